Background: an optimization exercise with open tools, aiming at small area, a short achievable clock period and few clock cycles. Do not read the settings as production practice.
RTL that was checked went through simulation tests only; none was proved equivalent to the original.
The runs stand in the order in which they began. Some may have run side by side, so a run need not build on the results above it, and the first need not be the original design.
The series may have gaps, and a smaller design here may also do less where the tests do not look.
Function not checked in runs 5 to 7, 9 to 11, 13, 14, 17, 18, 20 to 22, 24 and 26: the RTL went through the layout flow alone.
No activity file was given, so power comes from the tool's default toggle rates.

[flow/config.mk]
export PLATFORM = sky130hd
export DESIGN_NAME = Main
export DESIGN_NICKNAME = Main
export VERILOG_FILES = /design/flow/design.v
export SDC_FILE = /design/flow/constraint.sdc
export NUM_CORES = 4
export LEC_CHECK = 0
export CAP_MARGIN = 20
export CORE_MARGIN = 2
export CORE_UTILIZATION = 40
export SLEW_MARGIN = 20
[flow/run.sh]
#!/bin/bash
# synth_recipe.tcl (not shown) runs the flow's synth.tcl, then flattens the netlist and writes it again
# the make line also repeats each setting of config.mk as NAME=value (left out here)
make -C /OpenROAD-flow-scripts/flow DESIGN_CONFIG=/design/flow/config.mk WORK_HOME=/design/flow/orfs CLKGATE_MAP_FILE= SYNTH_SCRIPT=/design/flow/synth_recipe.tcl finish
[flow/design.v]
`timescale 1ns / 1ps
module fsm(
    input clk,
    input rst,
    input [1:0] operacion,
	 input [3:0] pc,
    output reg enmem,
    output reg enir,
    output reg enrop1,
    output reg enrop2,
    output reg enrio,
    output reg enpc,
	 output reg [1:0]seloper,
    output reg [1:0] selmux,
    output halted
    );
	 parameter SUM=2'b00, RES= 2'b01, MOV= 2'b10, OUT=2'b11;
	 parameter F = 4'b0000, D = 4'b0001, OP1 = 4'b0010, OP2 = 4'b0011, WC = 4'b0100, COU = 4'b0101, GA = 4'b0110, WB = 4'b0111, OA = 4'b1000, END= 4'b1111;
	 reg [3:0] actual, futuro;
	 assign halted = (actual == END);
	 always @(posedge clk)
	 begin
		if(rst)
			actual <= F;
		else
			actual <= futuro;
	 end
	 always @(actual, operacion, pc)
	 begin
			case(actual)
				F: futuro = D;
				D:begin
						case(operacion)
							SUM: futuro = OP1;
							RES: futuro = OP1;
							MOV: futuro = GA;
							default: futuro = OA;
						endcase
				  end
				OP1: futuro = OP2;
				OP2: futuro = WC;
				WC: futuro = COU;
				GA: futuro = WB;
				WB: futuro = COU;
				OA: futuro = COU;
				COU: begin
						if(pc == END)
							futuro = END;
						else
							futuro = F;
					  end
				END: futuro = END;
				default futuro = F;
			endcase
	 end
	 always @(actual, operacion)
	 begin
			enmem = 0;
			enir= 0;
			enrop1= 0;
			enrop2= 0;
			enrio= 0;
			enpc= 0;
			seloper = 0;
			selmux= 0;
			case(actual)
				F: begin
					enir= 1;
					end
				OP1: begin
					enrop1= 1;
					selmux= 2'b01;
					end
				OP2: begin
					enrop2= 1;
					selmux= 2'b10;
					seloper = operacion;
					end
				WC: begin
					enmem = 1;
					seloper = operacion;
					selmux= 2'b11;
					end
				GA: begin
					enrop1= 1;
					selmux= 2'b01;
					end
				WB: begin
					enmem = 1;
					seloper = operacion;
					selmux= 2'b10;
					end
				OA: begin
					enrio= 1;
					selmux= 2'b01;
					end
				COU: begin
					enpc= 1;
					end
				default: begin
					end
			endcase
	 end
endmodule
`timescale 1ns / 1ps
module contador(
    input en,
    input clk,
    input rst,
    output reg [3:0] c
    );
	 always  @(posedge clk)
	 begin
		if(rst)
			c <= 4'd0;
		else if(en)
			c <= c +1;
	 end
endmodule
`timescale 1ns / 1ps
module registro(
    input clk,
    input rst,
    input en,
    input [13:0] datain,
    output reg[13:0] dataout
    );
	 always @(posedge clk)
	 begin
		if(rst)
			dataout <= 14'd0;
		else if(en)
			dataout <= datain;
	 end
endmodule
`timescale 1ns / 1ps
module sumador(
    input [13:0] a,
    input [13:0] b,
	 input [1:0]oper,
    output reg [13:0] c
    );
	 parameter SUM=2'b00, RES= 2'b01, NO = 2'b10;
	 always @(a, b, oper)
	 begin
		case(oper)
			SUM: c = a+b;
			RES: c = a-b;
			NO: c = a;
			default: c = a;
		endcase
	 end
endmodule
`timescale 1ns / 1ps
module mux(
    input [1:0] sel,
    input [3:0] d1,
    input [3:0] d2,
    input [3:0] d3,
    input [3:0] d4,
    output reg [4:0] q
    );
	 parameter COM= 2'b00, A= 2'b01, B=2'b10, C=2'b11;
	always @(sel, d1, d2, d3, d4)
	begin
		case(sel)
			COM:begin
					q = {1'b0, d1};
				end
			A:begin
					q = {1'b1, d2};
				end
			B:begin
					q = {1'b1, d3};
				end
			default:begin
					q = {1'b1, d4};
				end
			endcase
	end
endmodule
`timescale 1ns / 1ps
module memoria(
    input clk,
    input en,
    input [4:0] address,
    input [13:0] datain,
    input ld_en,
    input [4:0] ld_addr,
    input [13:0] ld_data,
    output [13:0] dataout
    );
	 reg [13:0] mem [31:0];
	 assign dataout = mem[address];
	 always @( posedge clk)
	 begin
		if(ld_en)
			mem[ld_addr] <= ld_data;
		else if(en)
			mem[address] <= datain;
	 end
endmodule
`timescale 1ns / 1ps
module Main(
    input clk,
    input rst,
    input ld_en,
    input [4:0] ld_addr,
    input [13:0] ld_data,
    output [13:0] Outp,
    output reg out_valid,
    output halted
    );
	 wire wenmem, wenir, wenrop1, wenrop2, wenrio, wenpc;
	 wire [4:0] wadd;
	 wire [3:0] wpc;
	 wire [13:0] wRIo, wdop1, wdop2, wdatain, wmemdo;
	 wire [1:0] wselmux, wseloper;
	 fsm CONTROL(clk, rst, wRIo[13:12], wpc,wenmem, wenir, wenrop1, wenrop2, wenrio, wenpc, wseloper, wselmux, halted);
	 contador PC(wenpc, clk, rst, wpc);
	 registro RI(clk, rst, wenir, wmemdo, wRIo);
	 registro OP1(clk, rst, wenrop1, wmemdo, wdop1);
	 registro OP2(clk, rst, wenrop2, wmemdo, wdop2);
	 registro IO(clk, rst, wenrio, wmemdo, Outp);
	 sumador ALU(wdop1, wdop2, wseloper, wdatain);
	 mux addsel(wselmux, wpc, wRIo[11:8], wRIo[7:4], wRIo[3:0], wadd);
	 memoria mem(clk, wenmem, wadd, wdatain, ld_en, ld_addr, ld_data, wmemdo);
	 always @(posedge clk)
	 begin
		if(rst)
			out_valid <= 1'b0;
		else
			out_valid <= wenrio;
	 end
endmodule
[flow/constraint.sdc]
create_clock -name core_clock -period 7.0 [get_ports {clk}]
set_input_delay 1.4000 -clock core_clock [delete_from_list [all_inputs] [get_ports {clk}]]
set_output_delay 1.4000 -clock core_clock [all_outputs]
set_load 0.01 [all_outputs]
==> results of run 1 <==
## Yosys cell counts, drive strengths merged, types with 3 or more instances
library cell | count | area (um2)
or3 | 6 | 37.5
nand4 | 6 | 37.5
ha | 15 | 188
dfxtp | 65 | 1300
mux2i | 39 | 390
o21ai | 58 | 294
edfxtp | 448 | 13500
a2111oi | 40 | 357
nand2 | 247 | 927
inv | 10 | 37.5
and3 | 102 | 638
a211oi | 123 | 1050
nor4b | 3 | 26.3
a21oi | 53 | 265
nor3 | 12 | 60.1
a22oi | 41 | 308
a21o | 3 | 22.5
a31oi | 69 | 432
nand3 | 65 | 325
nor2 | 112 | 430
a21boi | 7 | 52.6
clkbuf | 76 | 287
nor4 | 3 | 18.8
nor2b | 9 | 56.3
xor2 | 13 | 114
and4 | 13 | 146
buf | 53 | 272
o31ai | 5 | 51.3
xnor2 | 10 | 87.6
nand2b | 6 | 37.5
and2 | 3 | 18.8
a32oi | 15 | 139
## registers in the layout, indices dropped and copies added (netlist names)
name,count
mem.mem,448
IO.dataout,14
OP1.dataout,14
OP2.dataout,14
RI.dataout,14
CONTROL.actual,4
PC.c,4
out_valid,1
## cells by family (layout without fill, tap and decap cells)
family                   count (synthesis)  count (layout)
AO/OA/AOI/OAI                          434             434
adder cells (fa/ha/maj)                 16              16
AND/OR/NAND/NOR                        600             600
flip-flops                             513             513
buffers and inverters                  139             195
multiplexers                            40              40
XOR/XNOR                                23              23
## routing by layer
metal	wire, um	vias to the layer above	global-route usage [%]
met5	103	-	1.39
met4	2420	2	8.58
met3	4050	116	3.13
met2	27800	570	33.1
met1	27300	7510	30.8
li1	-	6854	-
## area by class of cell
cell class                      instances  area [um2]
Timing Repair Buffer                   90         836
Sequential cell                       513       14800
Clock buffer                           68        1450
Inverter                               10        37.5
Multi-Input combinational cell       1113        7070
Fill cell                            4842       29700
Tap cell                              748         936
Clock inverter                         27         221
## power by group
group | total, mW | switching [mW] | internal (mW)
Combinational | 1.84 | 1.26 | 0.582
Sequential | 3.47 | 0.0488 | 3.42
Clock | 2.74 | 1.18 | 1.56
## worst register-to-register path, cell delays in order (launching register included)
cell      delay, ps
dfxtp_1         820
nand2_1         160
a21boi_1        200
or4b_1          720
nor2_1          160
a21o_1          130
inv_1            60
ha_1            260
nor2b_1         110
o21ai_0         100
a21boi_0        250
o21ai_0         150
a21oi_1         300
o21ai_0         110
a21boi_0        250
mux2_2          390
a31oi_4         740
## metrics by stage
stage                     total power, mW  setup slack, ps  instances  util [%]
after floorplan                      4.70             1830       1765         -
after global placement               5.32             1820       2469      42.7
after detailed placement             5.34             1640       2470      42.8
after CTS                            8.07             1620       2565      45.8
after global routing                 8.35             1380       2569      46.0
final                                8.06             1750       2569      46.0
## final timing paths
kind | startpoint | endpoint | slack, ps | cells after the start
hold reg to reg | RI.dataout[10] | RI.dataout[10] | 450 | 2
setup / recovery | CONTROL.actual[1] | mem.mem[0][11] | 1750 | 16
hold / removal | RI.dataout[10] | RI.dataout[10] | 450 | 2
setup reg to reg | CONTROL.actual[1] | mem.mem[0][11] | 1750 | 16
==> impl_metrics.yaml, run 1 <==
route:
  vias_per_cell: 5.86
  drt_iter0_drc: 1630
  first_pass_iters: 6
  vias: 15100
  drc: 0
  ant_nets: 0
  wl_mm: 61.7
  wl_per_cell_um: 24.0
critical_path:
  path_max_fanout: 32
  critPathKind: "flip-flop to flip-flop"
  worstSetupStartpointType: "flip-flop"
  worstPathCellList: "nand2_1, a21boi_1, or4b_1, nor2_1, a21o_1, inv_1, ha_1, nor2b_1, o21ai_0, a21boi_0, o21ai_0, a21oi_1, o21ai_0, a21boi_0, mux2_2, a31oi_4"
  end_kind: "flip-flop"
  required_ps: 7280
  worstPathArrival_ps: 5520
  critPathTopFamily: "compound AO/OA/AOI/OAI gates"
  cpMostUsedCell: "o21ai_0"
  crit_slowest_cell: "dfxtp_1"
  crit_path_max_incr_delay_ps: 820
  worst-path-buf-inv: 1
sta:
  fin_crit_sh_pct: 75.0
  finalMaxSlewViolations: 0
  finClkSkew_ps: 22.4
  fin_crit_ps: 5250
  finalHoldViolations: 0
  tightest_slew_ps: 1140
  hold_ws_ps: 451
  finalSetupViolations: 0
  max_freq_mhz: 191
  tns_ps: 0
  slew_headroom_pct: 21.9
  rsz0062_at_grt: "no"
clocking:
  cts-root-buf: "clkbuf_16"
  cts_buffer_depth: 3
  cts_hold_buffers: 0
  clk_latency_ps: 620
  post-cts-setup-buffers: 0
  ctsResizeCount: 0
  cts_tree: "yes"
  htreeDepth: 2
  cts.sinks: 513
  cts_made_buffers: 55
  clk_pin_slew_ps: 60
cells_and_area:
  design_area_um2: 25300
  final_nets: 1821
  layout_common_cells: "448 x edfxtp_1, 245 x nand2_1, 102 x and3_1"
  layout.cells.most_common: "edfxtp_1"
  area_growth_syn_to_layout_pct: 14.0
  insertedDiodeCount: 0
  drive_above_1_share_pct: 11.9
grt:
  grt_pass1_wl_mm: 92.6
  antenna_found_initial: 0
  grt_max_degree: 107
  grt_pass1_vias: 14500
  overflow: 0
  globalRouteTotalUtil_pct: 21.6
hold_path:
  hold_path.class: "flip-flop to flip-flop"
yosys:
  syn_nets: 1803
  ys_types: 70
  syn_inst: 1765
  synth_edf_count: 448
  synth_compound_area_share_pct: 14.2
  yosysWarnings: 7
  syn_area_um2: 22200
  ys_ff_latch: 513
  muxShareOfSynthArea_pct: 1.81
  synth_top_family_by_area: "compound AO/OA/AOI/OAI gates"
  avgSynthCellArea_um2: 12.6
  ys_seq_area_share_pct: 66.5
  synthXorXnorAreaFrac_pct: 0.908
  synth-async-reset-ratio_pct: 0
  synthAdderAreaFrac_pct: 0.936
  synth-simple-area-share_pct: 13.0
  synth_ff_type: "edfxtp_1"
floorplanning:
  die_area_um2: 57400
  dieWidth_um: 240
  die_h_um: 240
  io_pins: 38
  core_area_um2: 55000
  fp-row-count: 86
  initial_core_util_pct: 40.4
power_and_ir_drop:
  powerDensity_nw_per_um2: 318
  peakVddDrop_uv: 228
  leakagePower_nw: 8.32
place:
  place_area_um2: 23500
  io_buffers: 37
  routabilityCongestion: 0.873
  place_hpwl_mm: 37.7
outcome:
  status: "finished clean"
flow_run:
  drv_cap: 0
Testbench counts, summed over its fixed seeds: cycles 139,105.
==> run 2, diff against run 1 <==
==> flow/design.v (replaced) <==
`timescale 1ns / 1ps
module Main(
    input clk,
    input rst,
    input ld_en,
    input [4:0] ld_addr,
    input [13:0] ld_data,
    output reg [13:0] Outp,
    output reg out_valid,
    output reg halted
    );
    reg [13:0] prog [1:15];
    reg [13:0] data [0:15];
    reg [13:0] ir;
    reg [3:0]  pc;
    reg        fin;      
    reg        pend;     
    reg        xv;       
    reg [3:0]  xd;
    reg [13:0] xa, xb;
    reg        xc;
    wire [1:0] op = ir[13:12];
    wire [3:0] fa = ir[11:8];
    wire [3:0] fb = ir[7:4];
    wire [3:0] fc = ir[3:0];
    wire active = !rst && !fin;
    wire is_out = (op == 2'b11);
    wire is_mov = (op == 2'b10);
    wire is_sub = (op == 2'b01);
    wire [13:0] xres = xa + xb + {13'd0, xc};
    wire [13:0] ra = (xv && xd == fa) ? xres : data[fa];
    wire [13:0] rb = (xv && xd == fb) ? xres : data[fb];
    integer i;
    always @(posedge clk) begin
        for (i = 1; i < 16; i = i + 1)
            if (ld_en && ld_addr == i)
                prog[i] <= ld_data;
    end
    wire [13:0] wd = ld_en ? ld_data : xres;
    always @(posedge clk) begin
        for (i = 0; i < 16; i = i + 1)
            if ((ld_en && ld_addr == 16 + i) || (!ld_en && xv && xd == i))
                data[i] <= wd;
    end
    always @(posedge clk) begin
        if (rst) begin
            if (ld_en && ld_addr == 5'd0)
                ir <= ld_data;
        end else if (!fin)
            ir <= prog[pc + 4'd1];
    end
    always @(posedge clk) begin
        if (rst) begin
            pc <= 4'd0;
            fin <= 1'b0;
            pend <= 1'b0;
            halted <= 1'b0;
            xv <= 1'b0;
            out_valid <= 1'b0;
            Outp <= 14'd0;
        end else begin
            xv <= active && !is_out;
            out_valid <= active && is_out;
            pend <= active && pc == 4'd15 && is_out;
            if (pend || (active && pc == 4'd15 && !is_out))
                halted <= 1'b1;
            if (active) begin
                pc <= pc + 4'd1;
                if (pc == 4'd15)
                    fin <= 1'b1;
                if (is_out)
                    Outp <= ra;
            end
        end
    end
    always @(posedge clk) begin
        if (active && !is_out) begin
            xd <= is_mov ? fb : fc;
            xa <= ra;
            xb <= (rb & {14{~is_mov}}) ^ {14{is_sub}};
            xc <= is_sub;
        end
    end
endmodule
==> run 2 against run 1 <==
Clock-buffer cell count is 5 higher. Synthesized area up 11%. Combinational power down 15%. Highest routed layer unchanged.
==> impl_metrics.yaml, run 2 <==
outcome:
  status: "finished clean"
yosys:
  synthTopCellsByArea: "edfxtp_1 59%, mux2i_1 2.6%, a22oi_1 2.6%, o21ai_0 2.2%, nand2_1 2.0%"
  synth_commonest_cells: "481 x edfxtp_1, 130 x nand2_1, 108 x nor2_1"
  synth-async-reset-ratio_pct: 0
  netlist.area_leader.share_pct: 58.6
  synth.most_common_cell: "edfxtp_1"
  syn_nets: 2047
  avgSynthCellArea_um2: 12.3
  syn_inst: 2006
  yosysWarnings: 17
  yosys.area.top_type: "edfxtp_1"
  ys_ff_latch: 504
  synth_edf_count: 481
  ys_seq_area_share_pct: 60.5
  synth_ff_type: "edfxtp_1"
  syn_area_um2: 24600
  ys_types: 87
cells_and_area:
  utilization_pct: 46.5
  layout.cells.most_common: "edfxtp_1"
  final_nets: 2078
  layout_common_cells: "481 x edfxtp_1, 130 x nand2_1, 107 x o21ai_0"
  top_regs: "data: 224 flops, prog: 210 flops"
  largest_reg_flops: 224
  area_growth_syn_to_layout_pct: 14.2
  regMostFlops: "data"
  drive_above_1_share_pct: 13.3
grt:
  overflow: 0
  grt_max_degree: 65
  antenna_found_initial: 3
  grt_pass1_wl_mm: 136
  globalRouteTotalUtil_pct: 29.6
  grt_pass1_vias: 18900
clocking:
  cts_made_buffers: 56
  htreeDepth: 2
  cts-root-buf: "clkbuf_16"
  ctsResizeCount: 0
  cts_tree: "yes"
  clk_pin_slew_ps: 60
  cts.sinks: 504
  clk_latency_ps: 630
  post-cts-setup-buffers: 0
  cts_hold_buffers: 0
  cts_buffer_depth: 3
route:
  wl_per_cell_um: 33.1
  drt_iter0_drc: 2990
  wl_mm: 94.9
  ant_nets: 0
  first_pass_iters: 8
  vias: 19500
  vias_per_cell: 6.79
  drc: 0
sta:
  tightest_slew_ps: 1190
  finClkSkew_ps: 38.1
  finalMaxSlewViolations: 0
  hold_ws_ps: 464
  max_freq_mhz: 266
  rsz0062_at_grt: "no"
  slew_headroom_pct: 20.2
  fin_crit_ps: 3760
  finalSetupViolations: 0
  fin_crit_sh_pct: 53.7
  finalHoldViolations: 0
  setup_ws_ps: 3240
  tns_ps: 0
place:
  dp_slack_ps: 2740
  routabilityCongestion: 0.976
  place_hpwl_mm: 64.5
  io_buffers: 37
floorplanning:
  initial_core_util_pct: 40.7
  io_pins: 38
  core_area_um2: 60600
  die_h_um: 252
  die_area_um2: 63600
  dieWidth_um: 252
  fp-row-count: 90
critical_path:
  worstSetupStartpointType: "flip-flop"
  critPathKind: "flip-flop to flip-flop"
  path_max_fanout: 60
  worst-path-buf-inv: 2
  worstPathArrival_ps: 4140
  end_kind: "flip-flop"
  worstPathCellList: "ha_4, buf_4, nor3_1, a21oi_1, a21boi_1, buf_4, nor2_1, o2111ai_1, o211a_1"
  cpMostUsedCell: "buf_4"
  required_ps: 7380
  crit_slowest_cell: "ha_4"
  critPathTopFamily: "buffers and inverters"
  crit_path_max_incr_delay_ps: 690
power_and_ir_drop:
  powerDensity_nw_per_um2: 293
  leakagePower_nw: 9.14
  peakVddDrop_uv: 285
flow_run:
  drv_cap: 0
hold_path:
  hold_path.class: "flip-flop to flip-flop"
==> run 2: changes by cell type after synthesis, sizes merged, moves of 45 or more <==
| cell | previous run | this run |
|---|---|---|
| nand2 | 247 | 130 |
| a211oi | 123 | 22 |
| and3 | 102 | 25 |
| o21ai | 58 | 123 |
| a22oi | 41 | 87 |
| a31oi | 69 | 23 |
| mux2 | 1 | 47 |
| a221oi | 1 | 46 |
==> run 2: where the power goes <==
| group | internal [mW] | switching, mW | leakage (nW) |
|---|---|---|---|
| Sequential | 3.53 | 0.0689 | 4.56 |
| Clock | 1.81 | 1.26 | 0.942 |
| Combinational | 0.473 | 1.09 | 3.64 |
| Total | 5.82 | 2.42 | 9.14 |
==> run 2: worst paths after layout <==
| check | slack, ps | end | start | cells after the start |
|---|---|---|---|---|
| max reg2reg | 3240 | ir[8] | pc[0] | 9 |
| min reg2reg | 460 | Outp[6] | Outp[6] | 2 |
| max | 3240 | ir[8] | pc[0] | 9 |
| min | 460 | Outp[6] | Outp[6] | 2 |
==> run 2: logic make-up after synthesis <==
logic type      synth area share (%)
buf+inv                         3.25
xor+xnor                       0.711
fa+ha+maj                       1.03
mux                             5.34
flops                           60.5
compound gates                  19.3
simple gates                    9.89
==> run 2: layout make-up <==
type	instances	area (um2)
Fill cell	5443	32400
Sequential cell	504	14900
Multi-Input combinational cell	1310	9150
Clock buffer	73	1580
Timing Repair Buffer	122	1030
Tap cell	782	978
Clock inverter	33	334
Inverter	43	161
Antenna cell	3	7.51
==> run 2: layer usage <==
metal | global-route usage (%) | wire [um] | up-vias
met2 | 45.6 | 42200 | 1388
met1 | 37.7 | 35700 | 9603
met4 | 19.5 | 7030 | 4
met5 | 0 | 27 | -
met3 | 6.41 | 10000 | 343
li1 | - | - | 8141
==> run 2: worst reg2reg max path, stage by stage (launching register included) <==
cell and delay, ps:
dfxtp_1 540, ha_4 690, buf_4 700, nor3_1 130, a21oi_1 290, a21boi_1 120, buf_4 200, nor2_1 420
o2111ai_1 270, o211a_1 170
==> run 2: through the flow <==
| step | power (mW) | area [um2] | std cells |
|---|---|---|---|
| 2_1_floorplan | 4.51 | 24600 | 2006 |
| 3_3_place_gp | 5.16 | 26100 | 2759 |
| 3_5_place_dp | 5.17 | 26200 | 2760 |
| 4_1_cts | 8.21 | 28100 | 2866 |
| 5_1_grt | 8.46 | 28100 | 2867 |
| 6_report | 8.24 | 28100 | 2870 |
Testbench counts for the RTL of run 2, summed over its fixed seeds: cycles 57,899.
==> run 3, diff against run 2 <==
--- a/flow/design.v
+++ b/flow/design.v
@@ -14,3 +14,4 @@
     reg [13:0] ir;
-    reg [3:0]  pc;
+    reg [3:0]  pc;       
+    reg [3:0]  fidx;     
     reg        fin;      
@@ -29,6 +30,19 @@
     wire is_sub = (op == 2'b01);
+    wire last   = (pc == 4'd15);
     wire [13:0] xres = xa + xb + {13'd0, xc};
-    wire [13:0] ra = (xv && xd == fa) ? xres : data[fa];
-    wire [13:0] rb = (xv && xd == fb) ? xres : data[fb];
     integer i;
+    reg [13:0] ma, mb, mf;
+    always @(*) begin
+        ma = 14'd0;
+        mb = 14'd0;
+        mf = 14'd0;
+        for (i = 0; i < 16; i = i + 1) begin
+            ma = ma | (data[i] & {14{fa == i}});
+            mb = mb | (data[i] & {14{fb == i}});
+        end
+        for (i = 1; i < 16; i = i + 1)
+            mf = mf | (prog[i] & {14{fidx == i}});
+    end
+    wire [13:0] ra = (xv && xd == fa) ? xres : ma;
+    wire [13:0] rb = (xv && xd == fb) ? xres : mb;
     always @(posedge clk) begin
@@ -49,3 +63,3 @@
         end else if (!fin)
-            ir <= prog[pc + 4'd1];
+            ir <= mf;
     end
@@ -54,2 +68,3 @@
             pc <= 4'd0;
+            fidx <= 4'd1;
             fin <= 1'b0;
@@ -63,4 +78,4 @@
             out_valid <= active && is_out;
-            pend <= active && pc == 4'd15 && is_out;
-            if (pend || (active && pc == 4'd15 && !is_out))
+            pend <= active && last && is_out;
+            if (pend || (active && last && !is_out))
                 halted <= 1'b1;
@@ -68,3 +83,4 @@
                 pc <= pc + 4'd1;
-                if (pc == 4'd15)
+                fidx <= fidx + 4'd1;
+                if (last)
                     fin <= 1'b1;
@@ -76,8 +92,6 @@
     always @(posedge clk) begin
-        if (active && !is_out) begin
-            xd <= is_mov ? fb : fc;
-            xa <= ra;
-            xb <= (rb & {14{~is_mov}}) ^ {14{is_sub}};
-            xc <= is_sub;
-        end
+        xd <= is_mov ? fb : fc;
+        xa <= ra;
+        xb <= (rb & {14{~is_mov}}) ^ {14{is_sub}};
+        xc <= is_sub;
     end
==> run 3 against run 2 <==
Routed wire length decreased by 12%. Global-route usage decreased by 1.6 points. Critical endpoint is now Outp[8]. Synthesized area decreased by 6.8%. Still clean. First-iteration DRC count decreased by 12%. Register-to-register slack improved by 30 ps. Combinational power increased by about 20%. Final area decreased by 7.5%.
==> impl_metrics.yaml, run 3 <==
outcome:
  status: "finished clean"
floorplanning:
  core_area_um2: 56600
  io_pins: 38
  fp-row-count: 87
  die_area_um2: 59400
  die_h_um: 244
  dieWidth_um: 244
  initial_core_util_pct: 40.6
place:
  io_buffers: 37
  routabilityCongestion: 0.973
  place_hpwl_mm: 54.7
grt:
  grt_max_degree: 58
  antenna_found_initial: 1
  grt_pass1_wl_mm: 120
  grt_pass1_vias: 16600
  globalRouteTotalUtil_pct: 28.0
  overflow: 0
cells_and_area:
  drive_above_1_share_pct: 13.1
  utilization_pct: 46.0
  final_nets: 1826
  area_growth_syn_to_layout_pct: 13.4
  insertedDiodeCount: 0
  regMostFlops: "data"
  layout.cells.most_common: "edfxtp_1"
  largest_reg_flops: 224
  top_regs: "data: 224 flops, prog: 210 flops"
  layout_common_cells: "448 x edfxtp_1, 112 x nand2_1, 87 x nor2_1"
clocking:
  htreeDepth: 2
  cts_buffer_depth: 3
  cts_hold_buffers: 0
  post-cts-setup-buffers: 0
  cts.sinks: 508
  cts_made_buffers: 52
  clk_pin_slew_ps: 60
  ctsResizeCount: 0
  cts_tree: "yes"
  clk_latency_ps: 630
  cts-root-buf: "clkbuf_16"
sta:
  rsz0062_at_grt: "no"
  fin_crit_sh_pct: 53.3
  finClkSkew_ps: 23.3
  finalHoldViolations: 0
  finalSetupViolations: 0
  tns_ps: 0
  finalMaxSlewViolations: 0
  fin_crit_ps: 3730
  max_freq_mhz: 268
  tightest_slew_ps: 1200
  hold_ws_ps: 437
  slew_headroom_pct: 19.9
critical_path:
  path_max_fanout: 37
  crit_slowest_cell: "a2111oi_0"
  crit_path_max_incr_delay_ps: 900
  end_kind: "flip-flop"
  worstPathCellList: "buf_4, buf_4, nor3b_1, a32oi_1, a21oi_1, a2111oi_0, a31oi_1, a21o_1"
  worstSetupStartpointType: "flip-flop"
  required_ps: 7510
  critPathTopFamily: "compound AO/OA/AOI/OAI gates"
  worstPathArrival_ps: 4240
  cpMostUsedCell: "buf_4"
  critPathKind: "flip-flop to flip-flop"
  worst-path-buf-inv: 2
yosys:
  synth_edf_count: 448
  synth-async-reset-ratio_pct: 0
  avgSynthCellArea_um2: 13.2
  synth_ff_type: "edfxtp_1"
  ys_types: 80
  syn_area_um2: 23000
  ys_seq_area_share_pct: 63.8
  synth_commonest_cells: "448 x edfxtp_1, 112 x nand2_1, 92 x nor2_1"
  ys_ff_latch: 508
  synth.most_common_cell: "edfxtp_1"
  syn_nets: 1784
  netlist.area_leader.share_pct: 58.6
  yosys.area.top_type: "edfxtp_1"
  syn_inst: 1743
  synthTopCellsByArea: "edfxtp_1 59%, dfxtp_1 5.2%, mux2i_1 2.7%, a22oi_1 2.4%, nand2_1 1.8%"
  yosysWarnings: 3
route:
  drc: 0
  ant_nets: 0
  vias_per_cell: 6.64
  wl_mm: 83.7
  wl_per_cell_um: 32.4
  drt_iter0_drc: 2629
  first_pass_iters: 6
  vias: 17200
power_and_ir_drop:
  powerDensity_nw_per_um2: 323
  peakVddDrop_uv: 252
  leakagePower_nw: 8.69
flow_run:
  drv_cap: 0
hold_path:
  hold_path.class: "flip-flop to flip-flop"
[run 3: routing by layer]
metal | routed length [um] | GRT usage [%] | vias up
met3 | 9550 | 6.22 | 301
met1 | 32100 | 37.5 | 8528
li1 | - | - | 7022
met5 | 13 | 0 | -
met4 | 5580 | 16.4 | 2
met2 | 36500 | 41.9 | 1303
[run 3: cell families (layout without fill, tap and decap cells)]
logic type	Yosys count	after routing	synth area share (%)
AO/OA/AOI/OAI	515	515	16.7
AND/OR/NAND/NOR	413	413	8.86
XOR/XNOR	22	22	0.839
buffers and inverters	159	243	3.51
adder cells (fa/ha/maj)	19	19	1.10
flip-flops	508	508	63.8
multiplexers	107	107	5.25
[run 3: final cells by class]
class | count | area, um2
fill | 5060 | 30600
sequential | 508 | 14700
multi-input combinational | 1076 | 7670
clock buffer | 65 | 1370
tap | 756 | 946
timing repair buffer | 114 | 943
clock inverter | 31 | 342
inverter | 33 | 124
[run 3: final timing paths]
kind / startpoint / endpoint / slack (ps) / depth (start not counted)
worst max-delay path: ir[10] / Outp[8] / 3270 / 8
worst min-delay path: ir[0] / xd[0] / 440 / 2
worst max register to register: ir[10] / Outp[8] / 3270 / 8
worst min register to register: ir[0] / xd[0] / 440 / 2
[run 3: worst min-delay path, stage by stage, from the launching register on]
cell and delay [ps]:
edfxtp_1 330, nand2_1 40, o21ai_0 50
[run 3: report_power, final]
| part | leakage (nW) | internal (mW) | switching, mW | total, mW |
|---|---|---|---|---|
| Clock | 0.834 | 1.59 | 1.24 | 2.83 |
| Combinational | 3.30 | 0.563 | 1.32 | 1.88 |
| Sequential | 4.56 | 3.63 | 0.0839 | 3.72 |
[run 3: metrics by stage]
step	instances	area, um2	setup slack (ps)	power (mW)
finish	2583	26000	3270	8.43
global route	2583	26000	3310	8.67
CTS	2583	26000	3430	8.36
detailed placement	2487	24300	2790	5.58
global placement	2487	24300	2860	5.57
floorplan	1743	23000	3620	4.81
Testbench counts for the RTL of run 3, summed over its fixed seeds: cycles 57,899.
==> run 4, diff against run 3 <==
--- a/flow/config.mk
+++ b/flow/config.mk
@@ -10,2 +10,3 @@
 export CORE_UTILIZATION = 40
+export SETUP_SLACK_MARGIN = 3.5
 export SLEW_MARGIN = 20
==> run 4 against run 3 <==
Sequential power about the same. First-iteration DRC count decreased by 5.0%. Register-to-register slack improved by 170 ps. Core utilization increased by 0.11 points. Critical path type is now input port to flip-flop. Fmax increased by 4.5%. Critical endpoint is now data[9][0].
==> impl_metrics.yaml, run 4 <==
yosys:
  yosysWarnings: 3
  avgSynthCellArea_um2: 13.2
  ys_ff_latch: 508
  synthTopCellsByArea: "edfxtp_1 59%, dfxtp_1 5.2%, mux2i_1 2.7%, a22oi_1 2.4%, nand2_1 1.8%"
  ys_seq_area_share_pct: 63.8
  synth_ff_type: "edfxtp_1"
  synth-async-reset-ratio_pct: 0
  synth_edf_count: 448
  ys_types: 80
  synth.most_common_cell: "edfxtp_1"
  netlist.area_leader.share_pct: 58.6
  synth_commonest_cells: "448 x edfxtp_1, 112 x nand2_1, 92 x nor2_1"
  yosys.area.top_type: "edfxtp_1"
  syn_nets: 1784
  syn_area_um2: 23000
  syn_inst: 1743
cells_and_area:
  design_area_um2: 26100
  regMostFlops: "data"
  final_nets: 1830
  stdcell_count: 2588
  area_growth_syn_to_layout_pct: 13.7
  top_regs: "data: 224 flops, prog: 210 flops"
  utilization_pct: 46.1
  largest_reg_flops: 224
  layout_common_cells: "448 x edfxtp_1, 112 x nand2_1, 87 x nor2_1"
  drive_above_1_share_pct: 13.3
  layout.cells.most_common: "edfxtp_1"
critical_path:
  required_ps: 7230
  reg2reg_from: "ir[10]"
  critPathKind: "input port to flip-flop"
  worstSetupStartpointType: "input port"
  reg2reg_depth: 8
  crit_path_max_incr_delay_ps: 880
  crit_slowest_cell: "o22ai_2"
  worstPathCellList: "clkdlybuf4s50_1, buf_4, nor2b_1, nand3_1, o22ai_2"
  crit_path_end: "data[9][0]"
  cp-startpoint: "ld_en"
  r2r_end: "Outp[5]"
  path_max_fanout: 29
  end_kind: "flip-flop"
  r2r_slack_ps: 3440
  worstPathArrival_ps: 3800
route:
  wl_per_cell_um: 32.4
  drt_iter0_drc: 2498
  vias: 17100
  ant_nets: 0
  first_pass_iters: 8
  vias_per_cell: 6.62
  drc: 0
  wl_mm: 83.9
floorplanning:
  initial_core_util_pct: 40.6
  fp-row-count: 87
  dieWidth_um: 244
  io_pins: 38
  core_area_um2: 56600
  die_area_um2: 59400
  die_h_um: 244
hold_path:
  hold_path.class: "flip-flop to flip-flop"
sta:
  finalSetupViolations: 0
  fin_crit_ps: 3570
  hold_ws_ps: 433
  finClkSkew_ps: 24.4
  finalHoldViolations: 0
  setup_ws_ps: 3430
  tightest_slew_ps: 1170
  finalMaxSlewViolations: 0
  fin_crit_sh_pct: 51.0
  slew_headroom_pct: 22.0
  max_freq_mhz: 280
  tns_ps: 0
  rsz0062_at_grt: "yes"
grt:
  grt_pass1_vias: 16600
  antenna_found_initial: 1
  grt_max_degree: 58
  globalRouteTotalUtil_pct: 28.0
  grt_pass1_wl_mm: 120
  overflow: 0
place:
  place_area_um2: 24300
  io_buffers: 37
  dp_slack_ps: 2790
  routabilityCongestion: 0.973
  place_hpwl_mm: 54.7
  dp_cells: 2487
clocking:
  cts_buffer_depth: 3
  cts_hold_buffers: 0
  htreeDepth: 2
  cts.sinks: 508
  cts-root-buf: "clkbuf_16"
  clk_latency_ps: 630
  clk_pin_slew_ps: 60
  cts_made_buffers: 52
  cts_tree: "yes"
power_and_ir_drop:
  p_clk_share_pct: 33.5
  powerDensity_nw_per_um2: 323
  p_sw_mw: 2.65
  peakVddDrop_uv: 254
  p_seq_share_pct: 44.0
  p_comb_share_pct: 22.5
  intPower_mw: 5.79
  totalPowerFinal_mw: 8.44
  swShare_pct: 31.4
  leakagePower_nw: 8.71
outcome:
  status: "finished clean"
flow_run:
  drv_cap: 0
==> run 4: worst min-delay path by stage <==
stage / startpoint / end / slack, ps / cells past startpoint
4_1_cts: ir[0] / xd[0] / 440 / 2
6_report: ir[0] / xd[0] / 430 / 2
5_1_grt: ir[0] / xd[0] / 470 / 2
2_1_floorplan: pend / halted / 420 / 2
3_3_place_gp: ir[1] / xd[1] / 430 / 2
3_5_place_dp: ir[1] / xd[1] / 440 / 2
==> run 4: power groups by stage <==
stage               Sequential (mW)  Clock (mW)  Combinational (mW)
global route                   3.72        2.97                1.99
detailed placement             3.78           0                1.80
floorplan                      3.75           0                1.07
CTS                            3.71        2.84                1.81
global placement               3.78           0                1.80
finish                         3.71        2.83                1.90
==> run 4: routing by layer <==
metal  share of wire (%)  vias to the layer above  track usage, %
li1                    -                     7028               -
met1                  38                     8524            37.5
met2                  44                     1289            41.8
met3                  12                      298            6.26
met4                 6.5                        2            16.5
met5               0.015                        -               0
==> run 4: layout make-up <==
class | instances | area, um2
diodes | 1 | 2.50
multi-input cells | 1076 | 7680
flip-flops and latches | 508 | 14700
clock inverters | 31 | 342
well taps | 756 | 946
fillers | 5054 | 30500
repair buffers | 118 | 986
clock buffers | 65 | 1370
inverters | 33 | 124
==> run 4: worst max-delay path: cells and delay by family <==
kind	cells	cell delay (ps)
and+or+nand+nor	2	700
buffers and inverters	2	800
AOI/OAI and AO/OA	1	880
==> run 4: cell families after synthesis <==
family                     synth area share [%]
AOI/OAI and AO/OA                          16.7
xor gates and xnor gates                  0.839
adders and majority gates                  1.10
buffers and inverters                      3.51
DFF                                        63.8
muxes                                      5.25
and+or+nand+nor                            8.86
==> run 4: repair_timing <==
action                     4_1_cts  5_1_grt
buffers inserted                 0        4
cloned                           0        0
resized for setup                1        5
setup endpoints to repair       28       55
==> run 5, diff against run 4 <==
--- a/flow/design.v
+++ b/flow/design.v
@@ -55,3 +55,3 @@
         for (i = 0; i < 16; i = i + 1)
-            if ((ld_en && ld_addr == 16 + i) || (!ld_en && xv && xd == i))
+            if ((ld_en && ld_addr == 16 + i) || (xv && xd == i))
                 data[i] <= wd;
==> flow/flow/run.sh (new file) <==
#!/bin/bash
# The standard layout, with plain buffers on the ports (the platform's default
# picks a delay cell) and sizing not held to each cell's footprint.
set -euo pipefail
bash standard.sh \
  BUFFER_PORTS_ARGS="-buffer_cell sky130_fd_sc_hd__buf_4" \
  MATCH_CELL_FOOTPRINT=0 \
  finish > standard_flow.log 2>&1
==> flow/standard.sh (new file) <==
#!/bin/bash
# synth_recipe.tcl (not shown) runs the flow's synth.tcl, then flattens the netlist and writes it again
# the make line also repeats each setting of config.mk as NAME=value (left out here)
make -C /OpenROAD-flow-scripts/flow DESIGN_CONFIG=/design/flow/config.mk WORK_HOME=/design/flow/orfs CLKGATE_MAP_FILE= SYNTH_SCRIPT=/design/flow/synth_recipe.tcl "${@:-finish}"
--- a/flow/config.mk
+++ b/flow/config.mk
@@ -10,3 +10,3 @@
 export CORE_UTILIZATION = 40
-export SETUP_SLACK_MARGIN = 3.5
+export SETUP_SLACK_MARGIN = 4.5
 export SLEW_MARGIN = 20
removed: flow/run.sh
==> run 5 against run 4 <==
Register-to-register slack better by 800 ps. Critical path depth is 6 higher. Fmax is 29% higher. First-iteration DRC count is 3.6% higher. Die area is 0.21% higher. Clock skew is 0.83 ps higher. Clock power is 5% higher. Synthesized area is 0.21% higher. Largest cell class unchanged.
==> impl_metrics.yaml, run 5 <==
cells_and_area:
  multi_input_area_um2: 8750
  top_regs: "data: 224 flops, prog: 210 flops"
  regMostFlops: "data"
  layout_common_cells: "448 x edfxtp_1, 104 x nand2_1, 101 x buf_4"
  drive_above_1_share_pct: 26.8
  final_nets: 1920
  layout.cells.most_common: "edfxtp_1"
  design_area_um2: 28700
  largest_reg_flops: 224
  fillerInstances: 4775
  area_growth_syn_to_layout_pct: 24.5
  layout.area.seq_um2: 14700
power_and_ir_drop:
  leakagePower_nw: 9.64
  powerDensity_nw_per_um2: 323
  peakVddDrop_uv: 244
clocking:
  cts.sinks: 508
  cts-root-buf: "clkbuf_16"
  htreeDepth: 2
  cts_buffer_depth: 3
  cts_hold_buffers: 0
  cts_tree: "yes"
  cts_made_buffers: 54
  clk_pin_slew_ps: 60
  clk_latency_ps: 630
yosys:
  syn_area_um2: 23000
  synth_ff_type: "edfxtp_1"
  ys_types: 82
  syn_inst: 1769
  synth_commonest_cells: "448 x edfxtp_1, 110 x nand2_1, 104 x nor2_1"
  ys_ff_latch: 508
  synthTopCellsByArea: "edfxtp_1 58%, dfxtp_1 5.2%, mux2_2 2.5%, mux2i_1 2.2%, a22oi_1 2.0%"
  yosysWarnings: 3
  synth.most_common_cell: "edfxtp_1"
  synth-async-reset-ratio_pct: 0
  netlist.area_leader.share_pct: 58.4
  synth_edf_count: 448
  ys_seq_area_share_pct: 63.7
  syn_nets: 1810
  avgSynthCellArea_um2: 13.0
  yosys.area.top_type: "edfxtp_1"
sta:
  finalMaxSlewViolations: 0
  finalSetupViolations: 0
  tightest_slew_ps: 978
  max_freq_mhz: 363
  finalHoldViolations: 0
  slew_headroom_pct: 34.8
  fin_crit_ps: 2760
  rsz0062_at_grt: "yes"
  fin_crit_sh_pct: 39.4
  tns_ps: 0
  finClkSkew_ps: 25.2
floorplanning:
  die_h_um: 244
  initial_core_util_pct: 40.7
  dieWidth_um: 244
  core_area_um2: 56600
  io_pins: 38
  die_area_um2: 59500
  fp-row-count: 87
place:
  place_area_um2: 24500
  place_hpwl_mm: 53.7
  routabilityCongestion: 0.955
  io_buffers: 37
grt:
  antenna_found_initial: 6
  grt_pass1_vias: 17100
  grt_max_degree: 53
  overflow: 0
  grt_pass1_wl_mm: 124
  globalRouteTotalUtil_pct: 28.9
critical_path:
  worstPathCellList: "fa_2, inv_2, fa_2, nor2b_2, o31ai_4, a211oi_4, o31ai_2, nand2b_1, xnor2_2, o21ai_4, clkbuf_16"
  r2r_slack_ps: 4240
  required_ps: 7370
  reg2reg_depth: 11
  reg2reg_from: "xc"
  end_kind: "flip-flop"
  crit_path_max_incr_delay_ps: 390
  crit_slowest_cell: "fa_2"
  worstSetupStartpointType: "flip-flop"
  critPathTopFamily: "compound AO/OA/AOI/OAI gates"
  r2r_end: "data[3][12]"
  cpMostUsedCell: "fa_2"
  worstPathArrival_ps: 3120
  path_max_fanout: 8
  critPathKind: "flip-flop to flip-flop"
  worst-path-buf-inv: 2
flow_run:
  drv_cap: 0
hold_path:
  whs_path_depth: 2
  hold_path.class: "flip-flop to flip-flop"
  min_from: "ir[3]"
  min_to: "xd[3]"
route:
  wl_per_cell_um: 33.0
  drc: 0
  wl_mm: 88.6
  first_pass_iters: 6
  drt_iter0_drc: 2588
  vias: 17800
  ant_nets: 0
  vias_per_cell: 6.65
outcome:
  status: "finished clean"
## run 5: worst max path at each step
stage / startpoint / end / cells after the start
final: xc / data[3][12] / 11
after global routing: xc / data[3][12] / 11
after CTS: xc / data[3][12] / 11
after detailed placement: ld_en / data[3][1] / 3
after global placement: fidx[2] / ir[13] / 9
after floorplan: ld_en / data[12][0] / 4
## run 5: tightest hold or removal path: stages, from the launching register on
cell      delay, ps
edfxtp_1        320
nand2_1          40
o21ai_0          60
## run 5: logic make-up (layout without fill, tap and decap cells)
logic type	count (synthesis)	count (layout)	synth area share, %
xor+xnor	22	22	0.837
mux	112	112	5.66
simple gates	424	424	9.16
flops	508	508	63.7
compound gates	525	525	16.6
buf+inv	159	314	2.99
fa+ha+maj	19	19	1.10
other cells	0	4	0
## run 5: cell type report
class                   count  area share [%]
well taps                 756            3.30
flip-flops and latches    508            51.2
repair inverters            1          0.0262
clock buffers              68            5.15
inverters                  29           0.432
diodes                      4          0.0349
repair buffers            183            8.15
clock inverters            33            1.20
multi-input cells        1102            30.5
## run 5: power by group
group	switching (mW)	internal [mW]
sequential	0.0991	3.68
clock	1.24	1.72
combinational	1.62	0.917
total	2.96	6.31
## run 5: layer usage
| metal | GRT usage, % | share of wire (%) |
|---|---|---|
| met5 | 0 | 0.032 |
| met3 | 4.98 | 10 |
| met2 | 44.7 | 45 |
| met1 | 37.3 | 37 |
| met4 | 19.5 | 7.8 |
## run 5: through the flow
step	power, mW	hold WS, ps	util, %	instances	setup WS (ps)
global route	9.51	474	50.6	2680	4200
finish	9.27	452	50.6	2684	4240
floorplan	5.00	417	-	1769	4310
global placement	5.75	427	43.2	2472	3540
CTS	8.99	453	49.0	2641	4130
detailed placement	5.76	435	43.2	2472	3490
## run 5: timing repair
action | 4_1_cts | 5_1_grt
hold endpoints to repair | 0 | 0
setup buffers | 57 | 35
pin swaps | 40 | 40
setup endpoints to repair | 518 | 288
gates cloned | 11 | 4
resized for setup | 138 | 105
==> run 6, diff against run 5 <==
--- a/flow/config.mk
+++ b/flow/config.mk
@@ -10,3 +10,2 @@
 export CORE_UTILIZATION = 40
-export SETUP_SLACK_MARGIN = 4.5
 export SLEW_MARGIN = 20
==> run 6 against run 5 <==
Synthesized cell count is the same. Clock power shrank 1%. Worst setup slack lost 820 ps. Global-route usage shrank 2.4 points. Via count shrank 5.9%. Largest cell class unchanged. Clock skew grew 12 ps. Combinational power shrank 23%. Clock-buffer cell count shrank 8. Critical path depth shrank 2. Sequential share of layout area grew 5.0 points. Total power shrank 6.9%.
==> impl_metrics.yaml, run 6 <==
sta:
  slew_headroom_pct: 19.3
  tns_ps: 0
  tightest_slew_ps: 1200
  finalSetupViolations: 0
  finalMaxSlewViolations: 0
  max_freq_mhz: 280
  fin_crit_ps: 3570
  fin_crit_sh_pct: 51.0
  finClkSkew_ps: 37.4
  rsz0062_at_grt: "no"
  finalHoldViolations: 0
  setup_ws_ps: 3430
yosys:
  syn_area_um2: 23000
  synthTopCellsByArea: "edfxtp_1 58%, dfxtp_1 5.2%, mux2_2 2.5%, mux2i_1 2.2%, a22oi_1 2.0%"
  syn_nets: 1810
  synth_edf_count: 448
  ys_seq_area_share_pct: 63.7
  syn_inst: 1769
  synth_commonest_cells: "448 x edfxtp_1, 110 x nand2_1, 104 x nor2_1"
  synth.most_common_cell: "edfxtp_1"
  avgSynthCellArea_um2: 13.0
  synth_ff_type: "edfxtp_1"
  netlist.area_leader.share_pct: 58.4
  yosys.area.top_type: "edfxtp_1"
  ys_ff_latch: 508
  yosysWarnings: 3
  ys_types: 82
  synth-async-reset-ratio_pct: 0
hold_path:
  min_from: "pend"
  hold_path.class: "flip-flop to flip-flop"
grt:
  use_met1_pct: 35.1
  grt_pass1_vias: 16100
  grtUsageMet3_pct: 4.80
  grt_use_met2_pct: 41.5
  antenna_found_initial: 4
  overflow: 0
  grt_max_degree: 69
  globalRouteTotalUtil_pct: 26.5
  grt_pass1_wl_mm: 115
  top_usage_layer: "met2"
critical_path:
  worstPathCellList: "buf_4, clkinv_1, buf_4, nor2_2, and2_0, a22oi_1, o211ai_1, a2111oi_0, a21oi_1"
  critPathTopFamily: "buffers and inverters"
  cpMostUsedCell: "buf_4"
  cp-startpoint: "fidx[2]"
  crit_path_max_incr_delay_ps: 610
  end_kind: "flip-flop"
  critPathKind: "flip-flop to flip-flop"
  worst-path-buf-inv: 3
  reg2reg_from: "fidx[2]"
  path_max_fanout: 52
  required_ps: 7440
  worstPathArrival_ps: 4010
  crit_slowest_cell: "nor2_2"
  worstSetupStartpointType: "flip-flop"
cells_and_area:
  final_nets: 1836
  fillerInstances: 5071
  layout_common_cells: "448 x edfxtp_1, 110 x nand2_1, 102 x buf_4"
  stdcell_count: 2592
  utilization_pct: 46.1
  layout.area.seq_um2: 14700
  drive_above_1_share_pct: 15.4
  regMostFlops: "data"
  top_regs: "data: 224 flops, prog: 210 flops"
  layout.cells.most_common: "edfxtp_1"
  multi_input_area_um2: 7830
  largest_reg_flops: 224
  design_area_um2: 26100
  area_growth_syn_to_layout_pct: 13.4
  insertedDiodeCount: 0
clocking:
  cts.sinks: 508
  htreeDepth: 2
  cts_tree: "yes"
  cts_buffer_depth: 3
  post-cts-setup-buffers: 0
  clk_pin_slew_ps: 70
  cts_hold_buffers: 0
  cts_made_buffers: 50
  ctsResizeCount: 0
  cts-root-buf: "clkbuf_16"
  clk_latency_ps: 630
power_and_ir_drop:
  peakVddDrop_uv: 228
  leakagePower_nw: 8.72
  powerDensity_nw_per_um2: 330
floorplanning:
  dieWidth_um: 244
  fp-row-count: 87
  die_h_um: 244
  die_area_um2: 59500
  core_area_um2: 56600
  initial_core_util_pct: 40.7
  io_pins: 38
route:
  ant_nets: 0
  wl_mm: 80.0
  vias_per_cell: 6.47
  first_pass_iters: 8
  wl_per_cell_um: 30.9
  drt_iter0_drc: 2277
  vias: 16800
  drc: 0
flow_run:
  drv_cap: 0
place:
  dp_slack_ps: 3340
  dp_cells: 2499
  place_hpwl_mm: 51.8
  place_area_um2: 24300
  routabilityCongestion: 1.03
  io_buffers: 37
outcome:
  status: "finished clean"
==> run 6: cell families after synthesis <==
family	synth area share, %
compound gates	16.6
xor+xnor	0.837
fa+ha+maj	1.10
buf+inv	2.99
flops	63.7
mux	5.66
simple gates	9.16
==> run 6: layout make-up <==
class                      count  area share [%]
inverter                      29           0.417
timing repair buffer         104            3.07
clock buffer                  60            4.94
sequential                   508            56.1
multi-input combinational   1102            30.0
clock inverter                33            1.82
tap                          756            3.62
==> run 6: metrics by stage <==
step,power [mW],hold slack [ps]
finish,8.63,454
global route,8.88,480
CTS,8.59,464
detailed placement,5.71,443
global placement,5.68,430
floorplan,4.94,417
==> run 6: where the power goes <==
part           internal (mW)  switching [mW]
logic                  0.598            1.34
clock network           1.73            1.19
registers               3.67          0.0953
total                   6.00            2.63
==> run 6: worst reg2reg max path, stage by stage (launching register included) <==
cell	delay [ps]
dfxtp_2	320
buf_4	470
clkinv_1	550
buf_4	360
nor2_2	620
and2_0	520
a22oi_1	170
o211ai_1	100
a2111oi_0	90
a21oi_1	190
==> run 6: routing by layer <==
layer / vias up / routed length [um]
met5: - / 44
met3: 205 / 7690
met2: 1063 / 36500
li1: 7097 / -
met4: 6 / 4660
met1: 8409 / 31100
==> run 6: worst paths after layout <==
check	endpoint	slack [ps]	depth (start not counted)
max	ir[10]	3430	9
min	halted	450	2
max reg2reg	ir[10]	3430	9
min reg2reg	halted	450	2
==> run 7, diff against run 6 <==
--- a/flow/design.v
+++ b/flow/design.v
@@ -31,3 +31,19 @@
     wire last   = (pc == 4'd15);
-    wire [13:0] xres = xa + xb + {13'd0, xc};
+    reg [13:0] xres;
+    reg [13:0] pg_g, pg_p, ng, np;
+    integer k, d;
+    always @(*) begin
+        pg_g = xa & xb;
+        pg_p = xa ^ xb;
+        pg_g[0] = pg_g[0] | (pg_p[0] & xc);
+        ng = pg_g;
+        np = pg_p;
+        for (d = 1; d < 14; d = d * 2) begin
+            for (k = 13; k >= d; k = k - 1) begin
+                ng[k] = ng[k] | (np[k] & ng[k - d]);
+                np[k] = np[k] & np[k - d];
+            end
+        end
+        xres = pg_p ^ {ng[12:0], xc};
+    end
     integer i;
--- a/flow/config.mk
+++ b/flow/config.mk
@@ -10,2 +10,3 @@
 export CORE_UTILIZATION = 40
+export SETUP_SLACK_MARGIN = 4.5
 export SLEW_MARGIN = 20
==> run 7 against run 6 <==
Non-clock buffer count increased by 90. Fmax increased by 37%. Synthesized area increased by 0.46%. Worst setup slack improved by 960 ps. Clock power about the same. Register-to-register slack improved by 960 ps. Clock skew decreased by 21 ps. Sequential share of layout area decreased by 5.4 points. Final area increased by 11%. Critical endpoint is now data[14][12]. Highest routed layer unchanged.
==> impl_metrics.yaml, run 7 <==
critical_path:
  cpMostUsedCell: "fa_2"
  critPathKind: "flip-flop to flip-flop"
  worstPathArrival_ps: 2980
  required_ps: 7370
  critPathTopFamily: "adder cells"
  crit_slowest_cell: "fa_2"
  worstPathCellList: "fa_2, inv_2, fa_2, nand2b_4, a21o_4, a211o_1, and3b_2, xor2_4, o21ai_4, buf_12"
  worstSetupStartpointType: "flip-flop"
  end_kind: "flip-flop"
  path_max_fanout: 16
  worst-path-buf-inv: 2
  crit_path_max_incr_delay_ps: 360
yosys:
  ys_types: 89
  synth_commonest_cells: "448 x edfxtp_1, 119 x nand2_1, 86 x nor2_1"
  synthAdderAreaFrac_pct: 1.09
  yosysWarnings: 3
  synth.most_common_cell: "edfxtp_1"
  avgSynthCellArea_um2: 13.5
  synthTopCellsByArea: "edfxtp_1 58%, dfxtp_1 5.2%, mux2i_1 3.2%, mux2_2 2.4%, nand2_1 1.9%"
  yosys.area.top_type: "edfxtp_1"
  synth_edf_count: 448
  synth-async-reset-ratio_pct: 0
  syn_inst: 1712
  ys_seq_area_share_pct: 63.4
  synth_ff_type: "edfxtp_1"
  synth-simple-area-share_pct: 9.40
  netlist.area_leader.share_pct: 58.2
  synth_top_family_by_area: "compound AO/OA/AOI/OAI gates"
  ys_ff_latch: 508
  syn_area_um2: 23100
  synthXorXnorAreaFrac_pct: 1.06
  synth_compound_area_share_pct: 14.2
  syn_nets: 1753
  muxShareOfSynthArea_pct: 7.30
sta:
  fin_crit_sh_pct: 37.3
  tns_ps: 0
  finalSetupViolations: 0
  tightest_slew_ps: 909
  hold_ws_ps: 455
  slew_headroom_pct: 39.4
  finalHoldViolations: 0
  max_freq_mhz: 383
  fin_crit_ps: 2610
  finClkSkew_ps: 16.9
  rsz0062_at_grt: "yes"
  finalMaxSlewViolations: 0
route:
  drt_iter0_drc: 2943
  wl_mm: 86.4
  wl_per_cell_um: 32.6
  first_pass_iters: 8
  ant_nets: 0
  drc: 0
  vias: 17600
  vias_per_cell: 6.64
clocking:
  cts_tree: "yes"
  htreeDepth: 2
  cts_made_buffers: 54
  cts_buffer_depth: 3
  clk_pin_slew_ps: 60
  clk_latency_ps: 630
  cts-root-buf: "clkbuf_16"
  cts.sinks: 508
power_and_ir_drop:
  p_comb_share_pct: 27.4
  peakVddDrop_uv: 234
  p_seq_share_pct: 40.9
  totalPowerFinal_mw: 9.33
  p_clk_share_pct: 31.6
  p_sw_mw: 2.97
  intPower_mw: 6.36
  leakagePower_nw: 9.79
  swShare_pct: 31.8
  powerDensity_nw_per_um2: 323
cells_and_area:
  final_nets: 1883
  area_growth_syn_to_layout_pct: 25.0
  regMostFlops: "data"
  top_regs: "data: 224 flops, prog: 210 flops"
  drive_above_1_share_pct: 27.9
  largest_reg_flops: 224
  layout.cells.most_common: "edfxtp_1"
  layout_common_cells: "448 x edfxtp_1, 113 x nand2_1, 98 x buf_4"
grt:
  antenna_found_initial: 5
  grt_pass1_wl_mm: 119
  overflow: 0
  globalRouteTotalUtil_pct: 27.5
  grt_max_degree: 66
  grt_pass1_vias: 16400
floorplanning:
  die_area_um2: 59800
  dieWidth_um: 244
  io_pins: 38
  fp-row-count: 88
  die_h_um: 244
  initial_core_util_pct: 40.2
  core_area_um2: 57500
hold_path:
  hold_path.class: "flip-flop to flip-flop"
place:
  io_buffers: 37
  place_hpwl_mm: 51.3
  routabilityCongestion: 0.986
flow_run:
  drv_cap: 0
outcome:
  status: "finished clean"
run 7: changes by cell type in the layout (fill, tap and decap cells not counted), sizes merged, moves of 12 or more:
cell	before	now
mux2i	50	75
a21oi	71	34
and3	28	16
nand3	38	57
a22o	36	49
a22oi	60	42
o21ai	81	54
nor2	104	88
clkbuf	60	83
buf	104	179
run 7: cell type report:
type	instances	area, um2
Tap cell	765	957
Timing Repair inverter	1	7.51
Fill cell	4852	28600
Sequential cell	508	14700
Timing Repair Buffer	194	2520
Inverter	27	118
Multi-Input combinational cell	1056	8790
Clock buffer	68	1460
Antenna cell	1	2.50
Clock inverter	33	377
run 7: metrics by stage:
step                util, %  area (um2)  setup slack [ps]  std cells
finish                 50.3       28900              4390       2653
global route           50.3       28900              4290       2652
CTS                    48.2       27700              4290       2588
detailed placement     42.3       24300              3350       2420
floorplan                 -       23600              4330       1712
global placement       42.3       24300              3360       2419
run 7: worst register-to-register path, delay by kind of cell, from the launching register on:
kind | cells | cell delay (ps)
compound gates | 3 | 590
simple gates | 2 | 420
fa+ha+maj | 2 | 590
flops | 1 | 340
buf+inv | 2 | 210
xor+xnor | 1 | 200
run 7: timing repair:
item	CTS	global route
endpoints found under the setup margin	484	380
cloned	9	10
pin swaps	30	47
hold buffers	0	0
setup buffers	58	54
resized for setup	151	110
endpoints found under the hold margin	0	0
run 7: logic make-up (layout without fill, tap and decap cells):
family | after synthesis | after routing
multiplexers | 144 | 145
AND/OR/NAND/NOR | 433 | 434
other | 0 | 1
buffers and inverters | 150 | 323
adder cells (fa/ha/maj) | 19 | 19
flip-flops | 508 | 508
AO/OA/AOI/OAI | 430 | 430
XOR/XNOR | 28 | 28
run 7: final timing paths:
path | start | endpoint | slack [ps] | cells past startpoint
worst max-delay path | xc | data[14][12] | 4390 | 10
worst min register to register | ir[1] | xd[1] | 460 | 2
worst max register to register | xc | data[14][12] | 4390 | 10
worst min-delay path | ir[1] | xd[1] | 460 | 2
run 7: power by group through the flow:
stage	combinational, mW	sequential [mW]	clock (mW)
after floorplan	1.16	3.82	0
after global placement	1.82	3.87	0
after detailed placement	1.83	3.87	0
after CTS	2.19	3.81	2.97
after global routing	2.64	3.83	3.09
final	2.56	3.82	2.95
run 7: metal layers:
metal / part of all wire [%] / vias up / track usage (%)
met2: 44 / 1412 / 41.5
met4: 6.9 / 8 / 16.5
li1: - / 7078 / -
met5: 0.058 / - / 0
met1: 38 / 8793 / 36.9
met3: 11 / 322 / 5.19
==> run 8, diff against run 7 <==
--- a/flow/design.v
+++ b/flow/design.v
@@ -18,2 +18,3 @@
     reg        pend;     
+    reg        pv;       
     reg        xv;       
@@ -65,10 +66,9 @@
         for (i = 1; i < 16; i = i + 1)
-            if (ld_en && ld_addr == i)
-                prog[i] <= ld_data;
+            if (pv && xd == i)
+                prog[i] <= xa;
     end
-    wire [13:0] wd = ld_en ? ld_data : xres;
     always @(posedge clk) begin
         for (i = 0; i < 16; i = i + 1)
-            if ((ld_en && ld_addr == 16 + i) || (xv && xd == i))
-                data[i] <= wd;
+            if (xv && xd == i)
+                data[i] <= xres;
     end
@@ -79,3 +79,3 @@
         end else if (!fin)
-            ir <= mf;
+            ir <= (pv && xd == 4'd1) ? xa : mf;
     end
@@ -88,3 +88,4 @@
             halted <= 1'b0;
-            xv <= 1'b0;
+            xv <= ld_en && ld_addr[4];
+            pv <= ld_en && !ld_addr[4];
             out_valid <= 1'b0;
@@ -93,2 +94,3 @@
             xv <= active && !is_out;
+            pv <= 1'b0;
             out_valid <= active && is_out;
@@ -107,7 +109,9 @@
     end
+    wire pass = is_mov || rst;
+    wire neg  = is_sub && !rst;
     always @(posedge clk) begin
-        xd <= is_mov ? fb : fc;
-        xa <= ra;
-        xb <= (rb & {14{~is_mov}}) ^ {14{is_sub}};
-        xc <= is_sub;
+        xd <= rst ? ld_addr[3:0] : (is_mov ? fb : fc);
+        xa <= rst ? ld_data : ra;
+        xb <= (rb & {14{~pass}}) ^ {14{neg}};
+        xc <= neg;
     end
--- a/flow/config.mk
+++ b/flow/config.mk
@@ -10,2 +10,3 @@
 export CORE_UTILIZATION = 40
+export CTS_BUF_LIST = sky130_fd_sc_hd__clkbuf_4 sky130_fd_sc_hd__clkbuf_8
 export SETUP_SLACK_MARGIN = 4.5
==> run 8 against run 7 <==
Die area about the same. First-iteration DRC count down 14%. Sequential share of layout area up 2.9 points. Total power down 7.9%. Fmax down 3.4%. Critical path depth down 2. Clock power down 14%. Final area down 4.9%. Clock-buffer cell count up 46. Via count up 0.11%. Global-route usage down 0.48 points.
==> impl_metrics.yaml, run 8 <==
floorplanning:
  die_area_um2: 59700
  fp-row-count: 88
  die_h_um: 244
  io_pins: 38
  dieWidth_um: 244
  core_area_um2: 57400
  initial_core_util_pct: 40.3
sta:
  finalMaxSlewViolations: 0
  fin_crit_sh_pct: 38.6
  tightest_slew_ps: 1150
  max_freq_mhz: 370
  hold_ws_ps: 474
  slew_headroom_pct: 23.3
  setup_ws_ps: 4300
  finClkSkew_ps: 53.3
  fin_crit_ps: 2700
  rsz0062_at_grt: "yes"
  tns_ps: 0
  finalHoldViolations: 0
  finalSetupViolations: 0
clocking:
  clk_latency_ps: 700
  cts_buffer_depth: 3
  cts-root-buf: "clkbuf_8"
  cts_tree: "yes"
  cts.sinks: 509
  cts_made_buffers: 81
  clk_pin_slew_ps: 60
  cts_hold_buffers: 0
  htreeDepth: 3
critical_path:
  r2r_slack_ps: 4300
  worstSetupStartpointType: "flip-flop"
  reg2reg_from: "xa[5]"
  end_kind: "flip-flop"
  path_max_fanout: 17
  required_ps: 7530
  r2r_end: "Outp[13]"
  critPathKind: "flip-flop to flip-flop"
  reg2reg_depth: 8
  worstPathArrival_ps: 3230
grt:
  globalRouteTotalUtil_pct: 27.0
  grt_pass1_vias: 16600
  grt_pass1_wl_mm: 117
  grt_max_degree: 82
  antenna_found_initial: 0
  overflow: 0
power_and_ir_drop:
  powerDensity_nw_per_um2: 313
  p_sw_mw: 2.70
  swShare_pct: 31.4
  p_comb_share_pct: 25.3
  intPower_mw: 5.89
  p_clk_share_pct: 29.6
  leakagePower_nw: 9.21
  p_seq_share_pct: 45.1
  peakVddDrop_uv: 150
yosys:
  synth_edf_count: 448
  ys_ff_latch: 509
  syn_area_um2: 23100
  synth_ff_type: "edfxtp_1"
  avgSynthCellArea_um2: 13.3
  synth-async-reset-ratio_pct: 0
  ys_seq_area_share_pct: 63.5
  netlist.area_leader.share_pct: 58.2
  synth.most_common_cell: "edfxtp_1"
  synth_commonest_cells: "448 x edfxtp_1, 105 x nor2_1, 100 x nand2_1"
  yosys.area.top_type: "edfxtp_1"
  synthTopCellsByArea: "edfxtp_1 58%, dfxtp_1 5.3%, mux2_2 2.7%, mux2i_1 2.6%, a22oi_1 1.9%"
  yosysWarnings: 3
  syn_inst: 1737
  ys_types: 83
  syn_nets: 1778
place:
  routabilityCongestion: 0.939
  io_buffers: 37
  dp_slack_ps: 3380
  place_hpwl_mm: 48.4
hold_path:
  min_from: "pend"
  hold_path.class: "flip-flop to flip-flop"
  min_to: "halted"
  whs_path_depth: 2
route:
  vias_per_cell: 6.59
  drt_iter0_drc: 2535
  drc: 0
  wl_per_cell_um: 31.1
  ant_nets: 0
  first_pass_iters: 7
  vias: 17600
  wl_mm: 83.3
cells_and_area:
  layout.cells.most_common: "edfxtp_1"
  largest_reg_flops: 224
  insertedDiodeCount: 0
  layout_common_cells: "448 x edfxtp_1, 99 x nand2_1, 91 x buf_4"
  fillerInstances: 5036
  drive_above_1_share_pct: 26.6
  final_nets: 1888
  utilization_pct: 47.9
  area_growth_syn_to_layout_pct: 18.9
  top_regs: "data: 224 flops, prog: 210 flops"
  regMostFlops: "data"
outcome:
  status: "finished clean"
flow_run:
  drv_cap: 0
-- run 8: cell count changes in the layout (fill, tap and decap cells not counted), moves of 16 or more --
cell	before	now
a22oi_1	40	57
a32oi_1	25	42
buf_12	51	18
clkbuf_16	70	8
clkbuf_4	0	25
clkbuf_8	3	89
dfxtp_4	3	19
nor2_1	64	87
o21ai_0	41	57
o31ai_1	3	19
-- run 8: kinds of logic after synthesis --
logic type	synth area share, %
DFF	63.5
adders and majority gates	1.09
xor gates and xnor gates	0.720
AOI/OAI and AO/OA	15.5
muxes	7.03
buffers and inverters	2.92
and+or+nand+nor	9.27
-- run 8: area by class of cell --
type | instances | area [um2] | share of cell area, %
repair buffers | 155 | 1700 | 6.18
multi-input cells | 1072 | 8350 | 30.4
flip-flops and latches | 509 | 14800 | 53.7
well taps | 765 | 957 | 3.48
clock buffers | 114 | 1410 | 5.14
clock inverters | 32 | 173 | 0.628
repair inverters | 1 | 5.00 | 0.0182
inverters | 27 | 120 | 0.437
-- run 8: power by group through the flow --
stage	clock network, mW	registers [mW]	logic (mW)
after detailed placement	0	3.94	1.55
final	2.55	3.87	2.17
after global routing	2.70	3.88	2.24
after floorplan	0	3.86	1.00
after global placement	0	3.94	1.53
after CTS	2.57	3.87	1.86
-- run 8: worst max path at each step --
stage | from | end | slack, ps | cells after the start
after floorplan | xa[0] | data[0][13] | 4460 | 6
after global placement | xd[1] | ir[8] | 3360 | 8
after detailed placement | xd[1] | ir[8] | 3380 | 8
after CTS | xc | Outp[13] | 4240 | 8
after global routing | xa[0] | Outp[10] | 4250 | 10
final | xa[5] | Outp[13] | 4300 | 8
-- run 8: metrics by stage --
| step | instance area, um2 | instances | power (mW) |
|---|---|---|---|
| 6_report | 27500 | 2675 | 8.59 |
| 5_1_grt | 27500 | 2675 | 8.82 |
| 4_1_cts | 27000 | 2650 | 8.30 |
| 3_5_place_dp | 24300 | 2465 | 5.50 |
| 3_3_place_gp | 24300 | 2465 | 5.47 |
| 2_1_floorplan | 23200 | 1737 | 4.86 |
-- run 8: critical path, cell delays in order (launching register included) --
cell	delay, ps
dfxtp_2	440
ha_2	310
a2111o_1	470
or2_1	300
o211a_4	170
a311o_2	400
buf_6	150
o31ai_4	190
o21ai_1	90
-- run 8: layer usage --
layer	wire length [um]	up-vias	global-route usage (%)
met1	33200	8746	37.8
met4	4050	4	12.9
met2	35500	1411	39.1
li1	-	7198	-
met5	81	-	0.490
met3	10500	273	6.82
-- run 8: repair_timing --
action                                  4_1_cts  5_1_grt
gates resized for setup                     190       63
buffers inserted                             33       20
endpoints found under the setup margin      230      199
pin swaps                                    18       15
cloned                                        6        5
Testbench counts for the RTL of run 8, summed over its fixed seeds: cycles 57,899.
==> run 9, diff against run 8 <==
--- a/flow/design.v
+++ b/flow/design.v
@@ -21,4 +21,3 @@
     reg [3:0]  xd;
-    reg [13:0] xa, xb;
-    reg        xc;
+    reg [13:0] xg, xt, xq;   
     wire [1:0] op = ir[13:12];
@@ -33,17 +32,14 @@
     reg [13:0] xres;
-    reg [13:0] pg_g, pg_p, ng, np;
+    reg [13:0] ng, nt;
     integer k, d;
     always @(*) begin
-        pg_g = xa & xb;
-        pg_p = xa ^ xb;
-        pg_g[0] = pg_g[0] | (pg_p[0] & xc);
-        ng = pg_g;
-        np = pg_p;
+        ng = xg;
+        nt = xt;
         for (d = 1; d < 14; d = d * 2) begin
             for (k = 13; k >= d; k = k - 1) begin
-                ng[k] = ng[k] | (np[k] & ng[k - d]);
-                np[k] = np[k] & np[k - d];
+                ng[k] = ng[k] | (nt[k] & ng[k - d]);
+                nt[k] = nt[k] & nt[k - d];
             end
         end
-        xres = pg_p ^ {ng[12:0], xc};
+        xres = xq ^ {ng[12:0], 1'b0};
     end
@@ -67,3 +63,3 @@
             if (pv && xd == i)
-                prog[i] <= xa;
+                prog[i] <= xq;
     end
@@ -79,3 +75,3 @@
         end else if (!fin)
-            ir <= (pv && xd == 4'd1) ? xa : mf;
+            ir <= (pv && xd == 4'd1) ? xq : mf;
     end
@@ -111,7 +107,10 @@
     wire neg  = is_sub && !rst;
+    wire [13:0] sa = rst ? ld_data : ra;
+    wire [13:0] oa = sa ^ {14{neg}};
+    wire [13:0] ob = rb & {14{~pass}};
     always @(posedge clk) begin
         xd <= rst ? ld_addr[3:0] : (is_mov ? fb : fc);
-        xa <= rst ? ld_data : ra;
-        xb <= (rb & {14{~pass}}) ^ {14{neg}};
-        xc <= neg;
+        xg <= oa & ob;
+        xt <= oa | ob;
+        xq <= sa ^ ob;
     end
--- a/flow/config.mk
+++ b/flow/config.mk
@@ -10,3 +10,2 @@
 export CORE_UTILIZATION = 40
-export CTS_BUF_LIST = sky130_fd_sc_hd__clkbuf_4 sky130_fd_sc_hd__clkbuf_8
 export SETUP_SLACK_MARGIN = 4.5
==> run 9 against run 8 <==
Flip-flop and latch count rose by 10. Synthesized cell count rose by 3.8%. Worst setup slack got worse by 68 ps. Routed wire length rose by 12%. Clock-buffer cell count fell by 32. Critical path type unchanged. Critical endpoint is now xg[1].
==> impl_metrics.yaml, run 9 <==
power_and_ir_drop:
  leakagePower_nw: 10.0
  p_sw_mw: 3.07
  p_seq_share_pct: 44.7
  powerDensity_nw_per_um2: 325
  p_comb_share_pct: 24.7
  peakVddDrop_uv: 274
  intPower_mw: 6.43
  swShare_pct: 32.3
  p_clk_share_pct: 30.5
cells_and_area:
  regMostFlops: "data"
  area_growth_syn_to_layout_pct: 24.4
  layout.cells.most_common: "edfxtp_1"
  stdcell_count: 2777
  drive_above_1_share_pct: 28.6
  top_regs: "data: 224 flops, prog: 210 flops"
  design_area_um2: 29200
  layout_common_cells: "448 x edfxtp_1, 167 x buf_4, 97 x nand2_1"
  final_nets: 1992
  largest_reg_flops: 224
yosys:
  ys_types: 90
  synthTopCellsByArea: "edfxtp_1 57%, dfxtp_1 6.1%, a22oi_1 2.4%, mux2i_1 1.9%, nor2_1 1.7%"
  synth_edf_count: 448
  synth-async-reset-ratio_pct: 0
  avgSynthCellArea_um2: 13.0
  yosysWarnings: 3
  syn_nets: 1830
  syn_area_um2: 23500
  synth_ff_type: "edfxtp_1"
  ys_seq_area_share_pct: 63.3
  ys_ff_latch: 519
  synth_commonest_cells: "448 x edfxtp_1, 106 x nor2_1, 100 x nand2_1"
  netlist.area_leader.share_pct: 57.3
  synth.most_common_cell: "edfxtp_1"
  yosys.area.top_type: "edfxtp_1"
  syn_inst: 1803
route:
  ant_nets: 0
  wl_per_cell_um: 33.6
  drt_iter0_drc: 3557
  drc: 0
  first_pass_iters: 10
  vias_per_cell: 6.87
  wl_mm: 93.4
  vias: 19100
sta:
  fin_crit_ps: 2770
  finalSetupViolations: 0
  finalHoldViolations: 0
  setup_ws_ps: 4230
  finalMaxSlewViolations: 0
  rsz0062_at_grt: "yes"
  tns_ps: 0
  slew_headroom_pct: 27.2
  fin_crit_sh_pct: 39.5
  max_freq_mhz: 361
  tightest_slew_ps: 1090
  finClkSkew_ps: 45.6
  hold_ws_ps: 463
grt:
  antenna_found_initial: 0
  globalRouteTotalUtil_pct: 29.2
  grt_pass1_vias: 17400
  overflow: 0
  grt_pass1_wl_mm: 127
  grt_max_degree: 66
floorplanning:
  die_area_um2: 60700
  initial_core_util_pct: 40.6
  core_area_um2: 57900
  io_pins: 38
  dieWidth_um: 246
  die_h_um: 246
  fp-row-count: 88
place:
  place_hpwl_mm: 54.7
  dp_cells: 2539
  routabilityCongestion: 1.01
  io_buffers: 37
  dp_slack_ps: 3180
  place_area_um2: 24600
critical_path:
  required_ps: 7520
  path_max_fanout: 11
  end_kind: "flip-flop"
  critPathKind: "flip-flop to flip-flop"
  worstSetupStartpointType: "flip-flop"
  worstPathArrival_ps: 3290
hold_path:
  hold_path.class: "flip-flop to flip-flop"
clocking:
  cts-root-buf: "clkbuf_16"
  htreeDepth: 2
  cts_buffer_depth: 3
  clk_pin_slew_ps: 70
  clk_latency_ps: 650
  cts_made_buffers: 54
  cts.sinks: 519
  cts_tree: "yes"
outcome:
  status: "finished clean"
flow_run:
  drv_cap: 0
-- run 9: cell count changes after synthesis, sizes merged, moves of 16 or more --
cell,change
xnor2,+20
nand3b,-20
mux2,-17
mux2i,-16
a21oi,+19
a22oi,+18
-- run 9: timing repair --
item                       CTS  global route
hold buffers                 0             0
setup endpoints to repair  115            69
cloned                      15             8
resized for setup          220           138
buffers inserted            61            51
pin swaps                   25            64
-- run 9: cell families after synthesis --
| group | count (synthesis) | synth area share [%] |
|---|---|---|
| and+or+nand+nor | 450 | 9.85 |
| DFF | 519 | 63.3 |
| xor gates and xnor gates | 46 | 1.72 |
| buffers and inverters | 160 | 3.48 |
| AOI/OAI and AO/OA | 537 | 17.3 |
| muxes | 86 | 4.04 |
| adders and majority gates | 5 | 0.266 |
-- run 9: final timing paths --
path             end    start  slack, ps  depth (start not counted)
max            xg[1]   ir[10]       4230                         10
max reg2reg    xg[1]   ir[10]       4230                         10
min reg2reg  Outp[5]  Outp[5]        460                          2
min          Outp[5]  Outp[5]        460                          2
-- run 9: worst max-delay path, cell delays in order, from the launching register on --
cell and delay (ps):
edfxtp_1 440, buf_12 190, buf_12 130, clkbuf_16 180, and4b_1 180, o21ai_0 340, o221ai_2 210, nor3_4 390
a21oi_4 120, xnor2_2 170, a211oi_1 300
-- run 9: cell type report --
class | instances | area (um2)
fill | 4916 | 28700
antenna | 1 | 2.50
multi-input combinational | 1127 | 8870
clock buffer | 82 | 1520
timing repair inverter | 1 | 5.00
clock inverter | 20 | 238
tap | 765 | 957
timing repair buffer | 239 | 2580
sequential | 519 | 14900
inverter | 23 | 121
-- run 9: per-stage QoR --
step | power (mW) | util [%]
detailed placement | 5.97 | 42.6
global placement | 5.94 | 42.5
CTS | 9.10 | 48.5
floorplan | 5.17 | -
global route | 9.68 | 50.4
finish | 9.49 | 50.4
-- run 9: layer usage --
layer  up-vias  part of all wire, %  GRT usage (%)
li1       7557                    -              -
met1      9350                   37           38.2
met2      1692                   41           42.8
met3       468                   15           11.8
met4         4                  6.0           12.0
met5         -                 0.13          0.490
-- run 9: power by group through the flow --
stage	combinational, mW	clock [mW]	sequential [mW]
6_report	2.35	2.90	4.25
5_1_grt	2.37	3.04	4.26
4_1_cts	1.97	2.91	4.22
3_5_place_dp	1.68	0	4.29
3_3_place_gp	1.66	0	4.28
2_1_floorplan	1.02	0	4.14
==> run 10, diff against run 9 <==
--- a/flow/config.mk
+++ b/flow/config.mk
@@ -10,3 +10,3 @@
 export CORE_UTILIZATION = 40
-export SETUP_SLACK_MARGIN = 4.5
+export SETUP_SLACK_MARGIN = 4.8
 export SLEW_MARGIN = 20
==> run 10 against run 9 <==
Still clean on timing, DRC and antenna. Global-route usage rose by 1.8 points. Combinational power rose by 21%. Synthesized cell count did not move. Flip-flop and latch count did not move. Register-to-register slack improved by 100 ps. Via count rose by 4.0%. Fmax rose by 3.9%. Sequential share of layout area fell by 3.7 points. Routed wire length rose by 7.9%. First-iteration DRC count fell by 4.4%. Die area did not move.
==> impl_metrics.yaml, run 10 <==
route:
  wl_per_cell_um: 34.9
  first_pass_iters: 10
  vias_per_cell: 6.86
  ant_nets: 0
  drc: 0
  vias: 19800
  wl_mm: 101
  drt_iter0_drc: 3400
outcome:
  status: "finished clean"
cells_and_area:
  area_growth_syn_to_layout_pct: 34.3
  layout.area.seq_um2: 14900
  largest_reg_flops: 224
  regMostFlops: "data"
  drive_above_1_share_pct: 37.7
  fillerInstances: 4637
  insertedDiodeCount: 0
  design_area_um2: 31500
  multi_input_area_um2: 9660
  layout_common_cells: "448 x edfxtp_1, 207 x buf_4, 90 x nand2_1"
  top_regs: "data: 224 flops, prog: 210 flops"
  utilization_pct: 54.5
  final_nets: 2106
  layout.cells.most_common: "edfxtp_1"
yosys:
  synth_edf_count: 448
  ys_types: 90
  synth-async-reset-ratio_pct: 0
  synth.most_common_cell: "edfxtp_1"
  synthTopCellsByArea: "edfxtp_1 57%, dfxtp_1 6.1%, a22oi_1 2.4%, mux2i_1 1.9%, nor2_1 1.7%"
  synth_ff_type: "edfxtp_1"
  syn_nets: 1830
  syn_inst: 1803
  yosysWarnings: 3
  yosys.area.top_type: "edfxtp_1"
  ys_ff_latch: 519
  netlist.area_leader.share_pct: 57.3
  syn_area_um2: 23500
  ys_seq_area_share_pct: 63.3
  synth_commonest_cells: "448 x edfxtp_1, 106 x nor2_1, 100 x nand2_1"
  avgSynthCellArea_um2: 13.0
power_and_ir_drop:
  peakVddDrop_uv: 241
  p_comb_share_pct: 27.7
  leakagePower_nw: 11.0
  powerDensity_nw_per_um2: 326
  p_seq_share_pct: 41.5
  p_sw_mw: 3.35
  p_clk_share_pct: 30.8
  intPower_mw: 6.91
  swShare_pct: 32.7
sta:
  tightest_slew_ps: 1110
  tns_ps: 0
  finalMaxSlewViolations: 0
  fin_crit_sh_pct: 38.1
  max_freq_mhz: 375
  slew_headroom_pct: 26.0
  finalSetupViolations: 0
  finalHoldViolations: 0
  rsz0062_at_grt: "yes"
  finClkSkew_ps: 35.3
  fin_crit_ps: 2670
hold_path:
  min_to: "Outp[3]"
  min_from: "Outp[3]"
  whs_path_depth: 2
  hold_path.class: "flip-flop to flip-flop"
clocking:
  clk_latency_ps: 640
  cts_buffer_depth: 3
  cts.sinks: 519
  cts_tree: "yes"
  htreeDepth: 2
  clk_pin_slew_ps: 60
  cts_made_buffers: 55
  cts_hold_buffers: 0
  cts-root-buf: "clkbuf_16"
critical_path:
  critPathKind: "flip-flop to flip-flop"
  reg2reg_from: "ir[5]"
  r2r_slack_ps: 4330
  path_max_fanout: 6
  end_kind: "flip-flop"
  required_ps: 7500
  worstSetupStartpointType: "flip-flop"
  reg2reg_depth: 9
  r2r_end: "xt[1]"
  worstPathArrival_ps: 3160
  cp-startpoint: "ir[5]"
floorplanning:
  initial_core_util_pct: 40.6
  io_pins: 38
  fp-row-count: 88
  die_h_um: 246
  dieWidth_um: 246
  die_area_um2: 60700
  core_area_um2: 57900
grt:
  grt_max_degree: 47
  grt_pass1_vias: 18000
  overflow: 0
  grt_pass1_wl_mm: 133
  antenna_found_initial: 0
  globalRouteTotalUtil_pct: 31.0
place:
  place_area_um2: 24800
  routabilityCongestion: 1.02
  io_buffers: 37
  place_hpwl_mm: 55.7
flow_run:
  drv_cap: 0
==> run 10: changes by cell type in the layout (fill, tap and decap cells not counted), moves of 11 or more <==
cell,before,now
a21oi_1,60,49
o21ai_1,12,26
buf_6,25,69
nand3_1,53,41
nand3_2,4,15
a21oi_2,4,15
clkbuf_1,22,9
o21ai_0,47,26
buf_12,20,44
buf_4,167,207
==> run 10: layout make-up <==
cell class | instances | share of cell area, %
clock buffer | 64 | 4.47
clock inverter | 40 | 1.70
inverter | 23 | 0.425
multi-input combinational | 1130 | 30.6
sequential | 519 | 47.3
tap | 765 | 3.04
timing repair buffer | 350 | 12.4
==> run 10: per-layer routing <==
metal  wire length [um]  part of all wire, %  vias to the layer above  GRT usage (%)
met1              36400                   36                     9733           40.8
met3              16400                   16                      527           12.3
met2              41000                   41                     1804           44.5
met5                 26                0.026                        -              0
li1                   -                    -                     7770              -
met4               7000                  6.9                        2           14.8
==> run 10: per-stage QoR <==
step	setup slack (ps)	cells	hold WS, ps	total power [mW]
after CTS	4470	2756	466	9.63
after floorplan	4440	1803	446	5.19
final	4330	2891	476	10.3
after global placement	3400	2537	436	5.97
after detailed placement	3350	2537	438	6.00
after global routing	4250	2891	499	10.4
==> run 10: kinds of logic (layout without fill, tap and decap cells) <==
group           Yosys count  count (layout)  synth area share (%)
flops                   519             519                  63.3
buf+inv                 160             477                  3.48
fa+ha+maj                 5               5                 0.266
simple gates            450             452                  9.85
xor+xnor                 46              49                  1.72
compound gates          537             538                  17.3
mux                      86              86                  4.04
==> run 10: timing repair <==
action / CTS / global route
gates cloned: 23 / 16
setup endpoints to repair: 195 / 130
buffers inserted: 92 / 119
pin swaps: 62 / 131
gates resized for setup: 334 / 222
==> run 10: how the worst max path moves through the flow <==
stage | to | slack (ps)
global placement | ir[4] | 3400
global route | xt[3] | 4250
CTS | xq[10] | 4470
finish | xt[1] | 4330
floorplan | ir[0] | 4440
detailed placement | xq[0] | 3350
==> run 10: power by group through the flow <==
stage	registers (mW)	logic, mW	clock network [mW]
detailed placement	4.29	1.71	0
CTS	4.24	2.21	3.18
finish	4.26	2.84	3.16
floorplan	4.15	1.04	0
global placement	4.28	1.68	0
global route	4.28	2.86	3.31
==> run 10: worst max-delay path, stage by stage, from the launching register on <==
cell,delay (ps)
edfxtp_1,470
buf_12,200
nor2b_4,150
buf_6,130
a22oi_2,180
o21ai_1,90
a222oi_1,490
nand3_1,310
o211ai_1,320
o211ai_1,160
==> run 11, diff against run 10 <==
==> flow/flow/run.sh (replaced) <==
#!/bin/bash
# The standard layout, with plain buffers on the ports (the platform's default
# picks a delay cell), sizing not held to each cell's footprint, and a clock
# tree without dummy balancing loads.
set -euo pipefail
bash standard.sh \
  BUFFER_PORTS_ARGS="-buffer_cell sky130_fd_sc_hd__buf_4" \
  MATCH_CELL_FOOTPRINT=0 \
  CTS_ARGS="-sink_clustering_enable -repair_clock_nets -dont_use_dummy_load" \
  finish > standard_flow.log 2>&1
--- a/flow/config.mk
+++ b/flow/config.mk
@@ -10,3 +10,3 @@
 export CORE_UTILIZATION = 40
-export SETUP_SLACK_MARGIN = 4.8
+export SETUP_SLACK_MARGIN = 4.5
 export SLEW_MARGIN = 20
==> run 11 against run 10 <==
Flip-flop and latch count unchanged. Sequential power hardly changed. Worst setup slack worse by 48 ps. Core utilization shrank 4.6 points. Still clean. Routed wire length shrank 7.8%. Fmax shrank 1.8%. Clock-buffer cell count down 10.
==> impl_metrics.yaml, run 11 <==
outcome:
  status: "finished clean"
critical_path:
  r2r_end: "xt[3]"
  r2r_slack_ps: 4290
  worstPathCellList: "buf_12, buf_12, clkbuf_16, nor2b_1, buf_4, a32o_1, o21ai_0, a21oi_4, a211o_1"
  worstPathArrival_ps: 3230
  reg2reg_from: "ir[5]"
  cpMostUsedCell: "buf_12"
  reg2reg_depth: 9
  critPathKind: "flip-flop to flip-flop"
  worstSetupStartpointType: "flip-flop"
  required_ps: 7520
  crit_path_max_incr_delay_ps: 760
  path_max_fanout: 8
  end_kind: "flip-flop"
  crit_slowest_cell: "o21ai_0"
sta:
  finalMaxSlewViolations: 0
  slew_headroom_pct: 25.0
  finalSetupViolations: 0
  finClkSkew_ps: 79.4
  fin_crit_sh_pct: 38.8
  hold_ws_ps: 463
  tightest_slew_ps: 1120
  max_freq_mhz: 369
  rsz0062_at_grt: "yes"
  fin_crit_ps: 2710
  finalHoldViolations: 0
  tns_ps: 0
yosys:
  synth_ff_type: "edfxtp_1"
  synth.most_common_cell: "edfxtp_1"
  ys_ff_latch: 519
  netlist.area_leader.share_pct: 57.3
  synth-async-reset-ratio_pct: 0
  avgSynthCellArea_um2: 13.0
  synthTopCellsByArea: "edfxtp_1 57%, dfxtp_1 6.1%, a22oi_1 2.4%, mux2i_1 1.9%, nor2_1 1.7%"
  synth_edf_count: 448
  synth_commonest_cells: "448 x edfxtp_1, 106 x nor2_1, 100 x nand2_1"
  ys_types: 90
  ys_seq_area_share_pct: 63.3
  syn_area_um2: 23500
  yosys.area.top_type: "edfxtp_1"
  yosysWarnings: 3
  syn_nets: 1830
  syn_inst: 1803
floorplanning:
  die_h_um: 246
  dieWidth_um: 246
  fp-row-count: 88
  io_pins: 38
  initial_core_util_pct: 40.6
  core_area_um2: 57900
  die_area_um2: 60700
cells_and_area:
  regMostFlops: "data"
  final_nets: 1996
  layout.area.seq_um2: 14900
  layout_common_cells: "448 x edfxtp_1, 172 x buf_4, 97 x nand2_1"
  fillerInstances: 4952
  multi_input_area_um2: 8920
  drive_above_1_share_pct: 28.5
  utilization_pct: 49.8
  largest_reg_flops: 224
  layout.cells.most_common: "edfxtp_1"
  insertedDiodeCount: 0
  top_regs: "data: 224 flops, prog: 210 flops"
  area_growth_syn_to_layout_pct: 22.9
power_and_ir_drop:
  leakagePower_nw: 9.87
  powerDensity_nw_per_um2: 313
  peakVddDrop_uv: 269
grt:
  globalRouteTotalUtil_pct: 28.7
  grt_max_degree: 66
  antenna_found_initial: 1
  grt_pass1_vias: 17200
  grt_pass1_wl_mm: 125
  overflow: 0
flow_run:
  drv_cap: 0
clocking:
  cts-root-buf: "clkbuf_16"
  htreeDepth: 2
  cts_made_buffers: 54
  clk_pin_slew_ps: 60
  cts_tree: "yes"
  cts_buffer_depth: 3
  clk_latency_ps: 630
  cts.sinks: 519
  cts_hold_buffers: 0
route:
  vias: 19000
  ant_nets: 0
  wl_mm: 92.9
  drc: 0
  drt_iter0_drc: 3397
  wl_per_cell_um: 34.0
  vias_per_cell: 6.96
  first_pass_iters: 17
place:
  io_buffers: 37
  routabilityCongestion: 1.01
  place_hpwl_mm: 54.7
hold_path:
  whs_path_depth: 2
  min_from: "Outp[5]"
  hold_path.class: "flip-flop to flip-flop"
  min_to: "Outp[5]"
run 11: cell count changes in the layout (fill, tap and decap cells not counted), sizes merged, moves of 2 or more:
cell,delta
buf,-99
clkinv,-27
bufinv,-11
clkbuf,-17
inv,-2
run 11: area by class of cell:
| class | count | area share (%) |
|---|---|---|
| Sequential cell | 519 | 51.6 |
| Multi-Input combinational cell | 1126 | 30.9 |
| Timing Repair Buffer | 244 | 9.07 |
| Clock buffer | 54 | 4.68 |
| Tap cell | 765 | 3.32 |
| Inverter | 23 | 0.420 |
| Timing Repair inverter | 1 | 0.0173 |
run 11: cells by family after synthesis:
logic type	share of synthesized area (%)
xor+xnor	1.72
flops	63.3
buf+inv	3.48
fa+ha+maj	0.266
simple gates	9.85
compound gates	17.3
mux	4.04
run 11: stage by stage:
| step | instances | setup WS [ps] | total power, mW | cell area [um2] |
|---|---|---|---|---|
| after floorplan | 1803 | 4430 | 5.17 | 23600 |
| after global placement | 2539 | 3220 | 5.94 | 24600 |
| after detailed placement | 2539 | 3180 | 5.97 | 24600 |
| after CTS | 2659 | 4460 | 8.63 | 27500 |
| after global routing | 2732 | 4350 | 9.21 | 28900 |
| final | 2732 | 4290 | 9.03 | 28900 |
run 11: routing by layer:
metal | GRT usage [%] | vias up | routed length (um)
met2 | 42.4 | 1746 | 38500
met1 | 38.0 | 9265 | 34300
met3 | 10.9 | 485 | 14500
met4 | 11.7 | 0 | 5650
met5 | 0 | - | 0
li1 | - | 7506 | -
run 11: worst max-delay path by stage:
| stage | startpoint | endpoint | slack [ps] |
|---|---|---|---|
| 6_report | ir[5] | xt[3] | 4290 |
| 4_1_cts | ir[5] | xt[8] | 4460 |
| 3_5_place_dp | rst | xq[10] | 3180 |
| 2_1_floorplan | rst | ir[0] | 4430 |
| 5_1_grt | ir[5] | xt[3] | 4350 |
| 3_3_place_gp | rst | xq[10] | 3220 |
run 11: repair_timing:
action | 4_1_cts | 5_1_grt
hold endpoints to repair | 0 | 0
pin swaps | 27 | 70
endpoints found under the setup margin | 112 | 62
gates resized for setup | 209 | 149
cloned | 10 | 13
setup buffers | 56 | 60
run 11: worst max-delay path, delay by kind of cell (launching register included):
kind | cells | cell delay (ps)
AOI/OAI and AO/OA | 4 | 1520
buffers and inverters | 4 | 630
and+or+nand+nor | 1 | 70
DFF | 1 | 370
run 11: where the power goes:
| part | leakage (nW) | switching, mW | internal (mW) |
|---|---|---|---|
| Clock | 0.665 | 1.11 | 1.34 |
| Sequential | 4.66 | 0.303 | 3.94 |
| Combinational | 4.55 | 1.51 | 0.829 |
==> run 12, diff against run 11 <==
--- a/flow/design.v
+++ b/flow/design.v
@@ -21,3 +21,4 @@
     reg [3:0]  xd;
-    reg [13:0] xg, xt, xq;   
+    reg [13:0] xa, xb;
+    reg        xc;
     wire [1:0] op = ir[13:12];
@@ -32,14 +33,17 @@
     reg [13:0] xres;
-    reg [13:0] ng, nt;
+    reg [13:0] pg_g, pg_p, ng, np;
     integer k, d;
     always @(*) begin
-        ng = xg;
-        nt = xt;
+        pg_g = xa & xb;
+        pg_p = xa ^ xb;
+        pg_g[0] = pg_g[0] | (pg_p[0] & xc);
+        ng = pg_g;
+        np = pg_p;
         for (d = 1; d < 14; d = d * 2) begin
             for (k = 13; k >= d; k = k - 1) begin
-                ng[k] = ng[k] | (nt[k] & ng[k - d]);
-                nt[k] = nt[k] & nt[k - d];
+                ng[k] = ng[k] | (np[k] & ng[k - d]);
+                np[k] = np[k] & np[k - d];
             end
         end
-        xres = xq ^ {ng[12:0], 1'b0};
+        xres = pg_p ^ {ng[12:0], xc};
     end
@@ -63,3 +67,3 @@
             if (pv && xd == i)
-                prog[i] <= xq;
+                prog[i] <= xa;
     end
@@ -75,3 +79,3 @@
         end else if (!fin)
-            ir <= (pv && xd == 4'd1) ? xq : mf;
+            ir <= (pv && xd == 4'd1) ? xa : mf;
     end
@@ -107,10 +111,7 @@
     wire neg  = is_sub && !rst;
-    wire [13:0] sa = rst ? ld_data : ra;
-    wire [13:0] oa = sa ^ {14{neg}};
-    wire [13:0] ob = rb & {14{~pass}};
     always @(posedge clk) begin
         xd <= rst ? ld_addr[3:0] : (is_mov ? fb : fc);
-        xg <= oa & ob;
-        xt <= oa | ob;
-        xq <= sa ^ ob;
+        xa <= rst ? ld_data : ra;
+        xb <= (rb & {14{~pass}}) ^ {14{neg}};
+        xc <= neg;
     end
==> flow/flow/run.sh (replaced) <==
#!/bin/bash
# The standard layout, with plain buffers on the ports (the platform's default
# picks a delay cell) and sizing not held to each cell's footprint.
set -euo pipefail
bash standard.sh \
  BUFFER_PORTS_ARGS="-buffer_cell sky130_fd_sc_hd__buf_4" \
  MATCH_CELL_FOOTPRINT=0 \
  finish > standard_flow.log 2>&1
==> run 12 against run 11 <==
Still clean on timing, DRC and antenna. Flip-flop and latch count is 10 lower. Worst setup slack better by 18 ps. Routed wire length is 11% lower. First-iteration DRC count is 21% lower. Largest cell class unchanged. Largest power group unchanged.
==> impl_metrics.yaml, run 12 <==
route:
  ant_nets: 0
  drc: 0
  wl_per_cell_um: 31.4
  drt_iter0_drc: 2680
  vias_per_cell: 6.60
  first_pass_iters: 6
  wl_mm: 82.3
  vias: 17300
clocking:
  clk_pin_slew_ps: 60
  cts_hold_buffers: 0
  clk_latency_ps: 620
  cts.sinks: 509
  cts_made_buffers: 51
  cts-root-buf: "clkbuf_16"
  htreeDepth: 2
  cts_buffer_depth: 3
  cts_tree: "yes"
grt:
  grt_max_degree: 82
  globalRouteTotalUtil_pct: 26.6
  antenna_found_initial: 1
  overflow: 0
  grt_pass1_vias: 16300
  grt_pass1_wl_mm: 116
yosys:
  ys_seq_area_share_pct: 63.5
  yosysWarnings: 3
  synthXorXnorAreaFrac_pct: 0.720
  synthAdderAreaFrac_pct: 1.09
  ys_types: 83
  netlist.area_leader.share_pct: 58.2
  muxShareOfSynthArea_pct: 7.03
  synth-simple-area-share_pct: 9.27
  syn_nets: 1778
  synth_commonest_cells: "448 x edfxtp_1, 105 x nor2_1, 100 x nand2_1"
  synth-async-reset-ratio_pct: 0
  syn_area_um2: 23100
  synth_ff_type: "edfxtp_1"
  synth_top_family_by_area: "compound AO/OA/AOI/OAI gates"
  synth_edf_count: 448
  syn_inst: 1737
  synth_compound_area_share_pct: 15.5
  synthTopCellsByArea: "edfxtp_1 58%, dfxtp_1 5.3%, mux2_2 2.7%, mux2i_1 2.6%, a22oi_1 1.9%"
  ys_ff_latch: 509
  avgSynthCellArea_um2: 13.3
  synth.most_common_cell: "edfxtp_1"
  yosys.area.top_type: "edfxtp_1"
place:
  place_hpwl_mm: 48.4
  routabilityCongestion: 0.939
  io_buffers: 37
  dp_cells: 2465
critical_path:
  required_ps: 7340
  worstSetupStartpointType: "flip-flop"
  crit_slowest_cell: "fa_2"
  crit_path_max_incr_delay_ps: 440
  reg2reg_from: "xc"
  worstPathArrival_ps: 3040
  critPathKind: "flip-flop to flip-flop"
  cp-startpoint: "xc"
  critPathTopFamily: "compound AO/OA/AOI/OAI gates"
  path_max_fanout: 8
  worst-path-buf-inv: 0
  worstPathCellList: "fa_2, a211o_1, a211o_4, o211a_4, a311o_2, or2_4"
  end_kind: "flip-flop"
cells_and_area:
  area_growth_syn_to_layout_pct: 19.6
  insertedDiodeCount: 0
  largest_reg_flops: 224
  layout.cells.most_common: "edfxtp_1"
  utilization_pct: 48.2
  layout_common_cells: "448 x edfxtp_1, 101 x buf_4, 99 x nand2_1"
  multi_input_area_um2: 8450
  stdcell_count: 2621
  final_nets: 1855
  fillerInstances: 4926
  drive_above_1_share_pct: 24.8
  top_regs: "data: 224 flops, prog: 210 flops"
  layout.area.seq_um2: 14800
  regMostFlops: "data"
floorplanning:
  core_area_um2: 57400
  die_area_um2: 59700
  die_h_um: 244
  dieWidth_um: 244
  initial_core_util_pct: 40.3
  io_pins: 38
  fp-row-count: 88
hold_path:
  hold_path.class: "flip-flop to flip-flop"
  min_from: "pend"
sta:
  fin_crit_ps: 2690
  finalSetupViolations: 0
  hold_ws_ps: 487
  tightest_slew_ps: 1110
  finClkSkew_ps: 42.0
  fin_crit_sh_pct: 38.5
  slew_headroom_pct: 26.0
  tns_ps: 0
  finalHoldViolations: 0
  finalMaxSlewViolations: 0
  rsz0062_at_grt: "yes"
  max_freq_mhz: 371
power_and_ir_drop:
  peakVddDrop_uv: 192
  totalPowerFinal_mw: 8.87
  powerDensity_nw_per_um2: 321
  leakagePower_nw: 9.17
flow_run:
  drv_cap: 0
outcome:
  status: "finished clean"
-- run 12: cell type report --
class                   instances  area share (%)
flip-flops and latches        509            53.4
multi-input cells            1072            30.6
well taps                     765            3.46
clock inverters                32            1.41
inverters                      27           0.448
repair inverters                1          0.0181
clock buffers                  63            4.86
repair buffers                152            5.84
-- run 12: metal layers --
metal	vias to the layer above	global-route usage, %	part of all wire [%]
li1	7116	-	-
met2	1347	38.7	43
met1	8588	37.7	40
met5	-	0	0.016
met4	2	11.5	4.6
met3	252	6.78	13
-- run 12: final timing paths --
| path | endpoint | slack (ps) | depth (start not counted) |
|---|---|---|---|
| setup / recovery | data[6][13] | 4310 | 6 |
| hold / removal | halted | 490 | 2 |
| setup reg to reg | data[6][13] | 4310 | 6 |
| hold reg to reg | halted | 490 | 2 |
-- run 12: worst register-to-register path, stage by stage, from the launching register on --
cell     delay (ps)
dfxtp_2         320
fa_2            440
a211o_1         310
a211o_4         350
o211a_4         260
a311o_2         420
or2_4           320
-- run 12: report_power, final --
part / switching [mW] / internal, mW
combinational: 1.33 / 0.789
sequential: 0.149 / 3.72
clock: 1.19 / 1.69
total: 2.67 / 6.20
-- run 12: repair_timing --
action                     CTS  global route
cloned                       5             4
pin swaps                   27            17
buffers inserted            30            22
setup endpoints to repair  211           190
resized for setup          193            82
-- run 12: logic make-up (layout without fill, tap and decap cells) --
group | count (synthesis) | in the layout
flops | 509 | 509
simple gates | 420 | 422
fa+ha+maj | 19 | 19
buf+inv | 158 | 275
compound gates | 478 | 478
mux | 134 | 134
xor+xnor | 19 | 19
-- run 12: per-stage QoR --
step	instance area (um2)	setup slack, ps
after floorplan	23200	4460
after global placement	24300	3360
after detailed placement	24300	3380
after CTS	27000	4220
after global routing	27700	4280
final	27700	4310
Testbench counts for the RTL of run 12, summed over its fixed seeds: cycles 57,899.
==> run 13, diff against run 12 <==
--- a/flow/design.v
+++ b/flow/design.v
@@ -49,15 +49,26 @@
     end
+    function [13:0] rd16;
+        input [223:0] w;
+        input [3:0] s;
+        reg [13:0] q0, q1, q2, q3;
+        begin
+            q0 = s[1] ? (s[0] ? w[3*14 +: 14]  : w[2*14 +: 14])  : (s[0] ? w[1*14 +: 14]  : w[0*14 +: 14]);
+            q1 = s[1] ? (s[0] ? w[7*14 +: 14]  : w[6*14 +: 14])  : (s[0] ? w[5*14 +: 14]  : w[4*14 +: 14]);
+            q2 = s[1] ? (s[0] ? w[11*14 +: 14] : w[10*14 +: 14]) : (s[0] ? w[9*14 +: 14]  : w[8*14 +: 14]);
+            q3 = s[1] ? (s[0] ? w[15*14 +: 14] : w[14*14 +: 14]) : (s[0] ? w[13*14 +: 14] : w[12*14 +: 14]);
+            rd16 = s[3] ? (s[2] ? q3 : q2) : (s[2] ? q1 : q0);
+        end
+    endfunction
     integer i;
-    reg [13:0] ma, mb, mf;
+    reg [223:0] dflat, pflat;
     always @(*) begin
-        ma = 14'd0;
-        mb = 14'd0;
-        mf = 14'd0;
-        for (i = 0; i < 16; i = i + 1) begin
-            ma = ma | (data[i] & {14{fa == i}});
-            mb = mb | (data[i] & {14{fb == i}});
-        end
+        for (i = 0; i < 16; i = i + 1)
+            dflat[i*14 +: 14] = data[i];
+        pflat[13:0] = 14'd0;
         for (i = 1; i < 16; i = i + 1)
-            mf = mf | (prog[i] & {14{fidx == i}});
+            pflat[i*14 +: 14] = prog[i];
     end
+    wire [13:0] ma = rd16(dflat, fa);
+    wire [13:0] mb = rd16(dflat, fb);
+    wire [13:0] mf = rd16(pflat, fidx);
     wire [13:0] ra = (xv && xd == fa) ? xres : ma;
==> run 13 against run 12 <==
Cell count decreased by 18%. Worst hold slack got worse by 12 ps. Fmax shrank 4.7%. Via count shrank 27%. Worst setup slack worse by 130 ps. Synthesized area shrank 3.1%. Synthesized cell count decreased by 28%. Register-to-register slack worse by 130 ps. Critical endpoint is now xb[10]. Critical path depth grew 4. Clock-buffer cell count down 1.
==> impl_metrics.yaml, run 13 <==
yosys:
  ys_seq_area_share_pct: 65.5
  synth_edf_count: 448
  syn_inst: 1246
  synthTopCellsByArea: "edfxtp_1 60%, mux4_2 19%, dfxtp_1 5.4%, mux2_2 2.0%, nand2_1 1.2%"
  avgSynthCellArea_um2: 18.0
  muxShareOfSynthArea_pct: 22.1
  netlist.area_leader.share_pct: 60.0
  synthAdderAreaFrac_pct: 0.960
  ys_types: 63
  synth-simple-area-share_pct: 4.74
  synth_commonest_cells: "448 x edfxtp_1, 188 x mux4_2, 71 x nand2_1"
  yosys.area.top_type: "edfxtp_1"
  synth.most_common_cell: "edfxtp_1"
  synth-async-reset-ratio_pct: 0
  synth_ff_type: "edfxtp_1"
  ys_ff_latch: 509
  syn_nets: 1284
  synthXorXnorAreaFrac_pct: 0.860
  yosysWarnings: 3
  syn_area_um2: 22400
  synth_top_family_by_area: "multiplexers"
  synth_compound_area_share_pct: 4.08
clocking:
  cts_tree: "yes"
  htreeDepth: 2
  clk_pin_slew_ps: 60
  cts_buffer_depth: 3
  cts_made_buffers: 51
  cts.sinks: 509
  clk_latency_ps: 610
  cts_hold_buffers: 0
  cts-root-buf: "clkbuf_16"
route:
  ant_nets: 0
  wl_per_cell_um: 27.8
  drt_iter0_drc: 1312
  first_pass_iters: 5
  vias: 12600
  vias_per_cell: 5.91
  drc: 0
  wl_mm: 59.5
grt:
  overflow: 0
  grt_pass1_wl_mm: 85.5
  antenna_found_initial: 0
  globalRouteTotalUtil_pct: 20.6
  grt_max_degree: 86
  grt_pass1_vias: 12500
power_and_ir_drop:
  leakagePower_nw: 8.85
  peakVddDrop_uv: 182
  powerDensity_nw_per_um2: 312
  p_seq_share_pct: 46.7
  intPower_mw: 6.11
  p_comb_share_pct: 19.1
  p_clk_share_pct: 34.2
  swShare_pct: 26.2
  p_sw_mw: 2.17
  totalPowerFinal_mw: 8.28
sta:
  finClkSkew_ps: 29.1
  fin_crit_ps: 2830
  tightest_slew_ps: 1010
  tns_ps: 0
  fin_crit_sh_pct: 40.4
  finalHoldViolations: 0
  max_freq_mhz: 354
  rsz0062_at_grt: "yes"
  finalMaxSlewViolations: 0
  slew_headroom_pct: 32.7
  finalSetupViolations: 0
hold_path:
  hold_path.class: "flip-flop to flip-flop"
cells_and_area:
  layout.cells.most_common: "edfxtp_1"
  utilization_pct: 48.0
  drive_above_1_share_pct: 38.2
  layout_common_cells: "448 x edfxtp_1, 188 x mux4_2, 97 x buf_4"
  design_area_um2: 26500
  area_growth_syn_to_layout_pct: 18.3
  multi_input_area_um2: 7690
  regMostFlops: "data"
  largest_reg_flops: 224
  layout.area.seq_um2: 14800
  final_nets: 1385
  fillerInstances: 4559
  insertedDiodeCount: 0
  top_regs: "data: 224 flops, prog: 210 flops"
critical_path:
  critPathKind: "flip-flop to flip-flop"
  path_max_fanout: 4
  worstSetupStartpointType: "flip-flop"
  worstPathCellList: "fa_2, inv_2, fa_2, nor2b_4, o31a_1, o311a_4, or4_4, and3_4, or3_1, o2111ai_1"
  worstPathArrival_ps: 3350
  crit_slowest_cell: "or4_4"
  cpMostUsedCell: "fa_2"
  crit_path_max_incr_delay_ps: 410
  end_kind: "flip-flop"
  required_ps: 7530
place:
  routabilityCongestion: 0.870
  io_buffers: 37
  place_hpwl_mm: 34.0
  place_area_um2: 23800
floorplanning:
  initial_core_util_pct: 40.6
  dieWidth_um: 241
  core_area_um2: 55200
  fp-row-count: 86
  die_area_um2: 57900
  die_h_um: 241
  io_pins: 38
flow_run:
  drv_cap: 0
outcome:
  status: "finished clean"
## run 13: power by group through the flow
stage                     sequential (mW)  combinational, mW  clock (mW)
after floorplan                      3.86              0.885           0
after global routing                 3.88               1.69        2.99
after global placement               3.94               1.25           0
after detailed placement             3.95               1.27           0
after CTS                            3.87               1.49        2.88
final                                3.87               1.58        2.83
## run 13: through the flow
step	hold slack [ps]	setup WS, ps	instances
2_1_floorplan	446	4370	1246
3_3_place_gp	454	3570	1993
3_5_place_dp	464	3540	1994
4_1_cts	475	4170	2125
5_1_grt	498	4120	2137
6_report	475	4170	2137
## run 13: path summary, 6_finish.rpt
path	slack, ps	startpoint	depth (start not counted)	endpoint
max	4170	xa[0]	10	xb[10]
min	470	pend	2	halted
max reg2reg	4170	xa[0]	10	xb[10]
min reg2reg	470	pend	2	halted
## run 13: layout make-up
cell class / instances / area share [%]
clock inverters: 33 / 1.43
multi-input cells: 642 / 29.0
clock buffers: 62 / 5.13
inverters: 11 / 0.184
well taps: 748 / 3.53
repair buffers: 132 / 5.05
flip-flops and latches: 509 / 55.7
## run 13: critical path, delay by kind of cell, from the launching register on
kind | cells | cell delay [ps]
compound gates | 3 | 720
simple gates | 4 | 950
flops | 1 | 360
fa+ha+maj | 2 | 640
buf+inv | 1 | 70
## run 13: timing repair
action,4_1_cts,5_1_grt
cloned,4,4
pin swaps,16,7
setup endpoints to repair,212,102
buffers inserted,32,8
gates resized for setup,103,29
## run 13: kinds of logic after synthesis
kind of cell,count (synthesis)
mux,254
buf+inv,95
flops,509
simple gates,214
xor+xnor,22
fa+ha+maj,16
compound gates,136
## run 13: layer usage
layer	part of all wire [%]	up-vias	global-route usage, %
li1	-	5307	-
met1	42	6716	29.0
met2	47	528	32.8
met3	7.7	85	3.79
met4	2.6	0	6.06
met5	0	-	0
==> run 14, diff against run 13 <==
==> flow/flow/run.sh (replaced) <==
#!/bin/bash
# The standard layout, with plain buffers on the ports (the platform's default
# picks a delay cell), sizing not held to each cell's footprint, and a clock
# tree without dummy balancing loads.
set -euo pipefail
bash standard.sh \
  BUFFER_PORTS_ARGS="-buffer_cell sky130_fd_sc_hd__buf_4" \
  MATCH_CELL_FOOTPRINT=0 \
  CTS_ARGS="-sink_clustering_enable -repair_clock_nets -dont_use_dummy_load -sink_clustering_size 24 -sink_clustering_max_diameter 90" \
  finish > standard_flow.log 2>&1
==> run 14 against run 13 <==
Still clean. Sequential share of layout area rose by 2.0 points. Via count decreased by 1.4%. Clock power shrank 45%.
==> impl_metrics.yaml, run 14 <==
outcome:
  status: "finished clean"
sta:
  finClkSkew_ps: 47.9
  tightest_slew_ps: 1020
  rsz0062_at_grt: "yes"
  hold_ws_ps: 477
  tns_ps: 0
  fin_crit_sh_pct: 40.4
  max_freq_mhz: 354
  finalSetupViolations: 0
  fin_crit_ps: 2830
  slew_headroom_pct: 31.9
  finalHoldViolations: 0
  finalMaxSlewViolations: 0
grt:
  globalRouteTotalUtil_pct: 20.1
  antenna_found_initial: 0
  grt_pass1_wl_mm: 83.9
  grt_max_degree: 86
  grt_pass1_vias: 12200
  overflow: 0
cells_and_area:
  utilization_pct: 46.4
  top_regs: "data: 224 flops, prog: 210 flops"
  largest_reg_flops: 224
  fillerInstances: 4621
  area_growth_syn_to_layout_pct: 14.2
  layout.cells.most_common: "edfxtp_1"
  layout_common_cells: "448 x edfxtp_1, 188 x mux4_2, 99 x buf_4"
  regMostFlops: "data"
  insertedDiodeCount: 0
  drive_above_1_share_pct: 37.2
  final_nets: 1371
hold_path:
  min_from: "pend"
  whs_path_depth: 2
  min_to: "halted"
  hold_path.class: "flip-flop to flip-flop"
critical_path:
  end_kind: "flip-flop"
  r2r_end: "xa[8]"
  r2r_slack_ps: 4170
  reg2reg_from: "xa[0]"
  worstPathArrival_ps: 3280
  worstSetupStartpointType: "flip-flop"
  required_ps: 7450
  cp-startpoint: "xa[0]"
  reg2reg_depth: 11
  critPathKind: "flip-flop to flip-flop"
  path_max_fanout: 3
yosys:
  synth_edf_count: 448
  synth.most_common_cell: "edfxtp_1"
  synth_top_family_by_area: "multiplexers"
  synth-simple-area-share_pct: 4.74
  synth_ff_type: "edfxtp_1"
  yosys.area.top_type: "edfxtp_1"
  synthTopCellsByArea: "edfxtp_1 60%, mux4_2 19%, dfxtp_1 5.4%, mux2_2 2.0%, nand2_1 1.2%"
  ys_seq_area_share_pct: 65.5
  ys_types: 63
  synthXorXnorAreaFrac_pct: 0.860
  syn_nets: 1284
  synth_commonest_cells: "448 x edfxtp_1, 188 x mux4_2, 71 x nand2_1"
  syn_inst: 1246
  synth_compound_area_share_pct: 4.08
  muxShareOfSynthArea_pct: 22.1
  yosysWarnings: 3
  netlist.area_leader.share_pct: 60.0
  synthAdderAreaFrac_pct: 0.960
  synth-async-reset-ratio_pct: 0
  avgSynthCellArea_um2: 18.0
  syn_area_um2: 22400
  ys_ff_latch: 509
route:
  vias: 12500
  wl_per_cell_um: 28.0
  ant_nets: 0
  wl_mm: 58.2
  drt_iter0_drc: 1294
  first_pass_iters: 5
  vias_per_cell: 6.00
  drc: 0
power_and_ir_drop:
  leakagePower_nw: 8.42
  powerDensity_nw_per_um2: 277
  peakVddDrop_uv: 188
clocking:
  clk_latency_ps: 600
  cts_made_buffers: 26
  htreeDepth: 1
  cts-root-buf: "clkbuf_16"
  cts_buffer_depth: 3
  cts_hold_buffers: 0
  cts_tree: "yes"
  cts.sinks: 509
  clk_pin_slew_ps: 80
place:
  place_hpwl_mm: 34.0
  routabilityCongestion: 0.870
  io_buffers: 37
floorplanning:
  die_area_um2: 57900
  die_h_um: 241
  io_pins: 38
  fp-row-count: 86
  core_area_um2: 55200
  initial_core_util_pct: 40.6
  dieWidth_um: 241
flow_run:
  drv_cap: 0
run 14: what timing repair did:
action,4_1_cts,5_1_grt
resized for setup,96,51
setup buffers,31,22
cloned,4,2
pin swaps,10,17
setup endpoints to repair,211,114
run 14: worst max path at each step:
stage	endpoint	cells past startpoint
2_1_floorplan	xb[10]	10
3_3_place_gp	xa[8]	6
3_5_place_dp	xa[8]	6
4_1_cts	xb[10]	10
5_1_grt	xb[10]	10
6_report	xa[8]	11
run 14: per-stage QoR:
step	std cells	area [um2]	setup WS (ps)	total power [mW]
after global placement	1993	23800	3570	5.19
after detailed placement	1994	23800	3540	5.22
after global routing	2079	25600	4130	7.35
after floorplan	1246	22500	4370	4.74
final	2079	25600	4170	7.10
after CTS	2055	25200	4180	6.96
run 14: where the power goes:
| part | leakage [nW] | internal, mW | switching [mW] |
|---|---|---|---|
| Clock | 0.320 | 0.662 | 0.901 |
| Sequential | 4.56 | 3.72 | 0.138 |
| Combinational | 3.54 | 0.783 | 0.903 |
run 14: kinds of logic (layout without fill, tap and decap cells):
family                   Yosys count  count (layout)
AO/OA/AOI/OAI                    136             136
XOR/XNOR                          22              22
flip-flops                       509             509
buffers and inverters             95             180
multiplexers                     254             254
adder cells (fa/ha/maj)           16              16
AND/OR/NAND/NOR                  214             214
run 14: worst max-delay path, stage by stage (launching register included):
cell and delay [ps]:
dfxtp_4 370, fa_2 400, inv_2 60, fa_2 230, nor2b_4 50, o31a_1 280
o311a_4 330, buf_4 140, nor3_4 240, nor2_4 80, mux2_4 270, mux2_2 250
run 14: final cells by class:
cell class	instances	area [um2]	share of cell area [%]
flip-flops and latches	509	14800	57.6
multi-input cells	642	7730	30.2
repair buffers	143	1480	5.79
well taps	748	936	3.66
clock buffers	26	651	2.54
inverters	11	45.0	0.176
run 14: metal layers:
layer | global-route usage, % | wire, um
met5 | 0 | 0
met4 | 4.76 | 1290
met3 | 3.17 | 4450
met2 | 32.8 | 27900
met1 | 28.5 | 24600
==> run 15, diff against run 14 <==
--- a/flow/design.v
+++ b/flow/design.v
@@ -18,3 +18,6 @@
     reg        pend;     
+    reg        wv;       
     reg        pv;       
+    reg [3:0]  wd;
+    reg [13:0] wr;
     reg        xv;       
@@ -73,8 +76,8 @@
     wire [13:0] mf = rd16(pflat, fidx);
-    wire [13:0] ra = (xv && xd == fa) ? xres : ma;
-    wire [13:0] rb = (xv && xd == fb) ? xres : mb;
+    wire [13:0] ra = (xv && xd == fa) ? xres : (wv && wd == fa) ? wr : ma;
+    wire [13:0] rb = (xv && xd == fb) ? xres : (wv && wd == fb) ? wr : mb;
     always @(posedge clk) begin
         for (i = 1; i < 16; i = i + 1)
-            if (pv && xd == i)
-                prog[i] <= xa;
+            if (pv && wd == i)
+                prog[i] <= wr;
     end
@@ -82,4 +85,4 @@
         for (i = 0; i < 16; i = i + 1)
-            if (xv && xd == i)
-                data[i] <= xres;
+            if (wv && wd == i)
+                data[i] <= wr;
     end
@@ -90,3 +93,3 @@
         end else if (!fin)
-            ir <= (pv && xd == 4'd1) ? xa : mf;
+            ir <= (pv && wd == 4'd1) ? wr : mf;
     end
@@ -99,4 +102,3 @@
             halted <= 1'b0;
-            xv <= ld_en && ld_addr[4];
-            pv <= ld_en && !ld_addr[4];
+            xv <= 1'b0;
             out_valid <= 1'b0;
@@ -105,3 +107,2 @@
             xv <= active && !is_out;
-            pv <= 1'b0;
             out_valid <= active && is_out;
@@ -120,9 +121,13 @@
     end
-    wire pass = is_mov || rst;
-    wire neg  = is_sub && !rst;
     always @(posedge clk) begin
-        xd <= rst ? ld_addr[3:0] : (is_mov ? fb : fc);
-        xa <= rst ? ld_data : ra;
-        xb <= (rb & {14{~pass}}) ^ {14{neg}};
-        xc <= neg;
+        xd <= is_mov ? fb : fc;
+        xa <= ra;
+        xb <= (rb & {14{~is_mov}}) ^ {14{is_sub}};
+        xc <= is_sub;
+    end
+    always @(posedge clk) begin
+        wv <= rst ? (ld_en && ld_addr[4]) : xv;
+        pv <= rst && ld_en && !ld_addr[4];
+        wd <= rst ? ld_addr[3:0] : xd;
+        wr <= rst ? ld_data : xres;
     end
==> run 15 against run 14 <==
Sequential power up 6.0%. Highest routed layer unchanged. Sequential share of layout area down 0.64 points. Core utilization down 0.36 points. Fmax up 6.9%. Clock skew down 16 ps. Non-clock buffer count up 27. Global-route usage about the same. Die area up 3.4%. Critical path depth down 4. Still clean. Worst hold slack worse by 11 ps. Flip-flop and latch count up 19.
==> impl_metrics.yaml, run 15 <==
sta:
  fin_crit_sh_pct: 37.8
  hold_ws_ps: 467
  tns_ps: 0
  rsz0062_at_grt: "yes"
  finalSetupViolations: 0
  finalHoldViolations: 0
  fin_crit_ps: 2640
  setup_ws_ps: 4360
  tightest_slew_ps: 1100
  finalMaxSlewViolations: 0
  finClkSkew_ps: 32.0
  slew_headroom_pct: 26.8
  max_freq_mhz: 378
clocking:
  htreeDepth: 1
  cts.sinks: 528
  cts-root-buf: "clkbuf_16"
  cts_tree: "yes"
  clk_latency_ps: 570
  cts_made_buffers: 26
  cts_hold_buffers: 0
  clk_pin_slew_ps: 100
  cts_buffer_depth: 3
yosys:
  ys_seq_area_share_pct: 64.9
  ys_types: 63
  synth.most_common_cell: "edfxtp_1"
  synth_edf_count: 448
  syn_area_um2: 23200
  synth_ff_type: "edfxtp_1"
  syn_nets: 1365
  yosysWarnings: 3
  synthTopCellsByArea: "edfxtp_1 58%, mux4_2 18%, dfxtp_1 6.9%, mux2_2 1.7%, mux2i_1 1.3%"
  yosys.area.top_type: "edfxtp_1"
  syn_inst: 1327
  synth-async-reset-ratio_pct: 0
  netlist.area_leader.share_pct: 58.0
  ys_ff_latch: 528
  avgSynthCellArea_um2: 17.5
  synth_commonest_cells: "448 x edfxtp_1, 181 x mux4_2, 80 x dfxtp_1"
cells_and_area:
  final_nets: 1484
  design_area_um2: 26400
  utilization_pct: 46.0
  area_growth_syn_to_layout_pct: 14.1
  top_regs: "data: 224 flops, prog: 210 flops"
  regMostFlops: "data"
  drive_above_1_share_pct: 33.7
  layout.cells.most_common: "edfxtp_1"
  layout_common_cells: "448 x edfxtp_1, 183 x mux4_2, 133 x buf_4"
  fillerInstances: 4904
  largest_reg_flops: 224
flow_run:
  drv_cap: 0
route:
  vias_per_cell: 5.96
  ant_nets: 0
  wl_per_cell_um: 27.6
  drc: 0
  drt_iter0_drc: 1501
  wl_mm: 61.1
  vias: 13200
  first_pass_iters: 5
floorplanning:
  io_pins: 38
  die_h_um: 245
  initial_core_util_pct: 40.3
  dieWidth_um: 245
  fp-row-count: 88
  core_area_um2: 57500
  die_area_um2: 59900
grt:
  antenna_found_initial: 1
  overflow: 0
  globalRouteTotalUtil_pct: 20.1
  grt_pass1_vias: 13000
  grt_pass1_wl_mm: 88.3
  grt_max_degree: 59
place:
  io_buffers: 37
  routabilityCongestion: 0.859
  place_area_um2: 24500
  dp_slack_ps: 3350
  place_hpwl_mm: 36.0
critical_path:
  critPathKind: "flip-flop to flip-flop"
  path_max_fanout: 9
  critPathTopFamily: "multiplexers"
  cpMostUsedCell: "mux2_4"
  crit_slowest_cell: "mux4_1"
  worstSetupStartpointType: "flip-flop"
  worstPathCellList: "buf_12, buf_4, mux4_1, mux4_2, mux2_4, mux2_4, a21bo_1"
  worstPathArrival_ps: 3120
  end_kind: "flip-flop"
  crit_path_max_incr_delay_ps: 530
  required_ps: 7480
  worst-path-buf-inv: 2
outcome:
  status: "finished clean"
power_and_ir_drop:
  peakVddDrop_uv: 229
  powerDensity_nw_per_um2: 300
  leakagePower_nw: 8.85
hold_path:
  hold_path.class: "flip-flop to flip-flop"
run 15: layout make-up:
cell class / count / area [um2] / area share, %
timing repair inverter: 1 / 5.00 / 0.0189
sequential: 528 / 15100 / 57.0
multi-input combinational: 702 / 8010 / 30.3
clock buffer: 26 / 651 / 2.46
tap: 765 / 957 / 3.62
timing repair buffer: 170 / 1670 / 6.33
antenna: 1 / 2.50 / 0.00946
inverter: 17 / 71.3 / 0.270
run 15: through the flow:
stage	power [mW]	std cells
after floorplan	5.28	1327
after global placement	6.02	2105
after detailed placement	6.08	2105
after CTS	7.82	2169
after global routing	8.24	2210
final	7.94	2210
run 15: cells by family after synthesis:
group / synth area share [%]
XOR/XNOR: 1.40
adder cells (fa/ha/maj): 0.928
AO/OA/AOI/OAI: 5.18
multiplexers: 21.2
buffers and inverters: 1.98
flip-flops: 64.9
AND/OR/NAND/NOR: 4.43
run 15: where the power goes:
group	internal (mW)	switching (mW)	total (mW)
Combinational	0.861	1.42	2.28
Sequential	3.94	0.140	4.08
Clock	0.663	0.917	1.58
Total	5.47	2.48	7.94
run 15: what timing repair did:
item | CTS | global route
cloned | 10 | 5
buffers inserted | 28 | 35
pin swaps | 15 | 21
gates resized for setup | 98 | 46
setup endpoints to repair | 77 | 63
run 15: path summary, 6_finish.rpt:
check	slack [ps]	cells past startpoint	from	end
worst min register to register	470	2	Outp[8]	Outp[8]
worst max-delay path	4360	7	ir[8]	Outp[10]
worst min-delay path	470	2	Outp[8]	Outp[8]
worst max register to register	4360	7	ir[8]	Outp[10]
run 15: worst register-to-register path: stages (launching register included):
cell	delay [ps]
edfxtp_1	400
buf_12	170
buf_4	140
mux4_1	530
mux4_2	530
mux2_4	300
mux2_4	300
a21bo_1	170
run 15: per-layer routing:
metal  routed length (um)  track usage (%)  vias to the layer above
li1                     -                -                     5602
met1                26600             29.3                     6980
met2                28700             31.8                      504
met3                 4110             2.62                       83
met4                 1710             5.69                        0
met5                    0                0                        -
Testbench counts for the RTL of run 15, summed over its fixed seeds: cycles 57,899.
==> run 16, diff against run 15 <==
--- a/flow/config.mk
+++ b/flow/config.mk
@@ -9,3 +9,3 @@
 export CORE_MARGIN = 2
-export CORE_UTILIZATION = 40
+export CORE_UTILIZATION = 55
 export SETUP_SLACK_MARGIN = 4.5
==> run 16 against run 15 <==
Still clean. Clock-buffer cell count is the same. Synthesized cell count is the same. Worst setup slack gained 29 ps. Worst hold slack lost 24 ps. Total power shrank 0.73%. Critical path depth grew 1. Core utilization grew 16 points. Fmax grew 1.1%. Synthesized area is the same. Critical endpoint is now Outp[13]. Highest routed layer unchanged.
==> impl_metrics.yaml, run 16 <==
floorplanning:
  die_h_um: 209
  die_area_um2: 43800
  dieWidth_um: 209
  core_area_um2: 41800
  initial_core_util_pct: 55.5
  io_pins: 38
  fp-row-count: 75
yosys:
  netlist.area_leader.share_pct: 58.0
  synth_commonest_cells: "448 x edfxtp_1, 181 x mux4_2, 80 x dfxtp_1"
  syn_nets: 1365
  synth_edf_count: 448
  synth-async-reset-ratio_pct: 0
  synth_ff_type: "edfxtp_1"
  ys_ff_latch: 528
  syn_inst: 1327
  yosys.area.top_type: "edfxtp_1"
  ys_seq_area_share_pct: 64.9
  synthTopCellsByArea: "edfxtp_1 58%, mux4_2 18%, dfxtp_1 6.9%, mux2_2 1.7%, mux2i_1 1.3%"
  syn_area_um2: 23200
  synth.most_common_cell: "edfxtp_1"
  yosysWarnings: 3
  avgSynthCellArea_um2: 17.5
  ys_types: 63
clocking:
  cts.sinks: 528
  clk_pin_slew_ps: 100
  cts_tree: "yes"
  cts_buffer_depth: 3
  cts-root-buf: "clkbuf_16"
  htreeDepth: 1
  clk_latency_ps: 590
  cts_made_buffers: 26
sta:
  max_freq_mhz: 383
  finalHoldViolations: 0
  tightest_slew_ps: 898
  slew_headroom_pct: 40.0
  tns_ps: 0
  rsz0062_at_grt: "yes"
  finalMaxSlewViolations: 0
  finClkSkew_ps: 32.5
  fin_crit_ps: 2610
  finalSetupViolations: 0
  hold_ws_ps: 443
  fin_crit_sh_pct: 37.3
power_and_ir_drop:
  powerDensity_nw_per_um2: 303
  p_sw_mw: 2.48
  leakagePower_nw: 8.76
  peakVddDrop_uv: 229
  p_clk_share_pct: 20.0
  p_seq_share_pct: 51.8
  swShare_pct: 31.5
  p_comb_share_pct: 28.2
  intPower_mw: 5.40
critical_path:
  reg2reg_from: "ir[8]"
  r2r_end: "Outp[13]"
  r2r_slack_ps: 4390
  critPathKind: "flip-flop to flip-flop"
  worstPathArrival_ps: 3100
  path_max_fanout: 7
  worstSetupStartpointType: "flip-flop"
  required_ps: 7490
  reg2reg_depth: 8
  end_kind: "flip-flop"
route:
  wl_mm: 61.9
  first_pass_iters: 5
  drt_iter0_drc: 1579
  ant_nets: 0
  wl_per_cell_um: 31.4
  vias_per_cell: 6.71
  vias: 13200
  drc: 0
grt:
  overflow: 0
  grt_pass1_vias: 12700
  grt_pass1_wl_mm: 89.2
  grt_max_degree: 59
  globalRouteTotalUtil_pct: 28.6
  antenna_found_initial: 1
cells_and_area:
  layout.cells.most_common: "edfxtp_1"
  layout_common_cells: "448 x edfxtp_1, 186 x mux4_2, 123 x buf_4"
  area_growth_syn_to_layout_pct: 12.2
  drive_above_1_share_pct: 33.0
  largest_reg_flops: 224
  final_nets: 1471
  top_regs: "data: 224 flops, prog: 210 flops"
  regMostFlops: "data"
outcome:
  status: "finished clean"
hold_path:
  hold_path.class: "flip-flop to flip-flop"
  whs_path_depth: 2
  min_from: "pend"
  min_to: "halted"
place:
  io_buffers: 37
  routabilityCongestion: 0.825
  place_hpwl_mm: 36.3
flow_run:
  drv_cap: 0
-- run 16: cell count changes in the layout (fill, tap and decap cells not counted), sizes merged --
| cell | previous run | this run |
|---|---|---|
| clkdlybuf4s15 | 1 | 0 |
| diode | 1 | 4 |
| or2 | 2 | 1 |
| buf | 160 | 149 |
-- run 16: kinds of logic after synthesis --
group,count (synthesis),synth area share [%]
and+or+nand+nor,222,4.43
xor gates and xnor gates,37,1.40
buffers and inverters,99,1.98
muxes,251,21.2
adders and majority gates,16,0.928
AOI/OAI and AO/OA,174,5.18
DFF,528,64.9
-- run 16: critical path: stages (launching register included) --
cell      delay [ps]
edfxtp_1         390
buf_12           160
buf_8            120
buf_6            100
mux4_2           490
mux4_2           520
mux2_4           300
mux2_4           280
a21o_1           150
-- run 16: repair_timing --
action	4_1_cts	5_1_grt
hold buffers	0	0
setup endpoints to repair	83	68
setup buffers	34	15
pin swaps	10	5
cloned	12	3
gates resized for setup	96	29
-- run 16: cell type report --
cell class                      instances  area, um2
Clock buffer                           26        651
Sequential cell                       528      15100
Multi-Input combinational cell        701       7940
Inverter                               17       71.3
Timing Repair inverter                  1       5.00
Tap cell                              539        674
Fill cell                            3050      15800
Antenna cell                            4       10.0
Timing Repair Buffer                  158       1590
-- run 16: per-layer routing --
metal	up-vias	GRT usage (%)	routed length (um)
li1	5582	-	-
met1	6978	45.3	27300
met2	602	42.5	27700
met3	84	3.71	5150
met4	0	7.56	1750
met5	-	0	0
-- run 16: how the worst max path moves through the flow --
stage,startpoint,endpoint
floorplan,fidx[0],ir[0]
CTS,ir[8],Outp[10]
global route,ir[4],xb[13]
finish,ir[8],Outp[13]
detailed placement,rst,Outp[3]
global placement,rst,Outp[12]
-- run 16: per-stage QoR --
step | setup slack [ps] | utilization, % | total power [mW] | cell area (um2) | std cells
5_1_grt | 4310 | 62.3 | 8.16 | 26000 | 1971
2_1_floorplan | 4520 | - | 5.28 | 23200 | 1327
3_5_place_dp | 3460 | 58.0 | 6.08 | 24200 | 1880
4_1_cts | 4410 | 61.6 | 7.82 | 25700 | 1952
3_3_place_gp | 3480 | 58.0 | 6.05 | 24200 | 1880
6_report | 4390 | 62.3 | 7.89 | 26000 | 1974
-- run 16: power groups by stage --
stage / Combinational (mW) / Sequential (mW) / Clock (mW)
after floorplan: 1.02 / 4.26 / 0
after global placement: 1.90 / 4.15 / 0
after detailed placement: 1.93 / 4.15 / 0
after CTS: 2.12 / 4.08 / 1.62
after global routing: 2.34 / 4.10 / 1.71
final: 2.22 / 4.08 / 1.58
==> run 17, diff against run 16 <==
==> flow/design.v (replaced) <==
`timescale 1ns / 1ps
module Main(
    input clk,
    input rst,
    input ld_en,
    input [4:0] ld_addr,
    input [13:0] ld_data,
    output reg [13:0] Outp,
    output reg out_valid,
    output reg halted
    );
    function [3:0] dec2;
        input [1:0] x;
        dec2 = 4'b0001 << x;
    endfunction
    function [13:0] rd16;
        input [223:0] w;
        input [3:0] lo;
        input [3:0] hi;
        integer g, k;
        reg [13:0] q;
        begin
            rd16 = 14'd0;
            for (g = 0; g < 4; g = g + 1) begin
                q = 14'd0;
                for (k = 0; k < 4; k = k + 1)
                    q = q | (w[(4*g+k)*14 +: 14] & {14{lo[k]}});
                rd16 = rd16 | (q & {14{hi[g]}});
            end
        end
    endfunction
    reg [13:0] prog [1:15];
    reg [13:0] data [0:15];
    reg [1:0]  op;
    reg [3:0]  alo, ahi, blo, bhi, clo, chi;
    reg [3:0]  fidx;     
    reg        fin;      
    reg        pend;     
    reg        xv;       
    reg [3:0]  xlo, xhi;
    reg [13:0] xa, xb;
    reg        xc;
    reg        wv;       
    reg        pv;       
    reg [3:0]  wlo, whi;
    reg [13:0] wr;
    wire active = !rst && !fin;
    wire is_out = (op == 2'b11);
    wire is_mov = (op == 2'b10);
    wire is_sub = (op == 2'b01);
    wire last   = (fidx == 4'd0);
    wire [13:0] xres = xa + xb + {13'd0, xc};
    integer i;
    reg [223:0] dflat, pflat;
    always @(*) begin
        for (i = 0; i < 16; i = i + 1)
            dflat[i*14 +: 14] = data[i];
        pflat[13:0] = 14'd0;
        for (i = 1; i < 16; i = i + 1)
            pflat[i*14 +: 14] = prog[i];
    end
    wire [13:0] ma = rd16(dflat, alo, ahi);
    wire [13:0] mb = rd16(dflat, blo, bhi);
    wire [3:0]  flo = dec2(fidx[1:0]);
    wire [3:0]  fhi = dec2(fidx[3:2]);
    wire [13:0] mf = rd16(pflat, flo, fhi);
    wire xfa = xv && (xlo & alo) != 4'd0 && (xhi & ahi) != 4'd0;
    wire xfb = xv && (xlo & blo) != 4'd0 && (xhi & bhi) != 4'd0;
    wire wfa = wv && (wlo & alo) != 4'd0 && (whi & ahi) != 4'd0;
    wire wfb = wv && (wlo & blo) != 4'd0 && (whi & bhi) != 4'd0;
    wire [13:0] ra = xfa ? xres : wfa ? wr : ma;
    wire [13:0] rb = xfb ? xres : wfb ? wr : mb;
    always @(posedge clk) begin
        for (i = 1; i < 16; i = i + 1)
            if (pv && wlo[i % 4] && whi[i / 4])
                prog[i] <= wr;
    end
    always @(posedge clk) begin
        for (i = 0; i < 16; i = i + 1)
            if (wv && wlo[i % 4] && whi[i / 4])
                data[i] <= wr;
    end
    wire [13:0] fw = rst ? ld_data : (pv && wlo[1] && whi[0]) ? wr : mf;
    always @(posedge clk) begin
        if (rst ? (ld_en && ld_addr == 5'd0) : !fin) begin
            op  <= fw[13:12];
            ahi <= dec2(fw[11:10]);
            alo <= dec2(fw[9:8]);
            bhi <= dec2(fw[7:6]);
            blo <= dec2(fw[5:4]);
            chi <= dec2(fw[3:2]);
            clo <= dec2(fw[1:0]);
        end
    end
    always @(posedge clk) begin
        if (rst) begin
            fidx <= 4'd1;
            fin <= 1'b0;
            pend <= 1'b0;
            halted <= 1'b0;
            xv <= 1'b0;
            out_valid <= 1'b0;
            Outp <= 14'd0;
        end else begin
            xv <= active && !is_out;
            out_valid <= active && is_out;
            pend <= active && last && is_out;
            if (pend || (active && last && !is_out))
                halted <= 1'b1;
            if (active) begin
                fidx <= fidx + 4'd1;
                if (last)
                    fin <= 1'b1;
                if (is_out)
                    Outp <= ra;
            end
        end
    end
    always @(posedge clk) begin
        xlo <= is_mov ? blo : clo;
        xhi <= is_mov ? bhi : chi;
        xa <= ra;
        xb <= (rb & {14{~is_mov}}) ^ {14{is_sub}};
        xc <= is_sub;
    end
    always @(posedge clk) begin
        wv <= rst ? (ld_en && ld_addr[4]) : xv;
        pv <= rst && ld_en && !ld_addr[4];
        wlo <= rst ? dec2(ld_addr[1:0]) : xlo;
        whi <= rst ? dec2(ld_addr[3:2]) : xhi;
        wr <= rst ? ld_data : xres;
    end
endmodule
==> run 17 against run 16 <==
Highest routed layer unchanged. Die area is 1.0% lower. Via count increased by 18%. Clock skew up 2.4 ps. Clock power increased by 3%. Clock-buffer cell count unchanged. Core utilization about the same. Final area decreased by 1.7%. Synthesized area decreased by 1.0%. Flip-flop and latch count increased by 16. Synthesized cell count grew 25%. Worst hold slack improved by 18 ps. Fmax is 3.6% higher.
==> impl_metrics.yaml, run 17 <==
yosys:
  synth.most_common_cell: "edfxtp_1"
  syn_inst: 1656
  yosysWarnings: 3
  synth_commonest_cells: "460 x edfxtp_1, 264 x a22oi_1, 109 x nand2_1"
  avgSynthCellArea_um2: 13.9
  ys_ff_latch: 544
  ys_types: 74
  synthTopCellsByArea: "edfxtp_1 60%, a22oi_1 8.6%, dfxtp_1 7.3%, a22o_1 1.9%, nand2_1 1.8%"
  ys_seq_area_share_pct: 67.5
  synth_edf_count: 460
  synth-async-reset-ratio_pct: 0
  netlist.area_leader.share_pct: 60.2
  yosys.area.top_type: "edfxtp_1"
  syn_nets: 1696
  synth_ff_type: "edfxtp_1"
  syn_area_um2: 22900
cells_and_area:
  layout_common_cells: "460 x edfxtp_1, 263 x a22oi_1, 107 x nand2_1"
  insertedDiodeCount: 0
  regMostFlops: "data"
  top_regs: "data: 224 flops, prog: 210 flops"
  stdcell_count: 2224
  largest_reg_flops: 224
  area_growth_syn_to_layout_pct: 11.4
  layout.cells.most_common: "edfxtp_1"
  drive_above_1_share_pct: 15.9
  final_nets: 1734
floorplanning:
  initial_core_util_pct: 55.9
  die_area_um2: 43400
  io_pins: 38
  die_h_um: 208
  core_area_um2: 41000
  fp-row-count: 74
  dieWidth_um: 208
clocking:
  cts_buffer_depth: 3
  cts.sinks: 544
  clk_pin_slew_ps: 100
  cts-root-buf: "clkbuf_16"
  clk_latency_ps: 600
  cts_made_buffers: 26
  cts_tree: "yes"
  htreeDepth: 1
hold_path:
  hold_path.class: "flip-flop to flip-flop"
  whs_path_depth: 2
grt:
  antenna_found_initial: 1
  globalRouteTotalUtil_pct: 32.1
  grt_pass1_vias: 15000
  grt_pass1_wl_mm: 101
  overflow: 0
  grt_max_degree: 61
route:
  wl_per_cell_um: 32.1
  vias: 15700
  ant_nets: 0
  drc: 0
  wl_mm: 71.4
  drt_iter0_drc: 1977
  vias_per_cell: 7.04
  first_pass_iters: 8
sta:
  finalMaxSlewViolations: 0
  hold_ws_ps: 461
  finalSetupViolations: 0
  finalHoldViolations: 0
  tightest_slew_ps: 1150
  fin_crit_sh_pct: 36.1
  max_freq_mhz: 396
  rsz0062_at_grt: "yes"
  fin_crit_ps: 2520
  finClkSkew_ps: 34.9
  slew_headroom_pct: 23.4
  tns_ps: 0
power_and_ir_drop:
  p_clk_share_pct: 14.8
  powerDensity_nw_per_um2: 431
  p_comb_share_pct: 43.7
  leakagePower_nw: 8.84
  p_sw_mw: 4.33
  p_seq_share_pct: 41.6
  peakVddDrop_uv: 270
  intPower_mw: 6.68
  swShare_pct: 39.4
outcome:
  status: "finished clean"
critical_path:
  path_max_fanout: 12
  worstSetupStartpointType: "flip-flop"
  critPathKind: "flip-flop to flip-flop"
  required_ps: 7320
  reg2reg_depth: 10
  end_kind: "flip-flop"
  worstPathArrival_ps: 2850
flow_run:
  drv_cap: 0
place:
  dp_cells: 2164
  routabilityCongestion: 0.888
  io_buffers: 37
  place_hpwl_mm: 39.7
run 17: cell types whose count changed after synthesis, moves of 30 or more:
| cell | previous run | this run |
|---|---|---|
| a22oi_1 | 3 | 264 |
| mux4_2 | 181 | 10 |
| a21boi_0 | 3 | 50 |
| nand2_1 | 64 | 109 |
| and3_1 | 8 | 43 |
| a221oi_1 | 3 | 34 |
| a22o_1 | 21 | 51 |
run 17: timing repair:
action                     CTS  global route
gates resized for setup    112            53
pin swaps                    5            19
setup buffers                4            15
setup endpoints to repair   78            47
hold buffers                 0             0
cloned                       9             6
run 17: path summary, 6_finish.rpt:
check | slack (ps) | start | end
setup / recovery | 4480 | fidx[1] | op[0]
hold / removal | 460 | pend | halted
setup reg to reg | 4480 | fidx[1] | op[0]
hold reg to reg | 460 | pend | halted
run 17: final cells by class:
class | count | area (um2)
Inverter | 25 | 106
Clock buffer | 26 | 651
Timing Repair Buffer | 119 | 1240
Sequential cell | 544 | 15500
Multi-Input combinational cell | 975 | 7360
Fill cell | 3078 | 15500
Timing Repair inverter | 3 | 17.5
Tap cell | 532 | 666
run 17: logic make-up (layout without fill, tap and decap cells):
family,after synthesis,in the layout,share of synthesized area [%]
muxes,29,29,1.88
AOI/OAI and AO/OA,626,626,20.7
DFF,544,544,67.5
adders and majority gates,18,18,1.05
and+or+nand+nor,295,295,6.06
buffers and inverters,137,173,2.55
xor gates and xnor gates,7,7,0.267
run 17: routing by layer:
metal  global-route usage, %  share of wire (%)
met5                       0                  0
met4                    13.8                4.9
met3                    3.46                7.4
met2                    53.9                 49
met1                    42.9                 39
run 17: power by group through the flow:
stage	Sequential [mW]	Combinational, mW	Clock [mW]
after floorplan	4.71	2.38	0
after global placement	4.60	4.06	0
after detailed placement	4.61	4.10	0
after CTS	4.56	4.52	1.65
after global routing	4.61	5.08	1.74
final	4.57	4.81	1.63
run 17: critical path, stage by stage, from the launching register on:
cell	delay, ps
dfxtp_4	410
inv_4	60
ha_4	190
clkbuf_16	150
buf_4	200
a22o_1	230
a221oi_2	320
mux4_2	320
nand2_1	50
o21ai_0	180
o21ai_0	130
run 17: through the flow:
step                      instance area [um2]  worst slack, ps  total power, mW  util [%]
after floorplan                         23000             4590             7.09         -
after global placement                  23800             3200             8.67      58.0
after detailed placement                23800             3200             8.71      58.0
after CTS                               25100             4500             10.7      61.3
after global routing                    25600             4420             11.4      62.3
final                                   25600             4480             11.0      62.3
==> run 18, diff against run 17 <==
--- a/flow/config.mk
+++ b/flow/config.mk
@@ -9,3 +9,3 @@
 export CORE_MARGIN = 2
-export CORE_UTILIZATION = 55
+export CORE_UTILIZATION = 70
 export SETUP_SLACK_MARGIN = 4.5
==> run 18 against run 17 <==
Still clean on timing, DRC and antenna. Clock power hardly changed. Synthesized cell count stayed put. Total power is 1.1% lower. Register-to-register slack worse by 20 ps. Sequential share of layout area is 0.72 points higher. Routed wire length is 4.0% lower. Fmax is 0.86% lower. Via count is 4.3% higher. Clock-buffer cell count stayed put. Sequential power is 2% higher. Worst hold slack better by 19 ps. Largest power group is now sequential cells.
==> impl_metrics.yaml, run 18 <==
outcome:
  status: "finished clean"
clocking:
  clk_latency_ps: 590
  clk_pin_slew_ps: 100
  htreeDepth: 1
  cts_made_buffers: 26
  cts.sinks: 544
  cts_buffer_depth: 3
  cts-root-buf: "clkbuf_16"
  cts_hold_buffers: 0
  cts_tree: "yes"
place:
  dp_cells: 2062
  dp_slack_ps: 3210
  io_buffers: 37
  place_area_um2: 23600
  place_hpwl_mm: 36.6
  routabilityCongestion: 0.875
yosys:
  synth_ff_type: "edfxtp_1"
  netlist.area_leader.share_pct: 60.2
  syn_inst: 1656
  synth_edf_count: 460
  synth.most_common_cell: "edfxtp_1"
  ys_ff_latch: 544
  avgSynthCellArea_um2: 13.9
  syn_area_um2: 22900
  synth-async-reset-ratio_pct: 0
  yosysWarnings: 3
  yosys.area.top_type: "edfxtp_1"
  ys_seq_area_share_pct: 67.5
  ys_types: 74
  synth_commonest_cells: "460 x edfxtp_1, 264 x a22oi_1, 109 x nand2_1"
  synthTopCellsByArea: "edfxtp_1 60%, a22oi_1 8.6%, dfxtp_1 7.3%, a22o_1 1.9%, nand2_1 1.8%"
  syn_nets: 1696
sta:
  slew_headroom_pct: 19.9
  setup_ws_ps: 4450
  hold_ws_ps: 480
  finalSetupViolations: 0
  tightest_slew_ps: 1200
  fin_crit_sh_pct: 36.4
  fin_crit_ps: 2550
  finalMaxSlewViolations: 0
  rsz0062_at_grt: "yes"
  finClkSkew_ps: 31.5
  finalHoldViolations: 0
  tns_ps: 0
  max_freq_mhz: 393
grt:
  antenna_found_initial: 1
  grt_pass1_vias: 15400
  globalRouteTotalUtil_pct: 38.9
  grt_pass1_wl_mm: 96.0
  overflow: 0
  grt_max_degree: 61
flow_run:
  drv_cap: 0
floorplanning:
  core_area_um2: 32400
  fp-row-count: 66
  initial_core_util_pct: 70.9
  die_h_um: 185
  dieWidth_um: 185
  die_area_um2: 34200
  io_pins: 38
route:
  drt_iter0_drc: 2812
  wl_mm: 68.5
  ant_nets: 0
  vias: 16300
  first_pass_iters: 8
  wl_per_cell_um: 32.1
  vias_per_cell: 7.66
  drc: 0
critical_path:
  reg2reg_from: "alo[0]"
  crit_path_max_incr_delay_ps: 440
  path_max_fanout: 58
  end_kind: "flip-flop"
  reg2reg_depth: 8
  crit_slowest_cell: "a31oi_1"
  cp-startpoint: "alo[0]"
  r2r_end: "Outp[0]"
  worstPathArrival_ps: 3060
  worstPathCellList: "buf_6, a22o_1, o221ai_2, buf_6, nor2_1, a31oi_1, mux2_2, a21o_1"
  r2r_slack_ps: 4450
  required_ps: 7510
  worstSetupStartpointType: "flip-flop"
  critPathKind: "flip-flop to flip-flop"
  cpMostUsedCell: "buf_6"
power_and_ir_drop:
  totalPowerFinal_mw: 10.9
  leakagePower_nw: 8.79
  intPower_mw: 6.63
  peakVddDrop_uv: 395
  p_clk_share_pct: 14.7
  p_comb_share_pct: 42.6
  swShare_pct: 39.0
  powerDensity_nw_per_um2: 431
  p_sw_mw: 4.25
  p_seq_share_pct: 42.6
cells_and_area:
  utilization_pct: 78.0
  layout_common_cells: "460 x edfxtp_1, 264 x a22oi_1, 107 x nand2_1"
  area_growth_syn_to_layout_pct: 10.1
  regMostFlops: "data"
  layout.area.seq_um2: 15500
  top_regs: "data: 224 flops, prog: 210 flops"
  final_nets: 1733
  largest_reg_flops: 224
  drive_above_1_share_pct: 15.3
  layout.cells.most_common: "edfxtp_1"
  fillerInstances: 1935
  multi_input_area_um2: 7300
  design_area_um2: 25300
  stdcell_count: 2134
hold_path:
  min_from: "clo[1]"
  min_to: "xlo[1]"
  whs_path_depth: 1
  hold_path.class: "flip-flop to flip-flop"
-- run 18: how the worst max path moves through the flow --
stage / to / slack, ps
final: Outp[0] / 4450
after global routing: Outp[0] / 4440
after CTS: blo[1] / 4430
after detailed placement: alo[1] / 3210
after global placement: alo[1] / 3300
after floorplan: ahi[0] / 4590
-- run 18: power groups by stage --
stage	clock network (mW)	registers [mW]	logic, mW
3_5_place_dp	0	4.74	3.79
2_1_floorplan	0	4.71	2.38
6_report	1.60	4.64	4.64
4_1_cts	1.60	4.61	4.21
3_3_place_gp	0	4.72	3.72
5_1_grt	1.70	4.67	4.83
-- run 18: routing by layer --
metal / up-vias / share of wire, % / global-route usage, %
met5: - / 0 / 0
met4: 0 / 7.4 / 24.5
met3: 277 / 11 / 4.97
met2: 1237 / 47 / 61.8
met1: 8064 / 35 / 51.6
li1: 6765 / - / -
-- run 18: cell type report --
type                       instances  share of cell area [%]
antenna                            1                 0.00991
clock buffer                      26                    2.58
inverter                          25                   0.421
multi-input combinational        976                    28.9
sequential                       544                    61.4
tap                              442                    2.19
timing repair buffer             118                    4.45
timing repair inverter             2                  0.0495
-- run 18: critical path: cells and delay by family (launching register included) --
kind            cells  cell delay, ps
mux                 1             290
simple gates        1              80
buf+inv             2             540
flops               1             400
compound gates      4            1100
-- run 18: repair_timing --
action                                 CTS  global route
endpoints found under the hold margin    0             0
resized for setup                       71            49
setup endpoints to repair               72            79
buffers inserted                        16            15
cloned                                   7             7
pin swaps                                2            18
-- run 18: kinds of logic (layout without fill, tap and decap cells) --
kind of cell	Yosys count	in the layout	synth area share [%]
compound gates	626	627	20.7
flops	544	544	67.5
simple gates	295	295	6.06
buf+inv	137	171	2.55
mux	29	29	1.88
fa+ha+maj	18	18	1.05
xor+xnor	7	7	0.267
other cells	0	1	0
==> run 19, diff against run 18 <==
--- a/flow/design.v
+++ b/flow/design.v
@@ -35,3 +35,3 @@
     reg [3:0]  alo, ahi, blo, bhi, clo, chi;
-    reg [3:0]  fidx;     
+    reg [3:0]  flo, fhi;  
     reg        fin;      
@@ -50,3 +50,3 @@
     wire is_sub = (op == 2'b01);
-    wire last   = (fidx == 4'd0);
+    wire last   = flo[0] && fhi[0];
     wire [13:0] xres = xa + xb + {13'd0, xc};
@@ -63,4 +63,2 @@
     wire [13:0] mb = rd16(dflat, blo, bhi);
-    wire [3:0]  flo = dec2(fidx[1:0]);
-    wire [3:0]  fhi = dec2(fidx[3:2]);
     wire [13:0] mf = rd16(pflat, flo, fhi);
@@ -96,3 +94,4 @@
         if (rst) begin
-            fidx <= 4'd1;
+            flo <= 4'b0010;
+            fhi <= 4'b0001;
             fin <= 1'b0;
@@ -110,3 +109,5 @@
             if (active) begin
-                fidx <= fidx + 4'd1;
+                flo <= {flo[2:0], flo[3]};
+                if (flo[3])
+                    fhi <= {fhi[2:0], fhi[3]};
                 if (last)
--- a/flow/config.mk
+++ b/flow/config.mk
@@ -9,3 +9,3 @@
 export CORE_MARGIN = 2
-export CORE_UTILIZATION = 70
+export CORE_UTILIZATION = 55
 export SETUP_SLACK_MARGIN = 4.5
==> run 19 against run 18 <==
Still clean. Combinational power fell by 51%. Routed wire length fell by 0.67%. First-iteration DRC count fell by 35%. Flip-flop and latch count rose by 4. Critical path type unchanged. Critical endpoint is now xb[10].
==> impl_metrics.yaml, run 19 <==
route:
  drt_iter0_drc: 1834
  ant_nets: 0
  wl_per_cell_um: 30.0
  wl_mm: 68.0
  first_pass_iters: 6
  vias: 15300
  drc: 0
  vias_per_cell: 6.77
place:
  io_buffers: 37
  dp_cells: 2210
  dp_slack_ps: 3640
  place_hpwl_mm: 41.0
  place_area_um2: 23600
  routabilityCongestion: 0.874
sta:
  max_freq_mhz: 403
  slew_headroom_pct: 31.7
  fin_crit_sh_pct: 35.4
  hold_ws_ps: 450
  fin_crit_ps: 2480
  finalMaxSlewViolations: 0
  finClkSkew_ps: 46.3
  tightest_slew_ps: 1020
  rsz0062_at_grt: "yes"
  finalSetupViolations: 0
  setup_ws_ps: 4520
  finalHoldViolations: 0
  tns_ps: 0
hold_path:
  hold_path.class: "flip-flop to flip-flop"
  whs_path_depth: 2
floorplanning:
  io_pins: 38
  die_area_um2: 43200
  initial_core_util_pct: 55.8
  core_area_um2: 40900
  die_h_um: 208
  fp-row-count: 74
  dieWidth_um: 208
grt:
  antenna_found_initial: 0
  grt_pass1_wl_mm: 98.6
  grt_max_degree: 94
  overflow: 0
  globalRouteTotalUtil_pct: 31.0
  grt_pass1_vias: 14500
power_and_ir_drop:
  totalPowerFinal_mw: 8.18
  powerDensity_nw_per_um2: 328
  leakagePower_nw: 8.87
  peakVddDrop_uv: 271
clocking:
  cts-root-buf: "clkbuf_16"
  htreeDepth: 1
  cts_made_buffers: 27
  clk_pin_slew_ps: 90
  cts.sinks: 548
  clk_latency_ps: 610
  cts_tree: "yes"
  cts_buffer_depth: 3
critical_path:
  worstPathArrival_ps: 2920
  required_ps: 7440
  path_max_fanout: 36
  reg2reg_depth: 8
  end_kind: "flip-flop"
  critPathKind: "flip-flop to flip-flop"
  worstSetupStartpointType: "flip-flop"
cells_and_area:
  layout.cells.most_common: "edfxtp_1"
  area_growth_syn_to_layout_pct: 8.90
  final_nets: 1771
  layout_common_cells: "460 x edfxtp_1, 352 x a22oi_1, 207 x nand2_1"
  utilization_pct: 60.8
  stdcell_count: 2265
  largest_reg_flops: 224
  drive_above_1_share_pct: 11.7
  top_regs: "data: 224 flops, prog: 210 flops"
  regMostFlops: "data"
  design_area_um2: 24900
  insertedDiodeCount: 0
yosys:
  netlist.area_leader.share_pct: 60.4
  syn_nets: 1753
  ys_types: 67
  synth_ff_type: "edfxtp_1"
  syn_inst: 1717
  yosysWarnings: 3
  synth_commonest_cells: "460 x edfxtp_1, 357 x a22oi_1, 209 x nand2_1"
  syn_area_um2: 22900
  ys_ff_latch: 548
  synth-async-reset-ratio_pct: 0
  ys_seq_area_share_pct: 68.1
  avgSynthCellArea_um2: 13.3
  yosys.area.top_type: "edfxtp_1"
  synthTopCellsByArea: "edfxtp_1 60%, a22oi_1 12%, dfxtp_1 7.7%, nand2_1 3.4%, o21ai_0 1.7%"
  synth_edf_count: 460
  synth.most_common_cell: "edfxtp_1"
flow_run:
  drv_cap: 0
outcome:
  status: "finished clean"
[run 19: cell types whose count changed after synthesis, sizes merged, moves of 10 or more]
cell and delta:
a2111oi -11, a22o -29, mux4 -10, o21ai +24, a21oi -12, mux2i +13, nand2 +100, a22oi +93
a221oi -31, a21boi -44
[run 19: power breakdown]
group / total (mW) / leakage, nW / internal [mW] / switching [mW]
clock network: 1.65 / 0.333 / 0.687 / 0.965
logic: 2.26 / 3.61 / 0.702 / 1.56
registers: 4.26 / 4.93 / 4.11 / 0.158
[run 19: layout make-up]
| cell class | instances | area, um2 |
|---|---|---|
| fillers | 3141 | 16000 |
| flip-flops and latches | 548 | 15600 |
| multi-input cells | 1028 | 6900 |
| repair buffers | 105 | 947 |
| clock buffers | 27 | 676 |
| well taps | 532 | 666 |
| inverters | 24 | 101 |
| repair inverters | 1 | 7.51 |
[run 19: cells by family (layout without fill, tap and decap cells)]
group,after synthesis,after routing,synth area share [%]
fa+ha+maj,14,14,0.832
mux,25,25,1.13
flops,548,548,68.1
buf+inv,141,157,2.48
compound gates,597,597,19.5
simple gates,384,384,7.49
xor+xnor,8,8,0.389
[run 19: final timing paths]
kind | endpoint | start | slack (ps)
worst max register to register | xb[10] | blo[1] | 4520
worst max-delay path | xb[10] | blo[1] | 4520
worst min-delay path | xhi[2] | chi[2] | 450
worst min register to register | xhi[2] | chi[2] | 450
[run 19: routing by layer]
| metal | GRT usage, % | up-vias | wire, um |
|---|---|---|---|
| met5 | 0 | - | 0 |
| met4 | 12.4 | 0 | 3220 |
| met3 | 3.31 | 130 | 4870 |
| met2 | 51.0 | 726 | 33000 |
| met1 | 42.6 | 7679 | 27000 |
| li1 | - | 6789 | - |
[run 19: critical path: stages (launching register included)]
cell	delay [ps]
edfxtp_1	370
buf_4	250
buf_12	230
a22oi_1	190
nand2_1	120
a22oi_1	390
and3_1	250
nor2_1	70
a2111oi_1	420
[run 19: repair_timing]
action	4_1_cts	5_1_grt
cloned	2	0
setup endpoints to repair	88	34
setup buffers	19	7
pin swaps	8	14
hold buffers	0	0
gates resized for setup	60	34
Testbench counts for the RTL of run 19, summed over its fixed seeds: cycles 57,899.
==> run 20, diff against run 19 <==
--- a/flow/design.v
+++ b/flow/design.v
@@ -46,3 +46,2 @@
     reg [13:0] wr;
-    wire active = !rst && !fin;
     wire is_out = (op == 2'b11);
@@ -103,8 +102,8 @@
         end else begin
-            xv <= active && !is_out;
-            out_valid <= active && is_out;
-            pend <= active && last && is_out;
-            if (pend || (active && last && !is_out))
+            xv <= !fin && !is_out;
+            out_valid <= !fin && is_out;
+            pend <= !fin && last && is_out;
+            if (pend || (!fin && last && !is_out))
                 halted <= 1'b1;
-            if (active) begin
+            if (!fin) begin
                 flo <= {flo[2:0], flo[3]};
==> run 20 against run 19 <==
Clock power hardly changed. Cell count decreased by 1.1%. Critical endpoint is now xb[12]. Clock-buffer cell count stayed put. Fmax shrank 4.9%. Worst setup slack worse by 130 ps.
==> impl_metrics.yaml, run 20 <==
sta:
  setup_ws_ps: 4390
  finClkSkew_ps: 34.3
  finalHoldViolations: 0
  tightest_slew_ps: 981
  hold_ws_ps: 468
  fin_crit_sh_pct: 37.3
  finalMaxSlewViolations: 0
  finalSetupViolations: 0
  tns_ps: 0
  slew_headroom_pct: 34.4
  fin_crit_ps: 2610
  rsz0062_at_grt: "yes"
  max_freq_mhz: 383
place:
  place_hpwl_mm: 39.1
  io_buffers: 37
  dp_slack_ps: 3750
  routabilityCongestion: 0.884
flow_run:
  drv_cap: 0
floorplanning:
  die_area_um2: 42800
  io_pins: 38
  die_h_um: 207
  dieWidth_um: 207
  fp-row-count: 74
  core_area_um2: 40700
  initial_core_util_pct: 55.6
grt:
  grt_pass1_wl_mm: 96.0
  grt_max_degree: 92
  antenna_found_initial: 2
  overflow: 0
  globalRouteTotalUtil_pct: 31.2
  grt_pass1_vias: 14500
clocking:
  htreeDepth: 1
  cts.sinks: 548
  clk_pin_slew_ps: 100
  cts-root-buf: "clkbuf_16"
  cts_buffer_depth: 3
  cts_hold_buffers: 0
  cts_made_buffers: 27
  cts_tree: "yes"
  clk_latency_ps: 590
yosys:
  synth_edf_count: 460
  netlist.area_leader.share_pct: 61.0
  avgSynthCellArea_um2: 13.3
  synth.most_common_cell: "edfxtp_1"
  ys_ff_latch: 548
  synth_ff_type: "edfxtp_1"
  yosys.area.top_type: "edfxtp_1"
  ys_seq_area_share_pct: 68.8
  ys_types: 58
  syn_inst: 1700
  synthTopCellsByArea: "edfxtp_1 61%, a22oi_1 12%, dfxtp_1 7.8%, nand2_1 3.2%, o21ai_0 1.5%"
  yosysWarnings: 3
  syn_area_um2: 22600
  syn_nets: 1736
  synth_commonest_cells: "460 x edfxtp_1, 376 x a22oi_1, 193 x nand2_1"
  synth-async-reset-ratio_pct: 0
cells_and_area:
  utilization_pct: 60.6
  insertedDiodeCount: 0
  area_growth_syn_to_layout_pct: 8.98
  layout_common_cells: "460 x edfxtp_1, 367 x a22oi_1, 191 x nand2_1"
  final_nets: 1745
  largest_reg_flops: 224
  regMostFlops: "data"
  layout.cells.most_common: "edfxtp_1"
  fillerInstances: 3201
  top_regs: "data: 224 flops, prog: 210 flops"
  drive_above_1_share_pct: 12.7
critical_path:
  worstPathArrival_ps: 3110
  cp-startpoint: "xa[0]"
  reg2reg_from: "xa[0]"
  critPathKind: "flip-flop to flip-flop"
  path_max_fanout: 3
  end_kind: "flip-flop"
  required_ps: 7500
  worstSetupStartpointType: "flip-flop"
route:
  first_pass_iters: 7
  vias_per_cell: 6.80
  drt_iter0_drc: 2054
  drc: 0
  ant_nets: 0
  wl_mm: 67.2
  vias: 15200
  wl_per_cell_um: 30.0
hold_path:
  hold_path.class: "flip-flop to flip-flop"
  min_from: "Outp[13]"
power_and_ir_drop:
  swShare_pct: 33.2
  totalPowerFinal_mw: 8.29
  p_clk_share_pct: 20.0
  leakagePower_nw: 8.75
  p_seq_share_pct: 53.4
  peakVddDrop_uv: 314
  p_sw_mw: 2.75
  intPower_mw: 5.54
  p_comb_share_pct: 26.6
  powerDensity_nw_per_um2: 336
outcome:
  status: "finished clean"
[run 20: changes by cell type after synthesis, sizes merged, moves of 7 or more]
cell	delta
nand3	+15
a22oi	+19
nand2b	-7
a22o	-16
buf	+10
nand2	-15
o21ai	+18
nor3b	-8
nor3	+12
a21boi	-10
a2111oi	-7
a21o	-10
[run 20: power groups by stage]
stage	registers [mW]	logic (mW)	clock network [mW]
CTS	4.42	1.98	1.68
detailed placement	4.52	1.78	0
floorplan	4.45	0.943	0
global placement	4.51	1.76	0
global route	4.45	2.33	1.78
finish	4.43	2.20	1.66
[run 20: kinds of logic after synthesis]
kind of cell | Yosys count | synth area share [%]
compound gates | 568 | 18.1
flops | 548 | 68.8
simple gates | 379 | 7.45
buf+inv | 144 | 2.77
mux | 34 | 1.56
fa+ha+maj | 14 | 0.840
xor+xnor | 13 | 0.503
[run 20: critical path: stages, from the launching register on]
cell,delay (ps)
dfxtp_2,340
fa_2,410
inv_2,80
fa_2,190
and2b_2,240
nor3_2,120
o21ai_2,100
a31oi_2,230
o21ai_2,90
xnor2_2,160
buf_4,160
o221a_1,240
nor3_2,180
[run 20: timing repair]
| action | in CTS | in global routing |
|---|---|---|
| cloned | 0 | 2 |
| pin swaps | 12 | 24 |
| setup endpoints to repair | 109 | 76 |
| hold endpoints to repair | 0 | 0 |
| buffers inserted | 28 | 13 |
| resized for setup | 69 | 60 |
[run 20: final cells by class]
type	instances	area, um2	share of cell area, %
sequential	548	15600	63.2
inverter	21	82.6	0.335
timing repair buffer	102	961	3.89
multi-input combinational	1009	6690	27.1
clock buffer	27	676	2.74
tap	532	666	2.70
[run 20: per-layer routing]
metal / share of wire (%) / GRT usage [%]
met1: 40 / 42.4
met2: 49 / 51.6
met3: 7.2 / 3.64
met4: 4.5 / 12.3
met5: 0 / 0
[run 20: stage by stage]
| stage | std cells | area (um2) |
|---|---|---|
| after floorplan | 1700 | 22700 |
| after global placement | 2169 | 23200 |
| after detailed placement | 2169 | 23200 |
| after CTS | 2224 | 24400 |
| after global routing | 2239 | 24700 |
| final | 2239 | 24700 |
[run 20: final timing paths]
path | to | slack (ps) | cells after the start
worst max-delay path | xb[12] | 4390 | 12
worst min-delay path | Outp[13] | 470 | 2
worst min register to register | Outp[13] | 470 | 2
worst max register to register | xb[12] | 4390 | 12
==> run 21, diff against run 20 <==
--- a/flow/config.mk
+++ b/flow/config.mk
@@ -9,3 +9,3 @@
 export CORE_MARGIN = 2
-export CORE_UTILIZATION = 55
+export CORE_UTILIZATION = 70
 export SETUP_SLACK_MARGIN = 4.5
==> run 21 against run 20 <==
Fmax grew 1.3%. Clock power decreased by 4%. Synthesized area unchanged. Clock skew grew 32 ps. Core utilization rose by 17 points. Sequential power decreased by 2%. Routed wire length down 3.3%. Clock-buffer cell count is 1 lower. Via count increased by 3.8%. Final area shrank 0.18%. Critical path type unchanged. Critical endpoint is now Outp[12]. Largest cell class unchanged. Highest routed layer unchanged.
==> impl_metrics.yaml, run 21 <==
power_and_ir_drop:
  p_comb_share_pct: 27.7
  intPower_mw: 5.48
  p_sw_mw: 2.71
  peakVddDrop_uv: 319
  p_seq_share_pct: 52.8
  leakagePower_nw: 8.81
  powerDensity_nw_per_um2: 332
  swShare_pct: 33.1
  p_clk_share_pct: 19.5
cells_and_area:
  top_regs: "data: 224 flops, prog: 210 flops"
  layout.cells.most_common: "edfxtp_1"
  fillerInstances: 1918
  drive_above_1_share_pct: 12.6
  largest_reg_flops: 224
  regMostFlops: "data"
  area_growth_syn_to_layout_pct: 8.79
  final_nets: 1751
  layout_common_cells: "460 x edfxtp_1, 359 x a22oi_1, 191 x nand2_1"
yosys:
  syn_inst: 1700
  synth-async-reset-ratio_pct: 0
  netlist.area_leader.share_pct: 61.0
  synth_edf_count: 460
  ys_seq_area_share_pct: 68.8
  synthTopCellsByArea: "edfxtp_1 61%, a22oi_1 12%, dfxtp_1 7.8%, nand2_1 3.2%, o21ai_0 1.5%"
  synth.most_common_cell: "edfxtp_1"
  yosys.area.top_type: "edfxtp_1"
  synth_commonest_cells: "460 x edfxtp_1, 376 x a22oi_1, 193 x nand2_1"
  synth_ff_type: "edfxtp_1"
  syn_nets: 1736
  ys_ff_latch: 548
  ys_types: 58
  yosysWarnings: 3
  syn_area_um2: 22600
  avgSynthCellArea_um2: 13.3
route:
  vias: 15800
  first_pass_iters: 8
  wl_met3_mm: 7.12
  drt_iter0_drc: 2721
  drc: 0
  drt-met1-wl_mm: 22.5
  ant_nets: 0
  wl_mm: 65.0
  dr_wl_met2_mm: 31.0
  vias_per_cell: 7.47
  top_layer_used: "met4"
  wl_per_cell_um: 30.7
sta:
  finalHoldViolations: 0
  max_freq_mhz: 389
  tightest_slew_ps: 1060
  finalMaxSlewViolations: 0
  fin_crit_ps: 2570
  fin_crit_sh_pct: 36.8
  rsz0062_at_grt: "yes"
  hold_ws_ps: 465
  tns_ps: 0
  finalSetupViolations: 0
  slew_headroom_pct: 29.1
  finClkSkew_ps: 66.5
place:
  place_hpwl_mm: 36.7
  routabilityCongestion: 0.933
  io_buffers: 37
floorplanning:
  initial_core_util_pct: 71.4
  die_h_um: 184
  dieWidth_um: 184
  io_pins: 38
  die_area_um2: 33800
  fp-row-count: 65
  core_area_um2: 31700
clocking:
  cts_made_buffers: 26
  cts-root-buf: "clkbuf_16"
  htreeDepth: 1
  cts_hold_buffers: 0
  cts_tree: "yes"
  clk_latency_ps: 610
  clk_pin_slew_ps: 100
  cts.sinks: 548
  cts_buffer_depth: 3
critical_path:
  required_ps: 7440
  path_max_fanout: 3
  end_kind: "flip-flop"
  worstSetupStartpointType: "flip-flop"
  worstPathArrival_ps: 3020
  critPathKind: "flip-flop to flip-flop"
grt:
  overflow: 0
  antenna_found_initial: 0
  globalRouteTotalUtil_pct: 37.5
  grt_pass1_wl_mm: 92.0
  grt_max_degree: 92
  grt_pass1_vias: 14800
outcome:
  status: "finished clean"
hold_path:
  hold_path.class: "flip-flop to flip-flop"
flow_run:
  drv_cap: 0
==> run 21: changes by cell type in the layout (fill, tap and decap cells not counted), sizes merged <==
cell,change
buf,-2
clkbuf,+7
clkinvlp,-1
diode,+1
inv,+1
nand2,+1
==> run 21: path summary, 6_finish.rpt <==
kind / cells after the start / slack, ps / startpoint / endpoint
max reg2reg: 11 / 4430 / xa[0] / Outp[12]
min reg2reg: 2 / 470 / pend / halted
min: 2 / 470 / pend / halted
max: 11 / 4430 / xa[0] / Outp[12]
==> run 21: kinds of logic after synthesis <==
kind of cell / share of synthesized area, %
AO/OA/AOI/OAI: 18.1
flip-flops: 68.8
AND/OR/NAND/NOR: 7.45
buffers and inverters: 2.77
multiplexers: 1.56
adder cells (fa/ha/maj): 0.840
XOR/XNOR: 0.503
==> run 21: per-stage QoR <==
stage          cells  total power, mW  setup WS (ps)  utilization, %  cell area (um2)
6_report        2116             8.19           4430            77.7            24600
5_1_grt         2115             8.41           4320            77.7            24600
4_1_cts         2098             7.90           4430            76.4            24200
3_5_place_dp    2041             6.23           3840            72.8            23100
3_3_place_gp    2041             6.19           3860            72.8            23100
2_1_floorplan   1700             5.40           4350               -            22700
==> run 21: metal layers <==
layer	up-vias	global-route usage, %
li1	6711	-
met1	7684	50.3
met2	1167	60.7
met3	238	5.49
met4	0	19.3
met5	-	0
==> run 21: final cells by class <==
class	instances	area [um2]	share of cell area, %
clock buffer	26	651	2.64
multi-input combinational	1010	6760	27.4
sequential	548	15600	63.3
inverter	21	78.8	0.320
timing repair buffer	108	1050	4.25
antenna	1	2.50	0.0102
tap	402	503	2.04
==> run 21: worst max-delay path, stage by stage (launching register included) <==
cell and delay [ps]:
dfxtp_2 340, fa_2 410, inv_2 70, fa_2 200
and2b_2 250, nor3_4 150, o21ai_4 100, a31oi_4 200
o21ai_2 90, xnor2_2 280, mux2i_2 170, o21a_1 210
==> run 21: repair_timing <==
item	CTS	global route
setup endpoints to repair	103	67
pin swaps	14	23
setup buffers	29	11
cloned	2	6
gates resized for setup	66	55
==> run 21: power groups by stage <==
stage                     clock, mW  sequential [mW]  combinational, mW
final                          1.60             4.32               2.26
after global routing           1.70             4.34               2.37
after detailed placement          0             4.41               1.82
after global placement            0             4.40               1.79
after CTS                      1.59             4.31               2.00
after floorplan                   0             4.45              0.943
==> run 22, diff against run 21 <==
--- a/flow/design.v
+++ b/flow/design.v
@@ -40,4 +40,3 @@
     reg [3:0]  xlo, xhi;
-    reg [13:0] xa, xb;
-    reg        xc;
+    reg [13:0] xg, xt, xq;   
     reg        wv;       
@@ -50,3 +49,18 @@
     wire last   = flo[0] && fhi[0];
-    wire [13:0] xres = xa + xb + {13'd0, xc};
+    reg [13:0] xres;
+    reg [13:0] ng, nt;
+    integer k, d;
+    always @(*) begin
+        ng = xg;
+        nt = xt;
+        for (d = 1; d < 14; d = d * 2) begin
+            for (k = 13; k >= 0; k = k - 1) begin
+                if ((k & d) != 0) begin
+                    ng[k] = ng[k] | (nt[k] & ng[(k & ~(d - 1)) - 1]);
+                    nt[k] = nt[k] & nt[(k & ~(d - 1)) - 1];
+                end
+            end
+        end
+        xres = xq ^ {ng[12:0], 1'b0};
+    end
     integer i;
@@ -118,2 +132,4 @@
     end
+    wire [13:0] oa = ra ^ {14{is_sub}};
+    wire [13:0] ob = rb & {14{~is_mov}};
     always @(posedge clk) begin
@@ -121,5 +137,5 @@
         xhi <= is_mov ? bhi : chi;
-        xa <= ra;
-        xb <= (rb & {14{~is_mov}}) ^ {14{is_sub}};
-        xc <= is_sub;
+        xg <= oa & ob;
+        xt <= oa | ob;
+        xq <= ra ^ ob;
     end
==> run 22 against run 21 <==
Global-route usage fell by 0.59 points. Critical endpoint is now xt[5]. Synthesized cell count rose by 1.3%. Synthesized area increased by 1.5%. Highest routed layer unchanged. Critical path type unchanged. Non-clock buffer count unchanged. Core utilization is 0.18 points lower. Clock power increased by 3%. Critical path depth is 1 lower.
==> impl_metrics.yaml, run 22 <==
power_and_ir_drop:
  totalPowerFinal_mw: 8.12
  leakagePower_nw: 8.79
  powerDensity_nw_per_um2: 323
  peakVddDrop_uv: 324
grt:
  grtUsageMet3_pct: 6.13
  top_usage_layer: "met2"
  grt_max_degree: 90
  overflow: 0
  grt_pass1_wl_mm: 92.3
  grt_pass1_vias: 15100
  antenna_found_initial: 2
  grt_use_met2_pct: 60.4
  globalRouteTotalUtil_pct: 36.9
  use_met1_pct: 47.4
yosys:
  syn_nets: 1744
  avgSynthCellArea_um2: 13.4
  syn_inst: 1722
  syn_area_um2: 23000
  synthTopCellsByArea: "edfxtp_1 60%, a22oi_1 12%, dfxtp_1 8.5%, nand2_1 3.2%, nor2_1 1.3%"
  yosys.area.top_type: "edfxtp_1"
  synth_edf_count: 460
  ys_ff_latch: 558
  yosysWarnings: 3
  synth_commonest_cells: "460 x edfxtp_1, 379 x a22oi_1, 195 x nand2_1"
  ys_types: 64
  synth_ff_type: "edfxtp_1"
  synth-async-reset-ratio_pct: 0
  netlist.area_leader.share_pct: 60.1
  ys_seq_area_share_pct: 68.6
  synth.most_common_cell: "edfxtp_1"
critical_path:
  cpMostUsedCell: "buf_12"
  worstPathCellList: "buf_12, buf_16, a22o_4, o221ai_4, buf_12, nor2_1, a31o_1, mux2_4, xor2_2, nand2_1"
  critPathKind: "flip-flop to flip-flop"
  crit_slowest_cell: "edfxtp_1"
  worst-path-buf-inv: 3
  end_kind: "flip-flop"
  worstSetupStartpointType: "flip-flop"
  critPathTopFamily: "compound AO/OA/AOI/OAI gates"
  required_ps: 7470
  crit_path_max_incr_delay_ps: 480
  worstPathArrival_ps: 2970
  path_max_fanout: 8
route:
  wl_per_cell_um: 29.7
  vias_per_cell: 7.29
  drt_iter0_drc: 2602
  first_pass_iters: 8
  ant_nets: 0
  wl_mm: 64.7
  drc: 0
  vias: 15900
cells_and_area:
  area_growth_syn_to_layout_pct: 9.38
  layout.cells.most_common: "edfxtp_1"
  multi_input_area_um2: 7000
  top_regs: "data: 224 flops, prog: 210 flops"
  drive_above_1_share_pct: 13.0
  final_nets: 1761
  layout.area.seq_um2: 15800
  layout_common_cells: "460 x edfxtp_1, 370 x a22oi_1, 193 x nand2_1"
  design_area_um2: 25200
  largest_reg_flops: 224
  fillerInstances: 1975
  regMostFlops: "data"
  insertedDiodeCount: 0
sta:
  finalMaxSlewViolations: 0
  slew_headroom_pct: 31.6
  tightest_slew_ps: 1030
  tns_ps: 0
  fin_crit_ps: 2500
  finalSetupViolations: 0
  finalHoldViolations: 0
  rsz0062_at_grt: "yes"
  finClkSkew_ps: 33.8
  fin_crit_sh_pct: 35.7
  max_freq_mhz: 400
place:
  io_buffers: 37
  place_area_um2: 23500
  routabilityCongestion: 0.883
  place_hpwl_mm: 36.2
floorplanning:
  io_pins: 38
  core_area_um2: 32500
  die_h_um: 185
  initial_core_util_pct: 70.9
  die_area_um2: 34300
  fp-row-count: 66
  dieWidth_um: 185
flow_run:
  drv_cap: 0
clocking:
  cts-root-buf: "clkbuf_16"
  cts_made_buffers: 27
  htreeDepth: 1
  clk_latency_ps: 590
  cts_buffer_depth: 3
  cts_tree: "yes"
  cts.sinks: 558
  clk_pin_slew_ps: 100
hold_path:
  hold_path.class: "flip-flop to flip-flop"
outcome:
  status: "finished clean"
[run 22: worst register-to-register path, cell delays in order, from the launching register on]
cell and delay, ps:
edfxtp_1 480, buf_12 210, buf_16 160, a22o_4 320
o221ai_4 220, buf_12 170, nor2_1 50, a31o_1 230
mux2_4 310, xor2_2 170, nand2_1 60
[run 22: worst paths after layout]
path	end	startpoint	cells after the start	slack (ps)
min	halted	pend	2	460
max reg2reg	xt[5]	alo[0]	10	4500
min reg2reg	halted	pend	2	460
max	xt[5]	alo[0]	10	4500
[run 22: per-layer routing]
| layer | vias to the layer above | routed length (um) |
|---|---|---|
| li1 | 6756 | - |
| met1 | 7665 | 22000 |
| met2 | 1157 | 30500 |
| met3 | 313 | 7260 |
| met4 | 0 | 5000 |
| met5 | - | 0 |
[run 22: what timing repair did]
| item | CTS | global route |
|---|---|---|
| setup endpoints to repair | 115 | 96 |
| resized for setup | 38 | 58 |
| hold buffers | 0 | 0 |
| gates cloned | 4 | 6 |
| pin swaps | 3 | 22 |
| setup buffers | 21 | 13 |
| hold endpoints to repair | 0 | 0 |
[run 22: cell type report]
type	instances	area share, %
Sequential cell	558	62.8
Multi-Input combinational cell	1030	27.8
Timing Repair Buffer	108	4.31
Clock buffer	27	2.69
Tap cell	442	2.20
Inverter	14	0.209
[run 22: per-stage QoR]
stage	std cells	utilization [%]	hold WS (ps)	setup slack [ps]
2_1_floorplan	1722	-	417	4350
3_3_place_gp	2108	72.5	430	3800
3_5_place_dp	2108	72.5	444	3740
4_1_cts	2160	75.9	466	4470
5_1_grt	2179	77.5	499	4440
6_report	2179	77.5	462	4500
[run 22: where the power goes]
group	switching (mW)	internal, mW
Combinational	1.36	0.646
Sequential	0.247	4.22
Clock	0.960	0.687
[run 22: kinds of logic (layout without fill, tap and decap cells)]
kind of cell	Yosys count	count (layout)	share of synthesized area [%]
AO/OA/AOI/OAI	557	561	18.0
AND/OR/NAND/NOR	395	395	7.66
XOR/XNOR	39	39	1.49
multiplexers	35	35	1.73
flip-flops	558	558	68.6
buffers and inverters	138	149	2.57
==> run 23, diff against run 22 <==
--- a/flow/design.v
+++ b/flow/design.v
@@ -40,3 +40,4 @@
     reg [3:0]  xlo, xhi;
-    reg [13:0] xg, xt, xq;   
+    reg [13:0] xa, xb;
+    reg        xc;
     reg        wv;       
@@ -45,2 +46,3 @@
     reg [13:0] wr;
+    wire active = !rst && !fin;
     wire is_out = (op == 2'b11);
@@ -49,18 +51,3 @@
     wire last   = flo[0] && fhi[0];
-    reg [13:0] xres;
-    reg [13:0] ng, nt;
-    integer k, d;
-    always @(*) begin
-        ng = xg;
-        nt = xt;
-        for (d = 1; d < 14; d = d * 2) begin
-            for (k = 13; k >= 0; k = k - 1) begin
-                if ((k & d) != 0) begin
-                    ng[k] = ng[k] | (nt[k] & ng[(k & ~(d - 1)) - 1]);
-                    nt[k] = nt[k] & nt[(k & ~(d - 1)) - 1];
-                end
-            end
-        end
-        xres = xq ^ {ng[12:0], 1'b0};
-    end
+    wire [13:0] xres = xa + xb + {13'd0, xc};
     integer i;
@@ -116,8 +103,8 @@
         end else begin
-            xv <= !fin && !is_out;
-            out_valid <= !fin && is_out;
-            pend <= !fin && last && is_out;
-            if (pend || (!fin && last && !is_out))
+            xv <= active && !is_out;
+            out_valid <= active && is_out;
+            pend <= active && last && is_out;
+            if (pend || (active && last && !is_out))
                 halted <= 1'b1;
-            if (!fin) begin
+            if (active) begin
                 flo <= {flo[2:0], flo[3]};
@@ -132,4 +119,2 @@
     end
-    wire [13:0] oa = ra ^ {14{is_sub}};
-    wire [13:0] ob = rb & {14{~is_mov}};
     always @(posedge clk) begin
@@ -137,5 +122,5 @@
         xhi <= is_mov ? bhi : chi;
-        xg <= oa & ob;
-        xt <= oa | ob;
-        xq <= ra ^ ob;
+        xa <= ra;
+        xb <= (rb & {14{~is_mov}}) ^ {14{is_sub}};
+        xc <= is_sub;
     end
--- a/flow/flow/run.sh
+++ b/flow/flow/run.sh
@@ -8,3 +8,3 @@
   MATCH_CELL_FOOTPRINT=0 \
-  CTS_ARGS="-sink_clustering_enable -repair_clock_nets -dont_use_dummy_load -sink_clustering_size 24 -sink_clustering_max_diameter 90" \
+  CTS_ARGS="-sink_clustering_enable -repair_clock_nets -dont_use_dummy_load -sink_clustering_size 32 -sink_clustering_max_diameter 70" \
   finish > standard_flow.log 2>&1
--- a/flow/config.mk
+++ b/flow/config.mk
@@ -9,3 +9,3 @@
 export CORE_MARGIN = 2
-export CORE_UTILIZATION = 70
+export CORE_UTILIZATION = 55
 export SETUP_SLACK_MARGIN = 4.5
==> run 23 against run 22 <==
Still clean. Flip-flop and latch count fell by 10. Fmax fell by 1.4%. Sequential share of layout area fell by 0.52 points. Core utilization fell by 16 points. First-iteration DRC count fell by 31%. Via count fell by 2.3%. Worst setup slack got worse by 36 ps. Synthesized cell count fell by 0.29%. Total power rose by 4.0%. Sequential power fell by 4%. Clock power rose by 16%. Critical path type unchanged.
==> impl_metrics.yaml, run 23 <==
clocking:
  cts_made_buffers: 35
  clk_pin_slew_ps: 110
  cts_hold_buffers: 0
  htreeDepth: 2
  clk_latency_ps: 590
  cts_buffer_depth: 3
  cts-root-buf: "clkbuf_16"
  cts.sinks: 548
  cts_tree: "yes"
yosys:
  syn_area_um2: 22900
  synthTopCellsByArea: "edfxtp_1 60%, a22oi_1 12%, dfxtp_1 7.7%, nand2_1 3.4%, o21ai_0 1.7%"
  synth_edf_count: 460
  syn_inst: 1717
  yosysWarnings: 3
  ys_seq_area_share_pct: 68.1
  synth-async-reset-ratio_pct: 0
  yosys.area.top_type: "edfxtp_1"
  synth.most_common_cell: "edfxtp_1"
  netlist.area_leader.share_pct: 60.4
  syn_nets: 1753
  synth_ff_type: "edfxtp_1"
  avgSynthCellArea_um2: 13.3
  synth_commonest_cells: "460 x edfxtp_1, 357 x a22oi_1, 209 x nand2_1"
  ys_types: 67
  ys_ff_latch: 548
grt:
  overflow: 0
  grt_pass1_vias: 14600
  grt_pass1_wl_mm: 99.3
  antenna_found_initial: 0
  globalRouteTotalUtil_pct: 31.4
  grt_max_degree: 94
critical_path:
  reg2reg_depth: 8
  worstPathArrival_ps: 2950
  r2r_slack_ps: 4460
  critPathKind: "flip-flop to flip-flop"
  required_ps: 7410
  reg2reg_from: "blo[1]"
  end_kind: "flip-flop"
  cp-startpoint: "blo[1]"
  r2r_end: "xb[10]"
  path_max_fanout: 36
  worstSetupStartpointType: "flip-flop"
cells_and_area:
  utilization_pct: 61.2
  top_regs: "data: 224 flops, prog: 210 flops"
  final_nets: 1775
  regMostFlops: "data"
  layout.cells.most_common: "edfxtp_1"
  drive_above_1_share_pct: 11.5
  stdcell_count: 2269
  fillerInstances: 3138
  layout_common_cells: "460 x edfxtp_1, 353 x a22oi_1, 208 x nand2_1"
  insertedDiodeCount: 0
  layout.area.seq_um2: 15600
  area_growth_syn_to_layout_pct: 9.60
  multi_input_area_um2: 6890
  largest_reg_flops: 224
sta:
  max_freq_mhz: 394
  fin_crit_ps: 2540
  tns_ps: 0
  finalSetupViolations: 0
  setup_ws_ps: 4460
  slew_headroom_pct: 32.6
  finalMaxSlewViolations: 0
  rsz0062_at_grt: "yes"
  finalHoldViolations: 0
  finClkSkew_ps: 55.0
  tightest_slew_ps: 1010
  fin_crit_sh_pct: 36.2
hold_path:
  whs_path_depth: 2
  min_from: "clo[2]"
  hold_path.class: "flip-flop to flip-flop"
  min_to: "xlo[2]"
power_and_ir_drop:
  powerDensity_nw_per_um2: 337
  leakagePower_nw: 8.95
  peakVddDrop_uv: 220
place:
  dp_slack_ps: 3640
  place_hpwl_mm: 41.0
  dp_cells: 2210
  io_buffers: 37
  routabilityCongestion: 0.874
route:
  drt_iter0_drc: 1804
  drc: 0
  first_pass_iters: 9
  vias: 15500
  ant_nets: 0
  vias_per_cell: 6.84
  wl_per_cell_um: 30.3
  wl_mm: 68.7
floorplanning:
  fp-row-count: 74
  dieWidth_um: 208
  die_h_um: 208
  die_area_um2: 43200
  io_pins: 38
  core_area_um2: 40900
  initial_core_util_pct: 55.8
flow_run:
  drv_cap: 0
outcome:
  status: "finished clean"
==> run 23: final cells by class <==
class | count | area share (%)
inverter | 24 | 0.405
timing repair inverter | 1 | 0.0300
multi-input combinational | 1028 | 27.5
clock buffer | 35 | 3.50
tap | 532 | 2.66
timing repair buffer | 101 | 3.66
sequential | 548 | 62.2
==> run 23: power by group <==
group	total [mW]	internal, mW	leakage [nW]	switching (mW)
Clock	1.91	0.891	0.431	1.02
Sequential	4.27	4.11	4.93	0.158
Combinational	2.26	0.691	3.59	1.57
==> run 23: worst max path at each step <==
stage               endpoint  slack, ps  cells past startpoint
detailed placement  Outp[11]       3640                      6
finish                xb[10]       4460                      8
global route          xb[10]       4410                     10
floorplan             ahi[0]       4530                      5
global placement     Outp[7]       3780                      6
CTS                   xb[13]       4500                      8
==> run 23: stage by stage <==
step	power, mW	hold slack, ps	area, um2
2_1_floorplan	5.46	416	22900
6_report	8.44	408	25000
3_3_place_gp	6.33	426	23600
4_1_cts	8.32	417	24900
5_1_grt	8.69	458	25000
3_5_place_dp	6.36	427	23600
==> run 23: kinds of logic after synthesis <==
group / count (synthesis) / share of synthesized area (%)
DFF: 548 / 68.1
buffers and inverters: 141 / 2.48
and+or+nand+nor: 384 / 7.49
xor gates and xnor gates: 8 / 0.389
AOI/OAI and AO/OA: 597 / 19.5
adders and majority gates: 14 / 0.832
muxes: 25 / 1.13
==> run 23: per-layer routing <==
metal / global-route usage [%] / wire, um / share of wire [%]
met1: 43.0 / 27200 / 40
met2: 50.8 / 33300 / 48
met3: 3.46 / 4950 / 7.2
met4: 14.6 / 3270 / 4.8
met5: 0 / 0 / 0
==> run 23: worst max-delay path: stages, from the launching register on <==
cell       delay, ps
edfxtp_1         360
buf_4            250
buf_8            240
a22oi_1          200
nand2_1          110
a22oi_1          450
and3_1           260
nor2_1            70
a2111oi_1        430
==> run 23: repair_timing <==
item                                    4_1_cts  5_1_grt
gates resized for setup                      54       29
setup buffers                                19        3
cloned                                        2        0
pin swaps                                     7        9
endpoints found under the setup margin       99       27
hold endpoints to repair                      0        0
Testbench counts for the RTL of run 23, summed over its fixed seeds: cycles 57,899.
==> run 24, diff against run 23 <==
--- a/flow/design.v
+++ b/flow/design.v
@@ -40,4 +40,3 @@
     reg [3:0]  xlo, xhi;
-    reg [13:0] xa, xb;
-    reg        xc;
+    reg [13:0] xg, xt, xq;   
     reg        wv;       
@@ -46,3 +45,2 @@
     reg [13:0] wr;
-    wire active = !rst && !fin;
     wire is_out = (op == 2'b11);
@@ -51,3 +49,18 @@
     wire last   = flo[0] && fhi[0];
-    wire [13:0] xres = xa + xb + {13'd0, xc};
+    reg [13:0] xres;
+    reg [13:0] ng, nt;
+    integer k, d;
+    always @(*) begin
+        ng = xg;
+        nt = xt;
+        for (d = 1; d < 14; d = d * 2) begin
+            for (k = 13; k >= 0; k = k - 1) begin
+                if ((k & d) != 0) begin
+                    ng[k] = ng[k] | (nt[k] & ng[(k & ~(d - 1)) - 1]);
+                    nt[k] = nt[k] & nt[(k & ~(d - 1)) - 1];
+                end
+            end
+        end
+        xres = xq ^ {ng[12:0], 1'b0};
+    end
     integer i;
@@ -103,8 +116,8 @@
         end else begin
-            xv <= active && !is_out;
-            out_valid <= active && is_out;
-            pend <= active && last && is_out;
-            if (pend || (active && last && !is_out))
+            xv <= !fin && !is_out;
+            out_valid <= !fin && is_out;
+            pend <= !fin && last && is_out;
+            if (pend || (!fin && last && !is_out))
                 halted <= 1'b1;
-            if (active) begin
+            if (!fin) begin
                 flo <= {flo[2:0], flo[3]};
@@ -119,2 +132,4 @@
     end
+    wire [13:0] oa = ra ^ {14{is_sub}};
+    wire [13:0] ob = rb & {14{~is_mov}};
     always @(posedge clk) begin
@@ -122,5 +137,5 @@
         xhi <= is_mov ? bhi : chi;
-        xa <= ra;
-        xb <= (rb & {14{~is_mov}}) ^ {14{is_sub}};
-        xc <= is_sub;
+        xg <= oa & ob;
+        xt <= oa | ob;
+        xq <= ra ^ ob;
     end
--- a/flow/flow/run.sh
+++ b/flow/flow/run.sh
@@ -8,3 +8,3 @@
   MATCH_CELL_FOOTPRINT=0 \
-  CTS_ARGS="-sink_clustering_enable -repair_clock_nets -dont_use_dummy_load -sink_clustering_size 32 -sink_clustering_max_diameter 70" \
+  CTS_ARGS="-sink_clustering_enable -repair_clock_nets -dont_use_dummy_load -sink_clustering_size 24 -sink_clustering_max_diameter 90" \
   finish > standard_flow.log 2>&1
--- a/flow/config.mk
+++ b/flow/config.mk
@@ -9,4 +9,4 @@
 export CORE_MARGIN = 2
-export CORE_UTILIZATION = 55
-export SETUP_SLACK_MARGIN = 4.5
+export CORE_UTILIZATION = 70
+export SETUP_SLACK_MARGIN = 4.6
 export SLEW_MARGIN = 20
==> run 24 against run 23 <==
Combinational power down 6%. Clock skew down 20 ps. Cell count down 2.6%. Final area up 2.7%. Clock power down 14%. Fmax up 0.22%. Register-to-register slack about the same. Sequential power up 4.9%.
==> impl_metrics.yaml, run 24 <==
sta:
  finClkSkew_ps: 35.2
  tns_ps: 0
  hold_ws_ps: 462
  slew_headroom_pct: 31.8
  finalHoldViolations: 0
  finalSetupViolations: 0
  rsz0062_at_grt: "yes"
  finalMaxSlewViolations: 0
  setup_ws_ps: 4470
  fin_crit_sh_pct: 36.2
  max_freq_mhz: 395
  tightest_slew_ps: 1020
  fin_crit_ps: 2530
yosys:
  yosys.area.top_type: "edfxtp_1"
  ys_types: 64
  synth_ff_type: "edfxtp_1"
  ys_seq_area_share_pct: 68.6
  synth_edf_count: 460
  avgSynthCellArea_um2: 13.4
  syn_nets: 1744
  ys_ff_latch: 558
  synth.most_common_cell: "edfxtp_1"
  synth-async-reset-ratio_pct: 0
  synth_commonest_cells: "460 x edfxtp_1, 379 x a22oi_1, 195 x nand2_1"
  yosysWarnings: 3
  netlist.area_leader.share_pct: 60.1
  synthTopCellsByArea: "edfxtp_1 60%, a22oi_1 12%, dfxtp_1 8.5%, nand2_1 3.2%, nor2_1 1.3%"
  syn_area_um2: 23000
  syn_inst: 1722
cells_and_area:
  drive_above_1_share_pct: 17.1
  final_nets: 1792
  largest_reg_flops: 224
  layout.cells.most_common: "edfxtp_1"
  regMostFlops: "data"
  utilization_pct: 79.2
  layout_common_cells: "460 x edfxtp_1, 353 x a22oi_1, 192 x nand2_1"
  design_area_um2: 25700
  insertedDiodeCount: 0
  top_regs: "data: 224 flops, prog: 210 flops"
  fillerInstances: 1875
  area_growth_syn_to_layout_pct: 11.8
place:
  place_hpwl_mm: 36.2
  place_area_um2: 23500
  dp_slack_ps: 3740
  io_buffers: 37
  routabilityCongestion: 0.883
power_and_ir_drop:
  peakVddDrop_uv: 322
  leakagePower_nw: 9.02
  powerDensity_nw_per_um2: 320
critical_path:
  required_ps: 7510
  crit_path_max_incr_delay_ps: 450
  r2r_end: "xg[6]"
  r2r_slack_ps: 4470
  reg2reg_from: "alo[0]"
  cp-startpoint: "alo[0]"
  worstSetupStartpointType: "flip-flop"
  crit_path_end: "xg[6]"
  reg2reg_depth: 10
  path_max_fanout: 13
  crit_slowest_cell: "edfxtp_1"
  worstPathCellList: "buf_12, buf_16, a22o_4, o221ai_4, buf_12, nor2_1, a31o_1, mux2_4, xor2_2, nor2_1"
  worstPathArrival_ps: 3040
  critPathKind: "flip-flop to flip-flop"
  end_kind: "flip-flop"
grt:
  grt_pass1_wl_mm: 93.5
  overflow: 0
  antenna_found_initial: 3
  grt_pass1_vias: 15200
  grt_max_degree: 90
  globalRouteTotalUtil_pct: 37.5
clocking:
  clk_pin_slew_ps: 100
  cts_hold_buffers: 0
  cts-root-buf: "clkbuf_16"
  cts_buffer_depth: 3
  cts.sinks: 558
  cts_tree: "yes"
  htreeDepth: 1
  clk_latency_ps: 590
  cts_made_buffers: 27
route:
  first_pass_iters: 7
  vias_per_cell: 7.35
  vias: 16200
  ant_nets: 0
  wl_per_cell_um: 30.5
  wl_mm: 67.5
  drt_iter0_drc: 2771
  drc: 0
outcome:
  status: "finished clean"
floorplanning:
  die_h_um: 185
  dieWidth_um: 185
  io_pins: 38
  initial_core_util_pct: 70.9
  core_area_um2: 32500
  die_area_um2: 34300
  fp-row-count: 66
hold_path:
  hold_path.class: "flip-flop to flip-flop"
flow_run:
  drv_cap: 0
[run 24: cell count changes in the layout (fill, tap and decap cells not counted), sizes merged, moves of 10 or more]
cell and delta:
a211oi +10, a21o -16, a22o -14, a22oi +24, buf +31, dfxtp +10, ha -12, mux2 +19
nand2 -14, nor2 +16, nor2b +24, o21ai -18, xnor2 +17, xor2 +14
[run 24: worst min-delay path by stage]
stage | to | from | cells past startpoint | slack (ps)
floorplan | halted | pend | 2 | 420
global placement | halted | pend | 2 | 430
detailed placement | halted | pend | 2 | 440
CTS | halted | pend | 2 | 470
global route | halted | pend | 2 | 500
finish | halted | pend | 2 | 460
[run 24: what timing repair did]
item | in CTS | in global routing
gates resized for setup | 90 | 96
setup endpoints to repair | 133 | 115
buffers inserted | 32 | 26
pin swaps | 10 | 27
gates cloned | 6 | 11
[run 24: critical path: cells and delay by family (launching register included)]
family | cells | cell delay, ps
compound gates | 3 | 790
xor+xnor | 1 | 190
buf+inv | 3 | 500
flops | 1 | 450
mux | 1 | 320
simple gates | 2 | 170
[run 24: cell type report]
class                      instances  area (um2)  share of cell area [%]
sequential                       558       15800                    61.4
timing repair buffer             139        1450                    5.63
tap                              442         553                    2.15
multi-input combinational       1030        7180                    27.9
clock buffer                      27         676                    2.63
inverter                          14        52.6                   0.204
[run 24: stage by stage]
step / power (mW) / cells
3_5_place_dp: 6.30 / 2108
5_1_grt: 8.47 / 2210
2_1_floorplan: 5.57 / 1722
6_report: 8.24 / 2210
3_3_place_gp: 6.24 / 2108
4_1_cts: 7.98 / 2173
[run 24: cell families (layout without fill, tap and decap cells)]
group,count (synthesis),count (layout),synth area share [%]
buffers and inverters,138,180,2.57
AOI/OAI and AO/OA,557,561,18.0
and+or+nand+nor,395,395,7.66
DFF,558,558,68.6
muxes,35,35,1.73
xor gates and xnor gates,39,39,1.49
[run 24: report_power, final]
part | leakage (nW) | switching [mW] | total [mW] | internal (mW)
clock network | 0.333 | 0.957 | 1.64 | 0.687
registers | 5.02 | 0.256 | 4.48 | 4.22
logic | 3.68 | 1.42 | 2.12 | 0.700
[run 24: per-layer routing]
metal | up-vias | routed length (um) | GRT usage (%)
li1 | 6815 | - | -
met3 | 284 | 8120 | 6.82
met1 | 7874 | 22600 | 47.7
met5 | - | 0 | 0
met4 | 0 | 5200 | 22.5
met2 | 1265 | 31600 | 60.6
==> run 25, diff against run 24 <==
--- a/flow/design.v
+++ b/flow/design.v
@@ -40,3 +40,4 @@
     reg [3:0]  xlo, xhi;
-    reg [13:0] xg, xt, xq;   
+    reg [13:0] xa, xb;
+    reg        xc;
     reg        wv;       
@@ -45,2 +46,3 @@
     reg [13:0] wr;
+    wire active = !rst && !fin;
     wire is_out = (op == 2'b11);
@@ -49,18 +51,3 @@
     wire last   = flo[0] && fhi[0];
-    reg [13:0] xres;
-    reg [13:0] ng, nt;
-    integer k, d;
-    always @(*) begin
-        ng = xg;
-        nt = xt;
-        for (d = 1; d < 14; d = d * 2) begin
-            for (k = 13; k >= 0; k = k - 1) begin
-                if ((k & d) != 0) begin
-                    ng[k] = ng[k] | (nt[k] & ng[(k & ~(d - 1)) - 1]);
-                    nt[k] = nt[k] & nt[(k & ~(d - 1)) - 1];
-                end
-            end
-        end
-        xres = xq ^ {ng[12:0], 1'b0};
-    end
+    wire [13:0] xres = xa + xb + {13'd0, xc};
     integer i;
@@ -116,8 +103,8 @@
         end else begin
-            xv <= !fin && !is_out;
-            out_valid <= !fin && is_out;
-            pend <= !fin && last && is_out;
-            if (pend || (!fin && last && !is_out))
+            xv <= active && !is_out;
+            out_valid <= active && is_out;
+            pend <= active && last && is_out;
+            if (pend || (active && last && !is_out))
                 halted <= 1'b1;
-            if (!fin) begin
+            if (active) begin
                 flo <= {flo[2:0], flo[3]};
@@ -132,4 +119,2 @@
     end
-    wire [13:0] oa = ra ^ {14{is_sub}};
-    wire [13:0] ob = rb & {14{~is_mov}};
     always @(posedge clk) begin
@@ -137,5 +122,5 @@
         xhi <= is_mov ? bhi : chi;
-        xg <= oa & ob;
-        xt <= oa | ob;
-        xq <= ra ^ ob;
+        xa <= ra;
+        xb <= (rb & {14{~is_mov}}) ^ {14{is_sub}};
+        xc <= is_sub;
     end
--- a/flow/config.mk
+++ b/flow/config.mk
@@ -10,3 +10,3 @@
 export CORE_UTILIZATION = 70
-export SETUP_SLACK_MARGIN = 4.6
+export SETUP_SLACK_MARGIN = 4.5
 export SLEW_MARGIN = 20
==> run 25 against run 24 <==
Still clean on timing, DRC and antenna. Clock skew grew 4.5 ps. Final area shrank 4.7%. Die area is 0.59% lower. Cell count decreased by 2.1%. Core utilization decreased by 3.5 points. Global-route usage shrank 0.49 points. Fmax is 1.1% higher. Clock power down 2%. Critical endpoint is now xb[12]. Highest routed layer unchanged.
==> impl_metrics.yaml, run 25 <==
outcome:
  status: "finished clean"
place:
  routabilityCongestion: 0.936
  dp_slack_ps: 3740
  io_buffers: 37
  place_hpwl_mm: 36.9
clocking:
  cts.sinks: 548
  cts_made_buffers: 26
  cts_hold_buffers: 0
  cts_tree: "yes"
  clk_latency_ps: 600
  cts_buffer_depth: 3
  cts-root-buf: "clkbuf_16"
  htreeDepth: 1
  clk_pin_slew_ps: 100
yosys:
  syn_inst: 1717
  synth_compound_area_share_pct: 19.5
  synth_ff_type: "edfxtp_1"
  ys_ff_latch: 548
  synthAdderAreaFrac_pct: 0.832
  synthXorXnorAreaFrac_pct: 0.389
  syn_nets: 1753
  netlist.area_leader.share_pct: 60.4
  synth_top_family_by_area: "compound AO/OA/AOI/OAI gates"
  muxShareOfSynthArea_pct: 1.13
  avgSynthCellArea_um2: 13.3
  synthTopCellsByArea: "edfxtp_1 60%, a22oi_1 12%, dfxtp_1 7.7%, nand2_1 3.4%, o21ai_0 1.7%"
  yosys.area.top_type: "edfxtp_1"
  syn_area_um2: 22900
  synth.most_common_cell: "edfxtp_1"
  synth_edf_count: 460
  ys_types: 67
  synth_commonest_cells: "460 x edfxtp_1, 357 x a22oi_1, 209 x nand2_1"
  yosysWarnings: 3
  ys_seq_area_share_pct: 68.1
  synth-simple-area-share_pct: 7.49
  synth-async-reset-ratio_pct: 0
floorplanning:
  initial_core_util_pct: 70.6
  die_h_um: 185
  core_area_um2: 32400
  dieWidth_um: 185
  die_area_um2: 34100
  io_pins: 38
  fp-row-count: 66
sta:
  rsz0062_at_grt: "yes"
  finalHoldViolations: 0
  fin_crit_ps: 2500
  hold_ws_ps: 455
  tightest_slew_ps: 1170
  fin_crit_sh_pct: 35.8
  slew_headroom_pct: 21.8
  setup_ws_ps: 4500
  finalSetupViolations: 0
  max_freq_mhz: 399
  tns_ps: 0
  finClkSkew_ps: 39.7
  finalMaxSlewViolations: 0
route:
  drc: 0
  wl_mm: 62.7
  first_pass_iters: 8
  vias_per_cell: 7.30
  drt_iter0_drc: 2384
  wl_per_cell_um: 29.0
  vias: 15800
  ant_nets: 0
cells_and_area:
  multi_input_area_um2: 6870
  drive_above_1_share_pct: 10.5
  top_regs: "data: 224 flops, prog: 210 flops"
  layout.cells.most_common: "edfxtp_1"
  fillerInstances: 2039
  largest_reg_flops: 224
  final_nets: 1759
  insertedDiodeCount: 0
  regMostFlops: "data"
  layout_common_cells: "460 x edfxtp_1, 356 x a22oi_1, 208 x nand2_1"
  area_growth_syn_to_layout_pct: 7.24
  layout.area.seq_um2: 15600
critical_path:
  r2r_slack_ps: 4500
  path_max_fanout: 4
  worstSetupStartpointType: "flip-flop"
  reg2reg_from: "xc"
  critPathKind: "flip-flop to flip-flop"
  r2r_end: "xb[12]"
  end_kind: "flip-flop"
  required_ps: 7400
  reg2reg_depth: 10
  worstPathArrival_ps: 2910
grt:
  grt_pass1_wl_mm: 91.8
  antenna_found_initial: 0
  grt_max_degree: 94
  grt_pass1_vias: 14800
  globalRouteTotalUtil_pct: 37.0
  overflow: 0
hold_path:
  min_to: "xhi[0]"
  whs_path_depth: 2
  min_from: "chi[0]"
  hold_path.class: "flip-flop to flip-flop"
power_and_ir_drop:
  swShare_pct: 32.2
  p_sw_mw: 2.58
  p_clk_share_pct: 19.9
  p_comb_share_pct: 27.1
  powerDensity_nw_per_um2: 327
  peakVddDrop_uv: 317
  intPower_mw: 5.43
  p_seq_share_pct: 53.0
  leakagePower_nw: 8.77
flow_run:
  drv_cap: 0
run 25: changes by cell type after synthesis, moves of 13 or more:
cell | previous run | this run
nor2_1 | 80 | 63
nand2_1 | 195 | 209
a22o_1 | 8 | 21
mux2_2 | 24 | 6
nor2b_1 | 31 | 7
a21o_1 | 1 | 17
o21ai_0 | 56 | 76
buf_1 | 20 | 36
xor2_1 | 17 | 3
a22oi_1 | 379 | 357
xnor2_1 | 22 | 4
run 25: area by class of cell:
| cell class | instances | area share (%) |
|---|---|---|
| sequential | 548 | 63.6 |
| multi-input combinational | 1029 | 28.0 |
| timing repair buffer | 93 | 3.06 |
| clock buffer | 26 | 2.65 |
| tap | 442 | 2.26 |
| inverter | 24 | 0.398 |
| timing repair inverter | 1 | 0.0306 |
run 25: routing by layer:
metal | part of all wire, % | global-route usage (%) | up-vias
li1 | - | - | 6785
met1 | 35 | 48.8 | 7644
met2 | 48 | 60.2 | 1137
met3 | 11 | 5.37 | 216
met4 | 6.6 | 19.8 | 0
met5 | 0 | 0 | -
run 25: through the flow:
stage                     util (%)  cells  cell area (um2)  total power, mW
final                         75.7   2163            24500             8.02
after global routing          75.7   2163            24500             8.25
after floorplan                  -   1717            22900             5.46
after global placement        72.4   2109            23500             6.22
after CTS                     75.3   2158            24400             7.89
after detailed placement      72.4   2109            23500             6.27
run 25: how the worst max path moves through the flow:
| stage | startpoint | to | slack, ps | cells after the start |
|---|---|---|---|---|
| detailed placement | rst | Outp[11] | 3740 | 6 |
| global placement | rst | Outp[7] | 3840 | 6 |
| finish | xc | xb[12] | 4500 | 10 |
| global route | blo[0] | xb[13] | 4420 | 7 |
| floorplan | rst | ahi[0] | 4530 | 5 |
| CTS | Outp[6] | Outp[6] | 4510 | 1 |
run 25: critical path: stages, from the launching register on:
cell       delay, ps
dfxtp_2          340
fa_2             390
inv_2             60
fa_2             190
nand2b_4         140
a21oi_4           70
o21a_2           250
o211ai_1         410
nor2_1           100
a211oi_1         310
a2111oi_2         90
run 25: power by group through the flow:
stage | registers, mW | clock network, mW | logic [mW]
3_5_place_dp | 4.34 | 0 | 1.93
6_report | 4.25 | 1.60 | 2.17
2_1_floorplan | 4.44 | 0 | 1.02
5_1_grt | 4.26 | 1.70 | 2.29
4_1_cts | 4.24 | 1.60 | 2.05
3_3_place_gp | 4.33 | 0 | 1.89
run 25: logic make-up after synthesis:
family          count (synthesis)
buf+inv                       141
xor+xnor                        8
flops                         548
mux                            25
compound gates                597
simple gates                  384
fa+ha+maj                      14
run 25: repair_timing:
| item | CTS | global route |
|---|---|---|
| setup endpoints to repair | 62 | 31 |
| pin swaps | 6 | 11 |
| buffers inserted | 21 | 5 |
| cloned | 2 | 0 |
| resized for setup | 29 | 27 |
Testbench counts for the RTL of run 25, summed over its fixed seeds: cycles 57,899.
==> run 26, diff against run 25 <==
--- a/flow/design.v
+++ b/flow/design.v
@@ -40,4 +40,3 @@
     reg [3:0]  xlo, xhi;
-    reg [13:0] xa, xb;
-    reg        xc;
+    reg [13:0] xg, xt, xq;   
     reg        wv;       
@@ -46,3 +45,2 @@
     reg [13:0] wr;
-    wire active = !rst && !fin;
     wire is_out = (op == 2'b11);
@@ -51,3 +49,18 @@
     wire last   = flo[0] && fhi[0];
-    wire [13:0] xres = xa + xb + {13'd0, xc};
+    reg [13:0] xres;
+    reg [13:0] ng, nt;
+    integer k, d;
+    always @(*) begin
+        ng = xg;
+        nt = xt;
+        for (d = 1; d < 14; d = d * 2) begin
+            for (k = 13; k >= 0; k = k - 1) begin
+                if ((k & d) != 0) begin
+                    ng[k] = ng[k] | (nt[k] & ng[(k & ~(d - 1)) - 1]);
+                    nt[k] = nt[k] & nt[(k & ~(d - 1)) - 1];
+                end
+            end
+        end
+        xres = xq ^ {ng[12:0], 1'b0};
+    end
     integer i;
@@ -103,8 +116,8 @@
         end else begin
-            xv <= active && !is_out;
-            out_valid <= active && is_out;
-            pend <= active && last && is_out;
-            if (pend || (active && last && !is_out))
+            xv <= !fin && !is_out;
+            out_valid <= !fin && is_out;
+            pend <= !fin && last && is_out;
+            if (pend || (!fin && last && !is_out))
                 halted <= 1'b1;
-            if (active) begin
+            if (!fin) begin
                 flo <= {flo[2:0], flo[3]};
@@ -119,2 +132,4 @@
     end
+    wire [13:0] oa = ra ^ {14{is_sub}};
+    wire [13:0] ob = rb & {14{~is_mov}};
     always @(posedge clk) begin
@@ -122,5 +137,5 @@
         xhi <= is_mov ? bhi : chi;
-        xa <= ra;
-        xb <= (rb & {14{~is_mov}}) ^ {14{is_sub}};
-        xc <= is_sub;
+        xg <= oa & ob;
+        xt <= oa | ob;
+        xq <= ra ^ ob;
     end
--- a/flow/config.mk
+++ b/flow/config.mk
@@ -10,3 +10,3 @@
 export CORE_UTILIZATION = 70
-export SETUP_SLACK_MARGIN = 4.5
+export SETUP_SLACK_MARGIN = 4.35
 export SLEW_MARGIN = 20
==> run 26 against run 25 <==
First-iteration DRC count is 3.5% higher. Synthesized cell count increased by 0.29%. Worst hold slack better by 7.8 ps. Worst setup slack got worse by 230 ps. Still clean on timing, DRC and antenna. Clock power increased by 2%. Sequential share of layout area up 0.42 points. Largest power group unchanged. Core utilization increased by 0.25 points. Register-to-register slack worse by 230 ps. Highest routed layer unchanged.
==> impl_metrics.yaml, run 26 <==
cells_and_area:
  insertedDiodeCount: 0
  layout_common_cells: "460 x edfxtp_1, 375 x a22oi_1, 195 x nand2_1"
  regMostFlops: "data"
  utilization_pct: 76.0
  design_area_um2: 24700
  largest_reg_flops: 224
  layout.cells.most_common: "edfxtp_1"
  drive_above_1_share_pct: 10.7
  area_growth_syn_to_layout_pct: 7.21
  final_nets: 1746
  stdcell_count: 2164
  top_regs: "data: 224 flops, prog: 210 flops"
yosys:
  synth-async-reset-ratio_pct: 0
  synth.most_common_cell: "edfxtp_1"
  netlist.area_leader.share_pct: 60.1
  ys_types: 64
  synth_edf_count: 460
  yosys.area.top_type: "edfxtp_1"
  syn_area_um2: 23000
  avgSynthCellArea_um2: 13.4
  yosysWarnings: 3
  syn_nets: 1744
  ys_ff_latch: 558
  ys_seq_area_share_pct: 68.6
  synthTopCellsByArea: "edfxtp_1 60%, a22oi_1 12%, dfxtp_1 8.5%, nand2_1 3.2%, nor2_1 1.3%"
  synth_ff_type: "edfxtp_1"
  synth_commonest_cells: "460 x edfxtp_1, 379 x a22oi_1, 195 x nand2_1"
  syn_inst: 1722
hold_path:
  min_to: "halted"
  hold_path.class: "flip-flop to flip-flop"
  min_from: "pend"
  whs_path_depth: 2
sta:
  max_freq_mhz: 366
  finalMaxSlewViolations: 0
  fin_crit_ps: 2730
  slew_headroom_pct: 28.6
  tns_ps: 0
  setup_ws_ps: 4270
  finalHoldViolations: 0
  finClkSkew_ps: 34.6
  finalSetupViolations: 0
  fin_crit_sh_pct: 39.1
  hold_ws_ps: 463
  rsz0062_at_grt: "yes"
  tightest_slew_ps: 1070
floorplanning:
  io_pins: 38
  die_h_um: 185
  dieWidth_um: 185
  die_area_um2: 34300
  core_area_um2: 32500
  fp-row-count: 66
  initial_core_util_pct: 70.9
grt:
  overflow: 0
  grt_pass1_wl_mm: 91.8
  globalRouteTotalUtil_pct: 36.8
  grt_pass1_vias: 14900
  antenna_found_initial: 1
  grt_max_degree: 90
route:
  vias_per_cell: 7.24
  first_pass_iters: 9
  drt_iter0_drc: 2467
  wl_per_cell_um: 29.0
  drc: 0
  ant_nets: 0
  vias: 15700
  wl_mm: 62.7
outcome:
  status: "finished clean"
critical_path:
  reg2reg_from: "blo[0]"
  worstSetupStartpointType: "flip-flop"
  r2r_end: "xq[1]"
  critPathKind: "flip-flop to flip-flop"
  worstPathArrival_ps: 3200
  reg2reg_depth: 9
  r2r_slack_ps: 4270
  required_ps: 7470
  end_kind: "flip-flop"
  path_max_fanout: 59
clocking:
  clk_latency_ps: 570
  cts_tree: "yes"
  cts_buffer_depth: 3
  cts.sinks: 558
  cts_made_buffers: 27
  clk_pin_slew_ps: 90
  htreeDepth: 1
  cts_hold_buffers: 0
  cts-root-buf: "clkbuf_16"
flow_run:
  drv_cap: 0
place:
  place_area_um2: 23500
  dp_slack_ps: 3740
  io_buffers: 37
  routabilityCongestion: 0.883
  place_hpwl_mm: 36.2
  dp_cells: 2108
power_and_ir_drop:
  leakagePower_nw: 8.58
  peakVddDrop_uv: 322
  powerDensity_nw_per_um2: 325
  totalPowerFinal_mw: 8.00
[run 26: final cells by class]
cell class	instances	area, um2
sequential	558	15800
fill	2049	7800
multi-input combinational	1030	6800
timing repair buffer	93	790
clock buffer	27	676
tap	442	553
inverter	14	52.6
[run 26: worst max-delay path, stage by stage, from the launching register on]
cell      delay [ps]
edfxtp_1         390
buf_6            230
a22o_1           440
o221ai_4         390
buf_4            200
nor2_1            40
a31oi_1          360
mux2_2           240
nand2_1           90
xnor2_1          130
[run 26: power by group]
part           internal [mW]  switching, mW
clock                  0.686          0.952
combinational          0.586           1.32
sequential              4.22          0.242
total                   5.49           2.51
[run 26: cells by family after synthesis]
group	share of synthesized area, %
flip-flops	68.6
AO/OA/AOI/OAI	18.0
AND/OR/NAND/NOR	7.66
buffers and inverters	2.57
XOR/XNOR	1.49
multiplexers	1.73
[run 26: worst max-delay path by stage]
stage          startpoint      to  slack [ps]  cells after the start
2_1_floorplan         rst  ahi[0]        4350                      4
3_3_place_gp       alo[2]  xt[11]        3800                      8
3_5_place_dp       alo[2]  xt[11]        3740                      8
4_1_cts            alo[0]  xt[12]        4350                      9
5_1_grt            blo[0]   xq[8]        4300                      6
6_report           blo[0]   xq[1]        4270                      9
[run 26: repair_timing]
item / 4_1_cts / 5_1_grt
setup buffers: 19 / 6
gates resized for setup: 16 / 19
endpoints found under the setup margin: 65 / 83
pin swaps: 2 / 5
cloned: 3 / 1
[run 26: per-layer routing]
metal  track usage [%]  routed length, um  up-vias
met5                 0                  0        -
met4              19.6               4010        0
met3              5.51               6510      224
met2              60.6              30000     1022
met1              47.7              22200     7694
li1                  -                  -     6727

[static timing again, ports no longer ideal]
The flow's constraints put no driver on any port. The routed layouts listed below were extracted and timed again, unchanged, in two steps. Step 1 assumes that a clkbuf_16 drives the clock port and a buf_2 every other input. Step 2 also shifts input and output timing later by t, the mid clock arrival at the registers, as if the neighbouring blocks saw the same clock. a / b / c = ideal ports / drivers / drivers and shift; a / b = the first two.
| run | t (ns) | setup slack, ns | worst setup path at the end |
|---|---|---|---|
| run 1 | 0.667 | 1.753 / 1.753 / 1.753 | register to register |
| run 2 | 0.677 | 3.240 / 3.240 / 2.625 | input to register |
| run 3 | 0.679 | 3.271 / 3.271 / 2.763 | input to register |
| run 4 | 0.680 | 3.432 / 3.441 / 2.778 | input to register |
| run 5 | 0.678 | 4.244 / 4.244 / 3.826 | input to register |
| run 6 | 0.671 | 3.427 / 3.427 / 3.172 | input to register |
| run 7 | 0.682 | 4.390 / 4.390 / 3.877 | input to register |
| run 8 | 0.733 | 4.300 / 4.300 / 3.856 | input to register |
| run 9 | 0.679 | 4.232 / 4.232 / 3.826 | input to register |
| run 10 | 0.685 | 4.335 / 4.335 / 3.873 | input to register |
| run 11 | 0.643 | 4.287 / 4.287 / 3.854 | input to register |
| run 12 | 0.666 | 4.305 / 4.305 / 3.987 | input to register |
| run 13 | 0.655 | 4.172 / 4.172 / 3.926 | input to register |
| run 14 | 0.638 | 4.174 / 4.174 / 3.850 | input to register |
| run 15 | 0.620 | 4.357 / 4.357 / 3.959 | input to register |
| run 16 | 0.630 | 4.386 / 4.386 / 4.020 | input to register |
| run 17 | 0.643 | 4.476 / 4.476 / 4.050 | input to register |
| run 18 | 0.623 | 4.454 / 4.454 / 4.003 | input to register |
| run 19 | 0.646 | 4.520 / 4.468 / 3.976 | input to register |
| run 20 | 0.640 | 4.392 / 4.392 / 4.076 | input to register |
| run 21 | 0.625 | 4.426 / 4.426 / 4.010 | input to register |
| run 22 | 0.619 | 4.500 / 4.483 / 4.040 | input to register |
| run 23 | 0.626 | 4.463 / 4.463 / 4.071 | input to register |
| run 24 | 0.624 | 4.469 / 4.469 / 4.103 | input to register |
| run 25 | 0.628 | 4.496 / 4.481 / 4.026 | input to register |
| run 26 | 0.619 | 4.266 / 4.266 / 3.964 | input to register |
After both steps setup and hold are still met in every run listed. The setup slack of run 4, which loses most, moves by +0.009 ns with the drivers and by -0.654 ns with both steps.
